From an optimization exercise on the open Yosys and OpenROAD flow, aimed at small area; shortcuts taken in it are not production practice. Where RTL was checked, it was by simulation tests only, not by an equivalence proof against the original. Runs are listed by start time; runs that overlapped did not see each other's results, and the first one shown may already differ from the original design. The series may have gaps, and a smaller design here may also do less where the tests do not look. The RTL of run 9 was laid out without a check of its function. Power and IR drop assume default switching activity.

$ cat flow/design.v
module videoClockGenerator #(
    parameter H_ACTIVE = 24,
    parameter H_TOTAL = 32,
    parameter V_ACTIVE = 16,
    parameter V_TOTAL = 24,
    parameter SYNC_DELAY_H = 0,
    parameter SYNC_DELAY_V = 0
)(
    input iClk,
    input iRst,
    input iPixelSync,
    output reg oPixelSub,
    output reg [
	((H_TOTAL <= 2**1) ? 1 : 
   	(H_TOTAL <= 2**2) ? 2 : 
   	(H_TOTAL <= 2**3) ? 3 : 
	(H_TOTAL <= 2**4) ? 4 : 
	(H_TOTAL <= 2**5) ? 5 : 
	(H_TOTAL <= 2**6) ? 6 : 
	(H_TOTAL <= 2**7) ? 7 : 
	(H_TOTAL <= 2**8) ? 8 : 
	(H_TOTAL <= 2**9) ? 9 : 
	(H_TOTAL <= 2**10) ? 10 : 
	(H_TOTAL <= 2**11) ? 11 : 
	(H_TOTAL <= 2**12) ? 12 : 
	(H_TOTAL <= 2**13) ? 13 : 
	(H_TOTAL <= 2**14) ? 14 : 
	(H_TOTAL <= 2**15) ? 15 : 
	(H_TOTAL <= 2**16) ? 16 : 
	(H_TOTAL <= 2**17) ? 17 : 
	(H_TOTAL <= 2**18) ? 18 : 
	(H_TOTAL <= 2**19) ? 19 : 
	(H_TOTAL <= 2**20) ? 20 : 
	(H_TOTAL <= 2**21) ? 21 : 
	(H_TOTAL <= 2**22) ? 22 : 
	(H_TOTAL <= 2**23) ? 23 : 
	(H_TOTAL <= 2**24) ? 24 : 
	(H_TOTAL <= 2**25) ? 25 : 
	(H_TOTAL <= 2**26) ? 26 : 
	(H_TOTAL <= 2**27) ? 27 : 
	(H_TOTAL <= 2**28) ? 28 : 
	(H_TOTAL <= 2**29) ? 29 : 
	(H_TOTAL <= 2**30) ? 30 : 
	(H_TOTAL <= 2**31) ? 31 : 
	(H_TOTAL <= 2**32) ? 32 : 
   -1):0] oHpixel,
    output reg [
	((V_TOTAL <= 2**1) ? 1 : 
   	(V_TOTAL <= 2**2) ? 2 : 
   	(V_TOTAL <= 2**3) ? 3 : 
	(V_TOTAL <= 2**4) ? 4 : 
	(V_TOTAL <= 2**5) ? 5 : 
	(V_TOTAL <= 2**6) ? 6 : 
	(V_TOTAL <= 2**7) ? 7 : 
	(V_TOTAL <= 2**8) ? 8 : 
	(V_TOTAL <= 2**9) ? 9 : 
	(V_TOTAL <= 2**10) ? 10 : 
	(V_TOTAL <= 2**11) ? 11 : 
	(V_TOTAL <= 2**12) ? 12 : 
	(V_TOTAL <= 2**13) ? 13 : 
	(V_TOTAL <= 2**14) ? 14 : 
	(V_TOTAL <= 2**15) ? 15 : 
	(V_TOTAL <= 2**16) ? 16 : 
	(V_TOTAL <= 2**17) ? 17 : 
	(V_TOTAL <= 2**18) ? 18 : 
	(V_TOTAL <= 2**19) ? 19 : 
	(V_TOTAL <= 2**20) ? 20 : 
	(V_TOTAL <= 2**21) ? 21 : 
	(V_TOTAL <= 2**22) ? 22 : 
	(V_TOTAL <= 2**23) ? 23 : 
	(V_TOTAL <= 2**24) ? 24 : 
	(V_TOTAL <= 2**25) ? 25 : 
	(V_TOTAL <= 2**26) ? 26 : 
	(V_TOTAL <= 2**27) ? 27 : 
	(V_TOTAL <= 2**28) ? 28 : 
	(V_TOTAL <= 2**29) ? 29 : 
	(V_TOTAL <= 2**30) ? 30 : 
	(V_TOTAL <= 2**31) ? 31 : 
	(V_TOTAL <= 2**32) ? 32 : 
   -1):0] oVpixel,
    output reg oPixelSync,
    output reg oPixelActive
);
reg pixelSub;
reg [
	((H_TOTAL <= 2**1) ? 1 : 
   	(H_TOTAL <= 2**2) ? 2 : 
   	(H_TOTAL <= 2**3) ? 3 : 
	(H_TOTAL <= 2**4) ? 4 : 
	(H_TOTAL <= 2**5) ? 5 : 
	(H_TOTAL <= 2**6) ? 6 : 
	(H_TOTAL <= 2**7) ? 7 : 
	(H_TOTAL <= 2**8) ? 8 : 
	(H_TOTAL <= 2**9) ? 9 : 
	(H_TOTAL <= 2**10) ? 10 : 
	(H_TOTAL <= 2**11) ? 11 : 
	(H_TOTAL <= 2**12) ? 12 : 
	(H_TOTAL <= 2**13) ? 13 : 
	(H_TOTAL <= 2**14) ? 14 : 
	(H_TOTAL <= 2**15) ? 15 : 
	(H_TOTAL <= 2**16) ? 16 : 
	(H_TOTAL <= 2**17) ? 17 : 
	(H_TOTAL <= 2**18) ? 18 : 
	(H_TOTAL <= 2**19) ? 19 : 
	(H_TOTAL <= 2**20) ? 20 : 
	(H_TOTAL <= 2**21) ? 21 : 
	(H_TOTAL <= 2**22) ? 22 : 
	(H_TOTAL <= 2**23) ? 23 : 
	(H_TOTAL <= 2**24) ? 24 : 
	(H_TOTAL <= 2**25) ? 25 : 
	(H_TOTAL <= 2**26) ? 26 : 
	(H_TOTAL <= 2**27) ? 27 : 
	(H_TOTAL <= 2**28) ? 28 : 
	(H_TOTAL <= 2**29) ? 29 : 
	(H_TOTAL <= 2**30) ? 30 : 
	(H_TOTAL <= 2**31) ? 31 : 
	(H_TOTAL <= 2**32) ? 32 : 
   -1):0] hPixel;
reg [
	((V_TOTAL <= 2**1) ? 1 : 
   	(V_TOTAL <= 2**2) ? 2 : 
   	(V_TOTAL <= 2**3) ? 3 : 
	(V_TOTAL <= 2**4) ? 4 : 
	(V_TOTAL <= 2**5) ? 5 : 
	(V_TOTAL <= 2**6) ? 6 : 
	(V_TOTAL <= 2**7) ? 7 : 
	(V_TOTAL <= 2**8) ? 8 : 
	(V_TOTAL <= 2**9) ? 9 : 
	(V_TOTAL <= 2**10) ? 10 : 
	(V_TOTAL <= 2**11) ? 11 : 
	(V_TOTAL <= 2**12) ? 12 : 
	(V_TOTAL <= 2**13) ? 13 : 
	(V_TOTAL <= 2**14) ? 14 : 
	(V_TOTAL <= 2**15) ? 15 : 
	(V_TOTAL <= 2**16) ? 16 : 
	(V_TOTAL <= 2**17) ? 17 : 
	(V_TOTAL <= 2**18) ? 18 : 
	(V_TOTAL <= 2**19) ? 19 : 
	(V_TOTAL <= 2**20) ? 20 : 
	(V_TOTAL <= 2**21) ? 21 : 
	(V_TOTAL <= 2**22) ? 22 : 
	(V_TOTAL <= 2**23) ? 23 : 
	(V_TOTAL <= 2**24) ? 24 : 
	(V_TOTAL <= 2**25) ? 25 : 
	(V_TOTAL <= 2**26) ? 26 : 
	(V_TOTAL <= 2**27) ? 27 : 
	(V_TOTAL <= 2**28) ? 28 : 
	(V_TOTAL <= 2**29) ? 29 : 
	(V_TOTAL <= 2**30) ? 30 : 
	(V_TOTAL <= 2**31) ? 31 : 
	(V_TOTAL <= 2**32) ? 32 : 
   -1):0] vPixel;
always @(posedge iClk or posedge iRst) begin
    if(iRst) begin
        oPixelSub <= 0;
        oHpixel <= 0;
        oVpixel <= 0;
        oPixelSync <= 0;
        oPixelActive <= 0;
    end
    else begin      
        oPixelSync <= oPixelSub && oHpixel == (H_TOTAL-1 + SYNC_DELAY_H)%H_TOTAL && oVpixel == (V_TOTAL-1 + SYNC_DELAY_V)%V_TOTAL;
        oPixelActive <= oHpixel < (H_ACTIVE + SYNC_DELAY_H)%H_TOTAL && oVpixel < (V_ACTIVE + SYNC_DELAY_V)%V_TOTAL;
        oPixelSub <= ~oPixelSub;
        if(iPixelSync) begin
            oHpixel <= 0; 
            oVpixel <= 0;
            oPixelSub <= 0;
        end
        else if(oPixelSub) begin
            oHpixel <= oHpixel + 1;
            if(oHpixel == H_TOTAL-1) begin
                oHpixel <= 0;
                oVpixel <= oVpixel + 1;
                if(oVpixel == V_TOTAL-1) begin
                    oVpixel <= 0;
                end
            end
        end
    end
end
endmodule
module vgaReceiver #(
    parameter H_ACTIVE = 24,
    parameter H_TOTAL = 32,
    parameter V_ACTIVE = 16,
    parameter V_TOTAL = 24
)(
    input iClk,
    input iRst,
    input iHsync,
    input iVsync,
    input [7:0] iDataRed,
    input [7:0] iDataGreen,
    input [7:0] iDataBlue,
    input [
	((H_TOTAL <= 2**1) ? 1 : 
   	(H_TOTAL <= 2**2) ? 2 : 
   	(H_TOTAL <= 2**3) ? 3 : 
	(H_TOTAL <= 2**4) ? 4 : 
	(H_TOTAL <= 2**5) ? 5 : 
	(H_TOTAL <= 2**6) ? 6 : 
	(H_TOTAL <= 2**7) ? 7 : 
	(H_TOTAL <= 2**8) ? 8 : 
	(H_TOTAL <= 2**9) ? 9 : 
	(H_TOTAL <= 2**10) ? 10 : 
	(H_TOTAL <= 2**11) ? 11 : 
	(H_TOTAL <= 2**12) ? 12 : 
	(H_TOTAL <= 2**13) ? 13 : 
	(H_TOTAL <= 2**14) ? 14 : 
	(H_TOTAL <= 2**15) ? 15 : 
	(H_TOTAL <= 2**16) ? 16 : 
	(H_TOTAL <= 2**17) ? 17 : 
	(H_TOTAL <= 2**18) ? 18 : 
	(H_TOTAL <= 2**19) ? 19 : 
	(H_TOTAL <= 2**20) ? 20 : 
	(H_TOTAL <= 2**21) ? 21 : 
	(H_TOTAL <= 2**22) ? 22 : 
	(H_TOTAL <= 2**23) ? 23 : 
	(H_TOTAL <= 2**24) ? 24 : 
	(H_TOTAL <= 2**25) ? 25 : 
	(H_TOTAL <= 2**26) ? 26 : 
	(H_TOTAL <= 2**27) ? 27 : 
	(H_TOTAL <= 2**28) ? 28 : 
	(H_TOTAL <= 2**29) ? 29 : 
	(H_TOTAL <= 2**30) ? 30 : 
	(H_TOTAL <= 2**31) ? 31 : 
	(H_TOTAL <= 2**32) ? 32 : 
   -1):0] iHsyncOffset,
    input [
	((V_TOTAL <= 2**1) ? 1 : 
   	(V_TOTAL <= 2**2) ? 2 : 
   	(V_TOTAL <= 2**3) ? 3 : 
	(V_TOTAL <= 2**4) ? 4 : 
	(V_TOTAL <= 2**5) ? 5 : 
	(V_TOTAL <= 2**6) ? 6 : 
	(V_TOTAL <= 2**7) ? 7 : 
	(V_TOTAL <= 2**8) ? 8 : 
	(V_TOTAL <= 2**9) ? 9 : 
	(V_TOTAL <= 2**10) ? 10 : 
	(V_TOTAL <= 2**11) ? 11 : 
	(V_TOTAL <= 2**12) ? 12 : 
	(V_TOTAL <= 2**13) ? 13 : 
	(V_TOTAL <= 2**14) ? 14 : 
	(V_TOTAL <= 2**15) ? 15 : 
	(V_TOTAL <= 2**16) ? 16 : 
	(V_TOTAL <= 2**17) ? 17 : 
	(V_TOTAL <= 2**18) ? 18 : 
	(V_TOTAL <= 2**19) ? 19 : 
	(V_TOTAL <= 2**20) ? 20 : 
	(V_TOTAL <= 2**21) ? 21 : 
	(V_TOTAL <= 2**22) ? 22 : 
	(V_TOTAL <= 2**23) ? 23 : 
	(V_TOTAL <= 2**24) ? 24 : 
	(V_TOTAL <= 2**25) ? 25 : 
	(V_TOTAL <= 2**26) ? 26 : 
	(V_TOTAL <= 2**27) ? 27 : 
	(V_TOTAL <= 2**28) ? 28 : 
	(V_TOTAL <= 2**29) ? 29 : 
	(V_TOTAL <= 2**30) ? 30 : 
	(V_TOTAL <= 2**31) ? 31 : 
	(V_TOTAL <= 2**32) ? 32 : 
   -1):0] iVsyncOffset,
    output reg oPixelSync,
    output reg oPixelActive,
    output reg [7:0] oDataRed,
    output reg [7:0] oDataGreen,
    output reg [7:0] oDataBlue
);
reg pixelSub;
reg [
	((H_TOTAL <= 2**1) ? 1 : 
   	(H_TOTAL <= 2**2) ? 2 : 
   	(H_TOTAL <= 2**3) ? 3 : 
	(H_TOTAL <= 2**4) ? 4 : 
	(H_TOTAL <= 2**5) ? 5 : 
	(H_TOTAL <= 2**6) ? 6 : 
	(H_TOTAL <= 2**7) ? 7 : 
	(H_TOTAL <= 2**8) ? 8 : 
	(H_TOTAL <= 2**9) ? 9 : 
	(H_TOTAL <= 2**10) ? 10 : 
	(H_TOTAL <= 2**11) ? 11 : 
	(H_TOTAL <= 2**12) ? 12 : 
	(H_TOTAL <= 2**13) ? 13 : 
	(H_TOTAL <= 2**14) ? 14 : 
	(H_TOTAL <= 2**15) ? 15 : 
	(H_TOTAL <= 2**16) ? 16 : 
	(H_TOTAL <= 2**17) ? 17 : 
	(H_TOTAL <= 2**18) ? 18 : 
	(H_TOTAL <= 2**19) ? 19 : 
	(H_TOTAL <= 2**20) ? 20 : 
	(H_TOTAL <= 2**21) ? 21 : 
	(H_TOTAL <= 2**22) ? 22 : 
	(H_TOTAL <= 2**23) ? 23 : 
	(H_TOTAL <= 2**24) ? 24 : 
	(H_TOTAL <= 2**25) ? 25 : 
	(H_TOTAL <= 2**26) ? 26 : 
	(H_TOTAL <= 2**27) ? 27 : 
	(H_TOTAL <= 2**28) ? 28 : 
	(H_TOTAL <= 2**29) ? 29 : 
	(H_TOTAL <= 2**30) ? 30 : 
	(H_TOTAL <= 2**31) ? 31 : 
	(H_TOTAL <= 2**32) ? 32 : 
   -1):0]  hpixel;
reg [
	((V_TOTAL <= 2**1) ? 1 : 
   	(V_TOTAL <= 2**2) ? 2 : 
   	(V_TOTAL <= 2**3) ? 3 : 
	(V_TOTAL <= 2**4) ? 4 : 
	(V_TOTAL <= 2**5) ? 5 : 
	(V_TOTAL <= 2**6) ? 6 : 
	(V_TOTAL <= 2**7) ? 7 : 
	(V_TOTAL <= 2**8) ? 8 : 
	(V_TOTAL <= 2**9) ? 9 : 
	(V_TOTAL <= 2**10) ? 10 : 
	(V_TOTAL <= 2**11) ? 11 : 
	(V_TOTAL <= 2**12) ? 12 : 
	(V_TOTAL <= 2**13) ? 13 : 
	(V_TOTAL <= 2**14) ? 14 : 
	(V_TOTAL <= 2**15) ? 15 : 
	(V_TOTAL <= 2**16) ? 16 : 
	(V_TOTAL <= 2**17) ? 17 : 
	(V_TOTAL <= 2**18) ? 18 : 
	(V_TOTAL <= 2**19) ? 19 : 
	(V_TOTAL <= 2**20) ? 20 : 
	(V_TOTAL <= 2**21) ? 21 : 
	(V_TOTAL <= 2**22) ? 22 : 
	(V_TOTAL <= 2**23) ? 23 : 
	(V_TOTAL <= 2**24) ? 24 : 
	(V_TOTAL <= 2**25) ? 25 : 
	(V_TOTAL <= 2**26) ? 26 : 
	(V_TOTAL <= 2**27) ? 27 : 
	(V_TOTAL <= 2**28) ? 28 : 
	(V_TOTAL <= 2**29) ? 29 : 
	(V_TOTAL <= 2**30) ? 30 : 
	(V_TOTAL <= 2**31) ? 31 : 
	(V_TOTAL <= 2**32) ? 32 : 
   -1):0]  vpixel;
reg [
	((H_TOTAL <= 2**1) ? 1 : 
   	(H_TOTAL <= 2**2) ? 2 : 
   	(H_TOTAL <= 2**3) ? 3 : 
	(H_TOTAL <= 2**4) ? 4 : 
	(H_TOTAL <= 2**5) ? 5 : 
	(H_TOTAL <= 2**6) ? 6 : 
	(H_TOTAL <= 2**7) ? 7 : 
	(H_TOTAL <= 2**8) ? 8 : 
	(H_TOTAL <= 2**9) ? 9 : 
	(H_TOTAL <= 2**10) ? 10 : 
	(H_TOTAL <= 2**11) ? 11 : 
	(H_TOTAL <= 2**12) ? 12 : 
	(H_TOTAL <= 2**13) ? 13 : 
	(H_TOTAL <= 2**14) ? 14 : 
	(H_TOTAL <= 2**15) ? 15 : 
	(H_TOTAL <= 2**16) ? 16 : 
	(H_TOTAL <= 2**17) ? 17 : 
	(H_TOTAL <= 2**18) ? 18 : 
	(H_TOTAL <= 2**19) ? 19 : 
	(H_TOTAL <= 2**20) ? 20 : 
	(H_TOTAL <= 2**21) ? 21 : 
	(H_TOTAL <= 2**22) ? 22 : 
	(H_TOTAL <= 2**23) ? 23 : 
	(H_TOTAL <= 2**24) ? 24 : 
	(H_TOTAL <= 2**25) ? 25 : 
	(H_TOTAL <= 2**26) ? 26 : 
	(H_TOTAL <= 2**27) ? 27 : 
	(H_TOTAL <= 2**28) ? 28 : 
	(H_TOTAL <= 2**29) ? 29 : 
	(H_TOTAL <= 2**30) ? 30 : 
	(H_TOTAL <= 2**31) ? 31 : 
	(H_TOTAL <= 2**32) ? 32 : 
   -1):0] hsyncOffsetBuff;
reg [
	((V_TOTAL <= 2**1) ? 1 : 
   	(V_TOTAL <= 2**2) ? 2 : 
   	(V_TOTAL <= 2**3) ? 3 : 
	(V_TOTAL <= 2**4) ? 4 : 
	(V_TOTAL <= 2**5) ? 5 : 
	(V_TOTAL <= 2**6) ? 6 : 
	(V_TOTAL <= 2**7) ? 7 : 
	(V_TOTAL <= 2**8) ? 8 : 
	(V_TOTAL <= 2**9) ? 9 : 
	(V_TOTAL <= 2**10) ? 10 : 
	(V_TOTAL <= 2**11) ? 11 : 
	(V_TOTAL <= 2**12) ? 12 : 
	(V_TOTAL <= 2**13) ? 13 : 
	(V_TOTAL <= 2**14) ? 14 : 
	(V_TOTAL <= 2**15) ? 15 : 
	(V_TOTAL <= 2**16) ? 16 : 
	(V_TOTAL <= 2**17) ? 17 : 
	(V_TOTAL <= 2**18) ? 18 : 
	(V_TOTAL <= 2**19) ? 19 : 
	(V_TOTAL <= 2**20) ? 20 : 
	(V_TOTAL <= 2**21) ? 21 : 
	(V_TOTAL <= 2**22) ? 22 : 
	(V_TOTAL <= 2**23) ? 23 : 
	(V_TOTAL <= 2**24) ? 24 : 
	(V_TOTAL <= 2**25) ? 25 : 
	(V_TOTAL <= 2**26) ? 26 : 
	(V_TOTAL <= 2**27) ? 27 : 
	(V_TOTAL <= 2**28) ? 28 : 
	(V_TOTAL <= 2**29) ? 29 : 
	(V_TOTAL <= 2**30) ? 30 : 
	(V_TOTAL <= 2**31) ? 31 : 
	(V_TOTAL <= 2**32) ? 32 : 
   -1):0] vsyncOffsetBuff;
reg [7:0] hsyncBuff;
reg [7:0] vsyncBuff;
always @(posedge iClk or posedge iRst) begin
    if(iRst) begin
        pixelSub <= 0;
        hpixel <= 0;
        vpixel <= 0;
        oPixelSync <= 0;
        oPixelActive <= 0;
        hsyncBuff <= 0;
        vsyncBuff <= 0;
    end
    else begin      
        pixelSub <= ~pixelSub;
        hsyncBuff <= {hsyncBuff[6:0], iHsync};
        vsyncBuff <= {vsyncBuff[6:0], iVsync};
        if(hsyncBuff == 8'h0F) begin
            hpixel <= H_ACTIVE + iHsyncOffset; 
            pixelSub <= 1;
        end
        else if(pixelSub) begin
            hpixel <= hpixel + 1;
            if(hpixel == H_TOTAL-1) begin
                hpixel <= 0;
            end
        end
        if(vsyncBuff == 8'h0F) begin
            vpixel <= V_ACTIVE + iVsyncOffset;
        end
        else if(hpixel == H_TOTAL-1 && pixelSub) begin
            vpixel <= vpixel + 1;
            if(vpixel == V_TOTAL-1) begin
                vpixel <= 0;
            end
        end
        oPixelSync <= pixelSub && hpixel == H_TOTAL-1 && vpixel == V_TOTAL-1;
        if(vpixel < V_ACTIVE && hpixel < H_ACTIVE) begin
            oPixelActive <= 1;
            if(!pixelSub) begin
                oDataRed <= iDataRed;
                oDataGreen <= iDataGreen;
                oDataBlue <= iDataBlue;
            end
        end
        else begin
            oPixelActive <= 0;
            oDataRed <= 0;
            oDataGreen <= 0;
            oDataBlue <= 0;
        end
    end
end
endmodule
module scannerRGB2Bin (
    input iClk,
    input iRst,
    input iPixelSync,
    input iPixelActive,
    input [7:0] iDataRed,
    input [7:0] iDataGreen,
    input [7:0] iDataBlue,
    input [7:0] iThreshRed,
    input [7:0] iThreshGreen,
    input [7:0] iThreshBlue,
    output oPixelSync,
    output oPixelActive,
    output reg oDataBin
);
assign oPixelSync = iPixelSync;
assign oPixelActive = iPixelActive;
always @* begin
    if(iPixelActive) begin
        oDataBin <= iDataRed > iThreshRed || iDataGreen > iThreshGreen || iDataBlue > iThreshBlue;
    end
    else begin
        oDataBin <= 0;
    end
end
endmodule
module scannerEAN13 #(
    parameter H_ACTIVE = 24,
    parameter H_TOTAL = 32,
    parameter V_ACTIVE = 16,
    parameter V_TOTAL = 24,
    parameter MIN_MODULE_WIDTH = 4,
    parameter MAX_MODULE_WIDTH = 16,
    parameter TOL_MODULE_WIDTH = 2
)(
    input iClk,
    input iRst,
    input iPixelSync,
    input iPixelActive,
    input iPixelData,
    output oPixelSync,
    output oPixelActive,
    output reg oVideoModule,
    output reg oVideoMarker,
    output reg oVideoDigit,
(* KEEP = "TRUE" *) output reg [51:0] oDataCode,
    output [
	((V_TOTAL <= 2**1) ? 1 : 
   	(V_TOTAL <= 2**2) ? 2 : 
   	(V_TOTAL <= 2**3) ? 3 : 
	(V_TOTAL <= 2**4) ? 4 : 
	(V_TOTAL <= 2**5) ? 5 : 
	(V_TOTAL <= 2**6) ? 6 : 
	(V_TOTAL <= 2**7) ? 7 : 
	(V_TOTAL <= 2**8) ? 8 : 
	(V_TOTAL <= 2**9) ? 9 : 
	(V_TOTAL <= 2**10) ? 10 : 
	(V_TOTAL <= 2**11) ? 11 : 
	(V_TOTAL <= 2**12) ? 12 : 
	(V_TOTAL <= 2**13) ? 13 : 
	(V_TOTAL <= 2**14) ? 14 : 
	(V_TOTAL <= 2**15) ? 15 : 
	(V_TOTAL <= 2**16) ? 16 : 
	(V_TOTAL <= 2**17) ? 17 : 
	(V_TOTAL <= 2**18) ? 18 : 
	(V_TOTAL <= 2**19) ? 19 : 
	(V_TOTAL <= 2**20) ? 20 : 
	(V_TOTAL <= 2**21) ? 21 : 
	(V_TOTAL <= 2**22) ? 22 : 
	(V_TOTAL <= 2**23) ? 23 : 
	(V_TOTAL <= 2**24) ? 24 : 
	(V_TOTAL <= 2**25) ? 25 : 
	(V_TOTAL <= 2**26) ? 26 : 
	(V_TOTAL <= 2**27) ? 27 : 
	(V_TOTAL <= 2**28) ? 28 : 
	(V_TOTAL <= 2**29) ? 29 : 
	(V_TOTAL <= 2**30) ? 30 : 
	(V_TOTAL <= 2**31) ? 31 : 
	(V_TOTAL <= 2**32) ? 32 : 
   -1):0] oVpixel,
    output reg oNewData
);
wire pixelSub;
wire [
	((H_TOTAL <= 2**1) ? 1 : 
   	(H_TOTAL <= 2**2) ? 2 : 
   	(H_TOTAL <= 2**3) ? 3 : 
	(H_TOTAL <= 2**4) ? 4 : 
	(H_TOTAL <= 2**5) ? 5 : 
	(H_TOTAL <= 2**6) ? 6 : 
	(H_TOTAL <= 2**7) ? 7 : 
	(H_TOTAL <= 2**8) ? 8 : 
	(H_TOTAL <= 2**9) ? 9 : 
	(H_TOTAL <= 2**10) ? 10 : 
	(H_TOTAL <= 2**11) ? 11 : 
	(H_TOTAL <= 2**12) ? 12 : 
	(H_TOTAL <= 2**13) ? 13 : 
	(H_TOTAL <= 2**14) ? 14 : 
	(H_TOTAL <= 2**15) ? 15 : 
	(H_TOTAL <= 2**16) ? 16 : 
	(H_TOTAL <= 2**17) ? 17 : 
	(H_TOTAL <= 2**18) ? 18 : 
	(H_TOTAL <= 2**19) ? 19 : 
	(H_TOTAL <= 2**20) ? 20 : 
	(H_TOTAL <= 2**21) ? 21 : 
	(H_TOTAL <= 2**22) ? 22 : 
	(H_TOTAL <= 2**23) ? 23 : 
	(H_TOTAL <= 2**24) ? 24 : 
	(H_TOTAL <= 2**25) ? 25 : 
	(H_TOTAL <= 2**26) ? 26 : 
	(H_TOTAL <= 2**27) ? 27 : 
	(H_TOTAL <= 2**28) ? 28 : 
	(H_TOTAL <= 2**29) ? 29 : 
	(H_TOTAL <= 2**30) ? 30 : 
	(H_TOTAL <= 2**31) ? 31 : 
	(H_TOTAL <= 2**32) ? 32 : 
   -1):0]  hpixel;
wire [
	((V_TOTAL <= 2**1) ? 1 : 
   	(V_TOTAL <= 2**2) ? 2 : 
   	(V_TOTAL <= 2**3) ? 3 : 
	(V_TOTAL <= 2**4) ? 4 : 
	(V_TOTAL <= 2**5) ? 5 : 
	(V_TOTAL <= 2**6) ? 6 : 
	(V_TOTAL <= 2**7) ? 7 : 
	(V_TOTAL <= 2**8) ? 8 : 
	(V_TOTAL <= 2**9) ? 9 : 
	(V_TOTAL <= 2**10) ? 10 : 
	(V_TOTAL <= 2**11) ? 11 : 
	(V_TOTAL <= 2**12) ? 12 : 
	(V_TOTAL <= 2**13) ? 13 : 
	(V_TOTAL <= 2**14) ? 14 : 
	(V_TOTAL <= 2**15) ? 15 : 
	(V_TOTAL <= 2**16) ? 16 : 
	(V_TOTAL <= 2**17) ? 17 : 
	(V_TOTAL <= 2**18) ? 18 : 
	(V_TOTAL <= 2**19) ? 19 : 
	(V_TOTAL <= 2**20) ? 20 : 
	(V_TOTAL <= 2**21) ? 21 : 
	(V_TOTAL <= 2**22) ? 22 : 
	(V_TOTAL <= 2**23) ? 23 : 
	(V_TOTAL <= 2**24) ? 24 : 
	(V_TOTAL <= 2**25) ? 25 : 
	(V_TOTAL <= 2**26) ? 26 : 
	(V_TOTAL <= 2**27) ? 27 : 
	(V_TOTAL <= 2**28) ? 28 : 
	(V_TOTAL <= 2**29) ? 29 : 
	(V_TOTAL <= 2**30) ? 30 : 
	(V_TOTAL <= 2**31) ? 31 : 
	(V_TOTAL <= 2**32) ? 32 : 
   -1):0]  vpixel;
assign oVpixel = vpixel;
videoClockGenerator #(
    .H_ACTIVE(H_ACTIVE),
    .H_TOTAL(H_TOTAL),
    .V_ACTIVE(V_ACTIVE),
    .V_TOTAL(V_TOTAL),
    .SYNC_DELAY_H(0),
    .SYNC_DELAY_V(0)
) videoClockGeneratorInst (
    .iClk(iClk),
    .iRst(iRst),
    .iPixelSync(iPixelSync),
    .oPixelSub(pixelSub),
    .oHpixel(hpixel),
    .oVpixel(vpixel),
    .oPixelSync(oPixelSync),
    .oPixelActive(oPixelActive)
);
wire iData = ~iPixelData;
(* KEEP = "TRUE" *) reg [5:0] state;
(* KEEP = "TRUE" *) reg [5:0] newState;
reg nextModule;
reg nextDigit;
localparam IDLE = 6'h01, MARKER_START = 6'h02, GROUP_FIRST = 6'h04, 
        MARKER_MID = 6'h08, GROUP_SECOND = 6'h10, MARKER_END = 6'h20;
localparam DATA_BUFF_WIDTH = 2;
localparam PX_REG_WIDTH = 
	((MAX_MODULE_WIDTH+TOL_MODULE_WIDTH <= 2**1) ? 1 : 
   	(MAX_MODULE_WIDTH+TOL_MODULE_WIDTH <= 2**2) ? 2 : 
   	(MAX_MODULE_WIDTH+TOL_MODULE_WIDTH <= 2**3) ? 3 : 
	(MAX_MODULE_WIDTH+TOL_MODULE_WIDTH <= 2**4) ? 4 : 
	(MAX_MODULE_WIDTH+TOL_MODULE_WIDTH <= 2**5) ? 5 : 
	(MAX_MODULE_WIDTH+TOL_MODULE_WIDTH <= 2**6) ? 6 : 
	(MAX_MODULE_WIDTH+TOL_MODULE_WIDTH <= 2**7) ? 7 : 
	(MAX_MODULE_WIDTH+TOL_MODULE_WIDTH <= 2**8) ? 8 : 
	(MAX_MODULE_WIDTH+TOL_MODULE_WIDTH <= 2**9) ? 9 : 
	(MAX_MODULE_WIDTH+TOL_MODULE_WIDTH <= 2**10) ? 10 : 
	(MAX_MODULE_WIDTH+TOL_MODULE_WIDTH <= 2**11) ? 11 : 
	(MAX_MODULE_WIDTH+TOL_MODULE_WIDTH <= 2**12) ? 12 : 
	(MAX_MODULE_WIDTH+TOL_MODULE_WIDTH <= 2**13) ? 13 : 
	(MAX_MODULE_WIDTH+TOL_MODULE_WIDTH <= 2**14) ? 14 : 
	(MAX_MODULE_WIDTH+TOL_MODULE_WIDTH <= 2**15) ? 15 : 
	(MAX_MODULE_WIDTH+TOL_MODULE_WIDTH <= 2**16) ? 16 : 
	(MAX_MODULE_WIDTH+TOL_MODULE_WIDTH <= 2**17) ? 17 : 
	(MAX_MODULE_WIDTH+TOL_MODULE_WIDTH <= 2**18) ? 18 : 
	(MAX_MODULE_WIDTH+TOL_MODULE_WIDTH <= 2**19) ? 19 : 
	(MAX_MODULE_WIDTH+TOL_MODULE_WIDTH <= 2**20) ? 20 : 
	(MAX_MODULE_WIDTH+TOL_MODULE_WIDTH <= 2**21) ? 21 : 
	(MAX_MODULE_WIDTH+TOL_MODULE_WIDTH <= 2**22) ? 22 : 
	(MAX_MODULE_WIDTH+TOL_MODULE_WIDTH <= 2**23) ? 23 : 
	(MAX_MODULE_WIDTH+TOL_MODULE_WIDTH <= 2**24) ? 24 : 
	(MAX_MODULE_WIDTH+TOL_MODULE_WIDTH <= 2**25) ? 25 : 
	(MAX_MODULE_WIDTH+TOL_MODULE_WIDTH <= 2**26) ? 26 : 
	(MAX_MODULE_WIDTH+TOL_MODULE_WIDTH <= 2**27) ? 27 : 
	(MAX_MODULE_WIDTH+TOL_MODULE_WIDTH <= 2**28) ? 28 : 
	(MAX_MODULE_WIDTH+TOL_MODULE_WIDTH <= 2**29) ? 29 : 
	(MAX_MODULE_WIDTH+TOL_MODULE_WIDTH <= 2**30) ? 30 : 
	(MAX_MODULE_WIDTH+TOL_MODULE_WIDTH <= 2**31) ? 31 : 
	(MAX_MODULE_WIDTH+TOL_MODULE_WIDTH <= 2**32) ? 32 : 
   -1);
reg dataPrev;
reg [3:0] moduleIndex;
reg [3:0] digitIndex;
(* KEEP = "TRUE" *) reg [PX_REG_WIDTH:0] pxIndex;
(* KEEP = "TRUE" *) reg [PX_REG_WIDTH:0] moduleMaxIndex;
(* KEEP = "TRUE" *) wire dataRising = !dataPrev && iData;
(* KEEP = "TRUE" *) wire dataFalling = dataPrev && !iData;
reg [PX_REG_WIDTH-1:0] blackPxCount;
reg [5:0] digitDataBuffer;
wire [6:0] digitData;
reg [3:0] digitDecoded;
reg [1:0] digitType;
reg [4:0] groupDigitsTypeBuffer;
wire [5:0] groupDigitsType;
localparam DIGIT_L = 2'b01, DIGIT_G = 2'b10, DIGIT_R = 2'b11, DIGIT_ERROR = 2'b11;
always @* begin
    newState = IDLE;
    nextModule = 0;
    nextDigit = 0;
    case(state)
        IDLE:
            if(dataRising) begin
                newState = MARKER_START;
                nextModule = 1;
            end
        MARKER_START:  
            if(pxIndex >= MAX_MODULE_WIDTH) begin
                newState = IDLE;
            end
            else if((moduleIndex[0] && dataRising) || (!moduleIndex[0] && dataFalling)) begin
                if((moduleIndex[1:0] != 0 && (pxIndex < moduleMaxIndex-TOL_MODULE_WIDTH || pxIndex > moduleMaxIndex+TOL_MODULE_WIDTH))
                    || pxIndex < MIN_MODULE_WIDTH-1) begin
                    newState = IDLE; 
                end
                else if(moduleIndex[1:0] != 2'b10) begin
                    newState = MARKER_START;
                    nextModule = 1;
                end
                else begin
                    newState = GROUP_FIRST;
                    nextModule = 1;
                end
            end
            else begin
                newState = MARKER_START;
            end
        GROUP_FIRST:
            if(pxIndex == moduleMaxIndex) begin
                newState = GROUP_FIRST;
                nextModule = 1;
                if(moduleIndex == 6) begin
                    nextDigit = 1;
                    if(digitIndex == 5) begin
                        newState = MARKER_MID;
                    end
                end
            end
            else begin
                newState = GROUP_FIRST;
            end
        MARKER_MID:
            if(pxIndex == moduleMaxIndex) begin
                nextModule = 1;
                newState = MARKER_MID;
                if(moduleIndex == 4) begin
                    newState = GROUP_SECOND;
                end
            end
            else begin
                newState = MARKER_MID;
            end
        GROUP_SECOND:
            if(pxIndex == moduleMaxIndex) begin
                newState = GROUP_SECOND;
                nextModule = 1;
                if(moduleIndex == 6) begin
                    nextDigit = 1;
                    if(digitIndex == 5) begin
                        newState = MARKER_END;
                    end
                end
            end
            else begin
                newState = GROUP_SECOND;
            end
        MARKER_END:
            if(pxIndex == moduleMaxIndex) begin
                nextModule = 1;
                newState = MARKER_END;
                if(moduleIndex == 2) begin
                    newState = IDLE;
                end
            end
            else begin
                newState = MARKER_END;
            end
        default: begin
            newState = IDLE;
            nextModule = 1;
        end
    endcase
end
always @(posedge iClk or posedge iRst) begin
    if(iRst) begin
        state <= IDLE;
        dataPrev <= 1;
        pxIndex <= 0;
        moduleIndex <= 0;
        digitIndex <= 0;
        moduleMaxIndex <= 0;
        blackPxCount <= 0;
        oNewData <= 0;
    end
    else begin 
        oNewData <= 0;
        if(iPixelActive) begin
            if(!pixelSub) begin
                dataPrev <= iData;
                state <= newState;
                pxIndex <= pxIndex + 1;
                if(state == IDLE) begin
                    moduleMaxIndex <= 0;
                end
                else if(state == MARKER_START && nextModule) begin
                    if(moduleIndex == 0) begin
                        moduleMaxIndex <= pxIndex;
                    end
                    else if(moduleIndex == 1) begin
                        moduleMaxIndex <= (moduleMaxIndex + pxIndex) >> 1;
                    end
                end
                if(state == IDLE ) begin
                    moduleIndex <= 0;
                    pxIndex <= 0;
                    digitIndex <= 0;
                end
                else if(newState == MARKER_START || newState == GROUP_FIRST || newState == MARKER_MID || newState == GROUP_SECOND || newState == MARKER_END) begin
                    if(state != newState) begin
                        digitIndex <= 0;
                        moduleIndex <= 0;
                        pxIndex <= 0;
                    end
                    else if(nextDigit) begin
                        pxIndex <= 0;
                        moduleIndex <= 0;
                        digitIndex <= digitIndex + 1;
                    end 
                    else if(nextModule) begin
                        pxIndex <= 0;
                        moduleIndex <= moduleIndex + 1;
                    end
                end
                if(state != GROUP_FIRST && state != GROUP_SECOND) begin
                    blackPxCount <= 0;
                end
                if(state == GROUP_FIRST || state == GROUP_SECOND) begin
                    blackPxCount <= blackPxCount + dataPrev;
                    if(nextModule) begin
                        blackPxCount <= 0;
                        digitDataBuffer <= digitData[5:0];
                        if(nextDigit) begin
                            oDataCode[47:0] <= {oDataCode[43:0], digitDecoded};
                            groupDigitsTypeBuffer <= groupDigitsType[4:0];
                            if(state == GROUP_SECOND && digitIndex == 5) begin
                                oNewData <= 1;
                            end
                            else if(state == GROUP_FIRST && digitIndex == 5) begin
                                case (groupDigitsType)
                                    6'b111111: oDataCode[51:48] <= 4'd0;
                                    6'b110100: oDataCode[51:48] <= 4'd1;
                                    6'b110010: oDataCode[51:48] <= 4'd2;
                                    6'b110001: oDataCode[51:48] <= 4'd3;
                                    6'b101100: oDataCode[51:48] <= 4'd4;
                                    6'b100110: oDataCode[51:48] <= 4'd5;
                                    6'b100011: oDataCode[51:48] <= 4'd6;
                                    6'b101010: oDataCode[51:48] <= 4'd7;
                                    6'b101001: oDataCode[51:48] <= 4'd8;
                                    6'b100101: oDataCode[51:48] <= 4'd9;
                                    default: oDataCode[51:48] <= 4'hF;
                                endcase                
                            end
                        end
                    end
                end
            end
        end 
        else begin
            state <= IDLE;
            dataPrev <= 1;
        end
    end
end
always @(posedge iClk) begin
    oVideoMarker <= state == MARKER_START || state == MARKER_MID || state == MARKER_END;
    oVideoModule <= dataPrev;
    oVideoDigit <= (state == GROUP_FIRST || state == GROUP_SECOND) && digitIndex[0];
end
assign digitData = {digitDataBuffer, blackPxCount >= moduleMaxIndex[PX_REG_WIDTH:1]};
assign groupDigitsType = {groupDigitsTypeBuffer, digitType[0]};
always @* begin
    case(digitData) 
        7'b0001101: {digitType, digitDecoded} = {DIGIT_L, 4'd0};
        7'b0011001: {digitType, digitDecoded} = {DIGIT_L, 4'd1};
        7'b0010011: {digitType, digitDecoded} = {DIGIT_L, 4'd2};
        7'b0111101: {digitType, digitDecoded} = {DIGIT_L, 4'd3};
        7'b0100011: {digitType, digitDecoded} = {DIGIT_L, 4'd4};
        7'b0110001: {digitType, digitDecoded} = {DIGIT_L, 4'd5};
        7'b0101111: {digitType, digitDecoded} = {DIGIT_L, 4'd6};
        7'b0111011: {digitType, digitDecoded} = {DIGIT_L, 4'd7};
        7'b0110111: {digitType, digitDecoded} = {DIGIT_L, 4'd8};
        7'b0001011: {digitType, digitDecoded} = {DIGIT_L, 4'd9};
        7'b0100111: {digitType, digitDecoded} = {DIGIT_G, 4'd0};
        7'b0110011: {digitType, digitDecoded} = {DIGIT_G, 4'd1};
        7'b0011011: {digitType, digitDecoded} = {DIGIT_G, 4'd2};
        7'b0100001: {digitType, digitDecoded} = {DIGIT_G, 4'd3};
        7'b0011101: {digitType, digitDecoded} = {DIGIT_G, 4'd4};
        7'b0111001: {digitType, digitDecoded} = {DIGIT_G, 4'd5};
        7'b0000101: {digitType, digitDecoded} = {DIGIT_G, 4'd6};
        7'b0010001: {digitType, digitDecoded} = {DIGIT_G, 4'd7};
        7'b0001001: {digitType, digitDecoded} = {DIGIT_G, 4'd8};
        7'b0010111: {digitType, digitDecoded} = {DIGIT_G, 4'd9};
        7'b1110010: {digitType, digitDecoded} = {DIGIT_R, 4'd0};
        7'b1100110: {digitType, digitDecoded} = {DIGIT_R, 4'd1};
        7'b1101100: {digitType, digitDecoded} = {DIGIT_R, 4'd2};
        7'b1000010: {digitType, digitDecoded} = {DIGIT_R, 4'd3};
        7'b1011100: {digitType, digitDecoded} = {DIGIT_R, 4'd4};
        7'b1001110: {digitType, digitDecoded} = {DIGIT_R, 4'd5};
        7'b1010000: {digitType, digitDecoded} = {DIGIT_R, 4'd6};
        7'b1000100: {digitType, digitDecoded} = {DIGIT_R, 4'd7};
        7'b1001000: {digitType, digitDecoded} = {DIGIT_R, 4'd8};
        7'b1110100: {digitType, digitDecoded} = {DIGIT_R, 4'd9};
        default: {digitType, digitDecoded} = {DIGIT_ERROR, 4'd0};
    endcase
end
endmodule
module videoTestData #(
    parameter H_ACTIVE = 24,
    parameter H_TOTAL = 32,
    parameter V_ACTIVE = 16,
    parameter V_TOTAL = 24
)(
    input iClk,
    input iRst,
    input iPixelSync,
    input iPixelActive,
    input [7:0] iDataRed,
    input [7:0] iDataGreen,
    input [7:0] iDataBlue,
    input iTestData,
    output oPixelSync,
    output oPixelActive,
    output reg [7:0] oDataRed,
    output reg [7:0] oDataGreen,
    output reg [7:0] oDataBlue
);
wire pixelSub;
wire [
	((H_TOTAL <= 2**1) ? 1 : 
   	(H_TOTAL <= 2**2) ? 2 : 
   	(H_TOTAL <= 2**3) ? 3 : 
	(H_TOTAL <= 2**4) ? 4 : 
	(H_TOTAL <= 2**5) ? 5 : 
	(H_TOTAL <= 2**6) ? 6 : 
	(H_TOTAL <= 2**7) ? 7 : 
	(H_TOTAL <= 2**8) ? 8 : 
	(H_TOTAL <= 2**9) ? 9 : 
	(H_TOTAL <= 2**10) ? 10 : 
	(H_TOTAL <= 2**11) ? 11 : 
	(H_TOTAL <= 2**12) ? 12 : 
	(H_TOTAL <= 2**13) ? 13 : 
	(H_TOTAL <= 2**14) ? 14 : 
	(H_TOTAL <= 2**15) ? 15 : 
	(H_TOTAL <= 2**16) ? 16 : 
	(H_TOTAL <= 2**17) ? 17 : 
	(H_TOTAL <= 2**18) ? 18 : 
	(H_TOTAL <= 2**19) ? 19 : 
	(H_TOTAL <= 2**20) ? 20 : 
	(H_TOTAL <= 2**21) ? 21 : 
	(H_TOTAL <= 2**22) ? 22 : 
	(H_TOTAL <= 2**23) ? 23 : 
	(H_TOTAL <= 2**24) ? 24 : 
	(H_TOTAL <= 2**25) ? 25 : 
	(H_TOTAL <= 2**26) ? 26 : 
	(H_TOTAL <= 2**27) ? 27 : 
	(H_TOTAL <= 2**28) ? 28 : 
	(H_TOTAL <= 2**29) ? 29 : 
	(H_TOTAL <= 2**30) ? 30 : 
	(H_TOTAL <= 2**31) ? 31 : 
	(H_TOTAL <= 2**32) ? 32 : 
   -1):0]  hpixel;
wire [
	((V_TOTAL <= 2**1) ? 1 : 
   	(V_TOTAL <= 2**2) ? 2 : 
   	(V_TOTAL <= 2**3) ? 3 : 
	(V_TOTAL <= 2**4) ? 4 : 
	(V_TOTAL <= 2**5) ? 5 : 
	(V_TOTAL <= 2**6) ? 6 : 
	(V_TOTAL <= 2**7) ? 7 : 
	(V_TOTAL <= 2**8) ? 8 : 
	(V_TOTAL <= 2**9) ? 9 : 
	(V_TOTAL <= 2**10) ? 10 : 
	(V_TOTAL <= 2**11) ? 11 : 
	(V_TOTAL <= 2**12) ? 12 : 
	(V_TOTAL <= 2**13) ? 13 : 
	(V_TOTAL <= 2**14) ? 14 : 
	(V_TOTAL <= 2**15) ? 15 : 
	(V_TOTAL <= 2**16) ? 16 : 
	(V_TOTAL <= 2**17) ? 17 : 
	(V_TOTAL <= 2**18) ? 18 : 
	(V_TOTAL <= 2**19) ? 19 : 
	(V_TOTAL <= 2**20) ? 20 : 
	(V_TOTAL <= 2**21) ? 21 : 
	(V_TOTAL <= 2**22) ? 22 : 
	(V_TOTAL <= 2**23) ? 23 : 
	(V_TOTAL <= 2**24) ? 24 : 
	(V_TOTAL <= 2**25) ? 25 : 
	(V_TOTAL <= 2**26) ? 26 : 
	(V_TOTAL <= 2**27) ? 27 : 
	(V_TOTAL <= 2**28) ? 28 : 
	(V_TOTAL <= 2**29) ? 29 : 
	(V_TOTAL <= 2**30) ? 30 : 
	(V_TOTAL <= 2**31) ? 31 : 
	(V_TOTAL <= 2**32) ? 32 : 
   -1):0]  vpixel;
reg [8:0] frameIndex;
reg [7:0] testPatternLuminance;
reg testPatternRed;
reg testPatternGreen;
reg testPatternBlue;
videoClockGenerator #(
    .H_ACTIVE(H_ACTIVE),
    .H_TOTAL(H_TOTAL),
    .V_ACTIVE(V_ACTIVE),
    .V_TOTAL(V_TOTAL),
    .SYNC_DELAY_H(0),
    .SYNC_DELAY_V(0)
) videoClockGeneratorInst (
    .iClk(iClk),
    .iRst(iRst),
    .iPixelSync(iPixelSync),
    .oPixelSub(pixelSub),
    .oHpixel(hpixel),
    .oVpixel(vpixel),
    .oPixelSync(oPixelSync),
    .oPixelActive(oPixelActive)
);
always @(posedge iClk or posedge iRst) begin
    if(iRst) begin
        frameIndex <= 0;
    end
    else begin 
        if(iPixelSync) begin
            frameIndex <= frameIndex + 1;
        end
        if(!pixelSub) begin
            if(iPixelActive) begin
                if(iTestData) begin
                    oDataRed <= {8{testPatternRed}} & testPatternLuminance;
                    oDataGreen <= {8{testPatternGreen}} & testPatternLuminance;
                    oDataBlue <= {8{testPatternBlue}} & testPatternLuminance;
                end
                else begin
                    oDataRed <= iDataRed;
                    oDataGreen <= iDataGreen;
                    oDataBlue <= iDataBlue;
                end
            end
            else begin
                oDataRed <= 0;
                oDataGreen <= 0;
                oDataBlue <= 0;
            end
        end
    end
end
always @* begin
    if(vpixel == 0 || vpixel == V_ACTIVE-1 || hpixel == 0 || hpixel == H_ACTIVE-1) begin
        {testPatternRed, testPatternGreen, testPatternBlue} <= 3'b111;
        testPatternLuminance <= 8'hFF;
    end
    else if(vpixel == 1 || vpixel == V_ACTIVE-2 || hpixel == 1 || hpixel == H_ACTIVE-2) begin
        {testPatternRed, testPatternGreen, testPatternBlue} <= 3'b000;
        testPatternLuminance <= 8'h00;
    end
    else if((1 < vpixel && vpixel <= 1+3) || (V_ACTIVE-2-3 <= vpixel && vpixel < V_ACTIVE-2)
            || (1 < hpixel && hpixel <= 1+3) || (H_ACTIVE-2-3 <= hpixel && hpixel < H_ACTIVE-2)) begin
        {testPatternRed, testPatternGreen, testPatternBlue} <= 3'b111;
        testPatternLuminance <= 8'hFF;
    end
    else if((1 < vpixel && vpixel <= 1+3+3) || (V_ACTIVE-2-3-3 <= vpixel && vpixel < V_ACTIVE-2-3)
           || (1 < hpixel && hpixel <= 1+3+3) || (H_ACTIVE-2-3-3 <= hpixel && hpixel < H_ACTIVE-2-3)) begin
        {testPatternRed, testPatternGreen, testPatternBlue} <= 3'b000;
        testPatternLuminance <= 8'h00;
    end
    else if(hpixel <= 1+3+3+98*1) begin
        {testPatternRed, testPatternGreen, testPatternBlue} <= 3'b100;  
        testPatternLuminance <= 8'hFF;
    end
    else if(hpixel <= 1+3+3+98*2) begin
        {testPatternRed, testPatternGreen, testPatternBlue} <= 3'b010;  
        testPatternLuminance <= 8'hFF;
    end
    else if(hpixel <= 1+3+3+98*3) begin
        {testPatternRed, testPatternGreen, testPatternBlue} <= 3'b001;  
        testPatternLuminance <= 8'hFF;
    end
    else if(hpixel <= 1+3+3+98*4) begin
        {testPatternRed, testPatternGreen, testPatternBlue} <= 3'b111;  
        testPatternLuminance <= frameIndex[7:0] ^ {8{frameIndex[8]}};
    end
    else if(hpixel <= 1+3+3+98*5) begin
        {testPatternRed, testPatternGreen, testPatternBlue} <= 3'b111;  
        testPatternLuminance <= frameIndex[7:0] ^ {8{~frameIndex[8]}};
    end
    else if(hpixel <= 1+3+3+98*6) begin
       {testPatternRed, testPatternGreen, testPatternBlue} <= 3'b110;  
        testPatternLuminance <= 8'hFF;
    end
    else if(hpixel <= 1+3+3+98*7) begin
        {testPatternRed, testPatternGreen, testPatternBlue} <= 3'b011;  
        testPatternLuminance <= 8'hFF;
    end
    else if(hpixel <= 1+3+3+98*8) begin
        {testPatternRed, testPatternGreen, testPatternBlue} <= 3'b101;  
        testPatternLuminance <= 8'hFF;
    end
    else begin
        {testPatternRed, testPatternGreen, testPatternBlue} <= 3'b000;
        testPatternLuminance <= 8'h00;
    end
end
endmodule
module dviTransmitter #(
    parameter H_ACTIVE = 24,
    parameter H_FRONT_PORCH = 2,
    parameter H_SYNC = 8,
    parameter H_BACK_PORCH = 4,
    parameter H_TOTAL = H_ACTIVE + H_FRONT_PORCH + H_SYNC + H_BACK_PORCH,
    parameter V_ACTIVE = 16,
    parameter V_FRONT_PORCH = 2,
    parameter V_SYNC = 4,
    parameter V_BACK_PORCH = 8,
    parameter V_TOTAL = V_ACTIVE + V_FRONT_PORCH + V_SYNC + V_BACK_PORCH
)(
    input iClk,
    input iRst,
    input iPixelSync,
    input iPixelActive,
    input [7:0] iDataRed,
    input [7:0] iDataGreen,
    input [7:0] iDataBlue,
    output reg [11:0] oData,
    output reg oHsync,
    output reg oVsync,
    output reg oDe
);
wire pixelSub;
wire [
	((H_TOTAL <= 2**1) ? 1 : 
   	(H_TOTAL <= 2**2) ? 2 : 
   	(H_TOTAL <= 2**3) ? 3 : 
	(H_TOTAL <= 2**4) ? 4 : 
	(H_TOTAL <= 2**5) ? 5 : 
	(H_TOTAL <= 2**6) ? 6 : 
	(H_TOTAL <= 2**7) ? 7 : 
	(H_TOTAL <= 2**8) ? 8 : 
	(H_TOTAL <= 2**9) ? 9 : 
	(H_TOTAL <= 2**10) ? 10 : 
	(H_TOTAL <= 2**11) ? 11 : 
	(H_TOTAL <= 2**12) ? 12 : 
	(H_TOTAL <= 2**13) ? 13 : 
	(H_TOTAL <= 2**14) ? 14 : 
	(H_TOTAL <= 2**15) ? 15 : 
	(H_TOTAL <= 2**16) ? 16 : 
	(H_TOTAL <= 2**17) ? 17 : 
	(H_TOTAL <= 2**18) ? 18 : 
	(H_TOTAL <= 2**19) ? 19 : 
	(H_TOTAL <= 2**20) ? 20 : 
	(H_TOTAL <= 2**21) ? 21 : 
	(H_TOTAL <= 2**22) ? 22 : 
	(H_TOTAL <= 2**23) ? 23 : 
	(H_TOTAL <= 2**24) ? 24 : 
	(H_TOTAL <= 2**25) ? 25 : 
	(H_TOTAL <= 2**26) ? 26 : 
	(H_TOTAL <= 2**27) ? 27 : 
	(H_TOTAL <= 2**28) ? 28 : 
	(H_TOTAL <= 2**29) ? 29 : 
	(H_TOTAL <= 2**30) ? 30 : 
	(H_TOTAL <= 2**31) ? 31 : 
	(H_TOTAL <= 2**32) ? 32 : 
   -1):0]  hpixel;
wire [
	((V_TOTAL <= 2**1) ? 1 : 
   	(V_TOTAL <= 2**2) ? 2 : 
   	(V_TOTAL <= 2**3) ? 3 : 
	(V_TOTAL <= 2**4) ? 4 : 
	(V_TOTAL <= 2**5) ? 5 : 
	(V_TOTAL <= 2**6) ? 6 : 
	(V_TOTAL <= 2**7) ? 7 : 
	(V_TOTAL <= 2**8) ? 8 : 
	(V_TOTAL <= 2**9) ? 9 : 
	(V_TOTAL <= 2**10) ? 10 : 
	(V_TOTAL <= 2**11) ? 11 : 
	(V_TOTAL <= 2**12) ? 12 : 
	(V_TOTAL <= 2**13) ? 13 : 
	(V_TOTAL <= 2**14) ? 14 : 
	(V_TOTAL <= 2**15) ? 15 : 
	(V_TOTAL <= 2**16) ? 16 : 
	(V_TOTAL <= 2**17) ? 17 : 
	(V_TOTAL <= 2**18) ? 18 : 
	(V_TOTAL <= 2**19) ? 19 : 
	(V_TOTAL <= 2**20) ? 20 : 
	(V_TOTAL <= 2**21) ? 21 : 
	(V_TOTAL <= 2**22) ? 22 : 
	(V_TOTAL <= 2**23) ? 23 : 
	(V_TOTAL <= 2**24) ? 24 : 
	(V_TOTAL <= 2**25) ? 25 : 
	(V_TOTAL <= 2**26) ? 26 : 
	(V_TOTAL <= 2**27) ? 27 : 
	(V_TOTAL <= 2**28) ? 28 : 
	(V_TOTAL <= 2**29) ? 29 : 
	(V_TOTAL <= 2**30) ? 30 : 
	(V_TOTAL <= 2**31) ? 31 : 
	(V_TOTAL <= 2**32) ? 32 : 
   -1):0]  vpixel;
videoClockGenerator #(
    .H_ACTIVE(H_ACTIVE),
    .H_TOTAL(H_TOTAL),
    .V_ACTIVE(V_ACTIVE),
    .V_TOTAL(V_TOTAL),
    .SYNC_DELAY_H(0),
    .SYNC_DELAY_V(0)
) videoClockGeneratorInst (
    .iClk(iClk),
    .iRst(iRst),
    .iPixelSync(iPixelSync),
    .oPixelSub(pixelSub),
    .oHpixel(hpixel),
    .oVpixel(vpixel),
    .oPixelSync(),
    .oPixelActive()
);
always @(posedge iClk or posedge iRst) begin
    if(iRst) begin
        oData <= 0;
        oHsync <= 1;
        oVsync <= 1;
        oDe <= 0;
    end
    else begin      
        if(hpixel == H_ACTIVE+H_FRONT_PORCH && !pixelSub) begin
            oHsync <= 0;
        end
        else if(hpixel == H_ACTIVE+H_FRONT_PORCH+H_SYNC && !pixelSub) begin
            oHsync <= 1;
        end
        if(vpixel == V_ACTIVE+V_FRONT_PORCH && !pixelSub) begin
            oVsync <= 0;
        end
        else if(vpixel == V_ACTIVE+V_FRONT_PORCH+V_SYNC && !pixelSub) begin
            oVsync <= 1;
        end
        if(iPixelActive) begin
            oDe <= 1;
            oData <= pixelSub ? {iDataRed, iDataGreen[7:4]} : {iDataGreen[3:0], iDataBlue}; 
        end
        else begin
            oDe <= 0;
            oData <= 0;
        end
    end
end
endmodule
module videoScanPipe (
    input iClk,
    input iRst,
    input iVgaHsync,
    input iVgaVsync,
    input [7:0] iVgaDataRed,
    input [7:0] iVgaDataGreen,
    input [7:0] iVgaDataBlue,
    input [10:0] iHsyncOffset,
    input [9:0] iVsyncOffset,
    input [7:0] iThreshRed,
    input [7:0] iThreshGreen,
    input [7:0] iThreshBlue,
    input iTestData,
    output oDviDe,
    output oDviHsync,
    output oDviVsync,
    output [11:0] oDviData,
    output [51:0] oScannerDataCode,
    output [10:0] oScannerVpixel,
    output oScannerNewData
);
localparam H_ACTIVE = 800;
localparam H_FRONT_PORCH = 40;
localparam H_SYNC = 128;
localparam H_BACK_PORCH = 88;
localparam H_TOTAL = H_ACTIVE + H_FRONT_PORCH + H_SYNC + H_BACK_PORCH;
localparam V_ACTIVE = 600;
localparam V_FRONT_PORCH = 1;
localparam V_SYNC = 4;
localparam V_BACK_PORCH = 23;
localparam V_TOTAL = V_ACTIVE + V_FRONT_PORCH + V_SYNC + V_BACK_PORCH;
wire vgaSync, vgaActive;
wire [7:0] vgaDataRed, vgaDataGreen, vgaDataBlue;
wire scannerVideoSync, scannerVideoActive;
wire scannerVideoModule, scannerVideoMarker, scannerVideoDigit;
reg [7:0] scannerVideoRed, scannerVideoGreen, scannerVideoBlue;
wire binVideoSync, binVideoActive;
wire binVideoData;
wire videoMuxSync, videoMuxActive;
wire [7:0] videoMuxDataRed, videoMuxDataGreen, videoMuxDataBlue;
vgaReceiver #(
    .H_ACTIVE(H_ACTIVE),
    .H_TOTAL(H_TOTAL),
    .V_ACTIVE(V_ACTIVE),
    .V_TOTAL(V_TOTAL)
) vgaReceiverInst (
    .iClk(iClk),
    .iRst(iRst),
    .iHsync(iVgaHsync),
    .iVsync(iVgaVsync),
    .iDataRed(iVgaDataRed),
    .iDataGreen(iVgaDataGreen),
    .iDataBlue(iVgaDataBlue),
    .iHsyncOffset({1'b0, iHsyncOffset}),
    .iVsyncOffset({1'b0, iVsyncOffset}),
    .oPixelSync(vgaSync),
    .oPixelActive(vgaActive),
    .oDataRed(vgaDataRed),
    .oDataGreen(vgaDataGreen),
    .oDataBlue(vgaDataBlue)
);
scannerRGB2Bin scannerRGB2BinInst (
    .iClk(iClk),
    .iRst(iRst),
    .iPixelSync(vgaSync),
    .iPixelActive(vgaActive),
    .iDataRed(vgaDataRed),
    .iDataGreen(vgaDataGreen),
    .iDataBlue(vgaDataBlue),
    .iThreshRed(iThreshRed),
    .iThreshGreen(iThreshGreen),
    .iThreshBlue(iThreshBlue),
    .oPixelSync(binVideoSync),
    .oPixelActive(binVideoActive),
    .oDataBin(binVideoData)
);
scannerEAN13 #(
    .H_ACTIVE(H_ACTIVE),
    .H_TOTAL(H_TOTAL),
    .V_ACTIVE(V_ACTIVE),
    .V_TOTAL(V_TOTAL),
    .MIN_MODULE_WIDTH(3),
    .MAX_MODULE_WIDTH(8),
    .TOL_MODULE_WIDTH(1)
) scannerEAN13 (
    .iClk(iClk),
    .iRst(iRst),
    .iPixelSync(binVideoSync),
    .iPixelActive(binVideoActive),
    .iPixelData(binVideoData),
    .oPixelSync(scannerVideoSync),
    .oPixelActive(scannerVideoActive),
    .oVideoModule(scannerVideoModule),
    .oVideoMarker(scannerVideoMarker),
    .oVideoDigit(scannerVideoDigit),
    .oDataCode(oScannerDataCode),
    .oVpixel(oScannerVpixel),
    .oNewData(oScannerNewData)
);
always @* begin
    scannerVideoRed = {8{scannerVideoMarker}};
    scannerVideoGreen = {8{scannerVideoDigit}};
    scannerVideoBlue = 0;
    if(scannerVideoModule) begin
        scannerVideoRed = {1'b0, scannerVideoRed[7:1]};
        scannerVideoGreen = {1'b0, scannerVideoGreen[7:1]};
        scannerVideoBlue = {1'b0, scannerVideoBlue[7:1]};
    end
    else begin
        scannerVideoRed = {2'b1, scannerVideoRed[7:1]};
        scannerVideoGreen = {2'b1, scannerVideoGreen[7:1]};
        scannerVideoBlue = {2'b1, scannerVideoBlue[7:1]};
    end
end
videoTestData #(
    .H_ACTIVE(H_ACTIVE),
    .H_TOTAL(H_TOTAL),
    .V_ACTIVE(V_ACTIVE),
    .V_TOTAL(V_TOTAL)
) videoTestDataInst (
    .iClk(iClk),
    .iRst(iRst),
    .iPixelSync(scannerVideoSync),
    .iPixelActive(scannerVideoActive),
    .iDataRed(scannerVideoRed),
    .iDataGreen(scannerVideoGreen),
    .iDataBlue(scannerVideoBlue),
    .iTestData(iTestData),
    .oPixelSync(videoMuxSync),
    .oPixelActive(videoMuxActive),
    .oDataRed(videoMuxDataRed),
    .oDataGreen(videoMuxDataGreen),
    .oDataBlue(videoMuxDataBlue)
);
dviTransmitter #(
    .H_ACTIVE(H_ACTIVE),
    .H_FRONT_PORCH(H_FRONT_PORCH),
    .H_SYNC(H_SYNC),
    .H_BACK_PORCH(H_BACK_PORCH),
    .V_ACTIVE(V_ACTIVE),
    .V_FRONT_PORCH(V_FRONT_PORCH),
    .V_SYNC(V_SYNC),
    .V_BACK_PORCH(V_BACK_PORCH)
) dviTransmitterInst (
    .iClk(iClk),
    .iRst(iRst),
    .iPixelSync(videoMuxSync),
    .iPixelActive(videoMuxActive),
    .iDataRed(videoMuxDataRed),
    .iDataGreen(videoMuxDataGreen),
    .iDataBlue(videoMuxDataBlue),
    .oData(oDviData),
    .oHsync(oDviHsync),
    .oVsync(oDviVsync),
    .oDe(oDviDe)
);
endmodule
$ cat flow/run.sh
#!/bin/bash
# synth_recipe.tcl (not shown) runs the flow's synth.tcl, then flattens the netlist and writes it again
# the make line also repeats each setting of config.mk as NAME=value (left out here)
make -C /OpenROAD-flow-scripts/flow DESIGN_CONFIG=/design/flow/config.mk WORK_HOME=/design/flow/orfs CLKGATE_MAP_FILE= SYNTH_SCRIPT=/design/flow/synth_recipe.tcl finish
$ cat flow/config.mk
export PLATFORM = sky130hd
export DESIGN_NAME = videoScanPipe
export DESIGN_NICKNAME = videoScanPipe
export VERILOG_FILES = /design/flow/design.v
export SDC_FILE = /design/flow/constraint.sdc
export NUM_CORES = 4
export LEC_CHECK = 0
export CAP_MARGIN = 20
export CORE_MARGIN = 2
export CORE_UTILIZATION = 40
export SLEW_MARGIN = 20
$ cat flow/constraint.sdc
create_clock -name core_clock -period 8.0 [get_ports {iClk}]
set_input_delay 1.6000 -clock core_clock [delete_from_list [all_inputs] [get_ports {iClk}]]
set_output_delay 1.6000 -clock core_clock [all_outputs]
set_load 0.01 [all_outputs]
==> out/qor.csv, run 1 <==
metric,value,unit
via density per instance,5.29,
# resized after CTS,0,
WHS,0.371,ns
H-tree depth,1,
max_cap viols,0,
fin util,0.485,
# rows,72,
die width,201,um
leading area contributor after synthesis,dfrtp_1,
critical path class,primary input to flip-flop,
Synth cell types,96,
Die Y,201,um
CP Launch Type,primary input,
main flop type after synthesis,dfrtp_1,
Final Cell Area,18700,sq um
R2R Path End,scannerEAN13.oDataCode[10]$_DFFE_PP_,
residual DRC count,0,
TritonCTS clock tree,done,
WP data required,8.25,ns
DR iter-0 viols,830,
I/O pins,153,
min-delay src,vgaReceiverInst.vsyncBuff[4]$_DFF_PP0_,
Area after DPL,17600,sq um
Num Clock Sinks,286,
die area,40600,sq um
maximum vdd drop,0.000176,V
syn nets,1692,
ratio of cells with drive above 1 in the final layout,0.0714,
setup bufs post-CTS,0,
RSZ-0062 raised after global routing,no,
worst reg2reg setup slack,3.51,ns
Hold Path End,vgaReceiverInst.vsyncBuff[5]$_DFF_PP0_,
cell depth of the worst flop-to-flop path,13,
max-slew violations,0,
mux contribution to synthesized area,0.0189,
Synth Area per Inst,10.1,sq um
diode count,0,
Detail Route Antenna Nets,0,
Final Cycle Share,0.655,
initial antenna violation count,0,
main combinational cell family by area after synthesis,simple AND/OR/NAND/NOR gates,
clock buffer depth,3,
via count,11800,
Worst-Skew Late Latency,0.57,ns
reg2reg start,scannerEAN13.moduleMaxIndex[1]$_DFFE_PP0P_,
RD Place Congestion,0.873,
XOR/XNOR Fraction of Synth Area,0.0578,
Worst Tran Pin Value,0.907,ns
total chip power,3.30,mW
complex-gate fraction of the synthesized area,0.136,
post-route minimum period,5.24,ns
Hold Path Class,flip-flop to flip-flop,
crit path from,iThreshRed[1],
P_leak,7.81,nW
Final #Nets,1828,
register area share after synthesis,0.494,
WL/cell,15.2,um
number of global-route vias before repair,11400,
First-pass DRT Iterations,5,
Worst setup EP type,flip-flop,
Peak Freq,0.191,GHz
largest net degree at the start of global routing,67,
worst-path maximum fanout,35,
Synth Register Bits,286,
status,timing/DRC/antenna clean,
Slew HR,0.393,
clk slew on worst S/H paths,0.06,ns
I/O Buffers,152,
Netlist Area Pre-Place,15600,sq um
WL final,34000,um
leading post-synthesis cells by cell area,"dfrtp_1 27%, edfxtp_1 21%, ha_1 5.5%, nor2_1 3.6%, nand2_1 3.3%",
Hold Fails Final Rpt,0,
Post-synth EDFFs,111,
clock buffer count from CTS,31,
adder-cell area share of the yosys netlist,0.0567,
"Setup violations, final",0,
setup_tns,0,ns
HPWL after DPL,24600,um
Synthesis Warnings,7,
Initial Util,0.404,
overflow left after global routing,0,
total track usage,0.168,
Hold Buf Count CTS,0,
share of the synthesized area in the top cell type,0.270,
simple logic cell fraction of the synthesized area,0.203,
crit path DAT,5.49,ns
Fillers,3643,
Syn Inst Count,1548,
Layout Skew,0.0182,ns
core region area,38600,sq um
worst hold stages,0,
Area Overhead vs Synth,19.9,%
ys async rst share,0.601,
Root Driver,clkbuf_16,
first-pass GRT wire length,57500,um
PwrDens,177,nW/um^2
-- power by group --
| group | internal, mW | switching [mW] | total (mW) | leakage (nW) |
|---|---|---|---|---|
| combinational | 0.0984 | 0.104 | 0.203 | 3.99 |
| clock | 0.894 | 0.595 | 1.49 | 0.535 |
| sequential | 1.56 | 0.0443 | 1.61 | 3.28 |
-- layout by cell type, fill, tap and decap left out, drive strengths merged, types with 6 or more instances in the layout --
cell type	Yosys	routed
nor2b	32	32
nand4	28	28
o21bai	7	7
nand3b	6	6
o22ai	15	15
o31ai	9	9
nor4	19	19
a211oi	13	13
xor2	58	58
or4	10	10
inv	74	76
xnor2	44	44
mux2i	26	26
and2	29	29
or3	13	13
a21oi	79	79
clkinv	0	7
and3	25	25
a31oi	23	23
nor3b	7	7
nor2	152	152
clkbuf	43	42
buf	15	9
a21o	25	25
nor3	43	43
clkdlybuf4s50	0	152
dfrtp	168	168
o21ai	87	87
edfxtp	111	111
nand2	135	135
nand4b	6	6
nor4b	8	8
or2	8	8
o211ai	12	12
nand3	64	64
ha	69	69
and4	6	6
nand2b	12	12
-- logic make-up (layout without fill, tap and decap cells) --
group                    after synthesis  count (layout)
buffers and inverters                132             293
XOR/XNOR                             102             102
AO/OA/AOI/OAI                        319             319
multiplexers                          29              29
adder cells (fa/ha/maj)               70              70
AND/OR/NAND/NOR                      610             610
flip-flops                           286             286
-- through the flow --
| stage | cells | setup slack (ns) |
|---|---|---|
| 2_1_floorplan | 1548 | 0.294 |
| 3_3_place_gp | 2169 | 2.21 |
| 3_5_place_dp | 2169 | 2.08 |
| 4_1_cts | 2227 | 2.69 |
| 5_1_grt | 2227 | 2.43 |
| 6_report | 2227 | 2.76 |
-- worst max path at each step --
stage,end,slack (ns)
3_5_place_dp,scannerEAN13.oDataCode[4]$_DFFE_PP_,2.08
3_3_place_gp,scannerEAN13.oDataCode[4]$_DFFE_PP_,2.21
5_1_grt,scannerEAN13.oDataCode[8]$_DFFE_PP_,2.43
2_1_floorplan,scannerEAN13.groupDigitsTypeBuffer[0]$_DFFE_PP_,0.29
6_report,scannerEAN13.oDataCode[10]$_DFFE_PP_,2.76
4_1_cts,scannerEAN13.oDataCode[8]$_DFFE_PP_,2.69
-- layout make-up --
cell class              count  area [sq um]  share of cell area
clock inverters            16           159             0.00850
inverters                  74           283              0.0151
flip-flops and latches    286          7700               0.412
repair buffers            161          1590              0.0850
multi-input cells        1130          7370               0.394
well taps                 518           648              0.0347
clock buffers              42           943              0.0505
-- registers in the layout, indices dropped and copies added, names as in the netlist, 6 cells and up --
register,cells
dviTransmitterInst.videoClockGeneratorInst.oHpixel,12
videoTestDataInst.oDataRed,8
vgaReceiverInst.vsyncBuff,8
vgaReceiverInst.hsyncBuff,8
videoTestDataInst.oDataGreen,8
vgaReceiverInst.oDataBlue,8
scannerEAN13.oDataCode,52
videoTestDataInst.oDataBlue,8
dviTransmitterInst.videoClockGeneratorInst.oVpixel,11
vgaReceiverInst.oDataGreen,8
scannerEAN13.videoClockGeneratorInst.oVpixel,11
vgaReceiverInst.hpixel,12
videoTestDataInst.videoClockGeneratorInst.oVpixel,11
vgaReceiverInst.vpixel,11
videoTestDataInst.videoClockGeneratorInst.oHpixel,12
scannerEAN13.digitDataBuffer,6
scannerEAN13.videoClockGeneratorInst.oHpixel,12
videoTestDataInst.frameIndex,9
vgaReceiverInst.oDataRed,8
scannerEAN13.state,6
dviTransmitterInst.oData,12
-- cell usage after synthesis (all sizes together), types with 26 or more instances --
| cell type | instances |
|---|---|
| nor2 | 152 |
| nor3 | 43 |
| o21ai | 87 |
| nand3 | 64 |
| clkbuf | 43 |
| a21oi | 79 |
| nor2b | 32 |
| ha | 69 |
| edfxtp | 111 |
| nand2 | 135 |
| xor2 | 58 |
| mux2i | 26 |
| and2 | 29 |
| inv | 74 |
| xnor2 | 44 |
| nand4 | 28 |
| dfrtp | 168 |
-- routing by layer --
layer,vias to the layer above,global-route usage,wire [um],part of all wire
met4,0,0.0349,595,0.018
met1,5611,0.232,15500,0.46
met2,278,0.275,15900,0.47
li1,5857,-,-,-
met3,37,0.0350,2000,0.059
met5,-,0,0,0
-- worst max-delay path, cell delays in order --
cell and delay (ns):
clkdlybuf4s50_1 0.45, inv_1 0.04, ha_1 0.29, nor2b_1 0.13, o211ai_1 0.15, a21oi_1 0.08
o22ai_1 0.38, nand3_1 0.23, o311ai_2 0.40, a21o_1 0.20, and4_1 0.38, and2_2 0.73
buf_4 0.39
==> run 2, diff against run 1 <==
==> flow/design.v (replaced) <==
module videoScanPipe (
    input iClk,
    input iRst,
    input iVgaHsync,
    input iVgaVsync,
    input [7:0] iVgaDataRed,
    input [7:0] iVgaDataGreen,
    input [7:0] iVgaDataBlue,
    input [10:0] iHsyncOffset,
    input [9:0] iVsyncOffset,
    input [7:0] iThreshRed,
    input [7:0] iThreshGreen,
    input [7:0] iThreshBlue,
    input iTestData,
    output reg oDviDe,
    output reg oDviHsync,
    output reg oDviVsync,
    output reg [11:0] oDviData,
    output reg [51:0] oScannerDataCode,
    output [10:0] oScannerVpixel,
    output reg oScannerNewData
);
reg [3:0] hsSt, vsSt;
reg rSub;
reg [11:0] rH;
reg [10:0] rV;
reg rSync, rAct, rBin;
wire hsDet = hsSt == 4'd8;
wire vsDet = vsSt == 4'd8;
wire rHEnd = rH == 12'd1055;
wire rIn = rV < 11'd600 && rH < 12'd800;
function [3:0] syncNext;
    input [3:0] k;
    input b;
    begin
        if(k[3])
            syncNext = b ? 4'd0 : 4'd1;
        else if(k[2]) begin
            if(b) syncNext = k + 4'd1;
            else syncNext = (k == 4'd4) ? 4'd4 : 4'd1;
        end
        else
            syncNext = b ? 4'd0 : k + 4'd1;
    end
endfunction
always @(posedge iClk or posedge iRst) begin
    if(iRst) begin
        hsSt <= 4'd4;
        vsSt <= 4'd4;
        rSub <= 0;
        rH <= 0;
        rV <= 0;
        rSync <= 0;
        rAct <= 0;
        rBin <= 0;
    end
    else begin
        hsSt <= syncNext(hsSt, iVgaHsync);
        vsSt <= syncNext(vsSt, iVgaVsync);
        rSub <= ~rSub;
        if(hsDet) begin
            rH <= 12'd800 + {1'b0, iHsyncOffset};
            rSub <= 1;
        end
        else if(rSub) begin
            rH <= rHEnd ? 12'd0 : rH + 12'd1;
        end
        if(vsDet) begin
            rV <= 11'd600 + {1'b0, iVsyncOffset};
        end
        else if(rHEnd && rSub) begin
            rV <= (rV == 11'd627) ? 11'd0 : rV + 11'd1;
        end
        rSync <= rSub && rHEnd && rV == 11'd627;
        rAct <= rIn;
        if(rIn) begin
            if(!rSub)
                rBin <= iVgaDataRed > iThreshRed || iVgaDataGreen > iThreshGreen || iVgaDataBlue > iThreshBlue;
        end
        else begin
            rBin <= 0;
        end
    end
end
reg aSub;
reg [10:0] aH;
reg [9:0] aV;
reg aSync, aAct;
wire aHEnd = aH[10] & (&aH[4:0]);                        
wire aVEnd = aV[9] & aV[6] & aV[5] & aV[4] & aV[1] & aV[0];  
assign oScannerVpixel = {1'b0, aV};
always @(posedge iClk or posedge iRst) begin
    if(iRst) begin
        aSub <= 0;
        aH <= 0;
        aV <= 0;
        aSync <= 0;
        aAct <= 0;
    end
    else begin
        aSync <= aSub && aHEnd && aVEnd;
        aAct <= aH < 11'd800 && aV < 10'd600;
        aSub <= ~aSub;
        if(rSync) begin
            aH <= 0;
            aV <= 0;
            aSub <= 0;
        end
        else if(aSub) begin
            if(aHEnd) begin
                aH <= 0;
                aV <= aVEnd ? 10'd0 : aV + 10'd1;
            end
            else begin
                aH <= aH + 11'd1;
            end
        end
    end
end
localparam IDLE = 3'd0, MARKER_START = 3'd1, MARKER_MID = 3'd2, MARKER_END = 3'd3,
        GROUP_FIRST = 3'd4, GROUP_SECOND = 3'd5;
reg [2:0] state;
reg [2:0] newState;
reg nextModule;
reg nextDigit;
reg dataPrev;
reg [2:0] moduleIndex;
reg [2:0] digitIndex;
reg [3:0] pxIndex;
reg [2:0] moduleMaxIndex;
reg [1:0] blackPxCount;       
reg [5:0] digitDataBuffer;
reg [4:0] groupDigitsTypeBuffer;
reg oVideoModule, oVideoMarker, oVideoDigit;
wire iData = ~rBin;
wire dataRising = !dataPrev && iData;
wire dataFalling = dataPrev && !iData;
wire inGroup = state == GROUP_FIRST || state == GROUP_SECOND;
wire pxAtMax = pxIndex == {1'b0, moduleMaxIndex};
wire [6:0] digitData = {digitDataBuffer, blackPxCount >= moduleMaxIndex[2:1]};
wire [4:0] mmLo = {2'b0, moduleMaxIndex} - 5'd1;
wire [4:0] mmHi = {2'b0, moduleMaxIndex} + 5'd1;
reg [3:0] digitDecoded;
reg isG;
wire [5:0] groupDigitsType = {groupDigitsTypeBuffer, ~isG};
always @* begin
    newState = IDLE;
    nextModule = 0;
    nextDigit = 0;
    case(state)
        IDLE:
            if(dataRising) begin
                newState = MARKER_START;
                nextModule = 1;
            end
        MARKER_START:
            if(pxIndex[3]) begin
                newState = IDLE;
            end
            else if((moduleIndex[0] && dataRising) || (!moduleIndex[0] && dataFalling)) begin
                if((moduleIndex[1:0] != 0 && ({1'b0, pxIndex} < mmLo || {1'b0, pxIndex} > mmHi))
                    || pxIndex < 4'd2) begin
                    newState = IDLE;
                end
                else if(moduleIndex[1:0] != 2'b10) begin
                    newState = MARKER_START;
                    nextModule = 1;
                end
                else begin
                    newState = GROUP_FIRST;
                    nextModule = 1;
                end
            end
            else begin
                newState = MARKER_START;
            end
        GROUP_FIRST, GROUP_SECOND: begin
            newState = state;
            if(pxAtMax) begin
                nextModule = 1;
                if(moduleIndex == 3'd6) begin
                    nextDigit = 1;
                    if(digitIndex == 3'd5)
                        newState = (state == GROUP_FIRST) ? MARKER_MID : MARKER_END;
                end
            end
        end
        MARKER_MID:
            if(pxAtMax) begin
                nextModule = 1;
                newState = (moduleIndex == 3'd4) ? GROUP_SECOND : MARKER_MID;
            end
            else begin
                newState = MARKER_MID;
            end
        MARKER_END:
            if(pxAtMax) begin
                nextModule = 1;
                newState = (moduleIndex == 3'd2) ? IDLE : MARKER_END;
            end
            else begin
                newState = MARKER_END;
            end
        default: begin
            newState = IDLE;
            nextModule = 1;
        end
    endcase
end
always @(posedge iClk or posedge iRst) begin
    if(iRst) begin
        state <= IDLE;
        dataPrev <= 1;
        oScannerNewData <= 0;
    end
    else begin
        oScannerNewData <= 0;
        if(rAct) begin
            if(!aSub) begin
                dataPrev <= iData;
                state <= newState;
                if(inGroup && nextDigit && state == GROUP_SECOND && digitIndex == 3'd5)
                    oScannerNewData <= 1;
            end
        end
        else begin
            state <= IDLE;
            dataPrev <= 1;
        end
    end
end
always @(posedge iClk) begin
    if(rAct && !aSub) begin
        pxIndex <= pxIndex + 4'd1;
        if(state == IDLE) begin
            moduleMaxIndex <= 0;
        end
        else if(state == MARKER_START && nextModule) begin
            if(moduleIndex == 3'd0)
                moduleMaxIndex <= pxIndex[2:0];
            else if(moduleIndex == 3'd1)
                moduleMaxIndex <= ({1'b0, moduleMaxIndex} + pxIndex) >> 1;
        end
        if(state == IDLE) begin
            moduleIndex <= 0;
            pxIndex <= 0;
            digitIndex <= 0;
        end
        else if(newState != IDLE) begin
            if(state != newState) begin
                digitIndex <= 0;
                moduleIndex <= 0;
                pxIndex <= 0;
            end
            else if(nextDigit) begin
                pxIndex <= 0;
                moduleIndex <= 0;
                digitIndex <= digitIndex + 3'd1;
            end
            else if(nextModule) begin
                pxIndex <= 0;
                moduleIndex <= moduleIndex + 3'd1;
            end
        end
        if(!inGroup || nextModule)
            blackPxCount <= 0;
        else if(dataPrev && blackPxCount != 2'd3)
            blackPxCount <= blackPxCount + 2'd1;
        if(inGroup && nextModule) begin
            digitDataBuffer <= digitData[5:0];
            if(nextDigit) begin
                oScannerDataCode[47:0] <= {oScannerDataCode[43:0], digitDecoded};
                groupDigitsTypeBuffer <= groupDigitsType[4:0];
                if(state == GROUP_FIRST && digitIndex == 3'd5) begin
                    case (groupDigitsType)
                        6'b111111: oScannerDataCode[51:48] <= 4'd0;
                        6'b110100: oScannerDataCode[51:48] <= 4'd1;
                        6'b110010: oScannerDataCode[51:48] <= 4'd2;
                        6'b110001: oScannerDataCode[51:48] <= 4'd3;
                        6'b101100: oScannerDataCode[51:48] <= 4'd4;
                        6'b100110: oScannerDataCode[51:48] <= 4'd5;
                        6'b100011: oScannerDataCode[51:48] <= 4'd6;
                        6'b101010: oScannerDataCode[51:48] <= 4'd7;
                        6'b101001: oScannerDataCode[51:48] <= 4'd8;
                        6'b100101: oScannerDataCode[51:48] <= 4'd9;
                        default: oScannerDataCode[51:48] <= 4'hF;
                    endcase
                end
            end
        end
    end
end
always @(posedge iClk) begin
    oVideoMarker <= state == MARKER_START || state == MARKER_MID || state == MARKER_END;
    oVideoModule <= dataPrev;
    oVideoDigit <= inGroup && digitIndex[0];
end
always @* begin
    case(digitData)
        7'b0001101: {isG, digitDecoded} = {1'b0, 4'd0};
        7'b0011001: {isG, digitDecoded} = {1'b0, 4'd1};
        7'b0010011: {isG, digitDecoded} = {1'b0, 4'd2};
        7'b0111101: {isG, digitDecoded} = {1'b0, 4'd3};
        7'b0100011: {isG, digitDecoded} = {1'b0, 4'd4};
        7'b0110001: {isG, digitDecoded} = {1'b0, 4'd5};
        7'b0101111: {isG, digitDecoded} = {1'b0, 4'd6};
        7'b0111011: {isG, digitDecoded} = {1'b0, 4'd7};
        7'b0110111: {isG, digitDecoded} = {1'b0, 4'd8};
        7'b0001011: {isG, digitDecoded} = {1'b0, 4'd9};
        7'b0100111: {isG, digitDecoded} = {1'b1, 4'd0};
        7'b0110011: {isG, digitDecoded} = {1'b1, 4'd1};
        7'b0011011: {isG, digitDecoded} = {1'b1, 4'd2};
        7'b0100001: {isG, digitDecoded} = {1'b1, 4'd3};
        7'b0011101: {isG, digitDecoded} = {1'b1, 4'd4};
        7'b0111001: {isG, digitDecoded} = {1'b1, 4'd5};
        7'b0000101: {isG, digitDecoded} = {1'b1, 4'd6};
        7'b0010001: {isG, digitDecoded} = {1'b1, 4'd7};
        7'b0001001: {isG, digitDecoded} = {1'b1, 4'd8};
        7'b0010111: {isG, digitDecoded} = {1'b1, 4'd9};
        7'b1110010: {isG, digitDecoded} = {1'b0, 4'd0};
        7'b1100110: {isG, digitDecoded} = {1'b0, 4'd1};
        7'b1101100: {isG, digitDecoded} = {1'b0, 4'd2};
        7'b1000010: {isG, digitDecoded} = {1'b0, 4'd3};
        7'b1011100: {isG, digitDecoded} = {1'b0, 4'd4};
        7'b1001110: {isG, digitDecoded} = {1'b0, 4'd5};
        7'b1010000: {isG, digitDecoded} = {1'b0, 4'd6};
        7'b1000100: {isG, digitDecoded} = {1'b0, 4'd7};
        7'b1001000: {isG, digitDecoded} = {1'b0, 4'd8};
        7'b1110100: {isG, digitDecoded} = {1'b0, 4'd9};
        default: {isG, digitDecoded} = {1'b0, 4'd0};
    endcase
end
reg bSub;
reg [10:0] bH;
reg [9:0] bV;
reg bSync, bAct;
reg [8:0] frameIndex;
wire bHEnd = bH[10] & (&bH[4:0]);
wire bVEnd = bV[9] & bV[6] & bV[5] & bV[4] & bV[1] & bV[0];
always @(posedge iClk or posedge iRst) begin
    if(iRst) begin
        bSub <= 0;
        bH <= 0;
        bV <= 0;
        bSync <= 0;
        bAct <= 0;
        frameIndex <= 0;
    end
    else begin
        bSync <= bSub && bHEnd && bVEnd;
        bAct <= bH < 11'd800 && bV < 10'd600;
        bSub <= ~bSub;
        if(aSync) begin
            bH <= 0;
            bV <= 0;
            bSub <= 0;
            frameIndex <= frameIndex + 9'd1;
        end
        else if(bSub) begin
            if(bHEnd) begin
                bH <= 0;
                bV <= bVEnd ? 10'd0 : bV + 10'd1;
            end
            else begin
                bH <= bH + 11'd1;
            end
        end
    end
end
reg [2:0] tpRGB;
reg tpGray;
always @* begin
    tpGray = 0;
    if(bV == 0 || bV == 599 || bH == 0 || bH == 799)
        tpRGB = 3'b111;
    else if(bV == 1 || bV == 598 || bH == 1 || bH == 798)
        tpRGB = 3'b000;
    else if((1 < bV && bV <= 4) || (595 <= bV && bV < 598)
            || (1 < bH && bH <= 4) || (795 <= bH && bH < 798))
        tpRGB = 3'b111;
    else if((1 < bV && bV <= 7) || (592 <= bV && bV < 595)
            || (1 < bH && bH <= 7) || (792 <= bH && bH < 795))
        tpRGB = 3'b000;
    else if(bH <= 105) tpRGB = 3'b100;
    else if(bH <= 203) tpRGB = 3'b010;
    else if(bH <= 301) tpRGB = 3'b001;
    else if(bH <= 497) begin tpRGB = 3'b111; tpGray = 1; end
    else if(bH <= 595) tpRGB = 3'b110;
    else if(bH <= 693) tpRGB = 3'b011;
    else if(bH <= 791) tpRGB = 3'b101;
    else tpRGB = 3'b000;
end
wire [7:0] grayLum = frameIndex[7:0] ^ {8{frameIndex[8] ^ (bH > 399)}};
reg [2:0] pixEn;
reg [7:0] pixLum;
always @(posedge iClk) begin
    if(!bSub) begin
        if(aAct) begin
            if(iTestData) begin
                pixEn <= tpRGB;
                pixLum <= tpGray ? grayLum : 8'hFF;
            end
            else begin
                pixEn <= {oVideoMarker, oVideoDigit, 1'b0};
                pixLum <= {~oVideoModule, 7'h7F};
            end
        end
        else begin
            pixEn <= 0;
            pixLum[7] <= 0;
        end
    end
end
wire [7:0] pixR = {pixLum[7] & (pixEn[2] | ~iTestData), {7{pixEn[2]}} & pixLum[6:0]};
wire [7:0] pixG = {pixLum[7] & (pixEn[1] | ~iTestData), {7{pixEn[1]}} & pixLum[6:0]};
wire [7:0] pixB = {pixLum[7] & (pixEn[0] | ~iTestData), {7{pixEn[0]}} & pixLum[6:0]};
reg cSub;
reg [10:0] cH;
reg [9:0] cV;
wire cHEnd = cH[10] & (&cH[4:0]);
wire cVEnd = cV[9] & cV[6] & cV[5] & cV[4] & cV[1] & cV[0];
always @(posedge iClk or posedge iRst) begin
    if(iRst) begin
        cSub <= 0;
        cH <= 0;
        cV <= 0;
        oDviData <= 0;
        oDviHsync <= 1;
        oDviVsync <= 1;
        oDviDe <= 0;
    end
    else begin
        cSub <= ~cSub;
        if(bSync) begin
            cH <= 0;
            cV <= 0;
            cSub <= 0;
        end
        else if(cSub) begin
            if(cHEnd) begin
                cH <= 0;
                cV <= cVEnd ? 10'd0 : cV + 10'd1;
            end
            else begin
                cH <= cH + 11'd1;
            end
        end
        if(cH == 11'd840 && !cSub)
            oDviHsync <= 0;
        else if(cH == 11'd968 && !cSub)
            oDviHsync <= 1;
        if(cV == 10'd601 && !cSub)
            oDviVsync <= 0;
        else if(cV == 10'd605 && !cSub)
            oDviVsync <= 1;
        oDviDe <= bAct;
        if(bAct)
            oDviData <= cSub ? {pixR, pixG[7:4]} : {pixG[3:0], pixB};
        else
            oDviData <= 0;
    end
end
endmodule
==> run 2 against run 1 <==
Count of clock-buffer cells in the layout shrank 13; area after synthesis shrank 17%; largest power group unchanged; largest cell class is now multi-input combinational cells; wire length shrank 20%.
==> out/qor.csv, run 2 <==
metric,value,unit
Hold Fails Final Rpt,0,
"commonest non-fill, non-tap cell in the layout",nor2_1,
I/O Buffers,151,
ys async rst share,0.593,
WHS,0.445,ns
# rows,65,
die width,184,um
Synth cell types,92,
Synth Area per Inst,9.73,sq um
leading area contributor after synthesis,dfrtp_1,
die area,33800,sq um
Synth top cells by count,"158 x nor2_1, 129 x dfrtp_1, 101 x nand2_1",
Final #Nets,1592,
critical path class,flip-flop to flip-flop,
Worst Tran Pin Value,0.930,ns
final non-filler cell total,1872,
TritonCTS clock tree,done,
leading post-synthesis cells by cell area,"dfrtp_1 25%, edfxtp_1 21%, ha_1 6.6%, nor2_1 4.6%, xor2_1 3.3%",
Fillers,2961,
P_leak,6.56,nW
DR iter-0 viols,713,
largest registers,"oScannerDataCode x52, oDviData x12, rH x12",
Hold Path End,oScannerDataCode[22]$_DFFE_PP_,
Buf/Inv on CP,1,
Synth Register Bits,226,
largest net degree at the start of global routing,73,
overflow left after global routing,0,
post-route minimum period,3.32,ns
Final Cycle Share,0.415,
clock buffer count from CTS,27,
crit-path cells,"ha_1, nor4_2, buf_4, nand2_1, a22o_2, a221oi_4, mux2i_1, and2_1",
R2R Path End,moduleIndex[2]$_SDFFCE_PP0P_,
Worst setup EP type,flip-flop,
Die Y,184,um
Num Clock Sinks,226,
via count,9952,
worst reg2reg setup slack,4.68,ns
Worst-Skew Late Latency,0.53,ns
Slowest cell on crit path,edfxtp_1,
Final Cell Area,15600,sq um
main flop type after synthesis,dfrtp_1,
WL final,27300,um
CP max stage delay,0.52,ns
clk slew on worst S/H paths,0.06,ns
Peak Freq,0.301,GHz
setup bufs post-CTS,0,
diode count,0,
Syn Inst Count,1328,
total track usage,0.163,
fin util,0.491,
cell depth of the worst flop-to-flop path,8,
RSZ-0062 raised after global routing,no,
total chip power,2.86,mW
First-pass DRT Iterations,5,
Area after DPL,14700,sq um
HPWL after DPL,19700,um
Hold Buf Count CTS,0,
Layout Skew,0.0112,ns
Placed Cells,1822,
max_cap viols,0,
crit path DAT,3.56,ns
Slew HR,0.378,
Post-synth EDFFs,89,
PwrDens,184,nW/um^2
max reg flops,52,
"commonest cells after routing, fill and taps aside","157 x nor2_1, 151 x clkdlybuf4s50_1, 129 x dfrtp_1",
clock buffer depth,3,
Top delay family on crit path,compound AO/OA/AOI/OAI gates,
# resized after CTS,0,
status,timing/DRC/antenna clean,
H-tree depth,1,
Detail Route Antenna Nets,0,
core region area,31700,sq um
CP Launch Type,flip-flop,
I/O pins,153,
Setup WS pre-CTS,4.46,ns
reg2reg start,pxIndex[2]$_SDFFCE_PN0P_,
share of the synthesized area in the top cell type,0.250,
number of global-route vias before repair,9528,
Initial Util,0.408,
Area Overhead vs Synth,20.6,%
Netlist Area Pre-Place,12900,sq um
syn nets,1471,
WL/cell,14.6,um
ratio of cells with drive above 1 in the final layout,0.0599,
maximum vdd drop,0.000147,V
setup_tns,0,ns
initial antenna violation count,0,
WP data required,8.24,ns
Synthesis Warnings,1,
Hold Path Class,flip-flop to flip-flop,
Root Driver,clkbuf_16,
RD Place Congestion,0.868,
"Setup violations, final",0,
Largest Register,oScannerDataCode,
top-count cell post-synth,nor2_1,
first-pass GRT wire length,46500,um
max-slew violations,0,
via density per instance,5.32,
worst hold stages,0,
min-delay src,oScannerDataCode[18]$_DFFE_PP_,
register area share after synthesis,0.471,
worst-path maximum fanout,12,
Final Worst Setup Slack,4.68,ns
residual DRC count,0,
==> run 2: cell types whose count changed after synthesis, moves of 10 or more <==
cell and change:
dfrtp_1 -39, nand2_1 -34, o21ai_1 -12, edfxtp_1 -22
mux2i_1 -19, nor2b_1 -12, a21o_1 -19, clkbuf_1 -10
and2_1 -13
==> run 2: worst register-to-register path: cells and delay by family, from the launching register on <==
| family | cells | cell delay [ns] |
|---|---|---|
| AOI/OAI and AO/OA | 2 | 0.74 |
| and+or+nand+nor | 3 | 0.65 |
| DFF | 1 | 0.52 |
| muxes | 1 | 0.50 |
| adders and majority gates | 1 | 0.41 |
| buffers and inverters | 1 | 0.23 |
==> run 2: how the worst max path moves through the flow <==
stage | from | endpoint | cells after the start | slack (ns)
floorplan | iRst | aAct$_DFF_PP0_ | 1 | 2.83
global placement | iThreshGreen[1] | rBin$_DFFE_PP0P_ | 10 | 4.51
detailed placement | iThreshGreen[1] | rBin$_DFFE_PP0P_ | 10 | 4.46
CTS | moduleMaxIndex[1]$_SDFFCE_PN0P_ | moduleIndex[2]$_SDFFCE_PP0P_ | 11 | 4.68
global route | moduleMaxIndex[1]$_SDFFCE_PN0P_ | moduleIndex[1]$_SDFFCE_PP0P_ | 11 | 4.29
finish | pxIndex[2]$_SDFFCE_PN0P_ | moduleIndex[2]$_SDFFCE_PP0P_ | 8 | 4.68
==> run 2: layout make-up <==
class	count	area (sq um)	area share
multi-input combinational	963	6230	0.399
sequential	226	6090	0.391
timing repair buffer	155	1540	0.0989
clock buffer	29	683	0.0438
tap	402	503	0.0323
inverter	76	290	0.0186
clock inverter	21	251	0.0161
==> run 2: power breakdown <==
group / internal (mW) / switching (mW)
logic: 0.137 / 0.126
clock network: 0.783 / 0.492
registers: 1.26 / 0.0665
==> run 2: metal layers <==
metal / vias to the layer above / share of wire / track usage
li1: 4989 / - / -
met1: 4719 / 0.47 / 0.223
met2: 200 / 0.48 / 0.274
met3: 44 / 0.035 / 0.0238
met4: 0 / 0.018 / 0.0355
met5: - / 0 / 0
==> run 2: cells by family (layout without fill, tap and decap cells) <==
group	after synthesis	after routing	share of synthesized area
compound gates	267	267	0.135
xor+xnor	87	87	0.0604
fa+ha+maj	69	69	0.0674
buf+inv	139	281	0.0476
flops	226	226	0.471
mux	11	11	0.00890
other cells	1	1	0.000290
simple gates	528	528	0.209
==> run 3, diff against run 2 <==
==> flow/flow/run.sh (new file) <==
#!/bin/bash
# Standard layout, with two changes: synthesis leaves adders to ABC (no
# half/full adder cell extraction), and CTS inserts no dummy loads.
set -euo pipefail
bash standard.sh ADDER_MAP_FILE= synth > synth.log 2>&1
bash standard.sh ADDER_MAP_FILE= \
  "CTS_ARGS=-sink_clustering_enable -repair_clock_nets -dont_use_dummy_load" \
  finish > layout.log 2>&1
==> flow/standard.sh (new file) <==
#!/bin/bash
# synth_recipe.tcl (not shown) runs the flow's synth.tcl, then flattens the netlist and writes it again
# the make line also repeats each setting of config.mk as NAME=value (left out here)
make -C /OpenROAD-flow-scripts/flow DESIGN_CONFIG=/design/flow/config.mk WORK_HOME=/design/flow/orfs CLKGATE_MAP_FILE= SYNTH_SCRIPT=/design/flow/synth_recipe.tcl "${@:-finish}"
removed: flow/run.sh
==> run 3 against run 2 <==
Non-clock buffer count is 1 higher; flip-flop and latch count did not move; via count is 5.9% lower; clock skew increased by 0.0042 ns; fmax down 6.0%; highest routed layer unchanged; synthesized cell count shrank 5.6%; sequential share of layout area increased by 3.1 points; final cell count down 5.9%; still clean on timing, DRC and antenna; die area decreased by 6.8%; clock power is 22% lower; sequential power barely moved.
==> out/qor.csv, run 3 <==
metric,value,unit
Netlist Area Pre-Place,12000,sq um
Final #Nets,1447,
Slowest cell on crit path,nor4b_1,
die width,177,um
min-delay src,oScannerDataCode[10]$_DFFE_PP_,
Internal,1.98,mW
max_cap viols,0,
total track usage,0.158,
Fillers,2780,
Root Driver,clkbuf_16,
I/O Buffers,151,
main flop type after synthesis,dfrtp_1,
worst-path maximum fanout,15,
Hold Fails Final Rpt,0,
Clk network pwr share,0.387,
ys async rst share,0.593,
Slew HR,0.378,
Post-synth EDFFs,89,
CP Launch Type,flip-flop,
largest net degree at the start of global routing,75,
Hold Path Class,flip-flop to flip-flop,
"commonest cells after routing, fill and taps aside","151 x clkdlybuf4s50_1, 148 x nor2_1, 129 x dfrtp_1",
first-pass GRT wire length,41800,um
First-pass DRT Iterations,5,
Top delay family on crit path,simple AND/OR/NAND/NOR gates,
"Setup violations, final",0,
Synth cell types,91,
clk slew on worst S/H paths,0.05,ns
Hold Buf Count CTS,0,
max-slew violations,0,
initial antenna violation count,0,
setup bufs post-CTS,0,
Placed Cells,1734,
top-count cell post-synth,nor2_1,
ratio of cells with drive above 1 in the final layout,0.0532,
cell depth of the worst flop-to-flop path,7,
core region area,29600,sq um
post-route minimum period,3.53,ns
# resized after CTS,0,
# rows,63,
sw power,0.610,mW
WL final,25000,um
register area share after synthesis,0.506,
crit-path cells,"xor2_1, nor4_2, a21oi_1, a21oi_1, a31oi_1, nor3b_2, nor4b_1",
maximum vdd drop,0.000137,V
Syn Inst Count,1254,
worst reg2reg setup slack,4.47,ns
Worst Tran Pin Value,0.919,ns
Synth Area per Inst,9.59,sq um
DR iter-0 viols,562,
Buf/Inv on CP,0,
fin util,0.487,
setup_tns,0,ns
Peak Freq,0.283,GHz
Area Overhead vs Synth,20.0,%
Final Worst Setup Slack,4.47,ns
worst hold stages,0,
via count,9360,
reg2reg start,pxIndex[2]$_SDFFCE_PN0P_,
clock buffer count from CTS,27,
Layout Skew,0.0154,ns
overflow left after global routing,0,
TritonCTS clock tree,done,
status,timing/DRC/antenna clean,
switch share,0.236,
die area,31500,sq um
HPWL after DPL,17600,um
R2R Path End,oScannerDataCode[49]$_DFFE_PP_,
Worst setup EP type,flip-flop,
residual DRC count,0,
leading area contributor after synthesis,dfrtp_1,
part of the power in registers,0.519,
number of global-route vias before repair,8539,
leading post-synthesis cells by cell area,"dfrtp_1 27%, edfxtp_1 22%, nor2_1 4.6%, xnor2_1 4.2%, o21ai_0 4.1%",
Initial Util,0.406,
PwrDens,179,nW/um^2
clock buffer depth,3,
Largest Register,oScannerDataCode,
Detail Route Antenna Nets,0,
Synth top cells by count,"148 x nor2_1, 129 x dfrtp_1, 127 x nand2_1",
H-tree depth,1,
largest registers,"oScannerDataCode x52, oDviData x12, rH x12",
share of the synthesized area in the top cell type,0.268,
diode count,0,
Final Cycle Share,0.441,
syn nets,1328,
WP data required,8.13,ns
via density per instance,5.32,
Worst-Skew Late Latency,0.52,ns
WL/cell,14.2,um
RD Place Congestion,0.876,
Comb pwr share,0.094,
RSZ-0062 raised after global routing,no,
multi-input logic area,5440,sq um
Synth Register Bits,226,
Synthesis Warnings,1,
final non-filler cell total,1761,
crit path DAT,3.66,ns
most frequent CP cell,a21oi_1,
Num Clock Sinks,226,
P_leak,5.61,nW
max reg flops,52,
Hold Path End,oScannerDataCode[14]$_DFFE_PP_,
FF+latch area,6090,sq um
critical path class,flip-flop to flip-flop,
Die Y,177,um
I/O pins,153,
"commonest non-fill, non-tap cell in the layout",clkdlybuf4s50_1,
CP max stage delay,0.81,ns
Setup WS pre-CTS,4.12,ns
==> run 3: cell count changes in the layout (fill, tap and decap cells not counted), sizes merged, moves of 13 or more <==
cell	before	now
nand2	102	127
nand3	55	36
o21ai	72	100
a21oi	77	63
xnor2	39	57
inv	79	50
ha	68	0
maj3	0	13
==> run 3: layer usage <==
layer	part of all wire	up-vias	global-route usage
met2	0.48	211	0.263
met4	0.019	0	0.0369
li1	-	4686	-
met3	0.043	35	0.0229
met1	0.46	4428	0.216
met5	0	-	0
==> run 3: logic make-up (layout without fill, tap and decap cells) <==
logic type | after synthesis | count (layout) | share of synthesized area
other | 1 | 1 | 0.000312
flip-flops | 226 | 226 | 0.506
AND/OR/NAND/NOR | 504 | 504 | 0.211
XOR/XNOR | 101 | 101 | 0.0735
adder cells (fa/ha/maj) | 13 | 13 | 0.0109
multiplexers | 6 | 6 | 0.00520
AO/OA/AOI/OAI | 287 | 287 | 0.150
buffers and inverters | 116 | 233 | 0.0423
==> run 3: final cells by class <==
cell class / instances / area share
tap: 390 / 0.0338
sequential: 226 / 0.422
multi-input combinational: 912 / 0.376
clock buffer: 27 / 0.0468
inverter: 50 / 0.0133
timing repair buffer: 156 / 0.108
==> run 3: worst max-delay path by stage <==
stage                             startpoint                             end  slack (ns)  cells after the start
global route        pxIndex[2]$_SDFFCE_PN0P_  oScannerDataCode[49]$_DFFE_PP_        4.03                      8
global placement             iThreshGreen[0]                rBin$_DFFE_PP0P_        4.15                      9
floorplan                               iRst                  aAct$_DFF_PP0_        2.83                      1
finish              pxIndex[2]$_SDFFCE_PN0P_  oScannerDataCode[49]$_DFFE_PP_        4.47                      7
CTS                 pxIndex[2]$_SDFFCE_PN0P_  oScannerDataCode[49]$_DFFE_PP_        4.42                      7
detailed placement           iThreshGreen[0]                rBin$_DFFE_PP0P_        4.12                      9
==> run 3: through the flow <==
step | hold WS, ns | total power, mW | area (sq um)
2_1_floorplan | 0.379 | 1.52 | 12000
3_5_place_dp | 0.431 | 1.61 | 13800
6_report | 0.442 | 2.59 | 14400
4_1_cts | 0.439 | 2.63 | 14400
3_3_place_gp | 0.427 | 1.60 | 13800
5_1_grt | 0.450 | 2.72 | 14400
==> run 3: power groups by stage <==
stage          sequential, mW  clock, mW  combinational [mW]
2_1_floorplan            1.33          0               0.187
3_3_place_gp             1.36          0               0.241
3_5_place_dp             1.36          0               0.245
4_1_cts                  1.34       1.04               0.247
5_1_grt                  1.35       1.08               0.284
6_report                 1.34       1.00               0.243
==> run 4, diff against run 3 <==
--- a/flow/flow/run.sh
+++ b/flow/flow/run.sh
@@ -4,5 +4,5 @@
 set -euo pipefail
 bash standard.sh ADDER_MAP_FILE= synth > synth.log 2>&1
 bash standard.sh ADDER_MAP_FILE= \
-  "CTS_ARGS=-sink_clustering_enable -repair_clock_nets -dont_use_dummy_load" \
+  "CTS_ARGS=-sink_clustering_enable -repair_clock_nets -dont_use_dummy_load -buf_list sky130_fd_sc_hd__clkbuf_8 -sink_clustering_size 30" \
   finish > layout.log 2>&1
==> run 4 against run 3 <==
Core utilization decreased by 0.38 points; wire length increased by 0.43%; clock skew increased by 0.045 ns; flip-flop and latch count unchanged; sequential share of layout area increased by 0.33 points; non-clock buffer count unchanged; register-to-register slack improved by 0.03 ns; die area unchanged; global-route usage increased by 0.18 points; design area decreased by 0.77%; via count increased by 0.13%.
==> out/qor.csv, run 4 <==
metric,value,unit
max-slew violations,0,
syn nets,1328,
Synth cell types,91,
leading post-synthesis cells by cell area,"dfrtp_1 27%, edfxtp_1 22%, nor2_1 4.6%, xnor2_1 4.2%, o21ai_0 4.1%",
Root Driver,clkbuf_8,
overflow left after global routing,0,
status,timing/DRC/antenna clean,
total track usage,0.159,
# resized after CTS,0,
Synth Register Bits,226,
CP Launch Type,flip-flop,
P_leak,5.57,nW
Final Cycle Share,0.438,
setup bufs post-CTS,0,
largest registers,"oScannerDataCode x52, oDviData x12, rH x12",
clk slew on worst S/H paths,0.05,ns
Hold Buf Count CTS,0,
register area share after synthesis,0.506,
I/O pins,153,
leading area contributor after synthesis,dfrtp_1,
Die Y,177,um
maximum vdd drop,0.000114,V
final non-filler cell total,1775,
top-count cell post-synth,nor2_1,
max_cap viols,0,
Area after DPL,13800,sq um
Initial Util,0.406,
"Setup violations, final",0,
Final Worst Setup Slack,4.50,ns
Layout Skew,0.0605,ns
via count,9372,
WHS,0.432,ns
DR iter-0 viols,511,
RSZ-0062 raised after global routing,no,
critical path class,flip-flop to flip-flop,
initial antenna violation count,0,
Netlist Area Pre-Place,12000,sq um
Largest Register,oScannerDataCode,
via density per instance,5.28,
worst-path maximum fanout,53,
Synthesis Warnings,1,
number of global-route vias before repair,8720,
Detail Route Antenna Nets,0,
PwrDens,171,nW/um^2
residual DRC count,0,
cell depth of the worst flop-to-flop path,8,
Final Cell Area,14300,sq um
"commonest non-fill, non-tap cell in the layout",clkdlybuf4s50_1,
Synth top cells by count,"148 x nor2_1, 129 x dfrtp_1, 127 x nand2_1",
post-route minimum period,3.50,ns
# rows,63,
Placed Cells,1734,
Syn Inst Count,1254,
die width,177,um
"commonest cells after routing, fill and taps aside","151 x clkdlybuf4s50_1, 148 x nor2_1, 129 x dfrtp_1",
Post-synth EDFFs,89,
share of the synthesized area in the top cell type,0.268,
clock buffer count from CTS,41,
H-tree depth,2,
HPWL after DPL,17600,um
diode count,0,
WP data required,8.15,ns
Synth Area per Inst,9.59,sq um
ratio of cells with drive above 1 in the final layout,0.0628,
Setup WS pre-CTS,4.12,ns
first-pass GRT wire length,42100,um
TritonCTS clock tree,done,
largest net degree at the start of global routing,75,
ys async rst share,0.593,
clock buffer depth,3,
die area,31500,sq um
max reg flops,52,
Slew HR,0.385,
core region area,29600,sq um
First-pass DRT Iterations,7,
Worst setup EP type,flip-flop,
Worst Tran Pin Value,0.916,ns
Area Overhead vs Synth,19.1,%
Peak Freq,0.286,GHz
Worst-Skew Late Latency,0.53,ns
main flop type after synthesis,dfrtp_1,
I/O Buffers,151,
Hold Path Class,flip-flop to flip-flop,
setup_tns,0,ns
crit path DAT,3.65,ns
Num Clock Sinks,226,
worst hold stages,0,
RD Place Congestion,0.876,
Final #Nets,1461,
WL/cell,14.2,um
Hold Fails Final Rpt,0,
WL final,25200,um
run 4: stage by stage:
| stage | power (mW) | util |
|---|---|---|
| finish | 2.44 | 0.483 |
| global route | 2.59 | 0.483 |
| CTS | 2.49 | 0.483 |
| global placement | 1.60 | 0.464 |
| floorplan | 1.52 | - |
| detailed placement | 1.61 | 0.464 |
run 4: logic make-up after synthesis:
| group | after synthesis | synth area share |
|---|---|---|
| AO/OA/AOI/OAI | 287 | 0.150 |
| XOR/XNOR | 101 | 0.0735 |
| adder cells (fa/ha/maj) | 13 | 0.0109 |
| buffers and inverters | 116 | 0.0423 |
| flip-flops | 226 | 0.506 |
| multiplexers | 6 | 0.00520 |
| other | 1 | 0.000312 |
| AND/OR/NAND/NOR | 504 | 0.211 |
run 4: critical path: stages (launching register included):
cell	delay (ns)
edfxtp_1	0.59
xor2_1	0.27
nor4_2	0.50
a21oi_1	0.14
a21oi_1	0.16
a31oi_1	0.12
nor3b_2	0.57
and2_2	0.25
buf_4	0.53
run 4: path summary, 6_finish.rpt:
| path | to | slack (ns) | startpoint |
|---|---|---|---|
| hold reg to reg | oScannerDataCode[23]$_DFFE_PP_ | 0.43 | oScannerDataCode[19]$_DFFE_PP_ |
| setup / recovery | oScannerDataCode[47]$_DFFE_PP_ | 4.50 | pxIndex[2]$_SDFFCE_PN0P_ |
| hold / removal | oScannerDataCode[23]$_DFFE_PP_ | 0.43 | oScannerDataCode[19]$_DFFE_PP_ |
| max in group asynchronous | rH[9]$_DFFE_PP0P_ | 5.33 | iRst |
| setup reg to reg | oScannerDataCode[47]$_DFFE_PP_ | 4.50 | pxIndex[2]$_SDFFCE_PN0P_ |
| min in group asynchronous | aV[3]$_DFFE_PP0P_ | 1.53 | iRst |
run 4: layer usage:
metal | GRT usage | wire length, um
met1 | 0.213 | 11500
met2 | 0.264 | 12000
met3 | 0.0285 | 1120
met4 | 0.0471 | 525
met5 | 0 | 0
run 4: layout make-up:
class | instances | area, sq um
fill | 2805 | 15300
sequential | 226 | 6090
tap | 390 | 488
timing repair buffer | 156 | 1550
clock buffer | 41 | 564
inverter | 50 | 193
multi-input combinational | 912 | 5440
run 4: where the power goes:
| group | internal (mW) | switching (mW) |
|---|---|---|
| Combinational | 0.129 | 0.114 |
| Sequential | 1.26 | 0.0820 |
| Clock | 0.450 | 0.408 |
==> run 5, diff against run 4 <==
==> flow/flow/run.sh (replaced) <==
#!/bin/bash
# Standard layout, with two changes: synthesis leaves adders to ABC (no
# half/full adder cell extraction), and CTS inserts no dummy loads.
set -euo pipefail
bash standard.sh ADDER_MAP_FILE= synth > synth.log 2>&1
bash standard.sh ADDER_MAP_FILE= \
  "CTS_ARGS=-sink_clustering_enable -repair_clock_nets -dont_use_dummy_load -buf_list sky130_fd_sc_hd__clkbuf_4" \
  finish > layout.log 2>&1
==> run 5 against run 4 <==
Critical path depth did not move; sequential power about the same; final cell count grew 1.1%; critical endpoint is now groupDigitsTypeBuffer[4]$_DFFE_PP_.
==> out/qor.csv, run 5 <==
metric,value,unit
status,timing/DRC/antenna clean,
ratio of cells with drive above 1 in the final layout,0.0748,
residual DRC count,0,
largest net degree at the start of global routing,75,
Synth Area per Inst,9.59,sq um
Worst setup EP type,flip-flop,
die width,177,um
Area Overhead vs Synth,18.1,%
Hold Path End,oScannerDataCode[23]$_DFFE_PP_,
XOR/XNOR Fraction of Synth Area,0.0735,
number of global-route vias before repair,8824,
adder-cell area share of the yosys netlist,0.0109,
setup bufs post-CTS,0,
Area after DPL,13800,sq um
via count,9514,
clock buffer count from CTS,59,
main combinational cell family by area after synthesis,simple AND/OR/NAND/NOR gates,
Slew HR,0.386,
DR iter-0 viols,505,
syn nets,1328,
first-pass GRT wire length,42200,um
mux contribution to synthesized area,0.00520,
Peak Freq,0.285,GHz
Syn Inst Count,1254,
"commonest non-fill, non-tap cell in the layout",clkdlybuf4s50_1,
Hold Path Class,flip-flop to flip-flop,
TritonCTS clock tree,done,
min-delay src,oScannerDataCode[19]$_DFFE_PP_,
Detail Route Antenna Nets,0,
Num Clock Sinks,226,
core region area,29600,sq um
ys async rst share,0.593,
max_cap viols,0,
Post-synth EDFFs,89,
Hold Fails Final Rpt,0,
Synthesis Warnings,1,
worst hold stages,0,
share of the synthesized area in the top cell type,0.268,
Buf/Inv on CP,1,
Largest Register,oScannerDataCode,
crit path DAT,3.76,ns
post-route minimum period,3.51,ns
leading post-synthesis cells by cell area,"dfrtp_1 27%, edfxtp_1 22%, nor2_1 4.6%, xnor2_1 4.2%, o21ai_0 4.1%",
Worst-Skew Late Latency,0.68,ns
cell depth of the worst flop-to-flop path,8,
Root Driver,clkbuf_4,
CP max stage delay,0.60,ns
PwrDens,163,nW/um^2
clk slew on worst S/H paths,0.07,ns
simple logic cell fraction of the synthesized area,0.211,
reg2reg start,pxIndex[2]$_SDFFCE_PN0P_,
# resized after CTS,0,
max reg flops,52,
Netlist Area Pre-Place,12000,sq um
Initial Util,0.406,
worst reg2reg setup slack,4.49,ns
top-count cell post-synth,nor2_1,
worst-path maximum fanout,53,
Final Cycle Share,0.439,
I/O pins,153,
total track usage,0.160,
H-tree depth,2,
Hold Buf Count CTS,0,
R2R Path End,groupDigitsTypeBuffer[4]$_DFFE_PP_,
maximum vdd drop,0.000126,V
Final Cell Area,14200,sq um
Top delay family on crit path,simple AND/OR/NAND/NOR gates,
Synth cell types,91,
"commonest cells after routing, fill and taps aside","151 x clkdlybuf4s50_1, 148 x nor2_1, 129 x dfrtp_1",
Die Y,177,um
leading area contributor after synthesis,dfrtp_1,
WL final,25200,um
WL/cell,14.1,um
crit-path cells,"xor2_1, nor4_2, a21oi_1, a21oi_1, a31oi_1, nor3b_2, and2_2, buf_4",
Worst Tran Pin Value,0.915,ns
complex-gate fraction of the synthesized area,0.150,
RSZ-0062 raised after global routing,no,
Final #Nets,1479,
Layout Skew,0.105,ns
I/O Buffers,151,
clock buffer depth,3,
via density per instance,5.30,
largest registers,"oScannerDataCode x52, oDviData x12, rH x12",
Fillers,2817,
"Setup violations, final",0,
setup_tns,0,ns
WP data required,8.25,ns
RD Place Congestion,0.876,
Setup WS pre-CTS,4.12,ns
Synth top cells by count,"148 x nor2_1, 129 x dfrtp_1, 127 x nand2_1",
HPWL after DPL,17600,um
most frequent CP cell,a21oi_1,
Synth Register Bits,226,
overflow left after global routing,0,
register area share after synthesis,0.506,
main flop type after synthesis,dfrtp_1,
Final Worst Setup Slack,4.49,ns
critical path class,flip-flop to flip-flop,
P_leak,5.55,nW
Slowest cell on crit path,edfxtp_1,
# rows,63,
max-slew violations,0,
First-pass DRT Iterations,5,
die area,31500,sq um
CP Launch Type,flip-flop,
initial antenna violation count,1,
[run 5: cell counts after synthesis]
No cell type changed its count.
[run 5: layer usage]
layer	part of all wire	vias to the layer above	global-route usage
li1	-	4777	-
met1	0.45	4453	0.213
met2	0.47	233	0.261
met3	0.048	51	0.0311
met4	0.024	0	0.0557
met5	0	-	0
[run 5: report_power, final]
part	leakage [nW]	switching (mW)	internal, mW
Sequential	2.62	0.0821	1.26
Clock	0.271	0.402	0.331
Combinational	2.66	0.114	0.129
[run 5: metrics by stage]
stage	total power, mW	hold slack (ns)	std cells	util
2_1_floorplan	1.52	0.379	1254	-
3_3_place_gp	1.60	0.427	1734	0.464
3_5_place_dp	1.61	0.431	1734	0.464
4_1_cts	2.36	0.388	1793	0.479
5_1_grt	2.47	0.420	1794	0.479
6_report	2.32	0.412	1794	0.479
[run 5: cells by family after synthesis]
kind of cell | Yosys count
buffers and inverters | 116
adder cells (fa/ha/maj) | 13
multiplexers | 6
other | 1
AO/OA/AOI/OAI | 287
XOR/XNOR | 101
flip-flops | 226
AND/OR/NAND/NOR | 504
[run 5: cell type report]
type                       count  area [sq um]  area share
sequential                   226          6090       0.429
multi-input combinational    912          5440       0.383
timing repair buffer         156          1550       0.109
tap                          390           488      0.0343
clock buffer                  59           443      0.0312
inverter                      50           193      0.0136
antenna                        1          2.50    0.000176
[run 5: how the worst max path moves through the flow]
| stage | from | end | depth (start not counted) |
|---|---|---|---|
| floorplan | iRst | aAct$_DFF_PP0_ | 1 |
| global placement | iThreshGreen[0] | rBin$_DFFE_PP0P_ | 9 |
| detailed placement | iThreshGreen[0] | rBin$_DFFE_PP0P_ | 9 |
| CTS | pxIndex[2]$_SDFFCE_PN0P_ | groupDigitsTypeBuffer[1]$_DFFE_PP_ | 8 |
| global route | pxIndex[2]$_SDFFCE_PN0P_ | oScannerDataCode[49]$_DFFE_PP_ | 8 |
| finish | pxIndex[2]$_SDFFCE_PN0P_ | groupDigitsTypeBuffer[4]$_DFFE_PP_ | 8 |
[run 5: worst reg2reg max path, stage by stage, from the launching register on]
cell and delay [ns]:
edfxtp_1 0.60, xor2_1 0.27, nor4_2 0.50, a21oi_1 0.14, a21oi_1 0.17, a31oi_1 0.12, nor3b_2 0.56, and2_2 0.25
buf_4 0.53
==> run 6, diff against run 5 <==
==> flow/flow/run.sh (replaced) <==
#!/bin/bash
# Standard layout, with two changes: synthesis leaves adders to ABC (no
# half/full adder cell extraction), and CTS inserts no dummy loads.
set -euo pipefail
bash standard.sh ADDER_MAP_FILE= synth > synth.log 2>&1
bash standard.sh ADDER_MAP_FILE= \
  "CTS_ARGS=-sink_clustering_enable -repair_clock_nets -dont_use_dummy_load -buf_list sky130_fd_sc_hd__clkbuf_4 -sink_buffer_max_cap_derate 0.5" \
  finish > layout.log 2>&1
==> run 6 against run 5 <==
Design area is the same; wire length stayed put; critical path type unchanged; global-route usage unchanged; non-clock buffer count is the same; count of clock-buffer cells in the layout did not move; via count unchanged; clock power hardly changed; fmax unchanged; combinational power hardly changed; critical path depth is the same; highest routed layer unchanged; worst hold slack unchanged; largest cell class unchanged.
==> out/qor.csv, run 6 <==
metric,value,unit
Hold Path Class,flip-flop to flip-flop,
status,timing/DRC/antenna clean,
# resized after CTS,0,
die width,177,um
main flop type after synthesis,dfrtp_1,
"Setup violations, final",0,
Buf/Inv on CP,1,
die area,31500,sq um
core region area,29600,sq um
Root Driver,clkbuf_4,
critical path class,flip-flop to flip-flop,
Synth cell types,91,
Largest Register,oScannerDataCode,
register area share after synthesis,0.506,
I/O Buffers,151,
total track usage,0.160,
crit-path cells,"xor2_1, nor4_2, a21oi_1, a21oi_1, a31oi_1, nor3b_2, and2_2, buf_4",
crit path DAT,3.76,ns
maximum vdd drop,0.000126,V
Synth Area per Inst,9.59,sq um
Hold Fails Final Rpt,0,
Initial Util,0.406,
Post-synth EDFFs,89,
HPWL after DPL,17600,um
number of global-route vias before repair,8824,
via density per instance,5.30,
via count,9514,
Detail Route Antenna Nets,0,
Synth top cells by count,"148 x nor2_1, 129 x dfrtp_1, 127 x nand2_1",
Hold Buf Count CTS,0,
crit path from,pxIndex[2]$_SDFFCE_PN0P_,
Final #Nets,1479,
I/O pins,153,
syn nets,1328,
most frequent CP cell,a21oi_1,
R2R Path End,groupDigitsTypeBuffer[4]$_DFFE_PP_,
share of the synthesized area in the top cell type,0.268,
cell depth of the worst flop-to-flop path,8,
Final Cycle Share,0.439,
max_cap viols,0,
clock buffer depth,3,
max-slew violations,0,
clock buffer count from CTS,59,
leading post-synthesis cells by cell area,"dfrtp_1 27%, edfxtp_1 22%, nor2_1 4.6%, xnor2_1 4.2%, o21ai_0 4.1%",
P_leak,5.55,nW
Slowest cell on crit path,edfxtp_1,
max reg flops,52,
Netlist Area Pre-Place,12000,sq um
WL/cell,14.1,um
RD Place Congestion,0.876,
Worst-Skew Late Latency,0.68,ns
Layout Skew,0.105,ns
Synth Register Bits,226,
largest net degree at the start of global routing,75,
CP Launch Type,flip-flop,
RSZ-0062 raised after global routing,no,
Area Overhead vs Synth,18.1,%
PwrDens,163,nW/um^2
clk slew on worst S/H paths,0.07,ns
"commonest cells after routing, fill and taps aside","151 x clkdlybuf4s50_1, 148 x nor2_1, 129 x dfrtp_1",
Slew HR,0.386,
worst-path maximum fanout,53,
"commonest non-fill, non-tap cell in the layout",clkdlybuf4s50_1,
largest registers,"oScannerDataCode x52, oDviData x12, rH x12",
Area after DPL,13800,sq um
Top delay family on crit path,simple AND/OR/NAND/NOR gates,
WP depth,8,
worst reg2reg setup slack,4.49,ns
Worst setup EP type,flip-flop,
top-count cell post-synth,nor2_1,
Worst setup endpoint,groupDigitsTypeBuffer[4]$_DFFE_PP_,
overflow left after global routing,0,
Num Clock Sinks,226,
CP max stage delay,0.60,ns
Syn Inst Count,1254,
first-pass GRT wire length,42200,um
Die Y,177,um
WL final,25200,um
post-route minimum period,3.51,ns
leading area contributor after synthesis,dfrtp_1,
Peak Freq,0.285,GHz
ratio of cells with drive above 1 in the final layout,0.0748,
ys async rst share,0.593,
reg2reg start,pxIndex[2]$_SDFFCE_PN0P_,
DR iter-0 viols,505,
Synthesis Warnings,1,
setup_tns,0,ns
# rows,63,
residual DRC count,0,
Worst Tran Pin Value,0.915,ns
initial antenna violation count,1,
First-pass DRT Iterations,5,
Final Cell Area,14200,sq um
Fillers,2817,
WP data required,8.25,ns
H-tree depth,2,
setup bufs post-CTS,0,
TritonCTS clock tree,done,
## run 6: cell counts after synthesis
Identical to the previous run, type by type.
## run 6: how the worst min path moves through the flow
stage / start / to / depth (start not counted)
floorplan: bAct$_DFF_PP0_ / oDviDe$_DFF_PP0_ / 0
global route: oScannerDataCode[28]$_DFFE_PP_ / oScannerDataCode[32]$_DFFE_PP_ / 0
finish: oScannerDataCode[19]$_DFFE_PP_ / oScannerDataCode[23]$_DFFE_PP_ / 0
global placement: oScannerDataCode[20]$_DFFE_PP_ / oScannerDataCode[24]$_DFFE_PP_ / 0
CTS: oScannerDataCode[28]$_DFFE_PP_ / oScannerDataCode[32]$_DFFE_PP_ / 0
detailed placement: oScannerDataCode[10]$_DFFE_PP_ / oScannerDataCode[14]$_DFFE_PP_ / 0
## run 6: area by class of cell
cell class / count / area, sq um / area share
Antenna cell: 1 / 2.50 / 0.000176
Clock buffer: 59 / 443 / 0.0312
Inverter: 50 / 193 / 0.0136
Multi-Input combinational cell: 912 / 5440 / 0.383
Sequential cell: 226 / 6090 / 0.429
Tap cell: 390 / 488 / 0.0343
Timing Repair Buffer: 156 / 1550 / 0.109
## run 6: per-stage QoR
stage                     total power, mW  std cells  worst slack [ns]  hold WS, ns  utilization
after floorplan                      1.52       1254              2.83        0.379            -
after global placement               1.60       1734              4.15        0.427        0.464
after detailed placement             1.61       1734              4.12        0.431        0.464
after CTS                            2.36       1793              4.43        0.388        0.479
after global routing                 2.47       1794              4.06        0.420        0.479
final                                2.32       1794              4.49        0.412        0.479
## run 6: kinds of logic after synthesis
group / synth area share
simple gates: 0.211
compound gates: 0.150
flops: 0.506
buf+inv: 0.0423
xor+xnor: 0.0735
fa+ha+maj: 0.0109
mux: 0.00520
other cells: 0.000312
## run 6: routing by layer
layer	vias to the layer above	track usage	part of all wire
li1	4777	-	-
met1	4453	0.213	0.45
met2	233	0.261	0.47
met3	51	0.0311	0.048
met4	0	0.0557	0.024
met5	-	0	0
## run 6: power breakdown
group / internal (mW) / switching [mW]
sequential: 1.26 / 0.0821
clock: 0.331 / 0.402
combinational: 0.129 / 0.114
total: 1.72 / 0.598
==> run 7, diff against run 6 <==
==> flow/flow/run.sh (replaced) <==
#!/bin/bash
# Standard layout, with two changes: synthesis leaves adders to ABC (no
# half/full adder cell extraction), and CTS inserts no dummy loads.
set -euo pipefail
bash standard.sh ADDER_MAP_FILE= synth > synth.log 2>&1
bash standard.sh ADDER_MAP_FILE= \
  "CTS_ARGS=-sink_clustering_enable -repair_clock_nets -dont_use_dummy_load -buf_list sky130_fd_sc_hd__clkbuf_4 -sink_clustering_size 8 -sink_clustering_max_diameter 60" \
  finish > layout.log 2>&1
==> run 7 against run 6 <==
Global-route usage decreased by 0.097 points; synthesized cell count stayed put; power decreased by 7.0%; still clean on timing, DRC and antenna; clock skew down 0.028 ns; flip-flop and latch count unchanged; via count down 1.6%; first-iteration DRC count up 19%; critical path type unchanged; largest power group unchanged; worst hold slack better by 0.0024 ns; largest cell class unchanged.
==> out/qor.csv, run 7 <==
metric,value,unit
H-tree depth,2,
share of the synthesized area in the top cell type,0.268,
Netlist Area Pre-Place,12000,sq um
"Setup violations, final",0,
adder-cell area share of the yosys netlist,0.0109,
R2R Path End,oScannerDataCode[49]$_DFFE_PP_,
largest registers,"oScannerDataCode x52, oDviData x12, rH x12",
Worst-Skew Late Latency,0.63,ns
leading post-synthesis cells by cell area,"dfrtp_1 27%, edfxtp_1 22%, nor2_1 4.6%, xnor2_1 4.2%, o21ai_0 4.1%",
top-count cell post-synth,nor2_1,
die area,31500,sq um
clock buffer count from CTS,35,
ys async rst share,0.593,
core region area,29600,sq um
min-delay src,oScannerDataCode[28]$_DFFE_PP_,
Hold Path End,oScannerDataCode[32]$_DFFE_PP_,
Largest Register,oScannerDataCode,
Layout Skew,0.0763,ns
clk slew on worst S/H paths,0.08,ns
I/O pins,153,
Final Cycle Share,0.435,
clock buffer depth,3,
WP data required,8.22,ns
Hold Path Class,flip-flop to flip-flop,
Num Clock Sinks,226,
cell depth of the worst flop-to-flop path,7,
Worst setup EP type,flip-flop,
RSZ-0062 raised after global routing,no,
worst-path maximum fanout,15,
setup bufs post-CTS,0,
ratio of cells with drive above 1 in the final layout,0.0587,
die width,177,um
residual DRC count,0,
via count,9360,
I/O Buffers,151,
critical path class,flip-flop to flip-flop,
mux contribution to synthesized area,0.00520,
P_leak,5.43,nW
Post-synth EDFFs,89,
maximum vdd drop,0.0000953,V
worst hold stages,0,
max_cap viols,0,
max-slew violations,0,
syn nets,1328,
"commonest non-fill, non-tap cell in the layout",clkdlybuf4s50_1,
Synth top cells by count,"148 x nor2_1, 129 x dfrtp_1, 127 x nand2_1",
number of global-route vias before repair,8594,
WL/cell,14.1,um
Final #Nets,1455,
Die Y,177,um
post-route minimum period,3.48,ns
"commonest cells after routing, fill and taps aside","151 x clkdlybuf4s50_1, 148 x nor2_1, 129 x dfrtp_1",
First-pass DRT Iterations,7,
overflow left after global routing,0,
register area share after synthesis,0.506,
Slew HR,0.385,
# rows,63,
DR iter-0 viols,599,
Placed Cells,1734,
HPWL after DPL,17600,um
max reg flops,52,
Synth cell types,91,
PwrDens,154,nW/um^2
first-pass GRT wire length,41800,um
Hold Buf Count CTS,0,
Synth Register Bits,226,
Syn Inst Count,1254,
largest net degree at the start of global routing,75,
total track usage,0.159,
initial antenna violation count,1,
reg2reg start,pxIndex[2]$_SDFFCE_PN0P_,
main combinational cell family by area after synthesis,simple AND/OR/NAND/NOR gates,
Area Overhead vs Synth,16.6,%
Root Driver,clkbuf_4,
status,timing/DRC/antenna clean,
final non-filler cell total,1770,
Worst Tran Pin Value,0.915,ns
Hold Fails Final Rpt,0,
Initial Util,0.406,
leading area contributor after synthesis,dfrtp_1,
Synthesis Warnings,1,
Synth Area per Inst,9.59,sq um
TritonCTS clock tree,done,
Detail Route Antenna Nets,0,
main flop type after synthesis,dfrtp_1,
crit path DAT,3.70,ns
# resized after CTS,0,
fin util,0.473,
complex-gate fraction of the synthesized area,0.150,
RD Place Congestion,0.876,
WL final,25000,um
setup_tns,0,ns
worst reg2reg setup slack,4.52,ns
XOR/XNOR Fraction of Synth Area,0.0735,
Peak Freq,0.287,GHz
simple logic cell fraction of the synthesized area,0.211,
CP Launch Type,flip-flop,
via density per instance,5.29,
==> run 7: area by class of cell <==
cell class                 count  area (sq um)
sequential                   226          6090
inverter                      50           193
timing repair buffer         156          1550
antenna                        1          2.50
fill                        2827         15600
clock buffer                  35           263
tap                          390           488
multi-input combinational    912          5440
==> run 7: worst max path at each step <==
| stage | from | endpoint | slack [ns] | cells after the start |
|---|---|---|---|---|
| after global placement | iThreshGreen[0] | rBin$_DFFE_PP0P_ | 4.15 | 9 |
| after detailed placement | iThreshGreen[0] | rBin$_DFFE_PP0P_ | 4.12 | 9 |
| final | pxIndex[2]$_SDFFCE_PN0P_ | oScannerDataCode[49]$_DFFE_PP_ | 4.52 | 7 |
| after CTS | pxIndex[2]$_SDFFCE_PN0P_ | oScannerDataCode[49]$_DFFE_PP_ | 4.45 | 7 |
| after floorplan | iRst | aAct$_DFF_PP0_ | 2.83 | 1 |
| after global routing | pxIndex[2]$_SDFFCE_PN0P_ | oScannerDataCode[49]$_DFFE_PP_ | 4.05 | 8 |
==> run 7: report_power, final <==
part / switching [mW] / internal (mW) / leakage [nW]
Sequential: 0.0818 / 1.26 / 2.62
Clock: 0.371 / 0.202 / 0.161
Combinational: 0.114 / 0.129 / 2.66
==> run 7: logic make-up after synthesis <==
kind of cell,Yosys count
AO/OA/AOI/OAI,287
AND/OR/NAND/NOR,504
XOR/XNOR,101
adder cells (fa/ha/maj),13
multiplexers,6
buffers and inverters,116
other,1
flip-flops,226
==> run 7: per-layer routing <==
layer / track usage / wire [um] / up-vias
li1: - / - / 4706
met1: 0.217 / 11400 / 4400
met2: 0.262 / 12000 / 211
met3: 0.0244 / 1060 / 43
met4: 0.0485 / 556 / 0
met5: 0 / 0 / -
==> run 7: metrics by stage <==
| step | hold slack [ns] | power [mW] | instance area, sq um | worst slack [ns] |
|---|---|---|---|---|
| final | 0.414 | 2.16 | 14000 | 4.52 |
| after floorplan | 0.379 | 1.52 | 12000 | 2.83 |
| after global routing | 0.448 | 2.29 | 14000 | 4.05 |
| after CTS | 0.427 | 2.20 | 14000 | 4.45 |
| after detailed placement | 0.431 | 1.61 | 13800 | 4.12 |
| after global placement | 0.427 | 1.60 | 13800 | 4.15 |
==> run 7: worst max-delay path: stages, from the launching register on <==
cell and delay (ns):
edfxtp_1 0.60, xor2_1 0.27, nor4_2 0.49, a21oi_1 0.14
a21oi_1 0.16, a31oi_1 0.12, nor3b_2 0.55, nor4b_1 0.80
==> run 8, diff against run 7 <==
==> flow/flow/run.sh (replaced) <==
#!/bin/bash
# Standard layout, with two changes: synthesis leaves adders to ABC (no
# half/full adder cell extraction), and CTS inserts no dummy loads.
set -euo pipefail
bash standard.sh ADDER_MAP_FILE= synth > synth.log 2>&1
bash standard.sh ADDER_MAP_FILE= \
  "CTS_ARGS=-sink_clustering_enable -repair_clock_nets -dont_use_dummy_load -buf_list sky130_fd_sc_hd__clkbuf_8 -sink_clustering_size 14 -sink_clustering_max_diameter 60" \
  finish > layout.log 2>&1
==> run 8 against run 7 <==
Final cell count down 0.68%; via count down 0.72%; synthesized cell count unchanged; worst hold slack better by 0.028 ns; die area unchanged; power up 3.1%; sequential power about the same; wire length about the same; non-clock buffer count unchanged; global-route usage down 0.22 points; sequential share of layout area down 0.20 points; critical endpoint is now oScannerDataCode[27]$_DFFE_PP_; largest cell class unchanged; highest routed layer unchanged.
==> out/qor.csv, run 8 <==
metric,value,unit
number of global-route vias before repair,8544,
I/O Buffers,151,
Final Worst Setup Slack,4.51,ns
"Setup violations, final",0,
# rows,63,
total track usage,0.157,
Netlist Area Pre-Place,12000,sq um
Hold Buf Count CTS,0,
RD Place Congestion,0.876,
Root Driver,clkbuf_8,
CP Launch Type,flip-flop,
post-route minimum period,3.49,ns
clock buffer count from CTS,24,
status,timing/DRC/antenna clean,
crit path DAT,3.68,ns
largest net degree at the start of global routing,75,
WL final,25000,um
Placed Cells,1734,
leading post-synthesis cells by cell area,"dfrtp_1 27%, edfxtp_1 22%, nor2_1 4.6%, xnor2_1 4.2%, o21ai_0 4.1%",
Hold Path Class,flip-flop to flip-flop,
Worst Tran Pin Value,0.917,ns
residual DRC count,0,
Area Overhead vs Synth,17.1,%
DR iter-0 viols,571,
min-delay src,oScannerDataCode[19]$_DFFE_PP_,
Die Y,177,um
simple logic cell fraction of the synthesized area,0.211,
final non-filler cell total,1758,
max_cap viols,0,
Peak Freq,0.286,GHz
first-pass GRT wire length,41700,um
TritonCTS clock tree,done,
HPWL after DPL,17600,um
Worst setup EP type,flip-flop,
Synth Register Bits,226,
H-tree depth,1,
Syn Inst Count,1254,
Fillers,2821,
WHS,0.443,ns
I/O pins,153,
diode count,0,
XOR/XNOR Fraction of Synth Area,0.0735,
# resized after CTS,0,
worst-path maximum fanout,53,
via count,9293,
top-count cell post-synth,nor2_1,
max-slew violations,0,
Hold Fails Final Rpt,0,
via density per instance,5.29,
ratio of cells with drive above 1 in the final layout,0.0512,
First-pass DRT Iterations,5,
Synth top cells by count,"148 x nor2_1, 129 x dfrtp_1, 127 x nand2_1",
mux contribution to synthesized area,0.00520,
critical path class,flip-flop to flip-flop,
main combinational cell family by area after synthesis,simple AND/OR/NAND/NOR gates,
PwrDens,158,nW/um^2
complex-gate fraction of the synthesized area,0.150,
ys async rst share,0.593,
"commonest cells after routing, fill and taps aside","151 x clkdlybuf4s50_1, 148 x nor2_1, 129 x dfrtp_1",
initial antenna violation count,0,
adder-cell area share of the yosys netlist,0.0109,
Final Cycle Share,0.436,
Initial Util,0.406,
overflow left after global routing,0,
main flop type after synthesis,dfrtp_1,
Largest Register,oScannerDataCode,
P_leak,5.45,nW
die area,31500,sq um
Synth cell types,91,
Detail Route Antenna Nets,0,
Worst-Skew Late Latency,0.55,ns
crit path from,pxIndex[2]$_SDFFCE_PN0P_,
Synthesis Warnings,1,
max reg flops,52,
Slew HR,0.384,
Final #Nets,1444,
share of the synthesized area in the top cell type,0.268,
WL/cell,14.2,um
setup bufs post-CTS,0,
Post-synth EDFFs,89,
Layout Skew,0.0460,ns
syn nets,1328,
die width,177,um
setup_tns,0,ns
reg2reg start,pxIndex[2]$_SDFFCE_PN0P_,
WP data required,8.19,ns
"commonest non-fill, non-tap cell in the layout",clkdlybuf4s50_1,
core region area,29600,sq um
clock buffer depth,3,
Setup WS pre-CTS,4.12,ns
register area share after synthesis,0.506,
clk slew on worst S/H paths,0.10,ns
fin util,0.475,
largest registers,"oScannerDataCode x52, oDviData x12, rH x12",
leading area contributor after synthesis,dfrtp_1,
RSZ-0062 raised after global routing,no,
maximum vdd drop,0.0000936,V
Num Clock Sinks,226,
Synth Area per Inst,9.59,sq um
[run 8: cell types whose count changed in the layout (fill, tap and decap cells not counted)]
cell | previous run | this run
clkbuf_8 | 0 | 24
diode_2 | 1 | 0
clkbuf_4 | 35 | 0
[run 8: through the flow]
| step | instance area (sq um) | power [mW] |
|---|---|---|
| 4_1_cts | 14100 | 2.26 |
| 6_report | 14100 | 2.22 |
| 3_3_place_gp | 13800 | 1.60 |
| 3_5_place_dp | 13800 | 1.61 |
| 2_1_floorplan | 12000 | 1.52 |
| 5_1_grt | 14100 | 2.35 |
[run 8: metal layers]
metal	vias to the layer above	global-route usage	routed length, um
li1	4675	-	-
met1	4379	0.216	11400
met2	195	0.263	12000
met3	44	0.0212	1000
met4	0	0.0376	582
met5	-	0	0
[run 8: power by group]
part / switching, mW / internal (mW)
clock: 0.375 / 0.266
combinational: 0.113 / 0.129
sequential: 0.0820 / 1.26
total: 0.570 / 1.65
[run 8: path summary, 6_finish.rpt]
path | slack [ns] | endpoint | depth (start not counted)
hold / removal | 0.44 | oScannerDataCode[23]$_DFFE_PP_ | 0
max in group asynchronous | 5.38 | vsSt[3]$_DFF_PP0_ | 3
min in group asynchronous | 1.48 | cV[6]$_DFFE_PP0P_ | 2
setup reg to reg | 4.51 | oScannerDataCode[27]$_DFFE_PP_ | 8
hold reg to reg | 0.44 | oScannerDataCode[23]$_DFFE_PP_ | 0
setup / recovery | 4.51 | oScannerDataCode[27]$_DFFE_PP_ | 8
[run 8: critical path, cell delays in order, from the launching register on]
cell and delay (ns):
edfxtp_1 0.59, xor2_1 0.26, nor4_2 0.51, a21oi_1 0.14, a21oi_1 0.17, a31oi_1 0.12
nor3b_2 0.56, and2_2 0.25, buf_4 0.53
[run 8: cell families (layout without fill, tap and decap cells)]
group | after synthesis | in the layout
xor gates and xnor gates | 101 | 101
and+or+nand+nor | 504 | 504
AOI/OAI and AO/OA | 287 | 287
adders and majority gates | 13 | 13
other | 1 | 1
DFF | 226 | 226
muxes | 6 | 6
buffers and inverters | 116 | 230
[run 8: cell type report]
cell class | instances | area (sq um) | share of cell area
timing repair buffer | 156 | 1550 | 0.110
clock buffer | 24 | 330 | 0.0234
tap | 390 | 488 | 0.0346
sequential | 226 | 6090 | 0.432
multi-input combinational | 912 | 5440 | 0.386
inverter | 50 | 193 | 0.0137
==> run 9, diff against run 8 <==
--- a/flow/design.v
+++ b/flow/design.v
@@ -27,8 +27,8 @@
 reg rSync, rAct, rBin;
 wire hsDet = hsSt == 4'd8;
 wire vsDet = vsSt == 4'd8;
-wire rHEnd = rH == 12'd1055;
-wire rIn = rV < 11'd600 && rH < 12'd800;
+wire rHEnd = rH == 12'd255;             
+wire rIn = rV >= 11'd1448 && rH >= 12'd3296;    
 function [3:0] syncNext;
     input [3:0] k;
     input b;
@@ -48,8 +48,8 @@
         hsSt <= 4'd4;
         vsSt <= 4'd4;
         rSub <= 0;
-        rH <= 0;
-        rV <= 0;
+        rH <= 12'd3296;
+        rV <= 11'd1448;
         rSync <= 0;
         rAct <= 0;
         rBin <= 0;
@@ -59,19 +59,19 @@
         vsSt <= syncNext(vsSt, iVgaVsync);
         rSub <= ~rSub;
         if(hsDet) begin
-            rH <= 12'd800 + {1'b0, iHsyncOffset};
+            rH <= {1'b0, iHsyncOffset};
             rSub <= 1;
         end
         else if(rSub) begin
-            rH <= rHEnd ? 12'd0 : rH + 12'd1;
+            rH <= rHEnd ? 12'd3296 : rH + 12'd1;
         end
         if(vsDet) begin
-            rV <= 11'd600 + {1'b0, iVsyncOffset};
+            rV <= {1'b0, iVsyncOffset};
         end
         else if(rHEnd && rSub) begin
-            rV <= (rV == 11'd627) ? 11'd0 : rV + 11'd1;
+            rV <= (rV == 11'd27) ? 11'd1448 : rV + 11'd1;
         end
-        rSync <= rSub && rHEnd && rV == 11'd627;
+        rSync <= rSub && rHEnd && rV == 11'd27;
         rAct <= rIn;
         if(rIn) begin
             if(!rSub)
@@ -130,7 +130,6 @@
 reg [2:0] moduleMaxIndex;
 reg [1:0] blackPxCount;       
 reg [5:0] digitDataBuffer;
-reg [4:0] groupDigitsTypeBuffer;
 reg oVideoModule, oVideoMarker, oVideoDigit;
 wire iData = ~rBin;
 wire dataRising = !dataPrev && iData;
@@ -142,6 +141,7 @@
 wire [4:0] mmHi = {2'b0, moduleMaxIndex} + 5'd1;
 reg [3:0] digitDecoded;
 reg isG;
+reg [4:0] groupDigitsTypeBuffer;
 wire [5:0] groupDigitsType = {groupDigitsTypeBuffer, ~isG};
 always @* begin
     newState = IDLE;
@@ -295,40 +295,26 @@
     oVideoModule <= dataPrev;
     oVideoDigit <= inGroup && digitIndex[0];
 end
-always @* begin
-    case(digitData)
-        7'b0001101: {isG, digitDecoded} = {1'b0, 4'd0};
-        7'b0011001: {isG, digitDecoded} = {1'b0, 4'd1};
-        7'b0010011: {isG, digitDecoded} = {1'b0, 4'd2};
-        7'b0111101: {isG, digitDecoded} = {1'b0, 4'd3};
-        7'b0100011: {isG, digitDecoded} = {1'b0, 4'd4};
-        7'b0110001: {isG, digitDecoded} = {1'b0, 4'd5};
-        7'b0101111: {isG, digitDecoded} = {1'b0, 4'd6};
-        7'b0111011: {isG, digitDecoded} = {1'b0, 4'd7};
-        7'b0110111: {isG, digitDecoded} = {1'b0, 4'd8};
-        7'b0001011: {isG, digitDecoded} = {1'b0, 4'd9};
-        7'b0100111: {isG, digitDecoded} = {1'b1, 4'd0};
-        7'b0110011: {isG, digitDecoded} = {1'b1, 4'd1};
-        7'b0011011: {isG, digitDecoded} = {1'b1, 4'd2};
-        7'b0100001: {isG, digitDecoded} = {1'b1, 4'd3};
-        7'b0011101: {isG, digitDecoded} = {1'b1, 4'd4};
-        7'b0111001: {isG, digitDecoded} = {1'b1, 4'd5};
-        7'b0000101: {isG, digitDecoded} = {1'b1, 4'd6};
-        7'b0010001: {isG, digitDecoded} = {1'b1, 4'd7};
-        7'b0001001: {isG, digitDecoded} = {1'b1, 4'd8};
-        7'b0010111: {isG, digitDecoded} = {1'b1, 4'd9};
-        7'b1110010: {isG, digitDecoded} = {1'b0, 4'd0};
-        7'b1100110: {isG, digitDecoded} = {1'b0, 4'd1};
-        7'b1101100: {isG, digitDecoded} = {1'b0, 4'd2};
-        7'b1000010: {isG, digitDecoded} = {1'b0, 4'd3};
-        7'b1011100: {isG, digitDecoded} = {1'b0, 4'd4};
-        7'b1001110: {isG, digitDecoded} = {1'b0, 4'd5};
-        7'b1010000: {isG, digitDecoded} = {1'b0, 4'd6};
-        7'b1000100: {isG, digitDecoded} = {1'b0, 4'd7};
-        7'b1001000: {isG, digitDecoded} = {1'b0, 4'd8};
-        7'b1110100: {isG, digitDecoded} = {1'b0, 4'd9};
-        default: {isG, digitDecoded} = {1'b0, 4'd0};
+function rValid;
+    input [4:0] k;
+    case(k)
+        5'b11001, 5'b10011, 5'b10110, 5'b00001, 5'b01110,
+        5'b00111, 5'b01000, 5'b00010, 5'b00100, 5'b11010: rValid = 1'b1;
+        default: rValid = 1'b0;
     endcase
+endfunction
+function [3:0] rDigit;    
+    input [4:0] k;
+    rDigit = {~k[0] & (k[1] ^ (k[2] | ~k[3])), k[4] ^ (k[1] | k[3]), ~(k[2] ^ k[4]),
+            (k[0] | ~k[2]) & (k[1] | ~k[3])};
+endfunction
+wire codeOk = digitData[6] ^ digitData[0];
+wire [4:0] rlKey = digitData[5:1] ^ {5{~digitData[6]}};    
+wire [4:0] gKey = {digitData[1], digitData[2], digitData[3], digitData[4], digitData[5]};
+wire rlOk = codeOk & rValid(rlKey);
+always @* begin
+    isG = codeOk & ~digitData[6] & rValid(gKey);
+    digitDecoded = ({4{rlOk}} & rDigit(rlKey)) | ({4{isG}} & rDigit(gKey));
 end
 reg bSub;
 reg [10:0] bH;
@@ -367,53 +353,57 @@
         end
     end
 end
-reg [2:0] tpRGB;
-reg tpGray;
-always @* begin
-    tpGray = 0;
-    if(bV == 0 || bV == 599 || bH == 0 || bH == 799)
-        tpRGB = 3'b111;
-    else if(bV == 1 || bV == 598 || bH == 1 || bH == 798)
-        tpRGB = 3'b000;
-    else if((1 < bV && bV <= 4) || (595 <= bV && bV < 598)
-            || (1 < bH && bH <= 4) || (795 <= bH && bH < 798))
-        tpRGB = 3'b111;
-    else if((1 < bV && bV <= 7) || (592 <= bV && bV < 595)
-            || (1 < bH && bH <= 7) || (792 <= bH && bH < 795))
-        tpRGB = 3'b000;
-    else if(bH <= 105) tpRGB = 3'b100;
-    else if(bH <= 203) tpRGB = 3'b010;
-    else if(bH <= 301) tpRGB = 3'b001;
-    else if(bH <= 497) begin tpRGB = 3'b111; tpGray = 1; end
-    else if(bH <= 595) tpRGB = 3'b110;
-    else if(bH <= 693) tpRGB = 3'b011;
-    else if(bH <= 791) tpRGB = 3'b101;
-    else tpRGB = 3'b000;
-end
-wire [7:0] grayLum = frameIndex[7:0] ^ {8{frameIndex[8] ^ (bH > 399)}};
+wire vTop = bV[9:3] == 7'd0;
+wire vBot = bV[9] & bV[6] & bV[4];             
+wire hTop = bH[9:3] == 7'd0;                  
+wire hBot = bH[9] & bH[8] & bH[4] & bH[3];     
+wire [2:0] vd = vBot ? ~bV[2:0] : bV[2:0];
+wire [2:0] hd = hBot ? ~bH[2:0] : bH[2:0];
+wire vIn = vTop | vBot;
+wire hIn = hTop | hBot;
+wire d0 = (vIn && vd == 3'd0) || (hIn && hd == 3'd0);
+wire d1 = (vIn && vd == 3'd1) || (hIn && hd == 3'd1);
+wire d24 = (vIn && vd >= 3'd2 && vd <= 3'd4) || (hIn && hd >= 3'd2 && hd <= 3'd4);
+wire border = vIn | hIn;
+wire borderWhite = d0 | (!d1 & d24);
+wire c1 = bH[9:0] <= 10'd105;
+wire c2 = bH[9:0] <= 10'd203;
+wire c3 = bH[9:0] <= 10'd301;
+wire c4 = bH[9:0] <= 10'd399;
+wire c5 = bH[9:0] <= 10'd497;
+wire c6 = bH[9:0] <= 10'd595;
+wire c7 = bH[9:0] <= 10'd693;
+wire bandR = c1 | (!c3 & c6) | !c7;
+wire bandG = (!c1 & c2) | (!c3 & c7);
+wire bandB = (!c2 & c5) | !c6;
+wire [2:0] tpRGB = border ? {3{borderWhite}} : {bandR, bandG, bandB};
+wire tpGray = !border & !c3 & c5;
 reg [2:0] pixEn;
-reg [7:0] pixLum;
+reg pixGray, pixX;
 always @(posedge iClk) begin
     if(!bSub) begin
         if(aAct) begin
             if(iTestData) begin
                 pixEn <= tpRGB;
-                pixLum <= tpGray ? grayLum : 8'hFF;
+                pixGray <= tpGray;
+                pixX <= !c4;
             end
             else begin
                 pixEn <= {oVideoMarker, oVideoDigit, 1'b0};
-                pixLum <= {~oVideoModule, 7'h7F};
+                pixGray <= 0;
+                pixX <= ~oVideoModule;
             end
         end
         else begin
             pixEn <= 0;
-            pixLum[7] <= 0;
+            pixX <= 0;
         end
     end
 end
-wire [7:0] pixR = {pixLum[7] & (pixEn[2] | ~iTestData), {7{pixEn[2]}} & pixLum[6:0]};
-wire [7:0] pixG = {pixLum[7] & (pixEn[1] | ~iTestData), {7{pixEn[1]}} & pixLum[6:0]};
-wire [7:0] pixB = {pixLum[7] & (pixEn[0] | ~iTestData), {7{pixEn[0]}} & pixLum[6:0]};
+wire [7:0] pixLum = pixGray ? frameIndex[7:0] ^ {8{frameIndex[8] ^ pixX}} : 8'hFF;
+wire [7:0] pixR = {iTestData ? pixEn[2] & pixLum[7] : pixX, {7{pixEn[2]}} & pixLum[6:0]};
+wire [7:0] pixG = {iTestData ? pixEn[1] & pixLum[7] : pixX, {7{pixEn[1]}} & pixLum[6:0]};
+wire [7:0] pixB = {iTestData ? pixEn[0] & pixLum[7] : pixX, {7{pixEn[0]}} & pixLum[6:0]};
 reg cSub;
 reg [10:0] cH;
 reg [9:0] cV;
==> flow/flow/run.sh (replaced) <==
#!/bin/bash
# Layout: the standard synthesis; then its combinational logic re-mapped
# by ABC for area with the registers untouched (flow/remap.tcl), kept only if
# Yosys proves it equal to the standard netlist (flow/equiv.tcl); then the
# standard flow from floorplan on, with a clock tree of small buffers and no
# dummy loads. Each tool's output goes to a log of its own here.
set -euo pipefail
RES=orfs/results/$FLOW_PLATFORM/videoScanPipe/base
LIB=$FLOW_HOME/platforms/$FLOW_PLATFORM/lib/sky130_fd_sc_hd__tt_025C_1v80.lib
YOSYS=$(command -v yosys || echo "$FLOW_HOME/../tools/install/yosys/bin/yosys")

bash standard.sh synth > synth.log 2>&1

cp $RES/1_2_yosys.v synth_standard.v
DONT_USE=$(make -s -C "$FLOW_HOME" DESIGN_CONFIG="$PWD/config.mk" print-DONT_USE_CELLS 2>/dev/null \
  | sed 's/^DONT_USE_CELLS: //')
[[ -n "$DONT_USE" ]] || DONT_USE=$(grep -o 'sky130_fd_sc_hd__\(probe\|lpflow\)[a-z0-9_]*' $FLOW_HOME/platforms/$FLOW_PLATFORM/config.mk | tr '\n' ' ')
export REMAP_LIB=$LIB REMAP_IN=synth_standard.v REMAP_OUT=synth_remapped.v \
  REMAP_ABC=$PWD/flow/area.abc REMAP_DONT_USE="$DONT_USE"
if "$YOSYS" -c flow/remap.tcl > remap.log 2>&1 && "$YOSYS" -c flow/equiv.tcl > equiv.log 2>&1; then
  cp synth_remapped.v $RES/1_2_yosys.v
  rm -f $RES/1_synth.odb
  echo "using the re-mapped netlist"
else
  echo "re-mapping failed or was not proven; using the standard netlist"
fi

bash standard.sh \
  "CTS_ARGS=-sink_clustering_enable -repair_clock_nets -dont_use_dummy_load -buf_list sky130_fd_sc_hd__clkbuf_4 -sink_clustering_size 8 -sink_clustering_max_diameter 60" \
  finish > layout.log 2>&1
==> flow/flow/area.abc (new file) <==
strash
&get -n
&deepsyn -J 50 -T 300
&put
dch -f
amap
topo
==> flow/flow/equiv.tcl (new file) <==
# Prove the re-mapped netlist equal to the standard one: registers are paired
# by name and every register input and output port compared.
yosys -import
set lib $::env(REMAP_LIB)
read_liberty -overwrite -ignore_miss_func $lib
read_verilog $::env(REMAP_IN)
rename $::env(FLOW_TOP) gold
read_verilog $::env(REMAP_OUT)
rename $::env(FLOW_TOP) gate
hierarchy -check
flatten gold gate
async2sync
opt_clean
equiv_make gold gate eq
hierarchy -top eq
equiv_simple -undef
equiv_induct -undef
equiv_status -assert
==> flow/flow/remap.tcl (new file) <==
# Re-map the combinational logic of the synthesized netlist for area.
# Registers are kept as they are (same instances, names and cells); every
# other cell is read as its Liberty function and mapped again by ABC.
yosys -import
set lib $::env(REMAP_LIB)
set top $::env(FLOW_TOP)
read_liberty -overwrite -ignore_miss_func $lib
read_verilog $::env(REMAP_IN)
hierarchy -top $top
setattr -mod -set keep_hierarchy 1 sky130_fd_sc_hd__df* sky130_fd_sc_hd__edf*
flatten
select $top
opt_clean
set dont_use {}
foreach c $::env(REMAP_DONT_USE) { lappend dont_use -dont_use $c }
abc -script $::env(REMAP_ABC) -liberty $lib {*}$dont_use
opt_clean -purge
hilomap -singleton -hicell sky130_fd_sc_hd__conb_1 HI -locell sky130_fd_sc_hd__conb_1 LO
insbuf -buf sky130_fd_sc_hd__buf_4 A X
select -clear
hierarchy -top $top
blackbox sky130_fd_sc_hd__*
tee -o remap_stat.txt stat -liberty $lib
write_verilog -noattr -nohex -nodec $::env(REMAP_OUT)
==> run 9 against run 8 <==
First-iteration DRC count is 4.7% higher; area after synthesis is 4.2% higher; clock power is 9.4% lower; core utilization is 0.13 points higher; count of clock-buffer cells in the layout is 12 higher; design area is 4.0% higher; worst setup slack worse by 0.042 ns.
==> out/qor.csv, run 9 <==
metric,value,unit
leading area contributor after synthesis,dfrtp_1,
Num Clock Sinks,221,
clk slew on worst S/H paths,0.09,ns
Layout Skew,0.0584,ns
Syn Inst Count,1261,
RSZ-0062 raised after global routing,no,
Internal,1.61,mW
Area Overhead vs Synth,16.9,%
Hold Path End,oScannerDataCode[15]$_DFFE_PP_,
Largest Register,oScannerDataCode,
# rows,64,
I/O Buffers,151,
"commonest non-fill, non-tap cell in the layout",clkdlybuf4s50_1,
setup bufs post-CTS,0,
PwrDens,152,nW/um^2
final non-filler cell total,1796,
Final #Nets,1551,
max_cap viols,0,
sw power,0.614,mW
Peak Freq,0.283,GHz
largest registers,"oScannerDataCode x52, oDviData x12, rH x12",
Hold Path Class,flip-flop to flip-flop,
clock buffer depth,3,
WHS,0.420,ns
Die Y,181,um
WL/cell,14.9,um
cell depth of the worst flop-to-flop path,10,
via density per instance,5.42,
# resized after CTS,0,
"Setup violations, final",0,
worst reg2reg setup slack,4.47,ns
Worst-Skew Late Latency,0.62,ns
crit path DAT,4.01,ns
Comb pwr share,0.134,
WL final,26700,um
ys async rst share,0.606,
switch share,0.276,
die width,181,um
WP data required,8.48,ns
Slew HR,0.428,
First-pass DRT Iterations,6,
Placed Cells,1759,
Netlist Area Pre-Place,12500,sq um
core region area,30700,sq um
max reg flops,52,
initial antenna violation count,1,
syn nets,1411,
leading post-synthesis cells by cell area,"dfrtp_1 24%, edfxtp_1 20%, ha_1 7.5%, nor2_1 3.5%, dfstp_2 3.1%",
first-pass GRT wire length,45800,um
status,timing/DRC/antenna clean,
Hold Fails Final Rpt,0,
Worst Tran Pin Value,0.858,ns
largest net degree at the start of global routing,69,
Root Driver,clkbuf_4,
RD Place Congestion,0.831,
I/O pins,153,
maximum vdd drop,0.000137,V
ratio of cells with drive above 1 in the final layout,0.0593,
Synth top cells by count,"119 x dfrtp_1, 118 x nor2_1, 93 x nand2_1",
P_leak,6.24,nW
min-delay src,oScannerDataCode[11]$_DFFE_PP_,
HPWL after DPL,19100,um
number of global-route vias before repair,9428,
die area,32800,sq um
Synth Area per Inst,9.94,sq um
overflow left after global routing,0,
TritonCTS clock tree,done,
Hold Buf Count CTS,0,
Synth Register Bits,221,
clock buffer count from CTS,36,
Worst setup EP type,flip-flop,
main flop type after synthesis,dfrtp_1,
setup_tns,0,ns
reg2reg start,pxIndex[2]$_SDFFCE_PN0P_,
CP Launch Type,flip-flop,
"commonest cells after routing, fill and taps aside","151 x clkdlybuf4s50_1, 119 x dfrtp_1, 117 x nor2_1",
H-tree depth,2,
worst-path maximum fanout,12,
worst hold stages,0,
top-count cell post-synth,dfrtp_1,
Detail Route Antenna Nets,0,
max-slew violations,0,
Fillers,2895,
Synth cell types,86,
Clk network pwr share,0.261,
part of the power in registers,0.605,
Synthesis Warnings,1,
share of the synthesized area in the top cell type,0.237,
total track usage,0.165,
post-route minimum period,3.53,ns
residual DRC count,0,
Post-synth EDFFs,83,
critical path class,flip-flop to flip-flop,
Final Cycle Share,0.442,
register area share after synthesis,0.474,
via count,9727,
Initial Util,0.408,
DR iter-0 viols,598,
==> run 9: stage by stage <==
| stage | setup WS (ns) | power [mW] | area (sq um) | util |
|---|---|---|---|---|
| 6_report | 4.47 | 2.23 | 14700 | 0.477 |
| 5_1_grt | 4.24 | 2.38 | 14700 | 0.477 |
| 4_1_cts | 4.44 | 2.27 | 14600 | 0.476 |
| 3_5_place_dp | 4.44 | 1.67 | 14400 | 0.468 |
| 3_3_place_gp | 4.52 | 1.66 | 14400 | 0.468 |
| 2_1_floorplan | 2.84 | 1.57 | 12500 | - |
==> run 9: critical path: stages, from the launching register on <==
cell and delay [ns]:
edfxtp_1 0.53, ha_1 0.44, nor4_4 0.50, nand3_1 0.41
inv_2 0.34, mux2i_1 0.17, ha_1 0.26, or3_1 0.34
o211ai_1 0.09, a21oi_1 0.08, mux2_2 0.26
==> run 9: routing by layer <==
| metal | vias to the layer above | track usage | share of wire |
|---|---|---|---|
| met5 | - | 0 | 0 |
| met4 | 0 | 0.0420 | 0.019 |
| met3 | 41 | 0.0268 | 0.044 |
| met2 | 204 | 0.283 | 0.48 |
| met1 | 4649 | 0.217 | 0.45 |
| li1 | 4833 | - | - |
==> run 9: power by group through the flow <==
| stage | clock network, mW | registers [mW] | logic (mW) |
|---|---|---|---|
| after floorplan | 0 | 1.33 | 0.238 |
| after global placement | 0 | 1.37 | 0.296 |
| after detailed placement | 0 | 1.37 | 0.302 |
| after CTS | 0.621 | 1.35 | 0.304 |
| after global routing | 0.667 | 1.36 | 0.349 |
| final | 0.581 | 1.35 | 0.299 |
==> run 9: cell type report <==
type / instances / area (sq um) / share of cell area
multi-input cells: 912 / 6120 / 0.417
flip-flops and latches: 221 / 5940 / 0.406
repair buffers: 155 / 1540 / 0.105
well taps: 396 / 495 / 0.0338
inverters: 75 / 287 / 0.0195
clock buffers: 36 / 270 / 0.0184
diodes: 1 / 2.50 / 0.000171
==> run 9: worst max path at each step <==
stage / from / end / slack, ns / cells past startpoint
after floorplan: iRst / aAct$_DFF_PP0_ / 2.84 / 1
after global placement: iRst / rH[2]$_DFFE_PP0P_ / 4.52 / 3
after detailed placement: pxIndex[2]$_SDFFCE_PN0P_ / digitIndex[2]$_SDFFCE_PP0P_ / 4.44 / 7
after CTS: pxIndex[2]$_SDFFCE_PN0P_ / flip-flop / 4.44 / 12
after global routing: pxIndex[2]$_SDFFCE_PN0P_ / flip-flop / 4.24 / 12
final: pxIndex[2]$_SDFFCE_PN0P_ / flip-flop / 4.47 / 10
==> run 9: logic make-up (layout without fill, tap and decap cells) <==
kind of cell               count (synthesis)  after routing  synth area share
other                                      1              2          0.000299
adders and majority gates                 76             76            0.0764
AOI/OAI and AO/OA                        262            262             0.138
muxes                                     17             17            0.0141
buffers and inverters                    128            266            0.0393
DFF                                      221            221             0.474
and+or+nand+nor                          473            473             0.200
xor gates and xnor gates                  83             83            0.0580
==> run 10, diff against run 9 <==
--- a/flow/design.v
+++ b/flow/design.v
@@ -229,9 +229,20 @@
         end
     end
 end
+wire scanEn = rAct && !aSub;
+wire stay = state != IDLE && newState != IDLE && state == newState;
+wire pxClear = state == IDLE || (newState != IDLE && (state != newState || nextModule));
+wire miClear = state == IDLE || (newState != IDLE && (state != newState || nextDigit));
+wire diClear = state == IDLE || (newState != IDLE && state != newState);
+wire bpcClear = !inGroup || nextModule;
 always @(posedge iClk) begin
-    if(rAct && !aSub) begin
-        pxIndex <= pxIndex + 4'd1;
+    pxIndex <= (scanEn && pxClear) ? 4'd0 : pxIndex + {3'd0, scanEn};
+    moduleIndex <= (scanEn && miClear) ? 3'd0 : moduleIndex + {2'd0, scanEn && stay && nextModule && !nextDigit};
+    digitIndex <= (scanEn && diClear) ? 3'd0 : digitIndex + {2'd0, scanEn && stay && nextDigit};
+    blackPxCount <= (scanEn && bpcClear) ? 2'd0 : blackPxCount + {1'd0, scanEn && dataPrev && blackPxCount != 2'd3};
+end
+always @(posedge iClk) begin
+    if(scanEn) begin
         if(state == IDLE) begin
             moduleMaxIndex <= 0;
         end
@@ -241,31 +252,6 @@
             else if(moduleIndex == 3'd1)
                 moduleMaxIndex <= ({1'b0, moduleMaxIndex} + pxIndex) >> 1;
         end
-        if(state == IDLE) begin
-            moduleIndex <= 0;
-            pxIndex <= 0;
-            digitIndex <= 0;
-        end
-        else if(newState != IDLE) begin
-            if(state != newState) begin
-                digitIndex <= 0;
-                moduleIndex <= 0;
-                pxIndex <= 0;
-            end
-            else if(nextDigit) begin
-                pxIndex <= 0;
-                moduleIndex <= 0;
-                digitIndex <= digitIndex + 3'd1;
-            end
-            else if(nextModule) begin
-                pxIndex <= 0;
-                moduleIndex <= moduleIndex + 3'd1;
-            end
-        end
-        if(!inGroup || nextModule)
-            blackPxCount <= 0;
-        else if(dataPrev && blackPxCount != 2'd3)
-            blackPxCount <= blackPxCount + 2'd1;
         if(inGroup && nextModule) begin
             digitDataBuffer <= digitData[5:0];
             if(nextDigit) begin
--- a/flow/flow/run.sh
+++ b/flow/flow/run.sh
@@ -2,8 +2,8 @@
 # Layout: the standard synthesis; then its combinational logic re-mapped
 # by ABC for area with the registers untouched (flow/remap.tcl), kept only if
 # Yosys proves it equal to the standard netlist (flow/equiv.tcl); then the
-# standard flow from floorplan on, with a clock tree of small buffers and no
-# dummy loads. Each tool's output goes to a log of its own here.
+# standard flow from floorplan on, with the smallest buffer on each port and
+# a clock tree of small buffers and no dummy loads. Each tool's output goes to a log of its own here.
 set -euo pipefail
 RES=orfs/results/$FLOW_PLATFORM/videoScanPipe/base
 LIB=$FLOW_HOME/platforms/$FLOW_PLATFORM/lib/sky130_fd_sc_hd__tt_025C_1v80.lib
@@ -26,5 +26,6 @@
 fi
 
 bash standard.sh \
+  "BUFFER_PORTS_ARGS=-inputs -outputs -buffer_cell sky130_fd_sc_hd__buf_1" \
   "CTS_ARGS=-sink_clustering_enable -repair_clock_nets -dont_use_dummy_load -buf_list sky130_fd_sc_hd__clkbuf_4 -sink_clustering_size 8 -sink_clustering_max_diameter 60" \
   finish > layout.log 2>&1
--- a/flow/flow/equiv.tcl
+++ b/flow/flow/equiv.tcl
@@ -4,9 +4,9 @@
 set lib $::env(REMAP_LIB)
 read_liberty -overwrite -ignore_miss_func $lib
 read_verilog $::env(REMAP_IN)
-rename $::env(FLOW_TOP) gold
+yosys rename $::env(FLOW_TOP) gold
 read_verilog $::env(REMAP_OUT)
-rename $::env(FLOW_TOP) gate
+yosys rename $::env(FLOW_TOP) gate
 hierarchy -check
 flatten gold gate
 async2sync
==> run 10 against run 9 <==
Power fell by 7.3%; design area fell by 24%; register-to-register slack got worse by 0.82 ns; clock skew increased by 0.017 ns; fmax shrank 19%; largest cell class is now sequential cells; largest power group unchanged.
==> out/qor.csv, run 10 <==
metric,value,unit
R2R Path End,oScannerDataCode[50]$_DFFE_PP_,
Area Overhead vs Synth,11.6,%
fin util,0.456,
Final Worst Setup Slack,3.65,ns
Slew HR,0.408,
Fillers,2416,
via count,7952,
first-pass GRT wire length,34600,um
Area after DPL,10900,sq um
CP Launch Type,flip-flop,
Netlist Area Pre-Place,10000,sq um
P_leak,4.18,nW
WL/cell,12.8,um
total track usage,0.156,
I/O pins,153,
syn nets,1139,
max reg flops,52,
TritonCTS clock tree,done,
maximum vdd drop,0.000110,V
Final Cell Area,11200,sq um
initial antenna violation count,1,
Worst Tran Pin Value,0.888,ns
largest registers,"oScannerDataCode x52, oDviData x12, rH x12",
Hold Fails Final Rpt,0,
Detail Route Antenna Nets,0,
overflow left after global routing,0,
Synth Area per Inst,9.40,sq um
Synthesis Warnings,1,
min-delay src,oScannerDataCode[2]$_DFFE_PP_,
clock buffer depth,3,
max-slew violations,0,
HPWL after DPL,14700,um
Syn Inst Count,1065,
setup bufs post-CTS,0,
"Setup violations, final",0,
final non-filler cell total,1565,
clock buffer count from CTS,34,
die width,162,um
I/O Buffers,151,
"commonest cells after routing, fill and taps aside","188 x nor2_1, 156 x clkinv_1, 151 x buf_1",
cell depth of the worst flop-to-flop path,14,
clk slew on worst S/H paths,0.08,ns
max_cap viols,0,
# resized after CTS,0,
largest net degree at the start of global routing,71,
die area,26300,sq um
Hold Path Class,flip-flop to flip-flop,
ratio of cells with drive above 1 in the final layout,0.0419,
First-pass DRT Iterations,5,
PwrDens,185,nW/um^2
Placed Cells,1530,
"commonest non-fill, non-tap cell in the layout",nor2_1,
number of global-route vias before repair,7458,
Final #Nets,1316,
WP data required,8.29,ns
H-tree depth,2,
Layout Skew,0.0755,ns
crit path DAT,4.64,ns
Hold Path End,oScannerDataCode[6]$_DFFE_PP_,
setup_tns,0,ns
worst reg2reg setup slack,3.65,ns
status,timing/DRC/antenna clean,
via density per instance,5.08,
RSZ-0062 raised after global routing,no,
total chip power,2.06,mW
Worst-Skew Late Latency,0.62,ns
Hold Buf Count CTS,0,
Peak Freq,0.230,GHz
post-route minimum period,4.35,ns
WL final,20100,um
core region area,24500,sq um
WHS,0.408,ns
critical path class,flip-flop to flip-flop,
DR iter-0 viols,427,
# rows,57,
Largest Register,oScannerDataCode,
residual DRC count,0,
worst hold stages,0,
Setup WS pre-CTS,3.35,ns
Final Cycle Share,0.544,
reg2reg start,moduleMaxIndex[1]$_SDFFCE_PN0P_,
Initial Util,0.409,
Worst setup EP type,flip-flop,
RD Place Congestion,0.913,
Root Driver,clkbuf_4,
worst-path maximum fanout,54,
Num Clock Sinks,221,
Die Y,162,um
==> run 10: worst max-delay path by stage <==
stage | to | cells past startpoint | start | slack, ns
4_1_cts | oScannerDataCode[50]$_DFFE_PP_ | 14 | moduleMaxIndex[1]$_SDFFCE_PN0P_ | 3.42
3_3_place_gp | oScannerDataCode[50]$_DFFE_PP_ | 14 | moduleMaxIndex[1]$_SDFFCE_PN0P_ | 3.57
3_5_place_dp | oScannerDataCode[49]$_DFFE_PP_ | 14 | moduleMaxIndex[1]$_SDFFCE_PN0P_ | 3.35
2_1_floorplan | oScannerDataCode[48]$_DFFE_PP_ | 14 | moduleMaxIndex[1]$_SDFFCE_PN0P_ | 4.06
6_report | oScannerDataCode[50]$_DFFE_PP_ | 14 | moduleMaxIndex[1]$_SDFFCE_PN0P_ | 3.65
5_1_grt | oScannerDataCode[50]$_DFFE_PP_ | 14 | moduleMaxIndex[1]$_SDFFCE_PN0P_ | 3.04
==> run 10: worst max-delay path: stages, from the launching register on <==
cell	delay [ns]
edfxtp_1	0.41
clkinv_1	0.12
nor2_1	0.07
a21oi_1	0.26
clkinv_1	0.11
a21oi_1	0.13
a31oi_1	0.08
nor4_1	0.48
o21ai_0	0.31
nor2_1	0.50
nand3_1	0.24
clkinv_2	0.63
and3_1	0.30
nand2_1	0.12
nor2_1	0.32
==> run 10: power by group <==
part	switching, mW	total [mW]	internal [mW]
clock	0.359	0.556	0.196
sequential	0.0464	1.29	1.25
combinational	0.119	0.217	0.0983
total	0.525	2.06	1.54
==> run 10: final cells by class <==
class                      count  area (sq um)  share of cell area
inverter                     158           599              0.0537
multi-input combinational    675          3510               0.314
sequential                   221          5820               0.522
tap                          324           405              0.0363
antenna                        1          2.50            0.000224
clock buffer                  34           255              0.0229
timing repair buffer         152           574              0.0514
==> run 10: per-layer routing <==
layer,global-route usage,part of all wire,wire [um],vias to the layer above
met1,0.212,0.47,9370,3611
met5,0,0,0,-
met2,0.253,0.46,9150,218
met3,0.0340,0.057,1150,40
met4,0.0471,0.021,430,0
li1,-,-,-,4083
==> run 11, diff against run 10 <==
--- a/flow/flow/run.sh
+++ b/flow/flow/run.sh
@@ -2,8 +2,8 @@
 # Layout: the standard synthesis; then its combinational logic re-mapped
 # by ABC for area with the registers untouched (flow/remap.tcl), kept only if
 # Yosys proves it equal to the standard netlist (flow/equiv.tcl); then the
-# standard flow from floorplan on, with the smallest buffer on each port and
-# a clock tree of small buffers and no dummy loads. Each tool's output goes to a log of its own here.
+# standard flow from floorplan on, with a clock tree of small buffers and no
+# dummy loads. Each tool's output goes to a log of its own here.
 set -euo pipefail
 RES=orfs/results/$FLOW_PLATFORM/videoScanPipe/base
 LIB=$FLOW_HOME/platforms/$FLOW_PLATFORM/lib/sky130_fd_sc_hd__tt_025C_1v80.lib
@@ -26,6 +26,5 @@
 fi
 
 bash standard.sh \
-  "BUFFER_PORTS_ARGS=-inputs -outputs -buffer_cell sky130_fd_sc_hd__buf_1" \
   "CTS_ARGS=-sink_clustering_enable -repair_clock_nets -dont_use_dummy_load -buf_list sky130_fd_sc_hd__clkbuf_4 -sink_clustering_size 8 -sink_clustering_max_diameter 60" \
   finish > layout.log 2>&1
==> run 11 against run 10 <==
Still clean on timing, DRC and antenna; synthesized cell count did not move; design area up 8.3%; die area is the same; non-clock buffer count unchanged; register-to-register slack got worse by 0.05 ns; power fell by 0.29%; sequential power about the same; first-iteration DRC count down 18%; count of clock-buffer cells in the layout shrank 3; via count fell by 0.15%; fmax shrank 1.2%; sequential share of layout area is 4.0 points lower; largest cell class unchanged; highest routed layer unchanged.
==> out/qor.csv, run 11 <==
metric,value,unit
total chip power,2.06,mW
clock buffer depth,3,
"commonest non-fill, non-tap cell in the layout",nor2_1,
max reg flops,52,
Worst setup EP type,flip-flop,
Slew HR,0.438,
clk slew on worst S/H paths,0.10,ns
first-pass GRT wire length,34300,um
largest registers,"oScannerDataCode x52, oDviData x12, rH x12",
Netlist Area Pre-Place,10000,sq um
Die Y,162,um
maximum vdd drop,0.000112,V
# rows,57,
initial antenna violation count,1,
via density per instance,5.08,
CP Launch Type,flip-flop,
Area Overhead vs Synth,20.8,%
syn nets,1139,
die area,26300,sq um
DR iter-0 viols,352,
Layout Skew,0.0671,ns
max_cap viols,0,
RD Place Congestion,0.923,
Initial Util,0.409,
H-tree depth,1,
Root Driver,clkbuf_4,
reg2reg start,moduleMaxIndex[1]$_SDFFCE_PN0P_,
residual DRC count,0,
setup_tns,0,ns
WHS,0.395,ns
Worst Tran Pin Value,0.842,ns
crit path from,moduleMaxIndex[1]$_SDFFCE_PN0P_,
# resized after CTS,0,
WL/cell,12.9,um
via count,7940,
First-pass DRT Iterations,5,
Synth Area per Inst,9.40,sq um
Worst-Skew Late Latency,0.69,ns
Hold Buf Count CTS,0,
number of global-route vias before repair,7510,
Worst setup endpoint,oScannerDataCode[49]$_DFFE_PP_,
HPWL after DPL,14900,um
Synthesis Warnings,1,
Largest Register,oScannerDataCode,
Final Worst Setup Slack,3.60,ns
clock buffer count from CTS,31,
ratio of cells with drive above 1 in the final layout,0.0396,
die width,162,um
P_leak,4.55,nW
status,timing/DRC/antenna clean,
"Setup violations, final",0,
Hold Path Class,flip-flop to flip-flop,
Final #Nets,1313,
Syn Inst Count,1065,
R2R Path End,oScannerDataCode[49]$_DFFE_PP_,
Peak Freq,0.227,GHz
I/O pins,153,
WL final,20200,um
post-route minimum period,4.40,ns
RSZ-0062 raised after global routing,no,
crit path DAT,4.71,ns
WP data required,8.31,ns
Final Cycle Share,0.550,
Detail Route Antenna Nets,0,
"commonest cells after routing, fill and taps aside","188 x nor2_1, 156 x clkinv_1, 151 x clkdlybuf4s50_1",
Area after DPL,11900,sq um
worst-path maximum fanout,54,
total track usage,0.154,
worst reg2reg setup slack,3.60,ns
core region area,24500,sq um
setup bufs post-CTS,0,
I/O Buffers,151,
Final Cell Area,12100,sq um
overflow left after global routing,0,
Hold Fails Final Rpt,0,
Setup WS pre-CTS,3.40,ns
TritonCTS clock tree,done,
PwrDens,170,nW/um^2
critical path class,flip-flop to flip-flop,
Num Clock Sinks,221,
largest net degree at the start of global routing,77,
cell depth of the worst flop-to-flop path,14,
max-slew violations,0,
==> run 11: worst min-delay path by stage <==
stage / cells after the start / to / startpoint
finish: 0 / oScannerDataCode[6]$_DFFE_PP_ / oScannerDataCode[2]$_DFFE_PP_
global route: 0 / oScannerDataCode[7]$_DFFE_PP_ / oScannerDataCode[3]$_DFFE_PP_
CTS: 0 / oScannerDataCode[6]$_DFFE_PP_ / oScannerDataCode[2]$_DFFE_PP_
detailed placement: 0 / oScannerDataCode[7]$_DFFE_PP_ / oScannerDataCode[3]$_DFFE_PP_
global placement: 0 / oScannerDataCode[14]$_DFFE_PP_ / oScannerDataCode[10]$_DFFE_PP_
floorplan: 0 / oDviDe$_DFF_PP0_ / bAct$_DFF_PP0_
==> run 11: layout make-up <==
class / instances / area (sq um)
fill: 2295 / 12400
sequential: 221 / 5820
multi-input combinational: 675 / 3510
timing repair buffer: 152 / 1520
inverter: 158 / 599
tap: 324 / 405
clock buffer: 31 / 233
antenna: 1 / 2.50
==> run 11: power breakdown <==
group | switching (mW) | leakage (nW) | internal (mW)
combinational | 0.118 | 1.84 | 0.122
clock | 0.352 | 0.143 | 0.177
sequential | 0.0451 | 2.57 | 1.24
==> run 11: metal layers <==
| metal | vias up | routed length [um] | global-route usage | share of wire |
|---|---|---|---|---|
| met4 | 0 | 330 | 0.0342 | 0.016 |
| li1 | 4089 | - | - | - |
| met5 | - | 0 | 0 | 0 |
| met3 | 27 | 1240 | 0.0329 | 0.061 |
| met2 | 243 | 9100 | 0.253 | 0.45 |
| met1 | 3581 | 9510 | 0.210 | 0.47 |
==> run 11: worst max-delay path, stage by stage (launching register included) <==
cell,delay [ns]
edfxtp_1,0.42
clkinv_1,0.11
nor2_1,0.07
a21oi_1,0.26
clkinv_1,0.11
a21oi_1,0.13
a31oi_1,0.08
nor4_1,0.47
o21ai_0,0.31
nor2_1,0.54
nand3_1,0.25
clkinv_2,0.64
and3_1,0.29
nand2_1,0.11
nor2_1,0.28
==> run 11: through the flow <==
stage / utilization / std cells
6_report: 0.494 / 1562
5_1_grt: 0.494 / 1562
4_1_cts: 0.494 / 1561
3_5_place_dp: 0.485 / 1530
3_3_place_gp: 0.485 / 1530
2_1_floorplan: - / 1065
==> run 12, diff against run 11 <==
--- a/flow/design.v
+++ b/flow/design.v
@@ -15,8 +15,8 @@
     output reg oDviDe,
     output reg oDviHsync,
     output reg oDviVsync,
-    output reg [11:0] oDviData,
-    output reg [51:0] oScannerDataCode,
+    output [11:0] oDviData,
+    output [51:0] oScannerDataCode,
     output [10:0] oScannerVpixel,
     output reg oScannerNewData
 );
@@ -141,8 +141,25 @@
 wire [4:0] mmHi = {2'b0, moduleMaxIndex} + 5'd1;
 reg [3:0] digitDecoded;
 reg isG;
-reg [4:0] groupDigitsTypeBuffer;
-wire [5:0] groupDigitsType = {groupDigitsTypeBuffer, ~isG};
+reg [47:0] codeDigits;
+reg [5:0] firstParity;
+reg [3:0] firstDigit;
+always @* begin
+    case (firstParity)
+        6'b111111: firstDigit = 4'd0;
+        6'b110100: firstDigit = 4'd1;
+        6'b110010: firstDigit = 4'd2;
+        6'b110001: firstDigit = 4'd3;
+        6'b101100: firstDigit = 4'd4;
+        6'b100110: firstDigit = 4'd5;
+        6'b100011: firstDigit = 4'd6;
+        6'b101010: firstDigit = 4'd7;
+        6'b101001: firstDigit = 4'd8;
+        6'b100101: firstDigit = 4'd9;
+        default: firstDigit = 4'hF;
+    endcase
+end
+assign oScannerDataCode = {firstDigit, codeDigits};
 always @* begin
     newState = IDLE;
     nextModule = 0;
@@ -255,23 +272,9 @@
         if(inGroup && nextModule) begin
             digitDataBuffer <= digitData[5:0];
             if(nextDigit) begin
-                oScannerDataCode[47:0] <= {oScannerDataCode[43:0], digitDecoded};
-                groupDigitsTypeBuffer <= groupDigitsType[4:0];
-                if(state == GROUP_FIRST && digitIndex == 3'd5) begin
-                    case (groupDigitsType)
-                        6'b111111: oScannerDataCode[51:48] <= 4'd0;
-                        6'b110100: oScannerDataCode[51:48] <= 4'd1;
-                        6'b110010: oScannerDataCode[51:48] <= 4'd2;
-                        6'b110001: oScannerDataCode[51:48] <= 4'd3;
-                        6'b101100: oScannerDataCode[51:48] <= 4'd4;
-                        6'b100110: oScannerDataCode[51:48] <= 4'd5;
-                        6'b100011: oScannerDataCode[51:48] <= 4'd6;
-                        6'b101010: oScannerDataCode[51:48] <= 4'd7;
-                        6'b101001: oScannerDataCode[51:48] <= 4'd8;
-                        6'b100101: oScannerDataCode[51:48] <= 4'd9;
-                        default: oScannerDataCode[51:48] <= 4'hF;
-                    endcase
-                end
+                codeDigits <= {codeDigits[43:0], digitDecoded};
+                if(state == GROUP_FIRST)
+                    firstParity <= {firstParity[4:0], ~isG};
             end
         end
     end
@@ -386,10 +389,18 @@
         end
     end
 end
-wire [7:0] pixLum = pixGray ? frameIndex[7:0] ^ {8{frameIndex[8] ^ pixX}} : 8'hFF;
-wire [7:0] pixR = {iTestData ? pixEn[2] & pixLum[7] : pixX, {7{pixEn[2]}} & pixLum[6:0]};
-wire [7:0] pixG = {iTestData ? pixEn[1] & pixLum[7] : pixX, {7{pixEn[1]}} & pixLum[6:0]};
-wire [7:0] pixB = {iTestData ? pixEn[0] & pixLum[7] : pixX, {7{pixEn[0]}} & pixLum[6:0]};
+reg [2:0] pixEnD;
+reg pixGrayD, pixXD;
+always @(posedge iClk) begin
+    pixEnD <= pixEn;
+    pixGrayD <= pixGray;
+    pixXD <= pixX;
+end
+wire [7:0] pixLum = pixGrayD ? frameIndex[7:0] ^ {8{frameIndex[8] ^ pixXD}} : 8'hFF;
+wire [7:0] pixR = {iTestData ? pixEnD[2] & pixLum[7] : pixXD, {7{pixEnD[2]}} & pixLum[6:0]};
+wire [7:0] pixG = {iTestData ? pixEnD[1] & pixLum[7] : pixXD, {7{pixEnD[1]}} & pixLum[6:0]};
+wire [7:0] pixB = {iTestData ? pixEnD[0] & pixLum[7] : pixXD, {7{pixEnD[0]}} & pixLum[6:0]};
+assign oDviData = oDviDe ? (cSub ? {pixG[3:0], pixB} : {pixR, pixG[7:4]}) : 12'd0;
 reg cSub;
 reg [10:0] cH;
 reg [9:0] cV;
@@ -400,7 +411,6 @@
         cSub <= 0;
         cH <= 0;
         cV <= 0;
-        oDviData <= 0;
         oDviHsync <= 1;
         oDviVsync <= 1;
         oDviDe <= 0;
@@ -430,10 +440,6 @@
         else if(cV == 10'd605 && !cSub)
             oDviVsync <= 1;
         oDviDe <= bAct;
-        if(bAct)
-            oDviData <= cSub ? {pixR, pixG[7:4]} : {pixG[3:0], pixB};
-        else
-            oDviData <= 0;
     end
 end
 endmodule
--- a/flow/flow/run.sh
+++ b/flow/flow/run.sh
@@ -2,8 +2,8 @@
 # Layout: the standard synthesis; then its combinational logic re-mapped
 # by ABC for area with the registers untouched (flow/remap.tcl), kept only if
 # Yosys proves it equal to the standard netlist (flow/equiv.tcl); then the
-# standard flow from floorplan on, with a clock tree of small buffers and no
-# dummy loads. Each tool's output goes to a log of its own here.
+# standard flow from floorplan on, with the smallest buffer on each port and
+# a clock tree of small buffers and no dummy loads. Each tool's output goes to a log of its own here.
 set -euo pipefail
 RES=orfs/results/$FLOW_PLATFORM/videoScanPipe/base
 LIB=$FLOW_HOME/platforms/$FLOW_PLATFORM/lib/sky130_fd_sc_hd__tt_025C_1v80.lib
@@ -26,5 +26,6 @@
 fi
 
 bash standard.sh \
+  "BUFFER_PORTS_ARGS=-inputs -outputs -buffer_cell sky130_fd_sc_hd__buf_1" \
   "CTS_ARGS=-sink_clustering_enable -repair_clock_nets -dont_use_dummy_load -buf_list sky130_fd_sc_hd__clkbuf_4 -sink_clustering_size 8 -sink_clustering_max_diameter 60" \
   finish > layout.log 2>&1
==> run 12 against run 11 <==
Final cell count grew 0.38%; critical path type is now primary input to primary output; clock skew is 0.018 ns lower; power is 5.0% lower; sequential share of layout area increased by 2.3 points; largest power group unchanged; wire length decreased by 1.1%; fmax up 2.0%.
==> out/qor.csv, run 12 <==
metric,value,unit
via density per instance,5.11,
Peak Freq,0.232,GHz
"commonest cells after routing, fill and taps aside","185 x nor2_1, 164 x clkinv_1, 151 x buf_1",
Detail Route Antenna Nets,0,
Hold Buf Count CTS,0,
Final Cycle Share,0.539,
Area Overhead vs Synth,11.9,%
P_leak,4.14,nW
Worst Tran Pin Value,0.900,ns
Num Clock Sinks,211,
H-tree depth,1,
overflow left after global routing,0,
Synthesis Warnings,1,
RSZ-0062 raised after global routing,no,
Hold Fails Final Rpt,0,
Hold Path Class,flip-flop to flip-flop,
cell depth of the worst flop-to-flop path,16,
Worst setup EP type,primary output,
DR iter-0 viols,452,
core region area,24200,sq um
critical path class,primary input to primary output,
largest registers,"codeDigits x48, rH x12",
initial antenna violation count,1,
die width,161,um
Hold Path End,pixXD$_DFF_P_,
R2R Path End,moduleIndex[2]$_SDFF_PP0_,
max-slew violations,0,
post-route minimum period,4.32,ns
max_cap viols,0,
TritonCTS clock tree,done,
Netlist Area Pre-Place,9810,sq um
"Setup violations, final",0,
WL/cell,12.7,um
via count,8006,
"commonest non-fill, non-tap cell in the layout",nor2_1,
worst reg2reg setup slack,4.55,ns
Largest Register,codeDigits,
RD Place Congestion,0.891,
reg2reg start,pxIndex[2]$_SDFF_PP0_,
I/O Buffers,151,
largest net degree at the start of global routing,73,
worst-path maximum fanout,10,
Root Driver,clkbuf_4,
worst hold stages,0,
setup_tns,0,ns
fin util,0.454,
residual DRC count,0,
setup bufs post-CTS,0,
crit path DAT,2.72,ns
Die Y,161,um
Initial Util,0.406,
total track usage,0.154,
PwrDens,178,nW/um^2
clk slew on worst S/H paths,0.09,ns
max reg flops,48,
HPWL after DPL,14700,um
number of global-route vias before repair,7476,
I/O pins,153,
First-pass DRT Iterations,7,
first-pass GRT wire length,34100,um
maximum vdd drop,0.0000829,V
die area,25800,sq um
Worst-Skew Late Latency,0.66,ns
clock buffer count from CTS,31,
status,timing/DRC/antenna clean,
ratio of cells with drive above 1 in the final layout,0.0419,
min-delay src,pixX$_SDFFCE_PN0N_,
Final #Nets,1318,
WP data required,6.40,ns
# resized after CTS,0,
CP Launch Type,primary input,
clock buffer depth,3,
Layout Skew,0.0491,ns
Synth Area per Inst,9.18,sq um
WL final,20000,um
Syn Inst Count,1068,
syn nets,1142,
Slew HR,0.400,
# rows,57,
[run 12: area by class of cell]
| cell class | count | area [sq um] |
|---|---|---|
| diodes | 2 | 5.00 |
| clock buffers | 31 | 233 |
| fillers | 2380 | 13200 |
| inverters | 165 | 622 |
| multi-input cells | 681 | 3580 |
| flip-flops and latches | 211 | 5530 |
| well taps | 324 | 405 |
| repair buffers | 154 | 589 |
[run 12: metrics by stage]
| stage | instances | cell area (sq um) | hold slack, ns | setup slack, ns | total power [mW] |
|---|---|---|---|---|---|
| 2_1_floorplan | 1068 | 9810 | 0.323 | 1.90 | 1.41 |
| 3_5_place_dp | 1535 | 10700 | 0.327 | 3.69 | 1.47 |
| 5_1_grt | 1568 | 11000 | 0.342 | 3.49 | 2.08 |
| 4_1_cts | 1566 | 11000 | 0.339 | 3.70 | 2.00 |
| 3_3_place_gp | 1535 | 10700 | 0.324 | 3.74 | 1.46 |
| 6_report | 1568 | 11000 | 0.328 | 3.68 | 1.96 |
[run 12: worst max-delay path, stage by stage]
cell and delay, ns:
buf_1 0.15, clkinv_1 0.25, o22ai_1 0.19, a21oi_1 0.07, nor2_1 0.12, o21ai_0 0.10
o21ai_0 0.08, buf_1 0.16
[run 12: how the worst max path moves through the flow]
stage,cells past startpoint,to,slack (ns),from
floorplan,10,firstParity[0]$_DFFE_PP_,1.90,pxIndex[2]$_SDFF_PP0_
global placement,8,oDviData[3],3.74,iTestData
detailed placement,8,oDviData[11],3.69,iTestData
CTS,8,oDviData[11],3.70,iTestData
global route,8,oDviData[11],3.49,iTestData
finish,8,oDviData[11],3.68,iTestData
[run 12: power by group]
| part | leakage [nW] | internal (mW) | switching, mW |
|---|---|---|---|
| Clock | 0.143 | 0.177 | 0.337 |
| Sequential | 2.45 | 1.19 | 0.0524 |
| Combinational | 1.55 | 0.0905 | 0.111 |
[run 12: per-layer routing]
| metal | track usage | up-vias | part of all wire |
|---|---|---|---|
| met3 | 0.0302 | 35 | 0.053 |
| met5 | 0 | - | 0 |
| met2 | 0.267 | 208 | 0.48 |
| met1 | 0.198 | 3651 | 0.45 |
| li1 | - | 4112 | - |
| met4 | 0.0426 | 0 | 0.018 |
==> run 13, diff against run 12 <==
==> flow/flow/run.sh (replaced) <==
#!/bin/bash
# Layout: the standard synthesis; then its combinational logic re-mapped
# by ABC for area with the registers untouched (flow/remap.tcl, tried with
# eight ABC random seeds, smallest first), kept only if Yosys proves it
# equal to the standard netlist (flow/equiv.tcl); then the standard flow from
# floorplan on, with the smallest buffer on each port and a clock tree of
# small buffers and no dummy loads. Each tool's output goes to a log of its
# own here.
set -euo pipefail
RES=orfs/results/$FLOW_PLATFORM/videoScanPipe/base
LIB=$FLOW_HOME/platforms/$FLOW_PLATFORM/lib/sky130_fd_sc_hd__tt_025C_1v80.lib
YOSYS=$(command -v yosys || echo "$FLOW_HOME/../tools/install/yosys/bin/yosys")

bash standard.sh synth > synth.log 2>&1

cp $RES/1_2_yosys.v synth_standard.v
DONT_USE=$(make -s -C "$FLOW_HOME" DESIGN_CONFIG="$PWD/config.mk" print-DONT_USE_CELLS 2>/dev/null \
  | sed 's/^DONT_USE_CELLS: //')
[[ -n "$DONT_USE" ]] || DONT_USE=$(grep -o 'sky130_fd_sc_hd__\(probe\|lpflow\)[a-z0-9_]*' $FLOW_HOME/platforms/$FLOW_PLATFORM/config.mk | tr '\n' ' ')
export REMAP_LIB=$LIB REMAP_IN=$PWD/synth_standard.v REMAP_DONT_USE="$DONT_USE"

remap() {  # remap SEED
  sed "s/SEED/$1/" flow/area.abc > remap_s$1.abc
  REMAP_ABC=$PWD/remap_s$1.abc REMAP_OUT=$PWD/synth_remapped_s$1.v REMAP_STAT=$PWD/remap_stat_s$1.txt \
    timeout 600 "$YOSYS" -c flow/remap.tcl > remap_s$1.log 2>&1 || true
}
for s in 0 1 2 3; do remap $s & done; wait
for s in 4 5 6 7; do remap $s & done; wait

used=standard
for s in $(for f in remap_stat_s*.txt; do
             a=$(grep -o "Chip area for module .*: [0-9.]*" "$f" | awk "{print \$NF}" || true)
             [[ -n "$a" ]] && echo "$a ${f//[^0-9]/}"
           done | sort -g | awk '{print $2}'); do
  if REMAP_OUT=$PWD/synth_remapped_s$s.v timeout 1200 "$YOSYS" -c flow/equiv.tcl > equiv_s$s.log 2>&1; then
    cp synth_remapped_s$s.v $RES/1_2_yosys.v
    rm -f $RES/1_synth.odb
    used="re-mapped, seed $s"
    break
  fi
done
echo "netlist: $used" | tee netlist_choice.txt

bash standard.sh \
  "BUFFER_PORTS_ARGS=-inputs -outputs -buffer_cell sky130_fd_sc_hd__buf_1" \
  "CTS_ARGS=-sink_clustering_enable -repair_clock_nets -dont_use_dummy_load -buf_list sky130_fd_sc_hd__clkbuf_2 -sink_clustering_size 5 -sink_clustering_max_diameter 40" \
  finish > layout.log 2>&1
==> flow/flow/area.abc (replaced) <==
strash
&get -n
&deepsyn -J 50 -T 300 -S SEED
&put
dch -f
amap
topo
--- a/flow/flow/remap.tcl
+++ b/flow/flow/remap.tcl
@@ -20,5 +20,5 @@
 select -clear
 hierarchy -top $top
 blackbox sky130_fd_sc_hd__*
-tee -o remap_stat.txt stat -liberty $lib
+tee -o $::env(REMAP_STAT) stat -liberty $lib
 write_verilog -noattr -nohex -nodec $::env(REMAP_OUT)
==> run 13 against run 12 <==
Register-to-register slack got worse by 0.66 ns; critical endpoint is now oScannerDataCode[50]; design area fell by 0.83%; count of clock-buffer cells in the layout grew 19; critical path type is now flip-flop to primary output; worst hold slack better by 0.029 ns; fmax increased by 4.0%; largest power group unchanged; wire length down 0.57%; largest cell class unchanged; via count down 0.96%; core utilization is 0.70 points higher; clock skew up 0.029 ns; flip-flop and latch count did not move; synthesized cell count is 2.9% lower.
==> out/qor.csv, run 13 <==
metric,value,unit
status,timing/DRC/antenna clean,
Comb pwr share,0.095,
die width,160,um
Placed Cells,1499,
# rows,56,
syn nets,1111,
Hold Fails Final Rpt,0,
# resized after CTS,0,
clock buffer depth,3,
Clk network pwr share,0.274,
maximum vdd drop,0.0000810,V
CP Launch Type,flip-flop,
"Setup violations, final",0,
overflow left after global routing,0,
via density per instance,5.11,
post-route minimum period,4.15,ns
residual DRC count,0,
PwrDens,178,nW/um^2
met2 Resource Use GR,0.254,
crit-path cells,"nand2_1, o21ai_0, a2111oi_0, nor2_1, o41ai_1, nor2_1, a21oi_1, buf_1",
WHS,0.357,ns
gr busiest metal,met2,
DR iter-0 viols,475,
max_cap viols,0,
total chip power,1.94,mW
via count,7929,
number of global-route vias before repair,7433,
Slew HR,0.382,
Worst Tran Pin Value,0.927,ns
largest net degree at the start of global routing,77,
Hold Path Class,flip-flop to flip-flop,
WL final,19800,um
critical path class,flip-flop to primary output,
"commonest cells after routing, fill and taps aside","196 x nor2_1, 152 x clkinv_1, 151 x buf_1",
fin util,0.461,
Area Overhead vs Synth,12.1,%
Root Driver,clkbuf_2,
Worst setup EP type,primary output,
I/O pins,153,
initial antenna violation count,1,
setup_tns,0,ns
Initial Util,0.411,
final non-filler cell total,1551,
RD Place Congestion,0.871,
HPWL after DPL,14400,um
largest registers,"codeDigits x48, rH x12",
Worst-Skew Late Latency,0.76,ns
GR Layer Usage met3,0.0408,
worst-path maximum fanout,7,
Num Clock Sinks,211,
Top delay family on crit path,compound AO/OA/AOI/OAI gates,
TritonCTS clock tree,done,
max-slew violations,0,
Die Y,160,um
crit path DAT,2.55,ns
Fillers,2355,
sw power,0.516,mW
"commonest non-fill, non-tap cell in the layout",nor2_1,
core region area,23600,sq um
FF+latch area,5530,sq um
Final Cycle Share,0.519,
Syn Inst Count,1037,
Netlist Area Pre-Place,9700,sq um
total track usage,0.156,
WL/cell,12.8,um
First-pass DRT Iterations,5,
clock buffer count from CTS,50,
most frequent CP cell,nor2_1,
setup bufs post-CTS,0,
CP max stage delay,0.48,ns
clk slew on worst S/H paths,0.09,ns
Largest Register,codeDigits,
Buf/Inv on CP,1,
P_leak,4.14,nW
Synth Area per Inst,9.35,sq um
Slowest cell on crit path,edfxtp_1,
grt met1 use,0.200,
Hold Buf Count CTS,0,
Layout Skew,0.0778,ns
first-pass GRT wire length,33700,um
Final #Nets,1306,
multi-input logic area,3520,sq um
switch share,0.266,
ratio of cells with drive above 1 in the final layout,0.0577,
WP data required,6.40,ns
RSZ-0062 raised after global routing,no,
Detail Route Antenna Nets,0,
max reg flops,48,
die area,25500,sq um
H-tree depth,2,
part of the power in registers,0.631,
Internal,1.42,mW
Synthesis Warnings,1,
I/O Buffers,151,
Peak Freq,0.241,GHz
## run 13: changes by cell type in the layout (fill, tap and decap cells not counted), sizes merged, moves of 5 or more
cell	change
o32ai	-8
o221ai	+6
o211ai	-5
clkinv	-12
o31ai	+6
nor3	-22
clkbuf	+19
a31oi	-5
nand2	-9
o22ai	+5
nor2	+12
## run 13: worst register-to-register path, delay by kind of cell, from the launching register on
kind | cells | cell delay [ns]
buffers and inverters | 2 | 0.36
flip-flops | 1 | 0.38
AO/OA/AOI/OAI | 8 | 2.20
AND/OR/NAND/NOR | 5 | 1.10
## run 13: cell type report
cell class                 instances  area share
clock buffer                      50      0.0230
antenna                            2    0.000460
multi-input combinational        662       0.324
timing repair buffer             154      0.0542
tap                              319      0.0367
sequential                       211       0.509
inverter                         153      0.0530
## run 13: worst paths after layout
check                                          from                         to  slack, ns  cells after the start
hold reg to reg              pixEn[0]$_SDFFCE_PN0N_          pixEnD[0]$_DFF_P_       0.36                      0
hold / removal               pixEn[0]$_SDFFCE_PN0N_          pixEnD[0]$_DFF_P_       0.36                      0
setup / recovery           firstParity[2]$_DFFE_PP_       oScannerDataCode[50]       3.85                      8
setup reg to reg              pxIndex[2]$_SDFF_PP0_      pxIndex[2]$_SDFF_PP0_       3.89                     15
max in group asynchronous                      iRst  frameIndex[5]$_DFFE_PP0P_       5.69                      3
min in group asynchronous                      iRst          aV[4]$_DFFE_PP0P_       0.88                      2
## run 13: power groups by stage
stage	clock network (mW)	registers (mW)	logic (mW)
after global placement	0	1.25	0.184
after CTS	0.582	1.22	0.187
after global routing	0.619	1.23	0.214
final	0.531	1.22	0.184
after floorplan	0	1.23	0.144
after detailed placement	0	1.25	0.187
## run 13: layer usage
| metal | vias to the layer above | part of all wire |
|---|---|---|
| li1 | 4083 | - |
| met1 | 3594 | 0.45 |
| met2 | 217 | 0.46 |
| met3 | 35 | 0.063 |
| met4 | 0 | 0.023 |
| met5 | - | 0 |
## run 13: through the flow
step | cell area (sq um) | setup WS (ns)
final | 10900 | 3.85
after global routing | 10900 | 3.33
after CTS | 10900 | 3.71
after detailed placement | 10600 | 3.89
after global placement | 10600 | 3.94
after floorplan | 9700 | 2.67
==> run 14, diff against run 13 <==
--- a/flow/flow/run.sh
+++ b/flow/flow/run.sh
@@ -43,5 +43,5 @@
 
 bash standard.sh \
   "BUFFER_PORTS_ARGS=-inputs -outputs -buffer_cell sky130_fd_sc_hd__buf_1" \
-  "CTS_ARGS=-sink_clustering_enable -repair_clock_nets -dont_use_dummy_load -buf_list sky130_fd_sc_hd__clkbuf_2 -sink_clustering_size 5 -sink_clustering_max_diameter 40" \
+  "CTS_ARGS=-sink_clustering_enable -repair_clock_nets -dont_use_dummy_load -buf_list sky130_fd_sc_hd__clkbuf_4 -sink_clustering_size 10 -sink_clustering_max_diameter 80" \
   finish > layout.log 2>&1
==> run 14 against run 13 <==
Still clean; first-iteration DRC count decreased by 13%; clock power decreased by 12%; critical endpoint is now pxIndex[2]$_SDFF_PP0_; worst setup slack better by 0.037 ns; highest routed layer unchanged; design area decreased by 0.60%.
==> out/qor.csv, run 14 <==
metric,value,unit
core region area,23600,sq um
WP data required,8.53,ns
post-route minimum period,4.11,ns
Die Y,160,um
first-pass GRT wire length,33200,um
WL/cell,12.8,um
residual DRC count,0,
worst hold stages,0,
reg2reg start,pxIndex[2]$_SDFF_PP0_,
clock buffer depth,3,
cell depth of the worst flop-to-flop path,15,
Largest Register,codeDigits,
WHS,0.352,ns
GR Layer Usage met3,0.0275,
status,timing/DRC/antenna clean,
max-slew violations,0,
"commonest non-fill, non-tap cell in the layout",nor2_1,
Slew HR,0.381,
max_cap viols,0,
via count,7814,
syn nets,1111,
min-delay src,pixEn[0]$_SDFFCE_PN0N_,
# rows,56,
"Setup violations, final",0,
Hold Buf Count CTS,0,
Netlist Area Pre-Place,9700,sq um
I/O Buffers,151,
Root Driver,clkbuf_4,
max reg flops,48,
Placed Cells,1499,
via density per instance,5.12,
total track usage,0.151,
Hold Path End,pixEnD[0]$_DFF_P_,
final non-filler cell total,1525,
Final #Nets,1281,
Initial Util,0.411,
Final Cycle Share,0.514,
R2R Path End,pxIndex[2]$_SDFF_PP0_,
TritonCTS clock tree,done,
Final Cell Area,10800,sq um
PwrDens,173,nW/um^2
H-tree depth,1,
gr busiest metal,met2,
critical path class,flip-flop to flip-flop,
Worst setup EP type,flip-flop,
P_leak,4.05,nW
largest registers,"codeDigits x48, rH x12",
worst-path maximum fanout,6,
Detail Route Antenna Nets,0,
setup_tns,0,ns
die width,160,um
Peak Freq,0.243,GHz
WL final,19500,um
met2 Resource Use GR,0.256,
die area,25500,sq um
Syn Inst Count,1037,
First-pass DRT Iterations,5,
I/O pins,153,
RSZ-0062 raised after global routing,no,
clock buffer count from CTS,25,
number of global-route vias before repair,7235,
ratio of cells with drive above 1 in the final layout,0.0382,
Hold Fails Final Rpt,0,
# resized after CTS,0,
CP Launch Type,flip-flop,
clk slew on worst S/H paths,0.10,ns
Num Clock Sinks,211,
Worst Tran Pin Value,0.928,ns
Layout Skew,0.0595,ns
Worst-Skew Late Latency,0.65,ns
Hold Path Class,flip-flop to flip-flop,
largest net degree at the start of global routing,77,
HPWL after DPL,14400,um
Area Overhead vs Synth,11.5,%
DR iter-0 viols,412,
maximum vdd drop,0.0000873,V
crit path DAT,4.65,ns
Synth Area per Inst,9.35,sq um
initial antenna violation count,1,
overflow left after global routing,0,
RD Place Congestion,0.871,
setup bufs post-CTS,0,
grt met1 use,0.200,
Area after DPL,10600,sq um
worst reg2reg setup slack,3.89,ns
Synthesis Warnings,1,
"commonest cells after routing, fill and taps aside","196 x nor2_1, 152 x clkinv_1, 151 x buf_1",
==> run 14: report_power, final <==
group	total [mW]	leakage [nW]	internal, mW	switching [mW]
Combinational	0.184	1.49	0.0801	0.104
Sequential	1.22	2.45	1.18	0.0427
Clock	0.466	0.115	0.144	0.322
Total	1.87	4.05	1.40	0.468
==> run 14: worst max-delay path, cell delays in order, from the launching register on <==
cell	delay, ns
dfxtp_1	0.38
clkinv_1	0.18
o22ai_1	0.23
clkinv_1	0.18
o22ai_1	0.23
a211oi_1	0.11
a2111oi_0	0.60
and3_1	0.28
nand2_1	0.11
nor4b_1	0.49
nor2_1	0.08
o31ai_1	0.29
nand3_1	0.14
o21ai_0	0.18
o21ai_0	0.29
a211oi_1	0.26
==> run 14: worst max-delay path by stage <==
stage          cells past startpoint                     start  slack [ns]                       end
5_1_grt                           15     pxIndex[2]$_SDFF_PP0_        3.33     pxIndex[2]$_SDFF_PP0_
3_3_place_gp                       6                 iTestData        3.94               oDviData[3]
3_5_place_dp                       6                 iTestData        3.89              oDviData[11]
2_1_floorplan                     11     pxIndex[2]$_SDFF_PP0_        2.67  firstParity[0]$_DFFE_PP_
4_1_cts                            8  firstParity[2]$_DFFE_PP_        3.87      oScannerDataCode[50]
6_report                          15     pxIndex[2]$_SDFF_PP0_        3.89     pxIndex[2]$_SDFF_PP0_
==> run 14: layout make-up <==
cell class | instances | area [sq um]
inverters | 153 | 577
clock buffers | 25 | 188
multi-input cells | 662 | 3520
flip-flops and latches | 211 | 5530
well taps | 319 | 399
repair buffers | 154 | 589
diodes | 1 | 2.50
fillers | 2334 | 12800
==> run 14: routing by layer <==
metal / part of all wire / wire [um]
met1: 0.46 / 8960
met2: 0.46 / 8990
met3: 0.055 / 1080
met4: 0.023 / 444
met5: 0 / 0
==> run 14: metrics by stage <==
stage	power [mW]	setup WS, ns	util
3_3_place_gp	1.43	3.94	0.450
4_1_cts	1.91	3.87	0.458
6_report	1.87	3.89	0.458
5_1_grt	1.99	3.33	0.458
3_5_place_dp	1.43	3.89	0.450
2_1_floorplan	1.38	2.67	-
==> run 15, diff against run 14 <==
--- a/flow/flow/run.sh
+++ b/flow/flow/run.sh
@@ -43,5 +43,5 @@
 
 bash standard.sh \
   "BUFFER_PORTS_ARGS=-inputs -outputs -buffer_cell sky130_fd_sc_hd__buf_1" \
-  "CTS_ARGS=-sink_clustering_enable -repair_clock_nets -dont_use_dummy_load -buf_list sky130_fd_sc_hd__clkbuf_4 -sink_clustering_size 10 -sink_clustering_max_diameter 80" \
+  "CTS_ARGS=-sink_clustering_enable -repair_clock_nets -dont_use_dummy_load -buf_list sky130_fd_sc_hd__clkbuf_4 -sink_clustering_size 8 -sink_clustering_max_diameter 60" \
   finish > layout.log 2>&1
==> run 15 against run 14 <==
Fmax increased by 0.50%; core utilization increased by 0.16 points; flip-flop and latch count unchanged; clock skew decreased by 0.016 ns; wire length increased by 0.27%; sequential share of layout area decreased by 0.18 points; largest power group unchanged; critical path depth unchanged; global-route usage increased by 0.079 points.
==> out/qor.csv, run 15 <==
metric,value,unit
"commonest non-fill, non-tap cell in the layout",nor2_1,
number of global-route vias before repair,7278,
Root Driver,clkbuf_4,
max reg flops,48,
residual DRC count,0,
maximum vdd drop,0.0000781,V
setup_tns,0,ns
Final #Nets,1286,
die area,25500,sq um
Detail Route Antenna Nets,0,
Synthesis Warnings,1,
Hold Fails Final Rpt,0,
Worst-Skew Late Latency,0.66,ns
Hold Buf Count CTS,0,
# rows,56,
Layout Skew,0.0431,ns
First-pass DRT Iterations,5,
max-slew violations,0,
syn nets,1111,
# resized after CTS,0,
I/O pins,153,
Initial Util,0.411,
status,timing/DRC/antenna clean,
Largest Register,codeDigits,
initial antenna violation count,1,
CP max stage delay,0.60,ns
crit-path cells,"clkinv_1, o22ai_1, clkinv_1, o22ai_1, a211oi_1, a2111oi_0, and3_1, nand2_1, nor4b_1, nor2_1, o31ai_1, nand3_1, o21ai_0, o21ai_0, a211oi_1",
Final Cycle Share,0.511,
WL/cell,12.8,um
RSZ-0062 raised after global routing,no,
Netlist Area Pre-Place,9700,sq um
Area Overhead vs Synth,11.9,%
clk slew on worst S/H paths,0.10,ns
first-pass GRT wire length,33400,um
crit path DAT,4.66,ns
clock buffer count from CTS,30,
TritonCTS clock tree,done,
Peak Freq,0.244,GHz
post-route minimum period,4.09,ns
HPWL after DPL,14400,um
via density per instance,5.11,
WL final,19500,um
largest net degree at the start of global routing,77,
core region area,23600,sq um
ratio of cells with drive above 1 in the final layout,0.0421,
WHS,0.341,ns
worst-path maximum fanout,6,
WP data required,8.56,ns
"commonest cells after routing, fill and taps aside","196 x nor2_1, 152 x clkinv_1, 151 x buf_1",
worst reg2reg setup slack,3.91,ns
Num Clock Sinks,211,
Synth Area per Inst,9.35,sq um
Worst Tran Pin Value,0.930,ns
P_leak,4.07,nW
"Setup violations, final",0,
fin util,0.460,
die width,160,um
Die Y,160,um
PwrDens,176,nW/um^2
largest registers,"codeDigits x48, rH x12",
Slew HR,0.380,
max_cap viols,0,
setup bufs post-CTS,0,
CP Launch Type,flip-flop,
Hold Path Class,flip-flop to flip-flop,
clock buffer depth,3,
Worst setup EP type,flip-flop,
I/O Buffers,151,
Slowest cell on crit path,a2111oi_0,
critical path class,flip-flop to flip-flop,
via count,7823,
DR iter-0 viols,420,
RD Place Congestion,0.871,
total track usage,0.152,
overflow left after global routing,0,
H-tree depth,1,
Syn Inst Count,1037,
run 15: cell count changes in the layout (fill, tap and decap cells not counted):
| cell | before | now |
|---|---|---|
| clkbuf_4 | 25 | 30 |
run 15: critical path: cells and delay by family, from the launching register on:
family / cells / cell delay (ns)
AO/OA/AOI/OAI: 8 / 2.18
AND/OR/NAND/NOR: 5 / 1.10
flip-flops: 1 / 0.38
buffers and inverters: 2 / 0.35
run 15: path summary, 6_finish.rpt:
kind / start / endpoint / depth (start not counted)
setup / recovery: pxIndex[2]$_SDFF_PP0_ / pxIndex[2]$_SDFF_PP0_ / 15
hold / removal: pixEn[2]$_SDFFCE_PN0N_ / pixEnD[2]$_DFF_P_ / 0
setup reg to reg: pxIndex[2]$_SDFF_PP0_ / pxIndex[2]$_SDFF_PP0_ / 15
hold reg to reg: pixEn[2]$_SDFFCE_PN0N_ / pixEnD[2]$_DFF_P_ / 0
max in group asynchronous: iRst / frameIndex[8]$_DFFE_PP0P_ / 3
min in group asynchronous: iRst / aV[4]$_DFFE_PP0P_ / 2
run 15: per-layer routing:
| layer | global-route usage | wire length, um |
|---|---|---|
| met1 | 0.202 | 8960 |
| met2 | 0.256 | 9030 |
| met3 | 0.0286 | 1150 |
| met4 | 0.0417 | 394 |
| met5 | 0 | 0 |
run 15: area by class of cell:
class                   count  area [sq um]
fillers                  2341         12800
flip-flops and latches    211          5530
multi-input cells         662          3520
repair buffers            154           589
inverters                 153           577
well taps                 319           399
clock buffers              30           225
diodes                      1          2.50
run 15: through the flow:
step / cells / setup slack [ns] / power [mW] / area (sq um)
2_1_floorplan: 1037 / 2.67 / 1.38 / 9700
4_1_cts: 1529 / 3.84 / 1.95 / 10800
6_report: 1530 / 3.91 / 1.91 / 10900
3_3_place_gp: 1499 / 3.94 / 1.43 / 10600
5_1_grt: 1530 / 3.33 / 2.03 / 10900
3_5_place_dp: 1499 / 3.89 / 1.43 / 10600
run 15: report_power, final:
part           internal [mW]  total (mW)  leakage (nW)  switching (mW)
Clock                  0.171       0.506         0.138           0.335
Combinational         0.0801       0.184          1.49           0.104
Sequential              1.18        1.22          2.45          0.0425
Total                   1.43        1.91          4.07           0.481

## separate check: timing with driven ports
No port has a modelled driver above. Below, the same layouts with a new extraction and two added sets of constraints.
Step 1 sets driving cells, clkbuf_16 on the clock port and buf_2 on the other inputs (assumed; they add their load-dependent delay and slew).
Step 2, shift: input delay + t, output delay - t, t = (earliest + latest rising clock arrival at the registers) / 2. This alone moves slack from input paths to output paths.
a / b / c = ideal / step 1 / step 2; a / b = the first two.
| run | t, ns | setup WS [ns] | worst setup path at the end |
|---|---|---|---|
| run 1 | 0.607 | 2.759 / 2.786 / 2.179 | input to register |
| run 2 | 0.572 | 4.680 / 4.680 / 4.455 | input to register |
| run 3 | 0.557 | 4.468 / 4.468 / 4.129 | input to register |
| run 4 | 0.540 | 4.500 / 4.500 / 4.107 | input to register |
| run 5 | 0.676 | 4.486 / 4.486 / 4.071 | input to register |
| run 6 | 0.676 | 4.486 / 4.486 / 4.071 | input to register |
| run 7 | 0.638 | 4.517 / 4.517 / 4.116 | input to register |
| run 8 | 0.571 | 4.509 / 4.509 / 4.136 | input to register |
| run 9 | 0.633 | 4.466 / 4.466 / 4.466 | register to register |
| run 10 | 0.625 | 3.651 / 3.651 / 3.651 | register to register |
| run 11 | 0.695 | 3.596 / 3.596 / 3.596 | register to register |
| run 12 | 0.678 | 3.684 / 3.660 / 3.660 | input to output |
| run 13 | 0.775 | 3.852 / 3.809 / 3.889 | input to output |
| run 14 | 0.660 | 3.888 / 3.887 / 3.887 | input to output |
| run 15 | 0.684 | 3.909 / 3.892 / 3.892 | input to output |
After both steps every run listed still meets setup and hold. For run 1, which loses most, drivers alone change the setup slack by +0.027 ns; drivers and shift together by -0.580 ns.
